What follows belongs to an exercise in optimizing a design on an open flow for a short achievable clock period and few clock cycles; a production flow would make more cautious choices.
The RTL was checked by simulation tests, not by an equivalence proof against the original design.
Runs are listed by start time; runs that overlapped did not see each other's results, and the first one shown may already differ from the original design.
Some runs may be left out. An edit can pass the tests and still lose a function that they never use.
Power figures rest on the tool's default switching activity, not on a simulated workload.

==> flow/design.v <==
module ALU(
    output reg [31:0] alu_out,
    output flag_z, flag_v, flag_n,
    input [31:0] in0, in1,      
    input [4:0] shamt,
    input [15:0] perf_cnt,  
    input alu_ctrl0, alu_ctrl1, alu_ctrl2, alu_ctrl3
);
localparam ADD = 4'h0, SUB = 4'h1, LUI = 4'h2, MOV = 4'h3;
localparam AND = 4'h4, SLL = 4'h5, SRA = 4'h6, SRL = 4'h7; 
localparam NOT = 4'h8, OR = 4'h9, XOR = 4'ha, ADDB = 4'hb;
localparam ADDBI = 4'hc, SUBB = 4'hd, SUBBI = 4'he, LDC = 4'hf;  
wire [3:0] alu_ctrl = {alu_ctrl3, alu_ctrl2, alu_ctrl1, alu_ctrl0};
wire [31:0] dsll0, dsll1, dsll2, dsll3, dsll4;
wire [31:0] dsrl0, dsrl1, dsrl2, dsrl3, dsrl4;
wire [31:0] dsra0, dsra1, dsra2, dsra3, dsra4;
wire [8:0] addb0_int, addb1_int, addb2_int, addb3_int; 
wire [7:0] addb0, addb1, addb2, addb3;       
wire [7:0] subb0, subb1, subb2, subb3;
always @(*) begin
    case (alu_ctrl)
        ADD: alu_out = in0 + in1;
        SUB: alu_out = in0 - in1;
        LUI: alu_out = {in1[15:0], 16'h0000};    
        MOV: alu_out = in0;
        AND: alu_out = in0 & in1;
        SLL: alu_out = dsll4;
        SRA: alu_out = dsra4;
        SRL: alu_out = dsrl4;
        NOT: alu_out = ~in0;
        OR: alu_out = in0 | in1;
        XOR: alu_out = in0 ^ in1;
        ADDB: alu_out = {addb3, addb2, addb1, addb0};          
        ADDBI: alu_out = {addb3, addb2, addb1, addb0};
        SUBB: alu_out = {subb3, subb2, subb1, subb0};
        SUBBI: alu_out = {subb3, subb2, subb1, subb0};
        LDC: alu_out = {16'h0000, perf_cnt};
    endcase
end
assign flag_z = ~(|alu_out);
assign flag_n = alu_out[31];
assign flag_v = (in0[31] & in1[31] & ~alu_out[31]) || (~in0[31] & ~in1[31] & alu_out[31]);
assign dsll0 = shamt[0] ? {in0[30:0], 1'b0} : in0;         
assign dsll1 = shamt[1] ? {dsll0[29:0], 2'b00} : dsll0;
assign dsll2 = shamt[2] ? {dsll1[27:0], 4'h0} : dsll1;
assign dsll3 = shamt[3] ? {dsll2[23:0], 8'h00} : dsll2;
assign dsll4 = shamt[4] ? {dsll3[15:0], 16'h0000} : dsll3;
assign dsrl0 = shamt[0] ? {1'b0, in0[31:1]} : in0;     
assign dsrl1 = shamt[1] ? {2'b00, dsrl0[31:2]} : dsrl0;  
assign dsrl2 = shamt[2] ? {4'h0, dsrl1[31:4]} : dsrl1;
assign dsrl3 = shamt[3] ? {8'h00, dsrl2[31:8]} : dsrl2;
assign dsrl4 = shamt[4] ? {16'h0000, dsrl3[31:16]} : dsrl3;
assign dsra0 = shamt[0] ? { in0[31], in0[31:1]} : in0;
assign dsra1 = shamt[1] ? { {2{dsra0[31]}} , dsra0[31:2]} : dsra0;   
assign dsra2 = shamt[2] ? { {4{dsra1[31]}} , dsra1[31:4]} : dsra1;
assign dsra3 = shamt[3] ? { {8{dsra2[31]}} , dsra2[31:8]} : dsra2;
assign dsra4 = shamt[4] ? { {16{dsra3[31]}} , dsra3[31:16]} : dsra3;
assign addb0_int = in0[7:0] + in1[7:0];
assign addb1_int = (alu_ctrl == ADDBI) ? in0[15:8] + in1[7:0] : in0[15:8] + in1[15:8];
assign addb2_int = (alu_ctrl == ADDBI) ? in0[15:8] + in1[7:0] : in0[23:16] + in1[23:16];
assign addb3_int = (alu_ctrl == ADDBI) ? in0[15:8] + in1[7:0] : in0[31:24] + in1[31:24];
assign addb0 = addb0_int[8] ? 8'hFF : addb0_int[7:0];
assign addb1 = addb1_int[8] ? 8'hFF : addb1_int[7:0];
assign addb2 = addb2_int[8] ? 8'hFF : addb2_int[7:0];
assign addb3 = addb3_int[8] ? 8'hFF : addb3_int[7:0];
assign subb0 = in0[7:0] - in1[7:0];
assign subb1 = (alu_ctrl == SUBBI) ? in0[15:8] - in1[7:0] : in0[15:8] - in1[15:8];
assign subb2 = (alu_ctrl == SUBBI) ? in0[15:8] - in1[7:0] : in0[23:16] - in1[23:16];
assign subb3 = (alu_ctrl == SUBBI) ? in0[15:8] - in1[7:0] : in0[31:24] - in1[31:24];
endmodule
module branch_gen(
    output reg isBranch,
    input [5:0] opcode,
    input flag_z, flag_n, flag_v
);
localparam B = 6'b010011;
localparam BEQ = 6'b010100;
localparam BGT = 6'b010101;
localparam BGE = 6'b010110;
localparam BLE = 6'b010111;
localparam BLT = 6'b011000;  
localparam BNE = 6'b011001; 
always @(opcode or flag_n or flag_z or flag_v) begin
    case (opcode)
        B: isBranch = 1;
        BEQ: isBranch = flag_z;
        BGT: isBranch = (~flag_z) && (~flag_n);    
        BGE: isBranch = (~flag_n);
        BLE: isBranch = flag_z | flag_n;
        BLT: isBranch = flag_n;
        BNE: isBranch = ~flag_z;
        default: isBranch = 0;
    endcase
end
endmodule
module branch_pred(
    output pred_taken,    
    output [31:0] pred_addr,      
    input [31:0] pc_1, 
    input branch,           
    input taken, not_taken,   
    input [15:0] offset,     
    input clk, rst_n   
);
localparam TT = 2'b00;   
localparam T = 2'b01;     
localparam NT = 2'b10;    
localparam NNT = 2'b11;   
reg [1:0] state, nstate;
reg pred_taken_int;
always @(posedge clk or negedge rst_n) begin   
    if (!rst_n) 
        state <= T;    
    else 
        state <= nstate; 
end
always @(state or taken or not_taken) begin
    pred_taken_int = 0;
    nstate = T;
    case (state)
        TT: begin
            pred_taken_int = 1;
            if (not_taken) nstate = T;
            else nstate = TT;
            end
        T: begin
            pred_taken_int = 1;
            if (not_taken) nstate = NT;
            else if (taken) nstate = TT;
            else nstate = T;
           end
        NT: begin
             if (not_taken) nstate = NNT;
             else if (taken) nstate = T;
             else nstate = NT;
            end
       default: begin
             if (not_taken) nstate = NNT;
             else if (taken) nstate = NT;
             else nstate = NNT;
            end
    endcase
end
assign pred_taken = pred_taken_int && branch;
assign pred_addr = pc_1 + {{16{offset[15]}}, offset[15:0]};
endmodule
module decoder(
    input [5:0] opcode,
    output reg writeRd,
    output reg isSignEx,
    output reg ldic,
    output reg immed,
    output reg alu_ctrl3,
    output reg alu_ctrl2,
    output reg alu_ctrl1,
    output reg alu_ctrl0,
    output reg isJump,
    output reg isJR,
    output reg rs_read,
    output reg rt_read,
    output reg mem_ren,
    output reg mem_wen,
    output reg lw,
    output reg link,
    output reg reg_wen,
    output reg strcnt,
    output reg stpcnt,
    output reg halt,
    output reg inc_instr
 );
localparam NOP = 6'b000000;
localparam ADD = 6'b000001;
localparam ADDI = 6'b000010;
localparam SUB = 6'b000011;
localparam LUI = 6'b000100;
localparam MOV = 6'b000101;
localparam SLL = 6'b000110;
localparam SRA = 6'b000111;
localparam SRL = 6'b001000;
localparam AND = 6'b001001;
localparam ANDI = 6'b001010;
localparam NOT = 6'b001011;
localparam OR = 6'b001100;
localparam ORI = 6'b001101;
localparam XOR = 6'b001110;
localparam XORI = 6'b001111;
localparam LW = 6'b010001;
localparam SW = 6'b010010;
localparam B = 6'b010011;
localparam BEQ = 6'b010100;
localparam BGT = 6'b010101;
localparam BGE = 6'b010110;
localparam BLE = 6'b010111;
localparam BLT = 6'b011000;
localparam BNE = 6'b011001;
localparam J = 6'b011010;
localparam JAL = 6'b011011;
localparam JALR = 6'b011100;
localparam JR = 6'b011101;
localparam STRCNT = 6'b100000;
localparam STPCNT = 6'b100001;
localparam LDCC = 6'b100010;
localparam LDIC = 6'b100011;
localparam TX = 6'b110000;
localparam HALT = 6'b110001;
localparam ADDB = 6'b010100;
localparam ADDBI = 6'b010101;
localparam SUBB = 6'b010110;
localparam SUBBI = 6'b010111;
wire [5:0] ctrl_codes = opcode;
always @(ctrl_codes) begin
    case(ctrl_codes)
        NOP: begin
            writeRd = 0;
             isSignEx = 0;
             ldic = 0;
             immed = 0;
             alu_ctrl3 = 0;
             alu_ctrl2 = 0;
             alu_ctrl1 = 0;
             alu_ctrl0 = 0;
             isJump = 0;
             isJR = 0;
             rs_read = 0;
             rt_read = 0;
             mem_ren = 0;
             mem_wen = 0;
             lw = 0;
             link = 0;
             reg_wen = 0;
             strcnt = 0;
             stpcnt = 0;
             halt = 0;
             inc_instr = 0;
         end
        ADD: begin
            writeRd = 1;
             isSignEx = 0;
             ldic = 0;
             immed = 0;
             alu_ctrl3 = 0;
             alu_ctrl2 = 0;
             alu_ctrl1 = 0;
             alu_ctrl0 = 0;
             isJump = 0;
             isJR = 0;
             rs_read = 1;
             rt_read = 1;
             mem_ren = 0;
             mem_wen = 0;
             lw = 0;
             link = 0;
             reg_wen = 1;
             strcnt = 0;
             stpcnt = 0;
             halt = 0;
             inc_instr = 1;
         end
        ADDI: begin
            writeRd = 0;
             isSignEx = 1;
             ldic = 0;
             immed = 1;
             alu_ctrl3 = 0;
             alu_ctrl2 = 0;
             alu_ctrl1 = 0;
             alu_ctrl0 = 0;
             isJump = 0;
             isJR = 0;
             rs_read = 1;
             rt_read = 0;
             mem_ren = 0;
             mem_wen = 0;
             lw = 0;
             link = 0;
             reg_wen = 1;
             strcnt = 0;
             stpcnt = 0;
             halt = 0;
             inc_instr = 1;
         end
        SUB: begin
            writeRd = 1;
             isSignEx = 0;
             ldic = 0;
             immed = 0;
             alu_ctrl3 = 0;
             alu_ctrl2 = 0;
             alu_ctrl1 = 0;
             alu_ctrl0 = 1;
             isJump = 0;
             isJR = 0;
             rs_read = 1;
             rt_read = 1;
             mem_ren = 0;
             mem_wen = 0;
             lw = 0;
             link = 0;
             reg_wen = 1;
             strcnt = 0;
             stpcnt = 0;
             halt = 0;
             inc_instr = 1;
         end
        LUI: begin
            writeRd = 0;
             isSignEx = 0;
             ldic = 0;
             immed = 1;
             alu_ctrl3 = 0;
             alu_ctrl2 = 0;
             alu_ctrl1 = 1;
             alu_ctrl0 = 0;
             isJump = 0;
             isJR = 0;
             rs_read = 0;
             rt_read = 0;
             mem_ren = 0;
             mem_wen = 0;
             lw = 0;
             link = 0;
             reg_wen = 1;
             strcnt = 0;
             stpcnt = 0;
             halt = 0;
             inc_instr = 1;
         end
        MOV: begin
            writeRd = 0;
             isSignEx = 0;
             ldic = 0;
             immed = 0;
             alu_ctrl3 = 0;
             alu_ctrl2 = 0;
             alu_ctrl1 = 1;
             alu_ctrl0 = 1;
             isJump = 0;
             isJR = 0;
             rs_read = 1;
             rt_read = 0;
             mem_ren = 0;
             mem_wen = 0;
             lw = 0;
             link = 0;
             reg_wen = 1;
             strcnt = 0;
             stpcnt = 0;
             halt = 0;
             inc_instr = 1;
         end
        SLL: begin
            writeRd = 1;
             isSignEx = 0;
             ldic = 0;
             immed = 0;
             alu_ctrl3 = 0;
             alu_ctrl2 = 1;
             alu_ctrl1 = 0;
             alu_ctrl0 = 1;
             isJump = 0;
             isJR = 0;
             rs_read = 1;
             rt_read = 0;
             mem_ren = 0;
             mem_wen = 0;
             lw = 0;
             link = 0;
             reg_wen = 1;
             strcnt = 0;
             stpcnt = 0;
             halt = 0;
             inc_instr = 1;
         end
        SRA: begin
            writeRd = 1;
             isSignEx = 0;
             ldic = 0;
             immed = 0;
             alu_ctrl3 = 0;
             alu_ctrl2 = 1;
             alu_ctrl1 = 1;
             alu_ctrl0 = 0;
             isJump = 0;
             isJR = 0;
             rs_read = 1;
             rt_read = 0;
             mem_ren = 0;
             mem_wen = 0;
             lw = 0;
             link = 0;
             reg_wen = 1;
             strcnt = 0;
             stpcnt = 0;
             halt = 0;
             inc_instr = 1;
         end
        SRL: begin
            writeRd = 1;
             isSignEx = 0;
             ldic = 0;
             immed = 0;
             alu_ctrl3 = 0;
             alu_ctrl2 = 1;
             alu_ctrl1 = 1;
             alu_ctrl0 = 1;
             isJump = 0;
             isJR = 0;
             rs_read = 1;
             rt_read = 0;
             mem_ren = 0;
             mem_wen = 0;
             lw = 0;
             link = 0;
             reg_wen = 1;
             strcnt = 0;
             stpcnt = 0;
             halt = 0;
             inc_instr = 1;
         end
        AND: begin
            writeRd = 1;
             isSignEx = 0;
             ldic = 0;
             immed = 0;
             alu_ctrl3 = 0;
             alu_ctrl2 = 1;
             alu_ctrl1 = 0;
             alu_ctrl0 = 0;
             isJump = 0;
             isJR = 0;
             rs_read = 1;
             rt_read = 1;
             mem_ren = 0;
             mem_wen = 0;
             lw = 0;
             link = 0;
             reg_wen = 1;
             strcnt = 0;
             stpcnt = 0;
             halt = 0;
             inc_instr = 1;
         end
        ANDI: begin
            writeRd = 0;
             isSignEx = 0;
             ldic = 0;
             immed = 1;
             alu_ctrl3 = 0;
             alu_ctrl2 = 1;
             alu_ctrl1 = 0;
             alu_ctrl0 = 0;
             isJump = 0;
             isJR = 0;
             rs_read = 1;
             rt_read = 0;
             mem_ren = 0;
             mem_wen = 0;
             lw = 0;
             link = 0;
             reg_wen = 1;
             strcnt = 0;
             stpcnt = 0;
             halt = 0;
             inc_instr = 1;
         end
        NOT: begin
            writeRd = 0;
             isSignEx = 0;
             ldic = 0;
             immed = 0;
             alu_ctrl3 = 1;
             alu_ctrl2 = 0;
             alu_ctrl1 = 0;
             alu_ctrl0 = 0;
             isJump = 0;
             isJR = 0;
             rs_read = 1;
             rt_read = 0;
             mem_ren = 0;
             mem_wen = 0;
             lw = 0;
             link = 0;
             reg_wen = 1;
             strcnt = 0;
             stpcnt = 0;
             halt = 0;
             inc_instr = 1;
         end
        OR: begin
            writeRd = 1;
             isSignEx = 0;
             ldic = 0;
             immed = 0;
             alu_ctrl3 = 1;
             alu_ctrl2 = 0;
             alu_ctrl1 = 0;
             alu_ctrl0 = 1;
             isJump = 0;
             isJR = 0;
             rs_read = 1;
             rt_read = 1;
             mem_ren = 0;
             mem_wen = 0;
             lw = 0;
             link = 0;
             reg_wen = 1;
             strcnt = 0;
             stpcnt = 0;
             halt = 0;
             inc_instr = 1;
         end
        ORI: begin
            writeRd = 0;
             isSignEx = 0;
             ldic = 0;
             immed = 1;
             alu_ctrl3 = 1;
             alu_ctrl2 = 0;
             alu_ctrl1 = 0;
             alu_ctrl0 = 1;
             isJump = 0;
             isJR = 0;
             rs_read = 1;
             rt_read = 0;
             mem_ren = 0;
             mem_wen = 0;
             lw = 0;
             link = 0;
             reg_wen = 1;
             strcnt = 0;
             stpcnt = 0;
             halt = 0;
             inc_instr = 1;
         end
        XOR: begin
            writeRd = 1;
             isSignEx = 0;
             ldic = 0;
             immed = 0;
             alu_ctrl3 = 1;
             alu_ctrl2 = 0;
             alu_ctrl1 = 1;
             alu_ctrl0 = 0;
             isJump = 0;
             isJR = 0;
             rs_read = 1;
             rt_read = 1;
             mem_ren = 0;
             mem_wen = 0;
             lw = 0;
             link = 0;
             reg_wen = 1;
             strcnt = 0;
             stpcnt = 0;
             halt = 0;
             inc_instr = 1;
         end
        XORI: begin
            writeRd = 0;
             isSignEx = 0;
             ldic = 0;
             immed = 1;
             alu_ctrl3 = 1;
             alu_ctrl2 = 0;
             alu_ctrl1 = 1;
             alu_ctrl0 = 0;
             isJump = 0;
             isJR = 0;
             rs_read = 1;
             rt_read = 0;
             mem_ren = 0;
             mem_wen = 0;
             lw = 0;
             link = 0;
             reg_wen = 1;
             strcnt = 0;
             stpcnt = 0;
             halt = 0;
             inc_instr = 1;
         end
        LW: begin
            writeRd = 0;
             isSignEx = 0;
             ldic = 0;
             immed = 0;
             alu_ctrl3 = 0;
             alu_ctrl2 = 0;
             alu_ctrl1 = 0;
             alu_ctrl0 = 0;
             isJump = 0;
             isJR = 0;
             rs_read = 1;
             rt_read = 0;
             mem_ren = 1;
             mem_wen = 0;
             lw = 1;
             link = 0;
             reg_wen = 1;
             strcnt = 0;
             stpcnt = 0;
             halt = 0;
             inc_instr = 1;
         end
        SW: begin
            writeRd = 0;
             isSignEx = 0;
             ldic = 0;
             immed = 0;
             alu_ctrl3 = 0;
             alu_ctrl2 = 0;
             alu_ctrl1 = 0;
             alu_ctrl0 = 1;
             isJump = 0;
             isJR = 0;
             rs_read = 1;
             rt_read = 1;
             mem_ren = 0;
             mem_wen = 1;
             lw = 0;
             link = 0;
             reg_wen = 0;
             strcnt = 0;
             stpcnt = 0;
             halt = 0;
             inc_instr = 1;
         end
        B: begin
            writeRd = 0;
             isSignEx = 0;
             ldic = 0;
             immed = 0;
             alu_ctrl3 = 0;
             alu_ctrl2 = 0;
             alu_ctrl1 = 0;
             alu_ctrl0 = 1;
             isJump = 0;
             isJR = 0;
             rs_read = 1;
             rt_read = 1;
             mem_ren = 0;
             mem_wen = 0;
             lw = 0;
             link = 0;
             reg_wen = 0;
             strcnt = 0;
             stpcnt = 0;
             halt = 0;
             inc_instr = 1;
         end
        BEQ: begin
            writeRd = 0;
             isSignEx = 0;
             ldic = 0;
             immed = 0;
             alu_ctrl3 = 0;
             alu_ctrl2 = 0;
             alu_ctrl1 = 0;
             alu_ctrl0 = 1;
             isJump = 0;
             isJR = 0;
             rs_read = 1;
             rt_read = 1;
             mem_ren = 0;
             mem_wen = 0;
             lw = 0;
             link = 0;
             reg_wen = 0;
             strcnt = 0;
             stpcnt = 0;
             halt = 0;
             inc_instr = 1;
         end
        BGT: begin
            writeRd = 0;
             isSignEx = 0;
             ldic = 0;
             immed = 0;
             alu_ctrl3 = 0;
             alu_ctrl2 = 0;
             alu_ctrl1 = 0;
             alu_ctrl0 = 1;
             isJump = 0;
             isJR = 0;
             rs_read = 1;
             rt_read = 1;
             mem_ren = 0;
             mem_wen = 0;
             lw = 0;
             link = 0;
             reg_wen = 0;
             strcnt = 0;
             stpcnt = 0;
             halt = 0;
             inc_instr = 1;
         end
        BGE: begin
            writeRd = 0;
             isSignEx = 0;
             ldic = 0;
             immed = 0;
             alu_ctrl3 = 0;
             alu_ctrl2 = 0;
             alu_ctrl1 = 0;
             alu_ctrl0 = 1;
             isJump = 0;
             isJR = 0;
             rs_read = 1;
             rt_read = 1;
             mem_ren = 0;
             mem_wen = 0;
             lw = 0;
             link = 0;
             reg_wen = 0;
             strcnt = 0;
             stpcnt = 0;
             halt = 0;
             inc_instr = 1;
         end
        BLE: begin
            writeRd = 0;
             isSignEx = 0;
             ldic = 0;
             immed = 0;
             alu_ctrl3 = 0;
             alu_ctrl2 = 0;
             alu_ctrl1 = 0;
             alu_ctrl0 = 1;
             isJump = 0;
             isJR = 0;
             rs_read = 1;
             rt_read = 1;
             mem_ren = 0;
             mem_wen = 0;
             lw = 0;
             link = 0;
             reg_wen = 0;
             strcnt = 0;
             stpcnt = 0;
             halt = 0;
             inc_instr = 1;
         end
        BLT: begin
            writeRd = 0;
             isSignEx = 0;
             ldic = 0;
             immed = 0;
             alu_ctrl3 = 0;
             alu_ctrl2 = 0;
             alu_ctrl1 = 0;
             alu_ctrl0 = 1;
             isJump = 0;
             isJR = 0;
             rs_read = 1;
             rt_read = 1;
             mem_ren = 0;
             mem_wen = 0;
             lw = 0;
             link = 0;
             reg_wen = 0;
             strcnt = 0;
             stpcnt = 0;
             halt = 0;
             inc_instr = 1;
         end
        BNE: begin
            writeRd = 0;
             isSignEx = 0;
             ldic = 0;
             immed = 0;
             alu_ctrl3 = 0;
             alu_ctrl2 = 0;
             alu_ctrl1 = 0;
             alu_ctrl0 = 1;
             isJump = 0;
             isJR = 0;
             rs_read = 1;
             rt_read = 1;
             mem_ren = 0;
             mem_wen = 0;
             lw = 0;
             link = 0;
             reg_wen = 0;
             strcnt = 0;
             stpcnt = 0;
             halt = 0;
             inc_instr = 1;
         end
        J: begin
            writeRd = 0;
             isSignEx = 0;
             ldic = 0;
             immed = 0;
             alu_ctrl3 = 0;
             alu_ctrl2 = 0;
             alu_ctrl1 = 0;
             alu_ctrl0 = 0;
             isJump = 1;
             isJR = 0;
             rs_read = 0;
             rt_read = 0;
             mem_ren = 0;
             mem_wen = 0;
             lw = 0;
             link = 0;
             reg_wen = 0;
             strcnt = 0;
             stpcnt = 0;
             halt = 0;
             inc_instr = 1;
         end
        JAL: begin
            writeRd = 0;
             isSignEx = 0;
             ldic = 0;
             immed = 0;
             alu_ctrl3 = 0;
             alu_ctrl2 = 0;
             alu_ctrl1 = 0;
             alu_ctrl0 = 0;
             isJump = 1;
             isJR = 0;
             rs_read = 0;
             rt_read = 0;
             mem_ren = 0;
             mem_wen = 0;
             lw = 0;
             link = 1;
             reg_wen = 1;
             strcnt = 0;
             stpcnt = 0;
             halt = 0;
             inc_instr = 1;
         end
        JALR: begin
            writeRd = 0;
             isSignEx = 0;
             ldic = 0;
             immed = 0;
             alu_ctrl3 = 0;
             alu_ctrl2 = 0;
             alu_ctrl1 = 0;
             alu_ctrl0 = 0;
             isJump = 1;
             isJR = 1;
             rs_read = 1;
             rt_read = 0;
             mem_ren = 0;
             mem_wen = 0;
             lw = 0;
             link = 1;
             reg_wen = 1;
             strcnt = 0;
             stpcnt = 0;
             halt = 0;
             inc_instr = 1;
         end
        JR: begin
            writeRd = 0;
             isSignEx = 0;
             ldic = 0;
             immed = 0;
             alu_ctrl3 = 0;
             alu_ctrl2 = 0;
             alu_ctrl1 = 0;
             alu_ctrl0 = 0;
             isJump = 1;
             isJR = 1;
             rs_read = 1;
             rt_read = 0;
             mem_ren = 0;
             mem_wen = 0;
             lw = 0;
             link = 0;
             reg_wen = 0;
             strcnt = 0;
             stpcnt = 0;
             halt = 0;
             inc_instr = 1;
         end
        STRCNT: begin
            writeRd = 0;
             isSignEx = 0;
             ldic = 0;
             immed = 0;
             alu_ctrl3 = 0;
             alu_ctrl2 = 0;
             alu_ctrl1 = 0;
             alu_ctrl0 = 0;
             isJump = 0;
             isJR = 0;
             rs_read = 0;
             rt_read = 0;
             mem_ren = 0;
             mem_wen = 0;
             lw = 0;
             link = 0;
             reg_wen = 0;
             strcnt = 1;
             stpcnt = 0;
             halt = 0;
             inc_instr = 1;
         end
        STPCNT: begin
            writeRd = 0;
             isSignEx = 0;
             ldic = 0;
             immed = 0;
             alu_ctrl3 = 0;
             alu_ctrl2 = 0;
             alu_ctrl1 = 0;
             alu_ctrl0 = 0;
             isJump = 0;
             isJR = 0;
             rs_read = 0;
             rt_read = 0;
             mem_ren = 0;
             mem_wen = 0;
             lw = 0;
             link = 0;
             reg_wen = 0;
             strcnt = 0;
             stpcnt = 1;
             halt = 0;
             inc_instr = 1;
         end
        LDCC: begin
            writeRd = 0;
             isSignEx = 0;
             ldic = 0;
             immed = 0;
             alu_ctrl3 = 1;
             alu_ctrl2 = 1;
             alu_ctrl1 = 1;
             alu_ctrl0 = 1;
             isJump = 0;
             isJR = 0;
             rs_read = 0;
             rt_read = 0;
             mem_ren = 0;
             mem_wen = 0;
             lw = 0;
             link = 0;
             reg_wen = 1;
             strcnt = 0;
             stpcnt = 0;
             halt = 0;
             inc_instr = 1;
         end
        LDIC: begin
            writeRd = 0;
             isSignEx = 0;
             ldic = 1;
             immed = 0;
             alu_ctrl3 = 1;
             alu_ctrl2 = 1;
             alu_ctrl1 = 1;
             alu_ctrl0 = 1;
             isJump = 0;
             isJR = 0;
             rs_read = 0;
             rt_read = 0;
             mem_ren = 0;
             mem_wen = 0;
             lw = 0;
             link = 0;
             reg_wen = 1;
             strcnt = 0;
             stpcnt = 0;
             halt = 0;
             inc_instr = 1;
         end
        TX: begin
            writeRd = 0;
             isSignEx = 0;
             ldic = 0;
             immed = 0;
             alu_ctrl3 = 0;
             alu_ctrl2 = 0;
             alu_ctrl1 = 0;
             alu_ctrl0 = 0;
             isJump = 0;
             isJR = 0;
             rs_read = 0;
             rt_read = 0;
             mem_ren = 0;
             mem_wen = 0;
             lw = 0;
             link = 0;
             reg_wen = 0;
             strcnt = 0;
             stpcnt = 0;
             halt = 0;
             inc_instr = 1;
         end
        HALT: begin
            writeRd = 0;
             isSignEx = 0;
             ldic = 0;
             immed = 0;
             alu_ctrl3 = 0;
             alu_ctrl2 = 0;
             alu_ctrl1 = 0;
             alu_ctrl0 = 0;
             isJump = 0;
             isJR = 0;
             rs_read = 0;
             rt_read = 0;
             mem_ren = 0;
             mem_wen = 0;
             lw = 0;
             link = 0;
             reg_wen = 0;
             strcnt = 0;
             stpcnt = 0;
             halt = 1;
             inc_instr = 1;
         end
        ADDB: begin
            writeRd = 1;
             isSignEx = 0;
             ldic = 0;
             immed = 0;
             alu_ctrl3 = 1;
             alu_ctrl2 = 0;
             alu_ctrl1 = 1;
             alu_ctrl0 = 1;
             isJump = 0;
             isJR = 0;
             rs_read = 1;
             rt_read = 1;
             mem_ren = 0;
             mem_wen = 0;
             lw = 0;
             link = 0;
             reg_wen = 1;
             strcnt = 0;
             stpcnt = 0;
             halt = 0;
             inc_instr = 1;
         end
        ADDBI: begin
            writeRd = 0;
             isSignEx = 0;
             ldic = 0;
             immed = 1;
             alu_ctrl3 = 1;
             alu_ctrl2 = 1;
             alu_ctrl1 = 0;
             alu_ctrl0 = 0;
             isJump = 0;
             isJR = 0;
             rs_read = 1;
             rt_read = 0;
             mem_ren = 0;
             mem_wen = 0;
             lw = 0;
             link = 0;
             reg_wen = 1;
             strcnt = 0;
             stpcnt = 0;
             halt = 0;
             inc_instr = 1;
         end
        SUBB: begin
            writeRd = 1;
             isSignEx = 0;
             ldic = 0;
             immed = 0;
             alu_ctrl3 = 1;
             alu_ctrl2 = 1;
             alu_ctrl1 = 0;
             alu_ctrl0 = 1;
             isJump = 0;
             isJR = 0;
             rs_read = 1;
             rt_read = 1;
             mem_ren = 0;
             mem_wen = 0;
             lw = 0;
             link = 0;
             reg_wen = 1;
             strcnt = 0;
             stpcnt = 0;
             halt = 0;
             inc_instr = 1;
         end
        SUBBI: begin
            writeRd = 0;
             isSignEx = 0;
             ldic = 0;
             immed = 1;
             alu_ctrl3 = 1;
             alu_ctrl2 = 1;
             alu_ctrl1 = 1;
             alu_ctrl0 = 0;
             isJump = 0;
             isJR = 0;
             rs_read = 1;
             rt_read = 0;
             mem_ren = 0;
             mem_wen = 0;
             lw = 0;
             link = 0;
             reg_wen = 1;
             strcnt = 0;
             stpcnt = 0;
             halt = 0;
             inc_instr = 1;
         end
        default: begin
            writeRd = 0;
             isSignEx = 0;
             ldic = 0;
             immed = 0;
             alu_ctrl3 = 0;
             alu_ctrl2 = 0;
             alu_ctrl1 = 0;
             alu_ctrl0 = 0;
             isJump = 0;
             isJR = 0;
             rs_read = 0;
             rt_read = 0;
             mem_ren = 0;
             mem_wen = 0;
             lw = 0;
             link = 0;
             reg_wen = 0;
             strcnt = 0;
             stpcnt = 0;
             halt = 0;
             inc_instr = 0;
         end
    endcase
end
endmodule
module register_file(
    input [4:0] raddr0, raddr1,
    input we,
    input [4:0] waddr,
    input [31:0] din,
    input clk,
    output [31:0] dout0,
    output [31:0] dout1
);
reg [31:0] mem [0:31];
wire [31:0] dout0_int, dout1_int;
always @(posedge clk) begin
   if (we)
       mem[waddr] <= din;
end
assign dout0 = (we && raddr0 == waddr) ? din : mem[raddr0];
assign dout1 = (we && raddr1 == waddr) ? din : mem[raddr1];
endmodule
module hazard_detect(
    input changeFlow,  
    input [4:0] ID_rs, ID_rt,
    input rs_read, rt_read,
    input [4:0] EX_dst_reg, MEM_dst_reg,
    input EX_reg_wen, MEM_reg_wen,
    output flush_ID, flush_EX,    
    output stall_PC_ID
);
wire ex_dep, mem_dep;
assign ex_dep = (((ID_rs == EX_dst_reg) && rs_read) ||
                ((ID_rt == EX_dst_reg) && rt_read)) && EX_reg_wen;
assign mem_dep = (((ID_rs == MEM_dst_reg) && rs_read) ||
                ((ID_rt == MEM_dst_reg) && rt_read)) && MEM_reg_wen;
assign flush_ID = changeFlow;         
assign flush_EX = changeFlow || ex_dep || mem_dep;
assign stall_PC_ID = (ex_dep || mem_dep) && !changeFlow;    
endmodule
module IF_stage(
    input clk, rst,
    input changeFlow,
    input [31:0] jb_addr,
    input stall_PC,
    input taken, not_taken,    
    output [31:0] instr,
    output [31:0] pc_1,
    output pred_taken,
    output [9:0] imem_addr,
    input [31:0] imem_data
);
reg [31:0] pc;
wire [31:0] nxt_pc;
wire [31:0] pred_addr;
wire branch;    
always @(posedge clk or posedge rst) begin
    if (rst) 
        pc <= 32'h00000000;
    else if (!stall_PC)
        pc <= nxt_pc;
end
assign pc_1 = pc + 1;
assign nxt_pc = changeFlow ? jb_addr : (pred_taken ? pred_addr : pc_1);
assign imem_addr = pc[9:0];
assign instr = imem_data;
assign branch = (instr[31:26] == 6'b010011) |
                (instr[31:26] == 6'b010100) |
                (instr[31:26] == 6'b010101) |
                (instr[31:26] == 6'b010110) |
                (instr[31:26] == 6'b010111) |
                (instr[31:26] == 6'b011000) |
                (instr[31:26] == 6'b011001);
branch_pred i_branch_pred(
                          .branch(branch),
                          .taken(taken),
                          .not_taken(not_taken),
                          .pc_1(pc_1),
                          .offset(instr[15:0]),
                          .clk(clk),
                          .rst_n(rst),
                          .pred_taken(pred_taken),
                          .pred_addr(pred_addr));
endmodule
module ID_stage(
    input [31:0] instr,
    input clk,
    input [31:0] wdata,
    input [4:0] waddr,
    input reg_wen_WB,   
    output [31:0] rs_data, rt_data,
    output writeRd, ldic, isSignEx, immed,
    output alu_ctrl0, alu_ctrl1, alu_ctrl2, alu_ctrl3,
    output isJump, isJR, 
    output rs_read, rt_read,
    output mem_ren, mem_wen,
    output lw, link, reg_wen,
    output halt, strcnt, stpcnt,
    output inc_instr   
);
register_file i_register_file(
                              .raddr0(instr[25:21]),    
                              .raddr1(instr[20:16]),    
                              .we(reg_wen_WB),
                              .waddr(waddr),
                              .din(wdata),
                              .clk(clk),
                              .dout0(rs_data),
                              .dout1(rt_data));
decoder i_decoder(
                  .opcode(instr[31:26]),
                  .writeRd(writeRd),
                  .isSignEx(isSignEx),
                  .ldic(ldic),
                  .immed(immed),
                  .alu_ctrl3(alu_ctrl3),
                  .alu_ctrl2(alu_ctrl2),
                  .alu_ctrl1(alu_ctrl1),
                  .alu_ctrl0(alu_ctrl0),
                  .isJump(isJump),
                  .isJR(isJR),
                  .rs_read(rs_read),
                  .rt_read(rt_read),
                  .mem_ren(mem_ren),
                  .mem_wen(mem_wen),
                  .lw(lw),
                  .link(link),
                  .reg_wen(reg_wen),
                  .strcnt(strcnt),
                  .stpcnt(stpcnt),
                  .halt(halt),
                  .inc_instr(inc_instr));
endmodule
module EX_stage(              
    input [31:0] rs_data, rt_data,
    input [31:0] instr,
    input [15:0] instr_cnt, cycle_cnt,
    input [31:0] pc_1,
    input writeRd,    
    input ldic,     
    input isSignEx,   
    input immed,    
    input alu_ctrl0, alu_ctrl1, alu_ctrl2, alu_ctrl3,
    input isJump, isJR,
    input pred_taken,
    output [31:0] alu_result,
    output [31:0] mem_addr,
    output [31:0] jb_addr,    
    output [4:0] dst_reg,
    output changeFlow,    
    output taken, not_taken
);
wire flag_z, flag_n, flag_v;
wire [31:0] alu_in0, alu_in1;
wire [15:0] perf_cnt;
wire [4:0] shamt;
wire isBranch;
wire [31:0] branch_addr;
assign alu_in0 = rs_data;
assign alu_in1 = immed ? (isSignEx ? {{16{instr[15]}}, instr[15:0]} : {16'h0000, instr[15:0]}) : rt_data;
assign perf_cnt = ldic ? instr_cnt : cycle_cnt;
assign shamt = instr[10:6];
ALU iALU(.alu_out(alu_result), .flag_z(flag_z), .flag_v(flag_v), .flag_n(flag_n), .in1(alu_in1), .in0(alu_in0), .shamt(shamt),
         .perf_cnt(perf_cnt), .alu_ctrl0(alu_ctrl0), .alu_ctrl1(alu_ctrl1), .alu_ctrl2(alu_ctrl2), .alu_ctrl3(alu_ctrl3));
assign mem_addr = rs_data + {{16{instr[15]}}, instr[15:0]};
assign dst_reg = writeRd ? instr[15:11] : instr[20:16];
wire mispred_taken, mispred_nottaken;
branch_gen ibranch_gen(.isBranch(isBranch), .opcode(instr[31:26]), .flag_n(flag_n), .flag_z(flag_z), .flag_v(flag_v));
assign branch_addr = mispred_nottaken ? (pc_1 + {{16{instr[15]}}, instr[15:0]}) : pc_1;
assign mispred_taken = pred_taken && ~isBranch;   
assign mispred_nottaken = ~pred_taken && isBranch;
assign taken = isBranch;
assign not_taken = !isBranch;
assign jb_addr = (mispred_taken|mispred_nottaken) ? branch_addr : (isJR ? rs_data : {pc_1[31:26], instr[25:0]});
assign changeFlow = (mispred_taken|mispred_nottaken) | isJump;    
endmodule
module WB_stage(
    input [31:0] pc_1, alu_result, mem_rdata,
    input [4:0] dst_reg,
    input lw, link,
    output [31:0] wb_data,
    output [4:0] wb_addr
);
    assign wb_data = lw ? mem_rdata : (link ? pc_1 : alu_result);
    assign wb_addr = link ? 5'b11111 : dst_reg;
endmodule
module in_order_cpu(
    input clk, rst,
    output spart_wrt_en,
    output [31:0] spart_wrt_add,
    output [31:0] spart_wrt_data,
    output [9:0] imem_addr,
    input [31:0] imem_data,
    output dmem_ren,
    input [31:0] dmem_rdata
);
wire changeFlow;   
wire [31:0] jb_addr;   
wire [31:0] instr_IF;  
wire [31:0] pc_1_IF;    
wire flush_ID, flush_EX, stall_PC_ID;
wire taken, not_taken;    
wire pred_taken;
IF_stage i_IF_stage(.instr(instr_IF), .pc_1(pc_1_IF), .jb_addr(jb_addr), .changeFlow(changeFlow), 
                    .clk(clk), .rst(rst), .stall_PC(stall_PC_ID), .taken(taken), .not_taken(not_taken),
                    .pred_taken(pred_taken), .imem_addr(imem_addr), .imem_data(imem_data));
reg [31:0] instr_IF_ID;    
reg [31:0] pc_1_IF_ID;    
reg pred_taken_IF_ID;
always @(posedge clk or posedge rst) begin
    if (rst)
        {instr_IF_ID, pc_1_IF_ID, pred_taken_IF_ID} <= 0;
    else if (flush_ID) 
        {instr_IF_ID, pc_1_IF_ID, pred_taken_IF_ID} <= 0; 
    else if (!stall_PC_ID)
        {instr_IF_ID, pc_1_IF_ID, pred_taken_IF_ID} <= {instr_IF, pc_1_IF, pred_taken};
end
wire [31:0] rs_data, rt_data;
wire [31:0] wdata_WB;
wire [4:0] waddr_WB;
reg reg_wen_WB;
wire writeRd, ldic, isSignEx, immed;
wire alu_ctrl0, alu_ctrl1, alu_ctrl2, alu_ctrl3;
wire isJump, isJR;
wire rs_read, rt_read;
wire mem_ren, mem_wen;
wire lw, link, reg_wen;
wire halt, strcnt, stpcnt;
wire inc_instr;
ID_stage i_ID_stage(
                    .instr(instr_IF_ID),
                    .clk(clk),
                    .wdata(wdata_WB),
                    .waddr(waddr_WB),
                    .reg_wen_WB(reg_wen_WB),
                    .rs_data(rs_data),
                    .rt_data(rt_data),
                    .rs_read(rs_read),
                    .rt_read(rt_read),
                    .writeRd(writeRd),
                    .ldic(ldic),
                    .isSignEx(isSignEx),
                    .immed(immed),
                    .alu_ctrl0(alu_ctrl0),
                    .alu_ctrl1(alu_ctrl1),
                    .alu_ctrl2(alu_ctrl2),
                    .alu_ctrl3(alu_ctrl3),
                    .isJump(isJump),
                    .isJR(isJR),
                    .mem_ren(mem_ren),
                    .mem_wen(mem_wen),
                    .lw(lw),
                    .link(link),
                    .reg_wen(reg_wen),
                    .halt(halt),
                    .strcnt(strcnt),
                    .stpcnt(stpcnt),
                    .inc_instr(inc_instr));
reg [31:0] instr_ID_EX;    
reg [31:0] pc_1_ID_EX;    
reg writeRd_ID_EX, ldic_ID_EX, isSignEx_ID_EX, immed_ID_EX;
reg alu_ctrl0_ID_EX, alu_ctrl1_ID_EX, alu_ctrl2_ID_EX, alu_ctrl3_ID_EX;
reg isJump_ID_EX, isJR_ID_EX;
reg mem_ren_ID_EX, mem_wen_ID_EX;
reg lw_ID_EX, link_ID_EX, reg_wen_ID_EX;
reg strcnt_ID_EX, stpcnt_ID_EX;     
reg inc_instr_ID_EX;
reg pred_taken_ID_EX;
reg [31:0] rs_data_ID_EX, rt_data_ID_EX;
always @(posedge clk or posedge rst) begin
    if (rst) begin
        {rs_data_ID_EX, rt_data_ID_EX} <= 0;
    end
    else begin
        {rs_data_ID_EX, rt_data_ID_EX} <= {rs_data, rt_data};
    end
end
always @(posedge clk or posedge rst) begin
    if (rst) begin
        {writeRd_ID_EX, ldic_ID_EX, isSignEx_ID_EX, immed_ID_EX} <= 0;
        {alu_ctrl0_ID_EX, alu_ctrl1_ID_EX, alu_ctrl2_ID_EX, alu_ctrl3_ID_EX} <= 0;
        {isJump_ID_EX, isJR_ID_EX} <= 0;
        {mem_ren_ID_EX, mem_wen_ID_EX} <= 0;
        {lw_ID_EX, link_ID_EX, reg_wen_ID_EX} <= 0;
        {instr_ID_EX, pc_1_ID_EX} <= 0;
        {strcnt_ID_EX, stpcnt_ID_EX, inc_instr_ID_EX} <= 0;
        pred_taken_ID_EX <= 0;
   end
   else if (flush_EX) begin
        {writeRd_ID_EX, ldic_ID_EX, isSignEx_ID_EX, immed_ID_EX} <= 0;
        {alu_ctrl0_ID_EX, alu_ctrl1_ID_EX, alu_ctrl2_ID_EX, alu_ctrl3_ID_EX} <= 0;
        {isJump_ID_EX, isJR_ID_EX} <= 0;
        {mem_ren_ID_EX, mem_wen_ID_EX} <= 0;
        {lw_ID_EX, link_ID_EX, reg_wen_ID_EX} <= 0;
        {instr_ID_EX, pc_1_ID_EX} <= 0;
        {strcnt_ID_EX, stpcnt_ID_EX, inc_instr_ID_EX} <= 0;
        pred_taken_ID_EX <= 0;
   end
   else begin
        {writeRd_ID_EX, ldic_ID_EX, isSignEx_ID_EX, immed_ID_EX} <= {writeRd, ldic, isSignEx, immed};
        {alu_ctrl0_ID_EX, alu_ctrl1_ID_EX, alu_ctrl2_ID_EX, alu_ctrl3_ID_EX} <= {alu_ctrl0, alu_ctrl1, alu_ctrl2, alu_ctrl3};
        {isJump_ID_EX, isJR_ID_EX} <= {isJump, isJR};
        {mem_ren_ID_EX, mem_wen_ID_EX} <= {mem_ren, mem_wen};
        {lw_ID_EX, link_ID_EX, reg_wen_ID_EX} <= {lw, link, reg_wen};
        {instr_ID_EX, pc_1_ID_EX} <= {instr_IF_ID, pc_1_IF_ID};
        {strcnt_ID_EX, stpcnt_ID_EX, inc_instr_ID_EX} <= {strcnt, stpcnt, inc_instr};
        pred_taken_ID_EX <= pred_taken_IF_ID;
   end
end
wire [31:0] alu_result;
wire [31:0] mem_addr;
wire [4:0] dst_reg;
wire [15:0] instr_cnt, cycle_cnt;
EX_stage i_EX_stage(
                    .rs_data(rs_data_ID_EX),
                    .rt_data(rt_data_ID_EX),
                    .instr(instr_ID_EX),
                    .instr_cnt(instr_cnt),
                    .cycle_cnt(cycle_cnt),
                    .pc_1(pc_1_ID_EX),
                    .writeRd(writeRd_ID_EX),
                    .ldic(ldic_ID_EX),
                    .isSignEx(isSignEx_ID_EX),
                    .immed(immed_ID_EX),
                    .alu_ctrl0(alu_ctrl0_ID_EX),
                    .alu_ctrl1(alu_ctrl1_ID_EX),
                    .alu_ctrl2(alu_ctrl2_ID_EX),
                    .alu_ctrl3(alu_ctrl3_ID_EX),
                    .isJump(isJump_ID_EX),
                    .isJR(isJR_ID_EX),
                    .pred_taken(pred_taken_ID_EX),
                    .alu_result(alu_result),
                    .mem_addr(mem_addr),
                    .jb_addr(jb_addr),
                    .dst_reg(dst_reg),
                    .changeFlow(changeFlow),
                    .taken(taken),
                    .not_taken(not_taken));
reg [31:0] store_data;
reg [31:0] pc_1_EX_MEM; 
reg [31:0] alu_result_EX_MEM;
reg [31:0] mem_addr_EX_MEM;
reg [4:0] dst_reg_EX_MEM;
reg mem_ren_EX_MEM, mem_wen_EX_MEM;
reg lw_EX_MEM, link_EX_MEM, reg_wen_EX_MEM; 
reg strcnt_EX_MEM, stpcnt_EX_MEM;
reg inc_instr_EX_MEM;
always @(posedge clk or posedge rst) begin
    if (rst) begin 
        {store_data, pc_1_EX_MEM, alu_result_EX_MEM, mem_addr_EX_MEM, dst_reg_EX_MEM} <= 0;    
        {mem_ren_EX_MEM, mem_wen_EX_MEM} <= 0;           
        {lw_EX_MEM, link_EX_MEM, reg_wen_EX_MEM} <= 0;    
        {strcnt_EX_MEM, stpcnt_EX_MEM, inc_instr_EX_MEM} <= 0;
    end
    else begin
        {store_data, pc_1_EX_MEM, alu_result_EX_MEM}  <= {rt_data_ID_EX, pc_1_ID_EX, alu_result};    
        {mem_addr_EX_MEM, dst_reg_EX_MEM} <= {mem_addr, dst_reg};        
        {mem_ren_EX_MEM, mem_wen_EX_MEM} <= {mem_ren_ID_EX, mem_wen_ID_EX};           
        {lw_EX_MEM, link_EX_MEM, reg_wen_EX_MEM} <= {lw_ID_EX, link_ID_EX, reg_wen_ID_EX};    
        {strcnt_EX_MEM, stpcnt_EX_MEM, inc_instr_EX_MEM} <= {strcnt_ID_EX, stpcnt_ID_EX, inc_instr_ID_EX};
    end
end
hazard_detect i_hazard_detect(
                              .changeFlow(changeFlow),
                              .ID_rs(instr_IF_ID[25:21]),
                              .ID_rt(instr_IF_ID[20:16]),
                              .rs_read(rs_read),
                              .rt_read(rt_read),
                              .EX_dst_reg(dst_reg),
                              .MEM_dst_reg(dst_reg_EX_MEM),
                              .EX_reg_wen(reg_wen_ID_EX),
                              .MEM_reg_wen(reg_wen_EX_MEM),
                              .flush_ID(flush_ID),
                              .flush_EX(flush_EX),
                              .stall_PC_ID(stall_PC_ID));
wire [31:0] mem_rdata_MEM_WB;
assign dmem_ren = mem_ren_EX_MEM;
assign mem_rdata_MEM_WB = dmem_rdata;
assign spart_wrt_en = mem_wen_EX_MEM;
assign spart_wrt_add = mem_addr_EX_MEM;
assign spart_wrt_data = store_data;
reg [31:0] pc_1_MEM_WB;
reg [31:0] alu_result_MEM_WB;
reg [4:0] dst_reg_MEM_WB;
reg lw_MEM_WB, link_MEM_WB;   
reg strcnt_MEM_WB, stpcnt_MEM_WB;
reg inc_instr_MEM_WB;
always @(posedge clk or posedge rst) begin
    if (rst) begin
        {pc_1_MEM_WB, alu_result_MEM_WB, dst_reg_MEM_WB} <= 0;
        {lw_MEM_WB, link_MEM_WB, reg_wen_WB} <= 0;
        {strcnt_MEM_WB, stpcnt_MEM_WB} <= 0;
    end
    else begin
        {pc_1_MEM_WB, alu_result_MEM_WB, dst_reg_MEM_WB} <= {pc_1_EX_MEM, alu_result_EX_MEM, dst_reg_EX_MEM};
        {lw_MEM_WB, link_MEM_WB, reg_wen_WB} <= {lw_EX_MEM, link_EX_MEM, reg_wen_EX_MEM};
        {strcnt_MEM_WB, stpcnt_MEM_WB, inc_instr_MEM_WB} <= {strcnt_EX_MEM, stpcnt_EX_MEM, inc_instr_EX_MEM};
    end
end
WB_stage i_WB_stage(
                    .pc_1(pc_1_MEM_WB),
                    .alu_result(alu_result_MEM_WB),
                    .mem_rdata(mem_rdata_MEM_WB),
                    .dst_reg(dst_reg_MEM_WB),
                    .lw(lw_MEM_WB),
                    .link(link_MEM_WB),
                    .wb_data(wdata_WB),
                    .wb_addr(waddr_WB));
assign instr_cnt = 16'h0000;
assign cycle_cnt = 16'h0000;
endmodule
==> flow/run.sh <==
#!/bin/bash
# synth_recipe.tcl (not shown) runs the flow's synth.tcl, then flattens the netlist and writes it again
# the make line also repeats each setting of config.mk as NAME=value (left out here)
make -C /OpenROAD-flow-scripts/flow DESIGN_CONFIG=/design/flow/config.mk WORK_HOME=/design/flow/orfs CLKGATE_MAP_FILE= SYNTH_SCRIPT=/design/flow/synth_recipe.tcl finish
==> flow/config.mk <==
export PLATFORM = sky130hd
export DESIGN_NAME = in_order_cpu
export DESIGN_NICKNAME = in_order_cpu
export VERILOG_FILES = /design/flow/design.v
export SDC_FILE = /design/flow/constraint.sdc
export NUM_CORES = 4
export LEC_CHECK = 0
export CAP_MARGIN = 20
export CORE_MARGIN = 2
export CORE_UTILIZATION = 40
export SLEW_MARGIN = 20
==> flow/constraint.sdc <==
create_clock -name core_clock -period 10.5 [get_ports {clk}]
set_input_delay 2.1000 -clock core_clock [delete_from_list [all_inputs] [get_ports {clk}]]
set_output_delay 2.1000 -clock core_clock [all_outputs]
set_load 0.01 [all_outputs]
==> results of run 1 <==
layout make-up:
class,instances,area share
Antenna cell,7,0.000190
Clock buffer,206,0.0464
Clock inverter,82,0.00937
Inverter,211,0.00870
Multi-Input combinational cell,3941,0.411
Sequential cell,1474,0.457
Tap cell,2688,0.0365
Timing Repair Buffer,319,0.0310
worst max-delay path, delay by kind of cell (launching register included):
family	cells	cell delay [ns]
flops	1	0.66
compound gates	11	2.84
xor+xnor	1	0.19
buf+inv	4	0.59
fa+ha+maj	2	0.75
simple gates	12	4.76
synth_stat cells, drive strengths merged, types with 37 or more instances:
library cell,count
a211oi,49
a21o,59
a21oi,370
a22oi,44
a31oi,37
and2,81
buf,153
clkbuf,255
dfrtp,449
edfxtp,1024
ha,257
inv,209
mux2i,282
mux4,663
nand2,297
nand2b,46
nand3,88
nor2,477
nor3,74
o211ai,57
o21ai,213
o22ai,45
xnor2,154
xor2,73
worst min-delay path by stage:
stage,startpoint,end,slack [ns],cells after the start
6_report,alu_result_EX_MEM[3],alu_result_MEM_WB[3],0.33,0
5_1_grt,alu_result_EX_MEM[3],alu_result_MEM_WB[3],0.34,0
4_1_cts,alu_result_EX_MEM[3],alu_result_MEM_WB[3],0.32,0
3_5_place_dp,alu_result_EX_MEM[18],alu_result_MEM_WB[18],0.33,0
3_3_place_gp,pc_1_EX_MEM[25],pc_1_MEM_WB[25],0.33,0
2_1_floorplan,alu_result_EX_MEM[0],alu_result_MEM_WB[0],0.33,0
logic make-up (layout without fill, tap and decap cells):
family                     count (synthesis)  in the layout  share of synthesized area
AOI/OAI and AO/OA                       1187           1187                     0.0952
other                                      0              7                          0
adders and majority gates                271            271                     0.0426
and+or+nand+nor                         1278           1278                     0.0735
buffers and inverters                    621            818                     0.0313
xor gates and xnor gates                 227            227                     0.0242
DFF                                     1474           1474                      0.512
muxes                                    978            978                      0.221
registers in the layout, summed over array words and instances (netlist names), 2 cells and up:
signal and count:
alu_result_EX_MEM 32, alu_result_MEM_WB 32, dst_reg_EX_MEM 5, dst_reg_MEM_WB 5, i_ID_stage.i_register_file.mem 1024, i_IF_stage.i_branch_pred.state 2, i_IF_stage.pc 32, instr_ID_EX 32
instr_IF_ID 32, mem_addr_EX_MEM 32, pc_1_EX_MEM 32, pc_1_ID_EX 32, pc_1_IF_ID 32, pc_1_MEM_WB 32, rs_data_ID_EX 32, rt_data_ID_EX 32
store_data 32
metal layers:
| metal | share of wire | up-vias |
|---|---|---|
| met5 | 0.00019 | - |
| met4 | 0.068 | 10 |
| met3 | 0.086 | 848 |
| met2 | 0.46 | 3284 |
| met1 | 0.39 | 30100 |
| li1 | - | 23700 |
metrics by stage:
stage / worst slack [ns] / utilization / std cells / hold slack [ns]
detailed placement: 0.805 / 0.425 / 8632 / 0.335
finish: 0.525 / 0.451 / 8928 / 0.330
global placement: 0.730 / 0.425 / 8632 / 0.332
floorplan: 1.86 / - / 6036 / 0.331
global route: 0.0301 / 0.451 / 8921 / 0.338
CTS: 0.742 / 0.451 / 8920 / 0.323
==> out/metrics.yaml, run 1 <==
die:
  fp-row-count: 166
  core_area_um2: 204000
  die-area_um2: 209000
  initial_core_util: 0.402
  die_y_um: 457
  die_w_um: 457
  ios: 142
global_route:
  grt_pass1_vias: 56900
  grt_max_degree: 182
  met2_usage: 0.462
  antenna_found_initial: 22
  gr-total-overflow: 0
  grt_pass1_wl_um: 439000
  grt_use_met1: 0.389
  grt_usage: 0.296
  grt_util_met3: 0.0543
  busiest_layer: "met2"
placement:
  placed_area_um2: 86800
  io_buffers: 141
  routabilityCongestion: 1.09
  place_hpwl_um: 212000
logic_synthesis:
  asyncSetResetFlopFracSynth: 0.305
  ys_ff_latch: 1474
  syn_area_um2: 82100
  synthTopCellsByArea: "edfxtp_1 37%, mux4_2 18%, dfrtp_1 14%"
  syn_nets: 6373
  synth.avg_cell_area_um2: 13.6
  synth-edff-count: 1024
  ys_seq_area_frac: 0.512
  synth_top_area_frac: 0.375
  synth_ff_type: "edfxtp_1"
  yosysUniqueCellTypes: 114
  yosysWarnings: 7
  synth_area_leader_cell: "edfxtp_1"
  syn_inst: 6036
timing:
  fmax_mhz: 100
  rsz0062_at_grt: "false"
  finalHoldViolations: 0
  relSlewSlack: 0.161
  tightest_slew_ns: 1.22
  final-setup-viol-count: 0
  post-route-period-util: 0.950
  clock_skew_ns: 0.0537
  setup_tns_ns: 0
  finalMaxSlewViolations: 0
  min_period_ns: 9.97
setup_path:
  max_stage_delay_ns: 0.75
  crit_arrival_ns: 10.66
  cp_slowest_cell: "or4_1"
  cp-start-kind: "flop"
  reg2reg_slack_ns: 0.53
  cpMostUsedCell: "o21ai_0"
  crit_end: "i_IF_stage.pc[31]"
  startpoint: "immed_ID_EX"
  r2r_end: "i_IF_stage.pc[31]"
  cp_max_fo: 14
  reg2regPathDepth: 30
  crit_type: "flop to flop"
  end_kind: "flop"
  r2r-start: "immed_ID_EX"
  cp_data_required_time_ns: 11.19
job:
  cap_violations: 0
final_layout:
  multi_input_area_um2: 37800
  layout_commonest_cell: "edfxtp_1"
  drive_gt1_frac: 0.197
  fillers: 18000
  final_cell_mix: "1024 x edfxtp_1, 662 x mux4_2, 443 x nor2_1, 432 x dfrtp_1, 370 x a21oi_1"
  seqCellArea_um2: 42100
  synthToLayoutAreaGrowth_pct: 12.2
  fin_nets: 6441
  postLayoutCellArea_um2: 92000
clock_tree:
  cts_setup_buffers: 0
  cts_resized: 0
  clk_latency_ns: 0.86
  ctsHoldBuffers: 0
  cts_tree: "built"
  root_buffer: "clkbuf_16"
  cts-htree-levels: 4
  cts_buffers: 157
  path_clk_slew_ns: 0.07
  cts.sinks: 1474
  clk_path_buf_depth: 3
worst_hold_path:
  hold_class: "flop to flop"
routing:
  first_pass_iters: 19
  drc: 0
  wirelength_um: 313000
  wl_per_cell_um: 35.1
  antenna_left: 0
  drt-initial-drc-count: 7511
  vias_per_cell: 6.50
  num_vias: 58000
run_status:
  status: "finished clean"
Testbench counts, summed over its fixed seeds: cycles 172,265.
Power of run 1 is not shown: the default activity estimate is doubtful for this run.
==> inputs of run 2 (changes only) <==
==> flow/design.v (replaced) <==
module in_order_cpu(
    input clk, rst,
    output spart_wrt_en,
    output [31:0] spart_wrt_add,
    output [31:0] spart_wrt_data,
    output [9:0] imem_addr,
    input [31:0] imem_data,
    output dmem_ren,
    input [31:0] dmem_rdata
);
localparam NB = 8;    
localparam A_ADD = 0, A_SUB = 1, A_AND = 2, A_OR = 3, A_XOR = 4, A_SLL = 5, A_SRL = 6, A_SRA = 7;
reg [31:0] pc;
reg        d_valid;
reg [31:0] d_instr;
reg [31:0] d_pc;
reg [31:0] d_pc1;
reg        d_hit;      
reg        e_valid;
reg [31:0] e_a, e_b, e_sd;
reg [7:0]  e_op;
reg [4:0]  e_sh;
reg [4:0]  e_dst;
reg        e_regw, e_lw, e_sw, e_br, e_jr;
reg [2:0]  e_cond;
reg [31:0] e_pc1;
reg [31:0] m_res, m_sd;
reg [4:0]  m_dst;
reg        m_regw, m_lw, m_sw;
reg [31:0] w_res;
reg [4:0]  w_dst;
reg        w_regw, w_lw;
reg [31:0] x_val;
reg [4:0]  x_dst;
reg        x_regw;
reg [31:0] rf [0:31];
reg [NB-1:0] bt_v;
reg [31:0]   bt_tag [0:NB-1];
reg [31:0]   bt_tgt [0:NB-1];
reg [2:0]    bt_ptr;
assign imem_addr = pc[9:0];
wire [31:0] pc_inc = pc + 32'd1;
reg [NB-1:0] bt_hitv;
reg [31:0]   bt_target;
integer bi;
always @(*) begin
    bt_target = 32'd0;
    for (bi = 0; bi < NB; bi = bi + 1) begin
        bt_hitv[bi] = bt_v[bi] && (bt_tag[bi] == pc);
        bt_target = bt_target | ({32{bt_hitv[bi]}} & bt_tgt[bi]);
    end
end
wire bt_hit = |bt_hitv;
wire [5:0] op  = d_instr[31:26];
wire [4:0] rs  = d_instr[25:21];
wire [4:0] rt  = d_instr[20:16];
wire [4:0] rd  = d_instr[15:11];
wire [15:0] imm = d_instr[15:0];
wire op_add  = op == 6'h01;
wire op_addi = op == 6'h02;
wire op_sub  = op == 6'h03;
wire op_lui  = op == 6'h04;
wire op_mov  = op == 6'h05;
wire op_sll  = op == 6'h06;
wire op_sra  = op == 6'h07;
wire op_srl  = op == 6'h08;
wire op_and  = op == 6'h09;
wire op_andi = op == 6'h0a;
wire op_not  = op == 6'h0b;
wire op_or   = op == 6'h0c;
wire op_ori  = op == 6'h0d;
wire op_xor  = op == 6'h0e;
wire op_xori = op == 6'h0f;
wire op_lw   = op == 6'h11;
wire op_sw   = op == 6'h12;
wire op_b    = op == 6'h13;
wire op_bc   = (op >= 6'h14) && (op <= 6'h19);    
wire op_j    = op == 6'h1a;
wire op_jal  = op == 6'h1b;
wire op_jalr = op == 6'h1c;
wire op_jr   = op == 6'h1d;
wire op_ldc  = (op == 6'h22) || (op == 6'h23);
wire is_br   = op_b || op_bc;
wire is_ctrl = is_br || op_j || op_jal;        
wire link    = op_jal || op_jalr;
wire wr_rd   = op_add || op_sub || op_sll || op_sra || op_srl || op_and || op_or || op_xor;
wire wr_rt   = op_addi || op_lui || op_mov || op_andi || op_not || op_ori || op_xori || op_lw || op_ldc;
wire regw    = wr_rd || wr_rt || link;
wire [4:0] dst = link ? 5'd31 : (wr_rd ? rd : rt);
wire use_rs = op_add || op_addi || op_sub || op_mov || op_sll || op_sra || op_srl || op_and ||
              op_andi || op_not || op_or || op_ori || op_xor || op_xori || op_lw || op_sw ||
              op_bc || op_jalr || op_jr;
wire use_rt = op_add || op_sub || op_and || op_or || op_xor || op_sw || op_bc;
wire dep_e = e_valid && e_lw && ((use_rs && rs == e_dst) || (use_rt && rt == e_dst));
wire dep_m = m_lw && ((use_rs && rs == m_dst) || (use_rt && rt == m_dst));
wire stall = d_valid && (dep_e || dep_m);
wire [31:0] alu_res;
wire [31:0] w_val = w_lw ? dmem_rdata : w_res;
function [31:0] fwd;
    input [4:0] r;
    input [31:0] rfv, ev, mv, wv, xv;
    input e_hit_en, m_hit_en, w_hit_en, x_hit_en;
    input [4:0] ed, md, wd, xd;
    begin
        if (e_hit_en && ed == r)      fwd = ev;
        else if (m_hit_en && md == r) fwd = mv;
        else if (w_hit_en && wd == r) fwd = wv;
        else if (x_hit_en && xd == r) fwd = xv;
        else                             fwd = rfv;
    end
endfunction
wire e_fw = e_valid && e_regw;
wire [31:0] rs_val = fwd(rs, rf[rs], alu_res, m_res, w_val, x_val, e_fw, m_regw, w_regw, x_regw,
                     e_dst, m_dst, w_dst, x_dst);
wire [31:0] rt_val = fwd(rt, rf[rt], alu_res, m_res, w_val, x_val, e_fw, m_regw, w_regw, x_regw,
                     e_dst, m_dst, w_dst, x_dst);
wire [31:0] sext = {{16{imm[15]}}, imm};
wire [31:0] zext = {16'h0000, imm};
wire a_zero = op_lui || op_ldc || link;
wire [31:0] a_next = a_zero ? 32'd0 : rs_val;
wire [31:0] b_next = (op_addi || op_lw || op_sw)          ? sext :
                     (op_andi || op_ori || op_xori)       ? zext :
                     op_lui                               ? {imm, 16'h0000} :
                     op_not                               ? 32'hffffffff :
                     link                                 ? d_pc1 :
                     (op_mov || op_ldc)                   ? 32'd0 :
                     rt_val;
wire [7:0] op_next;
assign op_next[A_ADD] = op_add || op_addi || op_lw || op_sw;
assign op_next[A_SUB] = op_sub;
assign op_next[A_AND] = op_and || op_andi;
assign op_next[A_OR]  = op_or || op_ori || op_lui || op_mov || op_ldc || link;
assign op_next[A_XOR] = op_xor || op_xori || op_not;
assign op_next[A_SLL] = op_sll;
assign op_next[A_SRL] = op_srl;
assign op_next[A_SRA] = op_sra;
wire [31:0] br_tgt = d_pc1 + sext;
wire [31:0] d_tgt  = is_ctrl ? ((op_j || op_jal) ? {d_pc1[31:26], d_instr[25:0]} : br_tgt) : d_pc1;
wire d_go   = d_valid && !stall;
wire redir_d = d_go && (is_ctrl != d_hit);
wire bt_alloc = d_go && is_ctrl && !d_hit;
wire [31:0] sum  = e_a + e_b;
wire [31:0] diff = e_a - e_b;
wire [31:0] sll_r = e_a << e_sh;
wire [63:0] sr_w  = {{32{e_op[A_SRA] & e_a[31]}}, e_a} >> e_sh;
wire [31:0] sr_r  = sr_w[31:0];
assign alu_res = ({32{e_op[A_ADD]}} & sum) |
                 ({32{e_op[A_SUB]}} & diff) |
                 ({32{e_op[A_AND]}} & (e_a & e_b)) |
                 ({32{e_op[A_OR]}}  & (e_a | e_b)) |
                 ({32{e_op[A_XOR]}} & (e_a ^ e_b)) |
                 ({32{e_op[A_SLL]}} & sll_r) |
                 ({32{e_op[A_SRL] | e_op[A_SRA]}} & sr_r);
wire br_z = (e_a == e_b);
wire br_n = diff[31];
reg br_taken;
always @(*) begin
    case (e_cond)
        3'd0: br_taken = 1'b1;             
        3'd1: br_taken = br_z;             
        3'd2: br_taken = !br_z && !br_n;   
        3'd3: br_taken = !br_n;            
        3'd4: br_taken = br_z || br_n;     
        3'd5: br_taken = br_n;             
        3'd6: br_taken = !br_z;            
        default: br_taken = 1'b1;
    endcase
end
wire redir_e = e_valid && ((e_br && !br_taken) || e_jr);
wire [31:0] e_tgt = e_jr ? e_sd : e_pc1;    
always @(posedge clk or posedge rst) begin
    if (rst) begin
        pc <= 32'd0;
        d_valid <= 1'b0;
        d_instr <= 32'd0;
        d_pc <= 32'd0;
        d_pc1 <= 32'd0;
        d_hit <= 1'b0;
    end else if (redir_e) begin
        pc <= e_tgt;
        d_valid <= 1'b0;
    end else if (stall) begin
    end else if (redir_d) begin
        pc <= d_tgt;
        d_valid <= 1'b0;
    end else begin
        pc <= bt_hit ? bt_target : pc_inc;
        d_valid <= 1'b1;
        d_instr <= imem_data;
        d_pc <= pc;
        d_pc1 <= pc_inc;
        d_hit <= bt_hit;
    end
end
always @(posedge clk or posedge rst) begin
    if (rst) begin
        bt_v <= {NB{1'b0}};
        bt_ptr <= 3'd0;
    end else if (bt_alloc && !redir_e) begin
        bt_v[bt_ptr] <= 1'b1;
        bt_ptr <= bt_ptr + 3'd1;
    end
end
always @(posedge clk) begin
    if (bt_alloc && !redir_e) begin
        bt_tag[bt_ptr] <= d_pc;
        bt_tgt[bt_ptr] <= d_tgt;
    end
end
always @(posedge clk or posedge rst) begin
    if (rst) begin
        e_valid <= 1'b0;
        e_regw <= 1'b0; e_lw <= 1'b0; e_sw <= 1'b0; e_br <= 1'b0; e_jr <= 1'b0;
        e_a <= 32'd0; e_b <= 32'd0; e_sd <= 32'd0;
        e_op <= 8'd0; e_sh <= 5'd0; e_dst <= 5'd0; e_cond <= 3'd0; e_pc1 <= 32'd0;
    end else begin
        e_valid <= d_valid && !stall && !redir_e;
        e_regw <= regw;
        e_lw <= op_lw;
        e_sw <= op_sw;
        e_br <= is_br;
        e_jr <= op_jr || op_jalr;
        e_a <= a_next;
        e_b <= b_next;
        e_sd <= (op_jr || op_jalr) ? rs_val : rt_val;
        e_op <= op_next;
        e_sh <= d_instr[10:6];
        e_dst <= dst;
        e_cond <= op - 6'h13;
        e_pc1 <= d_pc1;
    end
end
always @(posedge clk or posedge rst) begin
    if (rst) begin
        m_res <= 32'd0; m_sd <= 32'd0; m_dst <= 5'd0; m_regw <= 1'b0; m_lw <= 1'b0; m_sw <= 1'b0;
        w_res <= 32'd0; w_dst <= 5'd0; w_regw <= 1'b0; w_lw <= 1'b0;
        x_val <= 32'd0; x_dst <= 5'd0; x_regw <= 1'b0;
    end else begin
        m_res <= alu_res;
        m_sd <= e_sd;
        m_dst <= e_dst;
        m_regw <= e_valid && e_regw;
        m_lw <= e_valid && e_lw;
        m_sw <= e_valid && e_sw;
        w_res <= m_res;
        w_dst <= m_dst;
        w_regw <= m_regw;
        w_lw <= m_lw;
        x_val <= w_val;
        x_dst <= w_dst;
        x_regw <= w_regw;
    end
end
always @(posedge clk) begin
    if (x_regw)
        rf[x_dst] <= x_val;
end
assign spart_wrt_en = m_sw;
assign spart_wrt_add = m_res;
assign spart_wrt_data = m_sd;
assign dmem_ren = m_lw;
endmodule
==> out/metrics.yaml, run 2 <==
routing:
  num_vias: 63800
  first_pass_iters: 9
  drt-initial-drc-count: 8545
  antenna_left: 0
  wl_per_cell_um: 34.2
  drc: 0
  wirelength_um: 339000
  vias_per_cell: 6.45
logic_synthesis:
  synth_top_family_by_area: "multiplexers"
  syn_area_um2: 97500
  asyncSetResetFlopFracSynth: 0.225
  synth-simple-area-share: 0.0535
  yosysMostFrequentCell: "edfxtp_1"
  muxShareOfSynthArea: 0.188
  synthTopCellsByArea: "edfxtp_1 47%, mux4_2 16%, dfrtp_1 11%"
  ys_seq_area_frac: 0.587
  syn_nets: 6662
  yosysUniqueCellTypes: 103
  ys_ff_latch: 1981
  synth_area_leader_cell: "edfxtp_1"
  synth_top_area_frac: 0.473
  syn_inst: 6456
  yosysWarnings: 1
  synth.avg_cell_area_um2: 15.1
  yosys-top-cells-count: "1536 x edfxtp_1, 680 x mux4_2, 445 x dfrtp_1"
  synth_compound_area_frac: 0.0895
  synth-edff-count: 1536
  synth_ff_type: "edfxtp_1"
  synth-xor-area-share: 0.0336
  yosys.area_share.adder: 0.0182
die:
  die_y_um: 498
  initial_core_util: 0.402
  die-area_um2: 248000
  fp-row-count: 181
  core_area_um2: 243000
  ios: 142
  die_w_um: 498
timing:
  finalMaxSlewViolations: 0
  clock_skew_ns: 0.0625
  tightest_slew_ns: 1.29
  finalHoldViolations: 0
  post-route-period-util: 0.616
  setup_tns_ns: 0
  final-setup-viol-count: 0
  min_period_ns: 6.47
  fmax_mhz: 155
  relSlewSlack: 0.130
  rsz0062_at_grt: "false"
global_route:
  grt_pass1_wl_um: 478000
  grt_max_degree: 161
  grt_pass1_vias: 61900
  gr-total-overflow: 0
  grt_usage: 0.268
  antenna_found_initial: 18
final_layout:
  largest_reg_flops: 1024
  reg_top3: "rf (1024), bt_tag (256), bt_tgt (256)"
  seqCellArea_um2: 57300
  fin_nets: 6714
  multi_input_area_um2: 37700
  final_cell_mix: "1536 x edfxtp_1, 680 x mux4_2, 410 x dfrtp_1, 323 x nand2_1, 270 x o21ai_0"
  fillers: 21100
  synthToLayoutAreaGrowth_pct: 12.3
  fin_util: 0.451
  drive_gt1_frac: 0.216
  layout_commonest_cell: "edfxtp_1"
  regMostFlops: "rf"
clock_tree:
  clk_latency_ns: 0.87
  cts_setup_buffers: 0
  root_buffer: "clkbuf_16"
  cts_resized: 0
  cts.sinks: 1981
  cts_buffers: 205
  cts_tree: "built"
  clk_path_buf_depth: 3
  cts-htree-levels: 4
  ctsHoldBuffers: 0
  path_clk_slew_ns: 0.07
setup_path:
  r2r-start: "e_a[24]"
  cp_top_family: "simple AND/OR/NAND/NOR gates"
  r2r_end: "bt_tgt[7][11]"
  worstPathCellList: "inv_1, ha_1, nor4_1, and3_1, a32oi_1, a311oi_1, nor2_1, o2bb2ai_1, o2111ai_2, a21oi_1, buf_4, nand2_1, nor2_4, buf_4"
  cpMostUsedCell: "buf_4"
  crit_type: "flop to flop"
  max_stage_delay_ns: 1.16
  cp_slowest_cell: "nor4_1"
  cp_max_fo: 34
  reg2regPathDepth: 14
  crit_arrival_ns: 6.97
  critical_path_buf_inv_count: 3
  startpoint: "e_a[24]"
  end_kind: "flop"
  cp_data_required_time_ns: 11.00
  cp-start-kind: "flop"
  reg2reg_slack_ns: 4.03
placement:
  place_hpwl_um: 215000
  routabilityCongestion: 0.994
  io_buffers: 141
worst_hold_path:
  hold_class: "flop to flop"
  holdPathStages: 0
  hold_start: "m_regw"
  hold_end: "w_regw"
job:
  cap_violations: 0
run_status:
  status: "finished clean"
## run 2: how the worst max path moves through the flow
stage | to | slack (ns) | cells past startpoint
floorplan | bt_tag[2][0] | 0.55 | 11
global placement | bt_tgt[7][4] | 4.19 | 14
detailed placement | bt_tgt[7][4] | 4.15 | 14
CTS | bt_tgt[7][10] | 4.13 | 14
global route | bt_tgt[7][11] | 3.79 | 14
finish | bt_tgt[7][11] | 4.03 | 14
## run 2: routing by layer
layer	global-route usage	vias up	wire [um]	share of wire
met1	0.356	33400	129000	0.38
met4	0.120	12	17200	0.051
met5	0	-	79	0.00023
li1	-	25800	-	-
met2	0.428	3814	161000	0.47
met3	0.0546	762	31900	0.094
## run 2: through the flow
stage                     worst slack (ns)  area, um2  hold WS [ns]  cells
after floorplan                      0.554      97500         0.349   6456
after global placement                4.19     102000         0.426   9499
after detailed placement              4.15     102000         0.416   9502
after CTS                             4.13     109000         0.442   9883
after global routing                  3.79     110000         0.460   9885
final                                 4.03     110000         0.447   9898
## run 2: cell families (layout without fill, tap and decap cells)
kind of cell	Yosys count	in the layout
flops	1981	1981
compound gates	1282	1282
simple gates	1085	1085
mux	958	958
buf+inv	636	862
xor+xnor	374	374
fa+ha+maj	140	140
other cells	0	14
## run 2: cell type report
| cell class | count | share of cell area |
|---|---|---|
| Multi-Input combinational cell | 3839 | 0.344 |
| Clock buffer | 257 | 0.0507 |
| Antenna cell | 14 | 0.000320 |
| Sequential cell | 1981 | 0.523 |
| Tap cell | 3202 | 0.0366 |
| Inverter | 155 | 0.00547 |
| Timing Repair Buffer | 326 | 0.0262 |
| Clock inverter | 124 | 0.0131 |
## run 2: worst reg2reg max path, cell delays in order (launching register included)
cell,delay [ns]
dfrtp_1,0.54
inv_1,0.08
ha_1,0.57
nor4_1,1.17
and3_1,0.35
a32oi_1,0.11
a311oi_1,0.30
nor2_1,0.09
o2bb2ai_1,0.18
o2111ai_2,0.34
a21oi_1,0.46
buf_4,0.29
nand2_1,0.17
nor2_4,0.82
buf_4,0.61
Testbench counts for the RTL of run 2, summed over its fixed seeds: cycles 120,764.
Power of run 2 is not shown: the default activity estimate is doubtful for this run.
==> inputs of run 3 (changes only) <==
--- a/flow/design.v
+++ b/flow/design.v
@@ -8,49 +8,45 @@
     output dmem_ren,
     input [31:0] dmem_rdata
 );
-localparam NB = 8;    
 localparam A_ADD = 0, A_SUB = 1, A_AND = 2, A_OR = 3, A_XOR = 4, A_SLL = 5, A_SRL = 6, A_SRA = 7;
 reg [31:0] pc;
 reg        d_valid;
 reg [31:0] d_instr;
 reg [31:0] d_pc;
 reg [31:0] d_pc1;
-reg        d_hit;      
+reg        d_pjr;      
+reg [31:0] d_ptgt;
 reg        e_valid;
 reg [31:0] e_a, e_b, e_sd;
 reg [7:0]  e_op;
 reg [4:0]  e_sh;
 reg [4:0]  e_dst;
-reg        e_regw, e_lw, e_sw, e_br, e_jr;
+reg        e_regw, e_lw, e_sw, e_br, e_jr;    
 reg [2:0]  e_cond;
 reg [31:0] e_pc1;
-reg [31:0] m_res, m_sd;
+reg        e_pjr, e_link;
+reg [31:0] e_ptgt;
+reg [31:0] mr_addr, mr_data;
+reg        mr_wen, mr_ren;
+reg [31:0] m_res;
 reg [4:0]  m_dst;
-reg        m_regw, m_lw, m_sw;
+reg        m_regw, m_lw;
 reg [31:0] w_res;
 reg [4:0]  w_dst;
-reg        w_regw, w_lw;
-reg [31:0] x_val;
-reg [4:0]  x_dst;
-reg        x_regw;
+reg        w_regw;
 reg [31:0] rf [0:31];
-reg [NB-1:0] bt_v;
-reg [31:0]   bt_tag [0:NB-1];
-reg [31:0]   bt_tgt [0:NB-1];
-reg [2:0]    bt_ptr;
+reg        ra_v;
+reg [31:0] ra_val;
 assign imem_addr = pc[9:0];
 wire [31:0] pc_inc = pc + 32'd1;
-reg [NB-1:0] bt_hitv;
-reg [31:0]   bt_target;
-integer bi;
-always @(*) begin
-    bt_target = 32'd0;
-    for (bi = 0; bi < NB; bi = bi + 1) begin
-        bt_hitv[bi] = bt_v[bi] && (bt_tag[bi] == pc);
-        bt_target = bt_target | ({32{bt_hitv[bi]}} & bt_tgt[bi]);
-    end
-end
-wire bt_hit = |bt_hitv;
+wire [5:0] f_op = imem_data[31:26];
+wire f_br  = (f_op >= 6'h13) && (f_op <= 6'h19);
+wire f_j   = (f_op == 6'h1a) || (f_op == 6'h1b);
+wire f_ret = (f_op == 6'h1d) && (imem_data[25:21] == 5'd31) && ra_v;
+wire [31:0] f_brt = pc_inc + {{16{imem_data[15]}}, imem_data[15:0]};
+wire [31:0] f_next = f_br  ? f_brt :
+                     f_j   ? {pc_inc[31:26], imem_data[25:0]} :
+                     f_ret ? ra_val : pc_inc;
 wire [5:0] op  = d_instr[31:26];
 wire [4:0] rs  = d_instr[25:21];
 wire [4:0] rt  = d_instr[20:16];
@@ -91,29 +87,33 @@
               op_andi || op_not || op_or || op_ori || op_xor || op_xori || op_lw || op_sw ||
               op_bc || op_jalr || op_jr;
 wire use_rt = op_add || op_sub || op_and || op_or || op_xor || op_sw || op_bc;
+wire e_fw = e_valid && e_regw;
 wire dep_e = e_valid && e_lw && ((use_rs && rs == e_dst) || (use_rt && rt == e_dst));
-wire dep_m = m_lw && ((use_rs && rs == m_dst) || (use_rt && rt == m_dst));
-wire stall = d_valid && (dep_e || dep_m);
+wire agu_haz = op_lw && ((e_fw && rs == e_dst) || (m_lw && rs == m_dst));
+wire sw_early = op_sw && !(e_fw && (rs == e_dst || rt == e_dst)) && !(m_lw && rs == m_dst);
+wire mem_busy = (op_lw || sw_early) && e_valid && e_sw;
+wire stall = d_valid && (dep_e || agu_haz || mem_busy);
 wire [31:0] alu_res;
-wire [31:0] w_val = w_lw ? dmem_rdata : w_res;
+wire [31:0] m_val = m_lw ? dmem_rdata : m_res;
 function [31:0] fwd;
     input [4:0] r;
-    input [31:0] rfv, ev, mv, wv, xv;
-    input e_hit_en, m_hit_en, w_hit_en, x_hit_en;
-    input [4:0] ed, md, wd, xd;
+    input [31:0] rfv, ev, mv, wv;
+    input e_hit_en, m_hit_en, w_hit_en;
+    input [4:0] ed, md, wd;
     begin
         if (e_hit_en && ed == r)      fwd = ev;
         else if (m_hit_en && md == r) fwd = mv;
         else if (w_hit_en && wd == r) fwd = wv;
-        else if (x_hit_en && xd == r) fwd = xv;
-        else                             fwd = rfv;
+        else                          fwd = rfv;
     end
 endfunction
-wire e_fw = e_valid && e_regw;
-wire [31:0] rs_val = fwd(rs, rf[rs], alu_res, m_res, w_val, x_val, e_fw, m_regw, w_regw, x_regw,
-                     e_dst, m_dst, w_dst, x_dst);
-wire [31:0] rt_val = fwd(rt, rf[rt], alu_res, m_res, w_val, x_val, e_fw, m_regw, w_regw, x_regw,
-                     e_dst, m_dst, w_dst, x_dst);
+wire [31:0] rs_val = fwd(rs, rf[rs], alu_res, m_val, w_res, e_fw, m_regw, w_regw, e_dst, m_dst, w_dst);
+wire [31:0] rt_val = fwd(rt, rf[rt], alu_res, m_val, w_res, e_fw, m_regw, w_regw, e_dst, m_dst, w_dst);
+wire [31:0] base_val = fwd(rs, rf[rs], 32'd0, m_res, w_res, 1'b0, m_regw, w_regw, e_dst, m_dst, w_dst);
+wire [31:0] ag_addr = base_val + {{16{imm[15]}}, imm};
+wire [31:0] sd_early = fwd(rt, rf[rt], 32'd0, m_val, w_res, 1'b0, m_regw, w_regw, e_dst, m_dst, w_dst);
+wire ld_go = d_valid && op_lw && !stall;
+wire st_go = d_valid && sw_early && !stall && !redir_e;
 wire [31:0] sext = {{16{imm[15]}}, imm};
 wire [31:0] zext = {16'h0000, imm};
 wire a_zero = op_lui || op_ldc || link;
@@ -134,11 +134,6 @@
 assign op_next[A_SLL] = op_sll;
 assign op_next[A_SRL] = op_srl;
 assign op_next[A_SRA] = op_sra;
-wire [31:0] br_tgt = d_pc1 + sext;
-wire [31:0] d_tgt  = is_ctrl ? ((op_j || op_jal) ? {d_pc1[31:26], d_instr[25:0]} : br_tgt) : d_pc1;
-wire d_go   = d_valid && !stall;
-wire redir_d = d_go && (is_ctrl != d_hit);
-wire bt_alloc = d_go && is_ctrl && !d_hit;
 wire [31:0] sum  = e_a + e_b;
 wire [31:0] diff = e_a - e_b;
 wire [31:0] sll_r = e_a << e_sh;
@@ -166,7 +161,8 @@
         default: br_taken = 1'b1;
     endcase
 end
-wire redir_e = e_valid && ((e_br && !br_taken) || e_jr);
+wire jr_ok = e_pjr && (e_ptgt == e_sd);
+wire redir_e = e_valid && ((e_br && !br_taken) || (e_jr && !jr_ok));
 wire [31:0] e_tgt = e_jr ? e_sd : e_pc1;    
 always @(posedge clk or posedge rst) begin
     if (rst) begin
@@ -175,36 +171,29 @@
         d_instr <= 32'd0;
         d_pc <= 32'd0;
         d_pc1 <= 32'd0;
-        d_hit <= 1'b0;
+        d_pjr <= 1'b0;
+        d_ptgt <= 32'd0;
     end else if (redir_e) begin
         pc <= e_tgt;
         d_valid <= 1'b0;
     end else if (stall) begin
-    end else if (redir_d) begin
-        pc <= d_tgt;
-        d_valid <= 1'b0;
-    end else begin
-        pc <= bt_hit ? bt_target : pc_inc;
+    end else begin
+        pc <= f_next;
         d_valid <= 1'b1;
         d_instr <= imem_data;
         d_pc <= pc;
         d_pc1 <= pc_inc;
-        d_hit <= bt_hit;
-    end
-end
-always @(posedge clk or posedge rst) begin
-    if (rst) begin
-        bt_v <= {NB{1'b0}};
-        bt_ptr <= 3'd0;
-    end else if (bt_alloc && !redir_e) begin
-        bt_v[bt_ptr] <= 1'b1;
-        bt_ptr <= bt_ptr + 3'd1;
-    end
-end
-always @(posedge clk) begin
-    if (bt_alloc && !redir_e) begin
-        bt_tag[bt_ptr] <= d_pc;
-        bt_tgt[bt_ptr] <= d_tgt;
+        d_pjr <= f_ret;
+        d_ptgt <= ra_val;
+    end
+end
+always @(posedge clk or posedge rst) begin
+    if (rst) begin
+        ra_v <= 1'b0;
+        ra_val <= 32'd0;
+    end else if (e_valid && e_link) begin
+        ra_v <= 1'b1;
+        ra_val <= e_pc1;
     end
 end
 always @(posedge clk or posedge rst) begin
@@ -213,11 +202,12 @@
         e_regw <= 1'b0; e_lw <= 1'b0; e_sw <= 1'b0; e_br <= 1'b0; e_jr <= 1'b0;
         e_a <= 32'd0; e_b <= 32'd0; e_sd <= 32'd0;
         e_op <= 8'd0; e_sh <= 5'd0; e_dst <= 5'd0; e_cond <= 3'd0; e_pc1 <= 32'd0;
+        e_pjr <= 1'b0; e_link <= 1'b0; e_ptgt <= 32'd0;
     end else begin
         e_valid <= d_valid && !stall && !redir_e;
         e_regw <= regw;
         e_lw <= op_lw;
-        e_sw <= op_sw;
+        e_sw <= op_sw && !sw_early;
         e_br <= is_br;
         e_jr <= op_jr || op_jalr;
         e_a <= a_next;
@@ -228,35 +218,42 @@
         e_dst <= dst;
         e_cond <= op - 6'h13;
         e_pc1 <= d_pc1;
-    end
-end
-always @(posedge clk or posedge rst) begin
-    if (rst) begin
-        m_res <= 32'd0; m_sd <= 32'd0; m_dst <= 5'd0; m_regw <= 1'b0; m_lw <= 1'b0; m_sw <= 1'b0;
-        w_res <= 32'd0; w_dst <= 5'd0; w_regw <= 1'b0; w_lw <= 1'b0;
-        x_val <= 32'd0; x_dst <= 5'd0; x_regw <= 1'b0;
+        e_pjr <= d_pjr;
+        e_link <= link;
+        e_ptgt <= d_ptgt;
+    end
+end
+wire e_st = e_valid && e_sw;
+always @(posedge clk or posedge rst) begin
+    if (rst) begin
+        mr_addr <= 32'd0; mr_data <= 32'd0; mr_wen <= 1'b0; mr_ren <= 1'b0;
+    end else begin
+        mr_wen <= e_st || st_go;
+        mr_ren <= !e_st && ld_go;
+        mr_addr <= e_st ? alu_res : ag_addr;
+        mr_data <= e_st ? e_sd : sd_early;
+    end
+end
+always @(posedge clk or posedge rst) begin
+    if (rst) begin
+        m_res <= 32'd0; m_dst <= 5'd0; m_regw <= 1'b0; m_lw <= 1'b0;
+        w_res <= 32'd0; w_dst <= 5'd0; w_regw <= 1'b0;
     end else begin
         m_res <= alu_res;
-        m_sd <= e_sd;
         m_dst <= e_dst;
         m_regw <= e_valid && e_regw;
         m_lw <= e_valid && e_lw;
-        m_sw <= e_valid && e_sw;
-        w_res <= m_res;
+        w_res <= m_val;
         w_dst <= m_dst;
         w_regw <= m_regw;
-        w_lw <= m_lw;
-        x_val <= w_val;
-        x_dst <= w_dst;
-        x_regw <= w_regw;
     end
 end
 always @(posedge clk) begin
-    if (x_regw)
-        rf[x_dst] <= x_val;
-end
-assign spart_wrt_en = m_sw;
-assign spart_wrt_add = m_res;
-assign spart_wrt_data = m_sd;
-assign dmem_ren = m_lw;
+    if (w_regw)
+        rf[w_dst] <= w_res;
+end
+assign spart_wrt_en = mr_wen;
+assign spart_wrt_add = mr_addr;
+assign spart_wrt_data = mr_data;
+assign dmem_ren = mr_ren;
 endmodule
==> flow/flow/run.sh (new file) <==
#!/bin/bash
set -euo pipefail
bash standard.sh SETUP_SLACK_MARGIN=7.0 finish > standard_flow.log 2>&1
==> flow/standard.sh (new file) <==
#!/bin/bash
# synth_recipe.tcl (not shown) runs the flow's synth.tcl, then flattens the netlist and writes it again
# the make line also repeats each setting of config.mk as NAME=value (left out here)
make -C /OpenROAD-flow-scripts/flow DESIGN_CONFIG=/design/flow/config.mk WORK_HOME=/design/flow/orfs CLKGATE_MAP_FILE= SYNTH_SCRIPT=/design/flow/synth_recipe.tcl "${@:-finish}"
--- a/flow/config.mk
+++ b/flow/config.mk
@@ -5,7 +5,8 @@
 export SDC_FILE = /design/flow/constraint.sdc
 export NUM_CORES = 4
 export LEC_CHECK = 0
+export ABC_CLOCK_PERIOD_IN_PS = 3500
 export CAP_MARGIN = 20
 export CORE_MARGIN = 2
-export CORE_UTILIZATION = 40
+export CORE_UTILIZATION = 45
 export SLEW_MARGIN = 20
removed: flow/run.sh
==> out/metrics.yaml, run 3 <==
logic_synthesis:
  yosysWarnings: 1
  syn_inst: 5583
  synth.avg_cell_area_um2: 14.4
  yosysUniqueCellTypes: 87
  synth-edff-count: 1024
  synth_top_area_frac: 0.382
  yosys-top-cells-count: "1024 x edfxtp_1, 704 x mux4_2, 495 x dfrtp_1"
  synth_area_leader_cell: "edfxtp_1"
  yosysMostFrequentCell: "edfxtp_1"
  asyncSetResetFlopFracSynth: 0.326
  synthTopCellsByArea: "edfxtp_1 38%, mux4_2 20%, dfrtp_1 15%"
  syn_nets: 5816
  ys_ff_latch: 1519
  ys_seq_area_frac: 0.535
  syn_area_um2: 80600
  synth_ff_type: "edfxtp_1"
timing:
  post-route-period-util: 0.479
  fmax_mhz: 199
  fin_ws_ns: 5.48
  relSlewSlack: 0.202
  setup_tns_ns: 0
  rsz0062_at_grt: "true"
  tightest_slew_ns: 1.20
  min_period_ns: 5.02
  clock_skew_ns: 0.0556
  final-setup-viol-count: 0
  finalMaxSlewViolations: 0
  finalHoldViolations: 0
routing:
  first_pass_iters: 9
  wl_per_cell_um: 36.7
  drc: 0
  vias_per_cell: 6.80
  antenna_left: 0
  num_vias: 58400
  wirelength_um: 315000
  drt-initial-drc-count: 8384
global_route:
  antenna_found_initial: 12
  grt_max_degree: 151
  grt_pass1_vias: 56800
  grt_usage: 0.340
  gr-total-overflow: 0
  grt_pass1_wl_um: 436000
setup_path:
  crit_type: "flop to flop"
  cp_data_required_time_ns: 11.17
  cp_max_fo: 7
  end_kind: "flop"
  reg2regPathDepth: 20
  reg2reg_slack_ns: 5.48
  r2r_end: "mr_addr[29]"
  r2r-start: "d_instr[21]"
  cp-start-kind: "flop"
  crit_arrival_ns: 5.70
worst_hold_path:
  hold_end: "e_ptgt[12]"
  hold_class: "flop to flop"
  holdPathStages: 0
  hold_start: "d_ptgt[12]"
placement:
  place_hpwl_um: 189000
  preCtsSetupSlack_ns: 3.99
  io_buffers: 141
  routabilityCongestion: 0.986
die:
  core_area_um2: 178000
  fp-row-count: 155
  die_w_um: 427
  die-area_um2: 182000
  initial_core_util: 0.452
  die_y_um: 427
  ios: 142
power_and_ir_drop:
  irDropWorstVdd_mv: 0.211
  seq_power_share: 0.291
  power.switching_mw: 13.2
  clkPwrFrac: 0.186
  sw_frac_of_total: 0.415
  leakage_nw: 36.6
  comb_power_share: 0.523
  internal-power_mw: 18.6
  p_per_area_nw_per_um2: 316
final_layout:
  largest_reg_flops: 1024
  final_cell_mix: "1024 x edfxtp_1, 704 x mux4_2, 396 x dfrtp_1, 382 x nor2_1, 360 x buf_4"
  multi_input_area_um2: 39800
  seqCellArea_um2: 43300
  fin_nets: 6325
  layout_commonest_cell: "edfxtp_1"
  drive_gt1_frac: 0.416
  regMostFlops: "rf"
  fillers: 13900
  synthToLayoutAreaGrowth_pct: 25.2
clock_tree:
  cts_tree: "built"
  cts.sinks: 1519
  ctsHoldBuffers: 0
  clk_latency_ns: 0.84
  path_clk_slew_ns: 0.06
  cts-htree-levels: 4
  cts_buffers: 165
  clk_path_buf_depth: 3
  root_buffer: "clkbuf_16"
job:
  cap_violations: 0
run_status:
  status: "finished clean"
run 3: cell types whose count changed after synthesis, moves of 77 or more:
cell / previous run / this run
edfxtp_1: 1536 / 1024
xor2_1: 212 / 51
a22oi_1: 157 / 7
nor2_1: 299 / 440
buf_2: 168 / 38
nand2_1: 324 / 204
mux2_2: 64 / 141
run 3: how the worst max path moves through the flow:
stage	from	endpoint	slack (ns)	cells after the start
6_report	d_instr[21]	mr_addr[29]	5.48	20
5_1_grt	d_instr[21]	mr_addr[31]	5.35	20
4_1_cts	d_instr[21]	mr_addr[30]	5.57	21
3_5_place_dp	d_instr[25]	mr_addr[30]	3.99	17
3_3_place_gp	d_instr[25]	mr_addr[30]	4.00	17
2_1_floorplan	rst	d_instr[0]	1.69	1
run 3: logic make-up (layout without fill, tap and decap cells):
| logic type | count (synthesis) | in the layout | share of synthesized area |
|---|---|---|---|
| adder cells (fa/ha/maj) | 168 | 168 | 0.0265 |
| AO/OA/AOI/OAI | 1136 | 1136 | 0.0929 |
| AND/OR/NAND/NOR | 974 | 985 | 0.0550 |
| multiplexers | 1048 | 1048 | 0.244 |
| buffers and inverters | 578 | 1215 | 0.0285 |
| flip-flops | 1519 | 1519 | 0.535 |
| other | 0 | 6 | 0 |
| XOR/XNOR | 160 | 160 | 0.0174 |
run 3: timing repair:
item / in CTS / in global routing
pin swaps: 159 / 142
gates cloned: 65 / 16
gates resized for setup: 1155 / 320
endpoints found under the hold margin: 0 / 0
buffers inserted: 252 / 132
endpoints found under the setup margin: 397 / 438
run 3: per-layer routing:
layer  track usage  routed length [um]  vias up
met2         0.533              146000     3770
li1              -                   -    23300
met1         0.433              113000    30400
met4         0.221               25400        2
met3        0.0683               30600      926
met5             0                  13        -
run 3: power by group through the flow:
stage	clock [mW]	combinational, mW	sequential [mW]
after global routing	6.22	17.3	9.33
after detailed placement	0	11.7	9.49
final	5.92	16.7	9.27
after global placement	0	11.7	9.44
after floorplan	0	7.87	8.65
after CTS	5.97	14.9	9.20
run 3: final cells by class:
type / count / share of cell area
multi-input cells: 3497 / 0.394
flip-flops and latches: 1519 / 0.429
well taps: 2355 / 0.0292
diodes: 6 / 0.000149
clock inverters: 96 / 0.0103
clock buffers: 210 / 0.0441
inverters: 171 / 0.00674
repair buffers: 738 / 0.0860
run 3: worst max-delay path, stage by stage (launching register included):
cell      delay, ns
dfrtp_4        0.43
buf_12         0.15
buf_16         0.17
buf_12         0.15
buf_12         0.14
mux4_2         0.49
mux4_2         0.52
mux2i_4        0.30
a211oi_2       0.14
a21o_1         0.21
ha_4           0.26
a21o_1         0.17
a21oi_2        0.18
o21ai_2        0.08
a221o_1        0.36
a41oi_4        0.25
o21ai_4        0.10
a221oi_4       0.38
nor2_1         0.08
a41oi_1        0.20
nand3_1        0.10
run 3: metrics by stage:
stage	util	hold slack [ns]	power [mW]	cell area [um2]	cells
floorplan	-	0.349	16.5	81500	5583
global placement	0.478	0.353	21.1	85300	7814
detailed placement	0.479	0.357	21.2	85300	7815
CTS	0.549	0.370	30.0	97800	8438
global route	0.566	0.384	32.9	101000	8588
finish	0.566	0.366	31.9	101000	8592
Testbench counts for the RTL of run 3, summed over its fixed seeds: cycles 112,264.
==> inputs of run 4 (changes only) <==
--- a/flow/design.v
+++ b/flow/design.v
@@ -12,8 +12,8 @@
 reg [31:0] pc;
 reg        d_valid;
 reg [31:0] d_instr;
-reg [31:0] d_pc;
 reg [31:0] d_pc1;
+reg [31:0] d_rs_oh, d_rt_oh;    
 reg        d_pjr;      
 reg [31:0] d_ptgt;
 reg        e_valid;
@@ -107,11 +107,21 @@
         else                          fwd = rfv;
     end
 endfunction
-wire [31:0] rs_val = fwd(rs, rf[rs], alu_res, m_val, w_res, e_fw, m_regw, w_regw, e_dst, m_dst, w_dst);
-wire [31:0] rt_val = fwd(rt, rf[rt], alu_res, m_val, w_res, e_fw, m_regw, w_regw, e_dst, m_dst, w_dst);
-wire [31:0] base_val = fwd(rs, rf[rs], 32'd0, m_res, w_res, 1'b0, m_regw, w_regw, e_dst, m_dst, w_dst);
+reg [31:0] rf_rs, rf_rt;
+integer ri;
+always @(*) begin
+    rf_rs = 32'd0;
+    rf_rt = 32'd0;
+    for (ri = 0; ri < 32; ri = ri + 1) begin
+        rf_rs = rf_rs | ({32{d_rs_oh[ri]}} & rf[ri]);
+        rf_rt = rf_rt | ({32{d_rt_oh[ri]}} & rf[ri]);
+    end
+end
+wire [31:0] rs_val = fwd(rs, rf_rs, alu_res, m_val, w_res, e_fw, m_regw, w_regw, e_dst, m_dst, w_dst);
+wire [31:0] rt_val = fwd(rt, rf_rt, alu_res, m_val, w_res, e_fw, m_regw, w_regw, e_dst, m_dst, w_dst);
+wire [31:0] base_val = fwd(rs, rf_rs, 32'd0, m_res, w_res, 1'b0, m_regw, w_regw, e_dst, m_dst, w_dst);
 wire [31:0] ag_addr = base_val + {{16{imm[15]}}, imm};
-wire [31:0] sd_early = fwd(rt, rf[rt], 32'd0, m_val, w_res, 1'b0, m_regw, w_regw, e_dst, m_dst, w_dst);
+wire [31:0] sd_early = fwd(rt, rf_rt, 32'd0, m_val, w_res, 1'b0, m_regw, w_regw, e_dst, m_dst, w_dst);
 wire ld_go = d_valid && op_lw && !stall;
 wire st_go = d_valid && sw_early && !stall && !redir_e;
 wire [31:0] sext = {{16{imm[15]}}, imm};
@@ -168,85 +178,87 @@
     if (rst) begin
         pc <= 32'd0;
         d_valid <= 1'b0;
-        d_instr <= 32'd0;
-        d_pc <= 32'd0;
-        d_pc1 <= 32'd0;
-        d_pjr <= 1'b0;
-        d_ptgt <= 32'd0;
     end else if (redir_e) begin
         pc <= e_tgt;
         d_valid <= 1'b0;
-    end else if (stall) begin
-    end else begin
+    end else if (!stall) begin
         pc <= f_next;
         d_valid <= 1'b1;
+    end
+end
+always @(posedge clk) begin
+    if (!redir_e && !stall) begin
         d_instr <= imem_data;
-        d_pc <= pc;
+        d_rs_oh <= 32'd1 << imem_data[25:21];
+        d_rt_oh <= 32'd1 << imem_data[20:16];
         d_pc1 <= pc_inc;
         d_pjr <= f_ret;
         d_ptgt <= ra_val;
     end
 end
 always @(posedge clk or posedge rst) begin
+    if (rst)
+        ra_v <= 1'b0;
+    else if (e_valid && e_link)
+        ra_v <= 1'b1;
+end
+always @(posedge clk) begin
+    if (e_valid && e_link)
+        ra_val <= e_pc1;
+end
+always @(posedge clk or posedge rst) begin
+    if (rst)
+        e_valid <= 1'b0;
+    else
+        e_valid <= d_valid && !stall && !redir_e;
+end
+always @(posedge clk) begin
+    e_regw <= regw;
+    e_lw <= op_lw;
+    e_sw <= op_sw && !sw_early;
+    e_br <= is_br;
+    e_jr <= op_jr || op_jalr;
+    e_a <= a_next;
+    e_b <= b_next;
+    e_sd <= (op_jr || op_jalr) ? rs_val : rt_val;
+    e_op <= op_next;
+    e_sh <= d_instr[10:6];
+    e_dst <= dst;
+    e_cond <= op - 6'h13;
+    e_pc1 <= d_pc1;
+    e_pjr <= d_pjr;
+    e_link <= link;
+    e_ptgt <= d_ptgt;
+end
+wire e_st = e_valid && e_sw;
+always @(posedge clk or posedge rst) begin
     if (rst) begin
-        ra_v <= 1'b0;
-        ra_val <= 32'd0;
-    end else if (e_valid && e_link) begin
-        ra_v <= 1'b1;
-        ra_val <= e_pc1;
-    end
-end
-always @(posedge clk or posedge rst) begin
-    if (rst) begin
-        e_valid <= 1'b0;
-        e_regw <= 1'b0; e_lw <= 1'b0; e_sw <= 1'b0; e_br <= 1'b0; e_jr <= 1'b0;
-        e_a <= 32'd0; e_b <= 32'd0; e_sd <= 32'd0;
-        e_op <= 8'd0; e_sh <= 5'd0; e_dst <= 5'd0; e_cond <= 3'd0; e_pc1 <= 32'd0;
-        e_pjr <= 1'b0; e_link <= 1'b0; e_ptgt <= 32'd0;
-    end else begin
-        e_valid <= d_valid && !stall && !redir_e;
-        e_regw <= regw;
-        e_lw <= op_lw;
-        e_sw <= op_sw && !sw_early;
-        e_br <= is_br;
-        e_jr <= op_jr || op_jalr;
-        e_a <= a_next;
-        e_b <= b_next;
-        e_sd <= (op_jr || op_jalr) ? rs_val : rt_val;
-        e_op <= op_next;
-        e_sh <= d_instr[10:6];
-        e_dst <= dst;
-        e_cond <= op - 6'h13;
-        e_pc1 <= d_pc1;
-        e_pjr <= d_pjr;
-        e_link <= link;
-        e_ptgt <= d_ptgt;
-    end
-end
-wire e_st = e_valid && e_sw;
-always @(posedge clk or posedge rst) begin
-    if (rst) begin
-        mr_addr <= 32'd0; mr_data <= 32'd0; mr_wen <= 1'b0; mr_ren <= 1'b0;
+        mr_wen <= 1'b0;
+        mr_ren <= 1'b0;
     end else begin
         mr_wen <= e_st || st_go;
         mr_ren <= !e_st && ld_go;
-        mr_addr <= e_st ? alu_res : ag_addr;
-        mr_data <= e_st ? e_sd : sd_early;
-    end
+    end
+end
+always @(posedge clk) begin
+    mr_addr <= e_st ? alu_res : ag_addr;
+    mr_data <= e_st ? e_sd : sd_early;
 end
 always @(posedge clk or posedge rst) begin
     if (rst) begin
-        m_res <= 32'd0; m_dst <= 5'd0; m_regw <= 1'b0; m_lw <= 1'b0;
-        w_res <= 32'd0; w_dst <= 5'd0; w_regw <= 1'b0;
+        m_regw <= 1'b0; m_lw <= 1'b0;
+        w_regw <= 1'b0;
     end else begin
-        m_res <= alu_res;
-        m_dst <= e_dst;
         m_regw <= e_valid && e_regw;
         m_lw <= e_valid && e_lw;
-        w_res <= m_val;
-        w_dst <= m_dst;
         w_regw <= m_regw;
     end
+end
+always @(posedge clk) begin
+    m_res <= alu_res;
+    m_dst <= e_dst;
+    w_res <= m_val;
+    w_dst <= m_dst;
 end
 always @(posedge clk) begin
     if (w_regw)
==> out/metrics.yaml, run 4 <==
clock_tree:
  clk_path_buf_depth: 3
  path_clk_slew_ns: 0.07
  root_buffer: "clkbuf_16"
  ctsHoldBuffers: 0
  cts.sinks: 1583
  cts_buffers: 164
  cts_tree: "built"
  cts-htree-levels: 4
  clk_latency_ns: 0.86
setup_path:
  cp_top_family: "compound AO/OA/AOI/OAI gates"
  reg2regPathDepth: 21
  cp_slowest_cell: "nor4_4"
  crit_type: "flop to flop"
  crit_arrival_ns: 5.59
  cp_data_required_time_ns: 11.13
  cp_max_fo: 5
  end_kind: "flop"
  max_stage_delay_ns: 0.58
  worstPathCellList: "buf_6, buf_6, a22o_1, a221oi_2, nand3_1, nor4_4, nand2_1, o211ai_1, nand2_2, ha_4, buf_4, a311o_1, a22oi_2, o21ai_4, o21ai_2, a21boi_2, buf_4, or2_4, a41oi_2, xor2_1, a21oi_2"
  cp.depth: 21
  critical_path_buf_inv_count: 4
  cp-start-kind: "flop"
timing:
  min_period_ns: 4.96
  rsz0062_at_grt: "true"
  finalMaxSlewViolations: 0
  clock_skew_ns: 0.0611
  fmax_mhz: 202
  relSlewSlack: 0.195
  tightest_slew_ns: 1.21
  setup_tns_ns: 0
  finalHoldViolations: 0
  post-route-period-util: 0.473
  final-setup-viol-count: 0
final_layout:
  largest_reg_flops: 1024
  fin_nets: 7006
  layout_commonest_cell: "edfxtp_1"
  fillers: 13600
  drive_gt1_frac: 0.252
  final_cell_mix: "1217 x edfxtp_1, 773 x a22oi_1, 399 x buf_4, 383 x nor2_1, 332 x nand2_1"
  regMostFlops: "rf"
  synthToLayoutAreaGrowth_pct: 24.8
die:
  fp-row-count: 149
  die_w_um: 412
  die_y_um: 412
  die-area_um2: 170000
  core_area_um2: 165000
  initial_core_util: 0.453
  ios: 142
global_route:
  grt_pass1_wl_um: 503000
  grt_pass1_vias: 62100
  antenna_found_initial: 19
  gr-total-overflow: 0
  grt_max_degree: 94
  grt_usage: 0.428
routing:
  wirelength_um: 378000
  drt-initial-drc-count: 15700
  wl_per_cell_um: 41.5
  antenna_left: 0
  vias_per_cell: 7.49
  num_vias: 68300
  first_pass_iters: 11
  drc: 0
logic_synthesis:
  synth-edff-count: 1217
  syn_area_um2: 74900
  yosysUniqueCellTypes: 92
  synthTopCellsByArea: "edfxtp_1 49%, dfxtp_1 8.7%, a22oi_1 7.8%"
  yosysWarnings: 1
  yosys-top-cells-count: "1217 x edfxtp_1, 779 x a22oi_1, 437 x nor2_1"
  syn_nets: 6535
  syn_inst: 6302
  synth_ff_type: "edfxtp_1"
  asyncSetResetFlopFracSynth: 0.0253
  synth_top_area_frac: 0.488
  ys_ff_latch: 1583
  yosysMostFrequentCell: "edfxtp_1"
  ys_seq_area_frac: 0.589
  synth.avg_cell_area_um2: 11.9
  synth_area_leader_cell: "edfxtp_1"
placement:
  io_buffers: 141
  place_hpwl_um: 218000
  routabilityCongestion: 0.994
job:
  cap_violations: 0
power_and_ir_drop:
  finalPower_mw: 31.0
  leakage_nw: 32.7
  p_per_area_nw_per_um2: 332
  irDropWorstVdd_mv: 0.185
worst_hold_path:
  hold_class: "flop to flop"
  holdPathStages: 0
run_status:
  status: "finished clean"
-- run 4: changes by cell type in the layout (fill, tap and decap cells not counted), sizes merged, moves of 131 or more --
cell    change
a221oi    +133
a22o      +135
a22oi     +772
dfrtp     -455
dfxtp     +326
edfxtp    +193
mux4      -649
nand2     +145
nand3     +131
-- run 4: cell families (layout without fill, tap and decap cells) --
group	Yosys count	after routing	synth area share
AOI/OAI and AO/OA	2102	2102	0.201
DFF	1583	1583	0.589
and+or+nand+nor	1508	1517	0.0962
buffers and inverters	588	1190	0.0309
muxes	209	209	0.0382
adders and majority gates	167	167	0.0283
xor gates and xnor gates	145	145	0.0170
other	0	16	0
-- run 4: repair_timing --
action | in CTS | in global routing
setup endpoints to repair | 447 | 357
cloned | 23 | 22
gates resized for setup | 973 | 346
pin swaps | 180 | 173
setup buffers | 212 | 127
-- run 4: worst register-to-register path, stage by stage, from the launching register on --
cell      delay [ns]
edfxtp_1        0.39
buf_6           0.17
buf_6           0.13
a22o_1          0.23
a221oi_2        0.18
nand3_1         0.17
nor4_4          0.58
nand2_1         0.17
o211ai_1        0.19
nand2_2         0.16
ha_4            0.29
buf_4           0.14
a311o_1         0.33
a22oi_2         0.24
o21ai_4         0.12
o21ai_2         0.21
a21boi_2        0.14
buf_4           0.16
or2_4           0.22
a41oi_2         0.14
xor2_1          0.23
a21oi_2         0.15
-- run 4: layout make-up --
type	instances	area, um2	area share
flip-flops and latches	1583	44300	0.474
inverters	156	613	0.00656
repair buffers	728	7420	0.0795
clock buffers	202	4390	0.0470
diodes	16	40.0	0.000429
clock inverters	104	1420	0.0152
multi-input cells	4140	32500	0.348
well taps	2189	2740	0.0293
-- run 4: stage by stage --
step                      instances  setup WS [ns]  hold slack (ns)  area, um2  utilization
after floorplan                6302           5.69            0.323      75600            -
after global placement         8412           4.28            0.324      79700        0.483
after detailed placement       8412           4.29            0.327      79800        0.483
after CTS                      8953           5.78            0.342      90300        0.547
after global routing           9105           5.49            0.346      93400        0.565
final                          9118           5.54            0.341      93400        0.566
-- run 4: where the power goes --
part	internal, mW	leakage [nW]	switching, mW	total, mW
clock	3.63	2.80	2.70	6.33
sequential	8.31	14.6	1.37	9.68
combinational	5.74	15.3	9.28	15.0
-- run 4: path summary, 6_finish.rpt --
path / from / endpoint / slack, ns
min in group asynchronous: rst / pc[6] / 1.75
worst max register to register: d_rs_oh[0] / mr_addr[27] / 5.54
worst min-delay path: d_ptgt[13] / e_ptgt[13] / 0.34
max in group asynchronous: rst / pc[1] / 8.20
worst min register to register: d_ptgt[13] / e_ptgt[13] / 0.34
worst max-delay path: d_rs_oh[0] / mr_addr[27] / 5.54
-- run 4: per-layer routing --
metal	up-vias	global-route usage	wire [um]
li1	26000	-	-
met3	1752	0.192	68600
met4	12	0.237	28000
met2	7351	0.561	146000
met1	33200	0.582	136000
met5	-	0.0102	335
Testbench counts for the RTL of run 4, summed over its fixed seeds: cycles 112,264.
==> inputs of run 5 (changes only) <==
--- a/flow/design.v
+++ b/flow/design.v
@@ -1,3 +1,49 @@
+module ks_add #(parameter W = 32) (
+    input  [W-1:0] a, b,
+    input          cin,
+    output [W-1:0] s,
+    output         cout
+);
+localparam N = W + 1;               
+localparam L = (N <= 2) ? 1 : (N <= 4) ? 2 : (N <= 8) ? 3 : (N <= 16) ? 4 : (N <= 32) ? 5 : (N <= 64) ? 6 : 7;
+genvar l, i;
+generate
+    for (l = 0; l <= L; l = l + 1) begin : lv
+        wire [N-1:0] g, p;
+        if (l == 0) begin : first
+            assign g = {a & b, cin};
+            assign p = {a ^ b, 1'b0};
+        end else begin : next
+            for (i = 0; i < N; i = i + 1) begin : bt
+                if (i >= (1 << (l-1))) begin : cmb
+                    assign g[i] = lv[l-1].g[i] | (lv[l-1].p[i] & lv[l-1].g[i-(1<<(l-1))]);
+                    assign p[i] = lv[l-1].p[i] & lv[l-1].p[i-(1<<(l-1))];
+                end else begin : pas
+                    assign g[i] = lv[l-1].g[i];
+                    assign p[i] = lv[l-1].p[i];
+                end
+            end
+        end
+    end
+endgenerate
+assign s = (a ^ b) ^ lv[L].g[W-1:0];
+assign cout = lv[L].g[W];
+endmodule
+module add_sext16 (
+    input  [31:0] a,
+    input  [15:0] imm,
+    input         cin,
+    output [31:0] s
+);
+wire [15:0] lo;
+wire        c;
+wire [15:0] hi_p1, hi_m1;
+ks_add #(16) i_lo (.a(a[15:0]), .b(imm), .cin(cin), .s(lo), .cout(c));
+ks_add #(16) i_p1 (.a(a[31:16]), .b(16'h0000), .cin(1'b1), .s(hi_p1), .cout());
+ks_add #(16) i_m1 (.a(a[31:16]), .b(16'hffff), .cin(1'b0), .s(hi_m1), .cout());
+assign s[15:0] = lo;
+assign s[31:16] = (c == imm[15]) ? a[31:16] : (c ? hi_p1 : hi_m1);
+endmodule
 module in_order_cpu(
     input clk, rst,
     output spart_wrt_en,
@@ -14,6 +60,8 @@
 reg [31:0] d_instr;
 reg [31:0] d_pc1;
 reg [31:0] d_rs_oh, d_rt_oh;    
+reg        d_pt;       
+reg [31:0] d_brt;      
 reg        d_pjr;      
 reg [31:0] d_ptgt;
 reg        e_valid;
@@ -23,7 +71,9 @@
 reg [4:0]  e_dst;
 reg        e_regw, e_lw, e_sw, e_br, e_jr;    
 reg [2:0]  e_cond;
-reg [31:0] e_pc1;
+reg [31:0] e_alt;      
+reg        e_pt, e_sdm;    
+reg        e_brv, e_jrv;   
 reg        e_pjr, e_link;
 reg [31:0] e_ptgt;
 reg [31:0] mr_addr, mr_data;
@@ -38,13 +88,18 @@
 reg        ra_v;
 reg [31:0] ra_val;
 assign imem_addr = pc[9:0];
-wire [31:0] pc_inc = pc + 32'd1;
+wire [31:0] pc_inc;
+ks_add #(32) i_pc_inc (.a(pc), .b(32'd0), .cin(1'b1), .s(pc_inc), .cout());
 wire [5:0] f_op = imem_data[31:26];
 wire f_br  = (f_op >= 6'h13) && (f_op <= 6'h19);
 wire f_j   = (f_op == 6'h1a) || (f_op == 6'h1b);
 wire f_ret = (f_op == 6'h1d) && (imem_data[25:21] == 5'd31) && ra_v;
-wire [31:0] f_brt = pc_inc + {{16{imem_data[15]}}, imem_data[15:0]};
-wire [31:0] f_next = f_br  ? f_brt :
+wire [31:0] f_brt;       
+add_sext16 i_f_brt (.a(pc), .imm(imem_data[15:0]), .cin(1'b1), .s(f_brt));
+wire f_same = imem_data[25:21] == imem_data[20:16];
+wire f_pt  = f_br && !(f_same && (f_op == 6'h15 || f_op == 6'h18 || f_op == 6'h19)) &&
+             !(!f_same && f_op == 6'h14 && !imem_data[15]);
+wire [31:0] f_next = f_pt  ? f_brt :
                      f_j   ? {pc_inc[31:26], imem_data[25:0]} :
                      f_ret ? ra_val : pc_inc;
 wire [5:0] op  = d_instr[31:26];
@@ -88,7 +143,7 @@
               op_bc || op_jalr || op_jr;
 wire use_rt = op_add || op_sub || op_and || op_or || op_xor || op_sw || op_bc;
 wire e_fw = e_valid && e_regw;
-wire dep_e = e_valid && e_lw && ((use_rs && rs == e_dst) || (use_rt && rt == e_dst));
+wire dep_e = e_valid && e_lw && ((use_rs && rs == e_dst) || (use_rt && !op_sw && rt == e_dst));
 wire agu_haz = op_lw && ((e_fw && rs == e_dst) || (m_lw && rs == m_dst));
 wire sw_early = op_sw && !(e_fw && (rs == e_dst || rt == e_dst)) && !(m_lw && rs == m_dst);
 wire mem_busy = (op_lw || sw_early) && e_valid && e_sw;
@@ -120,10 +175,12 @@
 wire [31:0] rs_val = fwd(rs, rf_rs, alu_res, m_val, w_res, e_fw, m_regw, w_regw, e_dst, m_dst, w_dst);
 wire [31:0] rt_val = fwd(rt, rf_rt, alu_res, m_val, w_res, e_fw, m_regw, w_regw, e_dst, m_dst, w_dst);
 wire [31:0] base_val = fwd(rs, rf_rs, 32'd0, m_res, w_res, 1'b0, m_regw, w_regw, e_dst, m_dst, w_dst);
-wire [31:0] ag_addr = base_val + {{16{imm[15]}}, imm};
+wire [31:0] ag_addr;
+add_sext16 i_ag (.a(base_val), .imm(imm), .cin(1'b0), .s(ag_addr));
 wire [31:0] sd_early = fwd(rt, rf_rt, 32'd0, m_val, w_res, 1'b0, m_regw, w_regw, e_dst, m_dst, w_dst);
 wire ld_go = d_valid && op_lw && !stall;
 wire st_go = d_valid && sw_early && !stall && !redir_e;
+wire jr_d = d_valid && (op_jr || op_jalr) && !d_pjr && !stall;
 wire [31:0] sext = {{16{imm[15]}}, imm};
 wire [31:0] zext = {16'h0000, imm};
 wire a_zero = op_lui || op_ldc || link;
@@ -144,8 +201,9 @@
 assign op_next[A_SLL] = op_sll;
 assign op_next[A_SRL] = op_srl;
 assign op_next[A_SRA] = op_sra;
-wire [31:0] sum  = e_a + e_b;
-wire [31:0] diff = e_a - e_b;
+wire [31:0] sum, diff;
+ks_add #(32) i_sum (.a(e_a), .b(e_b), .cin(1'b0), .s(sum), .cout());
+ks_add #(32) i_diff (.a(e_a), .b(~e_b), .cin(1'b1), .s(diff), .cout());
 wire [31:0] sll_r = e_a << e_sh;
 wire [63:0] sr_w  = {{32{e_op[A_SRA] & e_a[31]}}, e_a} >> e_sh;
 wire [31:0] sr_r  = sr_w[31:0];
@@ -172,8 +230,8 @@
     endcase
 end
 wire jr_ok = e_pjr && (e_ptgt == e_sd);
-wire redir_e = e_valid && ((e_br && !br_taken) || (e_jr && !jr_ok));
-wire [31:0] e_tgt = e_jr ? e_sd : e_pc1;    
+wire redir_e = (e_brv && (br_taken != e_pt)) || (e_jrv && !jr_ok);
+wire [31:0] e_tgt = e_jr ? e_sd : e_alt;    
 always @(posedge clk or posedge rst) begin
     if (rst) begin
         pc <= 32'd0;
@@ -181,17 +239,22 @@
     end else if (redir_e) begin
         pc <= e_tgt;
         d_valid <= 1'b0;
+    end else if (jr_d) begin
+        pc <= rs_val;
+        d_valid <= 1'b0;
     end else if (!stall) begin
         pc <= f_next;
         d_valid <= 1'b1;
     end
 end
 always @(posedge clk) begin
-    if (!redir_e && !stall) begin
+    if (!stall) begin
         d_instr <= imem_data;
         d_rs_oh <= 32'd1 << imem_data[25:21];
         d_rt_oh <= 32'd1 << imem_data[20:16];
         d_pc1 <= pc_inc;
+        d_pt <= f_pt;
+        d_brt <= f_brt;
         d_pjr <= f_ret;
         d_ptgt <= ra_val;
     end
@@ -204,20 +267,25 @@
 end
 always @(posedge clk) begin
     if (e_valid && e_link)
-        ra_val <= e_pc1;
+        ra_val <= e_b;    
 end
 always @(posedge clk or posedge rst) begin
-    if (rst)
+    if (rst) begin
         e_valid <= 1'b0;
-    else
+        e_brv <= 1'b0;
+        e_jrv <= 1'b0;
+    end else begin
         e_valid <= d_valid && !stall && !redir_e;
+        e_brv <= d_valid && !stall && !redir_e && is_br;
+        e_jrv <= d_valid && !stall && !redir_e && (op_jr || op_jalr) && d_pjr;
+    end
 end
 always @(posedge clk) begin
     e_regw <= regw;
     e_lw <= op_lw;
     e_sw <= op_sw && !sw_early;
     e_br <= is_br;
-    e_jr <= op_jr || op_jalr;
+    e_jr <= (op_jr || op_jalr) && d_pjr;
     e_a <= a_next;
     e_b <= b_next;
     e_sd <= (op_jr || op_jalr) ? rs_val : rt_val;
@@ -225,7 +293,9 @@
     e_sh <= d_instr[10:6];
     e_dst <= dst;
     e_cond <= op - 6'h13;
-    e_pc1 <= d_pc1;
+    e_alt <= d_pt ? d_pc1 : d_brt;
+    e_pt <= d_pt;
+    e_sdm <= op_sw && e_valid && e_lw && rt == e_dst;
     e_pjr <= d_pjr;
     e_link <= link;
     e_ptgt <= d_ptgt;
@@ -242,7 +312,7 @@
 end
 always @(posedge clk) begin
     mr_addr <= e_st ? alu_res : ag_addr;
-    mr_data <= e_st ? e_sd : sd_early;
+    mr_data <= e_st ? (e_sdm ? m_val : e_sd) : sd_early;
 end
 always @(posedge clk or posedge rst) begin
     if (rst) begin
==> flow/flow/run.sh (replaced) <==
#!/bin/bash
# The standard layout (standard.sh), with two changes:
#  * synthesis: the standard flow's synthesis script, but abc maps the logic with a
#    delay-driven script (flow/abc_fast.script) and the adders are left to abc
#    (ADDER_MAP_FILE empty); registers are mapped exactly as in the standard
#    synthesis;
#  * timing repair aims below the design's period (SETUP_SLACK_MARGIN).
# The constraints (constraint.sdc) are the design's, unchanged.
set -euo pipefail
export FAST_ABC_SCRIPT="$PWD/flow/abc_fast.script"
bash standard.sh SYNTH_SCRIPT="$PWD/flow/synth.tcl" ADDER_MAP_FILE= SETUP_SLACK_MARGIN=7.0 finish > standard_flow.log 2>&1
==> flow/flow/abc_fast.script (new file) <==
strash
dch
map -D 500
buffer
upsize -D 500
dnsize -D 500
==> flow/flow/synth.tcl (new file) <==
# The standard flow's synthesis script (synth_recipe.tcl) with one change: abc maps the
# logic with abc_fast.script (delay-driven map) instead of ORFS's speed script.
# Registers are mapped before abc, as in the standard synthesis.
proc synth {args} { yosys synth -nofsm -noshare {*}$args }
proc abc {args} {
  set i [lsearch -exact $args -script]
  if { $i >= 0 } { lset args [expr { $i + 1 }] $::env(FAST_ABC_SCRIPT) }
  yosys abc {*}$args
}
source $::env(SCRIPTS_DIR)/synth.tcl
# left out here: clear keep_hierarchy, flatten, clean up, hide names made inside functions, write 1_2_yosys.v
==> out/metrics.yaml, run 5 <==
logic_synthesis:
  yosysWarnings: 1
  syn_inst: 8201
  synth_area_leader_cell: "edfxtp_1"
  syn_area_um2: 79000
  synthTopCellsByArea: "edfxtp_1 48%, dfxtp_1 8.3%, nand2_1 7.6%"
  ys_seq_area_frac: 0.571
  yosys-top-cells-count: "1597 x nand2_1, 1250 x edfxtp_1, 714 x nor2_1"
  yosysMostFrequentCell: "nand2_1"
  synth_top_area_frac: 0.475
  asyncSetResetFlopFracSynth: 0.0259
  synth.avg_cell_area_um2: 9.63
  yosysUniqueCellTypes: 84
  synth-edff-count: 1250
  syn_nets: 8267
  ys_ff_latch: 1619
  synth_ff_type: "edfxtp_1"
clock_tree:
  root_buffer: "clkbuf_16"
  ctsHoldBuffers: 0
  clk_path_buf_depth: 3
  path_clk_slew_ns: 0.06
  clk_latency_ns: 0.90
  cts_buffers: 174
  cts_tree: "built"
  cts-htree-levels: 4
  cts.sinks: 1619
timing:
  setup_tns_ns: 0
  finalHoldViolations: 0
  rsz0062_at_grt: "true"
  clock_skew_ns: 0.0914
  min_period_ns: 4.12
  final-setup-viol-count: 0
  relSlewSlack: 0.130
  finalMaxSlewViolations: 0
  tightest_slew_ns: 1.30
  post-route-period-util: 0.392
  fmax_mhz: 243
setup_path:
  r2r-start: "d_rs_oh[12]"
  reg2regPathDepth: 19
  reg2reg_slack_ns: 6.38
  r2r_end: "mr_addr[20]"
  startpoint: "d_rs_oh[12]"
  cp_max_fo: 13
  crit_type: "flop to flop"
  end_kind: "flop"
  cp-start-kind: "flop"
  crit_arrival_ns: 4.82
  cp_data_required_time_ns: 11.20
final_layout:
  fin_cells: 11200
  final_cell_mix: "1513 x nand2_1, 1250 x edfxtp_1, 681 x a22oi_1, 575 x nor2_1, 492 x inv_1"
  regMostFlops: "rf"
  fin_util: 0.560
  synthToLayoutAreaGrowth_pct: 23.4
  fin_nets: 8728
  drive_gt1_frac: 0.195
  largest_reg_flops: 1024
  layout_commonest_cell: "nand2_1"
power_and_ir_drop:
  internal-power_mw: 12.9
  p_per_area_nw_per_um2: 207
  sw_frac_of_total: 0.360
  clkPwrFrac: 0.314
  seq_power_share: 0.416
  comb_power_share: 0.270
  leakage_nw: 36.3
  irDropWorstVdd_mv: 0.219
  power.switching_mw: 7.24
  finalPower_mw: 20.1
run_status:
  status: "finished clean"
placement:
  place_hpwl_um: 286000
  dpl.cell_count: 10500
  routabilityCongestion: 1.04
  io_buffers: 141
routing:
  first_pass_iters: 21
  wirelength_um: 456000
  wl_per_cell_um: 40.9
  drc: 0
  drt-initial-drc-count: 16200
  num_vias: 79700
  vias_per_cell: 7.14
  antenna_left: 0
worst_hold_path:
  hold_start: "d_ptgt[21]"
  hold_class: "flop to flop"
  hold_end: "e_ptgt[21]"
  holdPathStages: 0
global_route:
  grt_pass1_vias: 73000
  grt_max_degree: 73
  antenna_found_initial: 44
  grt_pass1_wl_um: 600000
  grt_usage: 0.486
  gr-total-overflow: 0
die:
  initial_core_util: 0.453
  core_area_um2: 174000
  ios: 142
  die_w_um: 423
  die_y_um: 423
  die-area_um2: 179000
  fp-row-count: 153
job:
  cap_violations: 0
## run 5: layout make-up
type	instances	area, um2
repair buffers	709	7600
flip-flops and latches	1619	45300
multi-input cells	5604	33600
fillers	15400	76700
diodes	29	72.6
well taps	2325	2910
clock buffers	230	4800
inverters	549	2220
repair inverters	5	50.0
clock inverters	94	980
## run 5: timing repair
action                                  4_1_cts  5_1_grt
setup buffers                               168      123
pin swaps                                   140      195
gates cloned                                 32       12
endpoints found under the hold margin         0        0
endpoints found under the setup margin      516      215
gates resized for setup                    1185      469
## run 5: worst max-delay path by stage
stage / to
after floorplan: pc[24]
after CTS: mr_addr[18]
after global routing: mr_addr[25]
after detailed placement: pc[16]
final: mr_addr[20]
after global placement: pc[16]
## run 5: logic make-up after synthesis
group,share of synthesized area
simple gates,0.178
compound gates,0.188
flops,0.571
buf+inv,0.0488
xor+xnor,0.00894
mux,0.00480
## run 5: worst max-delay path: stages, from the launching register on
cell,delay [ns]
edfxtp_1,0.39
buf_6,0.21
buf_16,0.23
a22oi_1,0.18
nand2_1,0.08
nor2_1,0.10
nand4_1,0.56
nand2_1,0.27
o211ai_2,0.17
o211ai_2,0.14
nand2_1,0.20
nor2_4,0.17
nand4_1,0.16
buf_12,0.20
buf_6,0.12
o211ai_4,0.27
buf_12,0.18
a22oi_2,0.05
o22ai_1,0.12
nand2_1,0.14
## run 5: stage by stage
step	worst slack [ns]	hold WS (ns)	area, um2
floorplan	6.52	0.323	79300
detailed placement	4.33	0.327	83900
global route	6.38	0.341	97400
global placement	4.48	0.324	83900
CTS	6.70	0.337	94500
finish	6.38	0.336	97500
## run 5: routing by layer
metal | part of all wire | global-route usage | up-vias
li1 | - | - | 31300
met5 | 0.00099 | 0.00484 | -
met2 | 0.41 | 0.705 | 7727
met3 | 0.14 | 0.169 | 2402
met4 | 0.11 | 0.421 | 18
met1 | 0.33 | 0.574 | 38200
## run 5: power by group through the flow
stage	clock, mW	sequential, mW	combinational (mW)
after floorplan	0	8.14	2.45
after CTS	6.29	8.30	4.75
final	6.33	8.38	5.44
after global routing	6.55	8.39	5.64
after detailed placement	0	8.44	4.17
after global placement	0	8.44	4.19
Testbench counts for the RTL of run 5, summed over its fixed seeds: cycles 110,994.
==> inputs of run 6 (changes only) <==
--- a/flow/design.v
+++ b/flow/design.v
@@ -144,8 +144,8 @@
 wire use_rt = op_add || op_sub || op_and || op_or || op_xor || op_sw || op_bc;
 wire e_fw = e_valid && e_regw;
 wire dep_e = e_valid && e_lw && ((use_rs && rs == e_dst) || (use_rt && !op_sw && rt == e_dst));
-wire agu_haz = op_lw && ((e_fw && rs == e_dst) || (m_lw && rs == m_dst));
-wire sw_early = op_sw && !(e_fw && (rs == e_dst || rt == e_dst)) && !(m_lw && rs == m_dst);
+wire agu_haz = op_lw && ((e_fw && rs == e_dst) || (m_regw && rs == m_dst));
+wire sw_early = op_sw && !(e_fw && (rs == e_dst || rt == e_dst)) && !(m_regw && rs == m_dst);
 wire mem_busy = (op_lw || sw_early) && e_valid && e_sw;
 wire stall = d_valid && (dep_e || agu_haz || mem_busy);
 wire [31:0] alu_res;
@@ -174,7 +174,7 @@
 end
 wire [31:0] rs_val = fwd(rs, rf_rs, alu_res, m_val, w_res, e_fw, m_regw, w_regw, e_dst, m_dst, w_dst);
 wire [31:0] rt_val = fwd(rt, rf_rt, alu_res, m_val, w_res, e_fw, m_regw, w_regw, e_dst, m_dst, w_dst);
-wire [31:0] base_val = fwd(rs, rf_rs, 32'd0, m_res, w_res, 1'b0, m_regw, w_regw, e_dst, m_dst, w_dst);
+wire [31:0] base_val = fwd(rs, rf_rs, 32'd0, 32'd0, w_res, 1'b0, 1'b0, w_regw, e_dst, m_dst, w_dst);
 wire [31:0] ag_addr;
 add_sext16 i_ag (.a(base_val), .imm(imm), .cin(1'b0), .s(ag_addr));
 wire [31:0] sd_early = fwd(rt, rf_rt, 32'd0, m_val, w_res, 1'b0, m_regw, w_regw, e_dst, m_dst, w_dst);
==> out/metrics.yaml, run 6 <==
run_status:
  status: "finished clean"
logic_synthesis:
  syn_area_um2: 78600
  synthTopCellsByArea: "edfxtp_1 48%, dfxtp_1 8.3%, nand2_1 8.2%"
  syn_nets: 8257
  yosysUniqueCellTypes: 78
  synth_top_area_frac: 0.478
  synth-edff-count: 1250
  yosysMostFrequentCell: "nand2_1"
  synth_ff_type: "edfxtp_1"
  asyncSetResetFlopFracSynth: 0.0259
  ys_ff_latch: 1619
  syn_inst: 8191
  synth.avg_cell_area_um2: 9.59
  ys_seq_area_frac: 0.574
  yosys-top-cells-count: "1716 x nand2_1, 1250 x edfxtp_1, 717 x nor2_1"
  synth_area_leader_cell: "edfxtp_1"
  yosysWarnings: 1
clock_tree:
  cts-htree-levels: 4
  clk_path_buf_depth: 3
  cts_buffers: 172
  clk_latency_ns: 0.88
  cts.sinks: 1619
  cts_tree: "built"
  root_buffer: "clkbuf_16"
  path_clk_slew_ns: 0.06
worst_hold_path:
  hold_end: "e_ptgt[7]"
  hold_start: "d_ptgt[7]"
  holdPathStages: 0
  hold_class: "flop to flop"
die:
  ios: 142
  die_w_um: 422
  die_y_um: 422
  core_area_um2: 174000
  fp-row-count: 153
  die-area_um2: 178000
  initial_core_util: 0.453
setup_path:
  reg2reg_slack_ns: 6.51
  end_kind: "flop"
  reg2regPathDepth: 18
  cp_max_fo: 12
  crit_type: "flop to flop"
  worstPathCellList: "buf_12, buf_8, a22oi_1, nand2_1, nor2_1, nand4_1, o21ai_2, nand2_2, nand4_1, buf_4, o21a_2, a21oi_4, buf_12, o21ai_4, buf_4, a22oi_2, o22ai_2, nand2_2"
  r2r-start: "d_rs_oh[22]"
  cp_slowest_cell: "edfxtp_1"
  critical_path_buf_inv_count: 5
  cp-start-kind: "flop"
  crit_arrival_ns: 4.70
  cp_data_required_time_ns: 11.21
  cp_top_family: "compound AO/OA/AOI/OAI gates"
  r2r_end: "mr_addr[19]"
  max_stage_delay_ns: 0.44
routing:
  vias_per_cell: 7.18
  num_vias: 80500
  wl_per_cell_um: 40.6
  drc: 0
  drt-initial-drc-count: 16900
  wirelength_um: 456000
  first_pass_iters: 13
  antenna_left: 0
global_route:
  antenna_found_initial: 48
  grt_pass1_wl_um: 604000
  grt_use_met1: 0.578
  met2_usage: 0.697
  busiest_layer: "met2"
  grt_max_degree: 82
  grt_util_met3: 0.192
  grt_pass1_vias: 73400
  grt_usage: 0.492
  gr-total-overflow: 0
power_and_ir_drop:
  irDropWorstVdd_mv: 0.172
  power.switching_mw: 7.31
  seq_power_share: 0.411
  clkPwrFrac: 0.312
  p_per_area_nw_per_um2: 206
  internal-power_mw: 12.8
  comb_power_share: 0.277
  sw_frac_of_total: 0.363
  finalPower_mw: 20.1
  leakage_nw: 36.5
timing:
  clock_skew_ns: 0.0646
  setup_tns_ns: 0
  fin_ws_ns: 6.51
  post-route-period-util: 0.380
  relSlewSlack: 0.167
  tightest_slew_ns: 1.25
  rsz0062_at_grt: "true"
  finalMaxSlewViolations: 0
  final-setup-viol-count: 0
  fmax_mhz: 251
  min_period_ns: 3.99
  finalHoldViolations: 0
placement:
  io_buffers: 141
  placed_area_um2: 83600
  place_hpwl_um: 281000
  preCtsSetupSlack_ns: 3.68
  routabilityCongestion: 1.08
final_layout:
  largest_reg_flops: 1024
  fin_nets: 8774
  postLayoutCellArea_um2: 98000
  layout_commonest_cell: "nand2_1"
  drive_gt1_frac: 0.207
  synthToLayoutAreaGrowth_pct: 24.7
  regMostFlops: "rf"
  final_cell_mix: "1605 x nand2_1, 1250 x edfxtp_1, 650 x a22oi_1, 584 x nor2_1, 450 x inv_1"
job:
  cap_violations: 0
## run 6: cells by family after synthesis
logic type / after synthesis / share of synthesized area
XOR/XNOR: 71 / 0.00809
buffers and inverters: 928 / 0.0457
AO/OA/AOI/OAI: 2187 / 0.182
flip-flops: 1619 / 0.574
AND/OR/NAND/NOR: 3324 / 0.182
multiplexers: 62 / 0.00833
## run 6: cell type report
| class | count | area, um2 |
|---|---|---|
| repair inverters | 4 | 60.1 |
| fillers | 15100 | 75600 |
| clock buffers | 222 | 4750 |
| flip-flops and latches | 1619 | 45300 |
| clock inverters | 99 | 988 |
| multi-input cells | 5661 | 34000 |
| diodes | 29 | 72.6 |
| inverters | 496 | 2030 |
| repair buffers | 754 | 7900 |
| well taps | 2325 | 2910 |
## run 6: stage by stage
stage,hold slack [ns],cells,utilization
2_1_floorplan,0.323,8191,-
3_3_place_gp,0.324,10500,0.481
3_5_place_dp,0.327,10500,0.481
4_1_cts,0.316,11100,0.551
5_1_grt,0.316,11200,0.564
6_report,0.315,11200,0.564
## run 6: worst max path at each step
stage	to	start	slack, ns	cells after the start
6_report	mr_addr[19]	d_rs_oh[22]	6.51	18
5_1_grt	mr_addr[14]	d_rs_oh[12]	6.61	17
4_1_cts	pc[24]	imem_data[30]	6.83	13
3_5_place_dp	pc[27]	imem_data[21]	3.68	15
3_3_place_gp	pc[27]	imem_data[21]	3.63	15
2_1_floorplan	pc[16]	imem_data[13]	6.55	15
## run 6: repair_timing
action | in CTS | in global routing
gates cloned | 38 | 9
resized for setup | 1272 | 461
hold buffers | 0 | 0
buffers inserted | 256 | 92
setup endpoints to repair | 488 | 214
pin swaps | 180 | 182
## run 6: power by group through the flow
stage / combinational, mW / sequential [mW] / clock [mW]
finish: 5.58 / 8.28 / 6.29
floorplan: 2.42 / 8.09 / 0
CTS: 4.94 / 8.22 / 6.24
global placement: 4.31 / 8.36 / 0
global route: 5.75 / 8.29 / 6.50
detailed placement: 4.31 / 8.37 / 0
## run 6: per-layer routing
metal  vias up  wire, um
met5         -       457
met4        42     53800
met3      2694     70800
met2      8340    183000
met1     38100    147000
li1      31300         -
Testbench counts for the RTL of run 6, summed over its fixed seeds: cycles 111,201.
==> inputs of run 7 (changes only) <==
--- a/flow/design.v
+++ b/flow/design.v
@@ -60,6 +60,7 @@
 reg [31:0] d_instr;
 reg [31:0] d_pc1;
 reg [31:0] d_rs_oh, d_rt_oh;    
+reg [31:0] d_rs_rf, d_rt_rf;    
 reg        d_pt;       
 reg [31:0] d_brt;      
 reg        d_pjr;      
@@ -84,6 +85,9 @@
 reg [31:0] w_res;
 reg [4:0]  w_dst;
 reg        w_regw;
+reg [31:0] x_res;
+reg [4:0]  x_dst;
+reg        x_regw;
 reg [31:0] rf [0:31];
 reg        ra_v;
 reg [31:0] ra_val;
@@ -144,40 +148,49 @@
 wire use_rt = op_add || op_sub || op_and || op_or || op_xor || op_sw || op_bc;
 wire e_fw = e_valid && e_regw;
 wire dep_e = e_valid && e_lw && ((use_rs && rs == e_dst) || (use_rt && !op_sw && rt == e_dst));
-wire agu_haz = op_lw && ((e_fw && rs == e_dst) || (m_regw && rs == m_dst));
-wire sw_early = op_sw && !(e_fw && (rs == e_dst || rt == e_dst)) && !(m_regw && rs == m_dst);
+wire agu_haz = op_lw && ((e_fw && rs == e_dst) || (m_lw && rs == m_dst));
+wire sw_early = op_sw && !(e_fw && (rs == e_dst || rt == e_dst)) && !(m_lw && rs == m_dst);
 wire mem_busy = (op_lw || sw_early) && e_valid && e_sw;
 wire stall = d_valid && (dep_e || agu_haz || mem_busy);
 wire [31:0] alu_res;
 wire [31:0] m_val = m_lw ? dmem_rdata : m_res;
 function [31:0] fwd;
     input [4:0] r;
-    input [31:0] rfv, ev, mv, wv;
-    input e_hit_en, m_hit_en, w_hit_en;
-    input [4:0] ed, md, wd;
+    input [31:0] rfv, ev, mv, wv, xv;
+    input e_hit_en, m_hit_en, w_hit_en, x_hit_en;
+    input [4:0] ed, md, wd, xd;
     begin
         if (e_hit_en && ed == r)      fwd = ev;
         else if (m_hit_en && md == r) fwd = mv;
         else if (w_hit_en && wd == r) fwd = wv;
+        else if (x_hit_en && xd == r) fwd = xv;
         else                          fwd = rfv;
     end
 endfunction
+wire [31:0] f_rs_oh = 32'd1 << imem_data[25:21];
+wire [31:0] f_rt_oh = 32'd1 << imem_data[20:16];
+wire [31:0] rd_rs_oh = stall ? d_rs_oh : f_rs_oh;
+wire [31:0] rd_rt_oh = stall ? d_rt_oh : f_rt_oh;
 reg [31:0] rf_rs, rf_rt;
 integer ri;
 always @(*) begin
     rf_rs = 32'd0;
     rf_rt = 32'd0;
     for (ri = 0; ri < 32; ri = ri + 1) begin
-        rf_rs = rf_rs | ({32{d_rs_oh[ri]}} & rf[ri]);
-        rf_rt = rf_rt | ({32{d_rt_oh[ri]}} & rf[ri]);
+        rf_rs = rf_rs | ({32{rd_rs_oh[ri]}} & rf[ri]);
+        rf_rt = rf_rt | ({32{rd_rt_oh[ri]}} & rf[ri]);
     end
 end
-wire [31:0] rs_val = fwd(rs, rf_rs, alu_res, m_val, w_res, e_fw, m_regw, w_regw, e_dst, m_dst, w_dst);
-wire [31:0] rt_val = fwd(rt, rf_rt, alu_res, m_val, w_res, e_fw, m_regw, w_regw, e_dst, m_dst, w_dst);
-wire [31:0] base_val = fwd(rs, rf_rs, 32'd0, 32'd0, w_res, 1'b0, 1'b0, w_regw, e_dst, m_dst, w_dst);
+wire [31:0] rs_val = fwd(rs, d_rs_rf, alu_res, m_val, w_res, x_res, e_fw, m_regw, w_regw, x_regw,
+                         e_dst, m_dst, w_dst, x_dst);
+wire [31:0] rt_val = fwd(rt, d_rt_rf, alu_res, m_val, w_res, x_res, e_fw, m_regw, w_regw, x_regw,
+                         e_dst, m_dst, w_dst, x_dst);
+wire [31:0] base_val = fwd(rs, d_rs_rf, 32'd0, m_res, w_res, x_res, 1'b0, m_regw, w_regw, x_regw,
+                           e_dst, m_dst, w_dst, x_dst);
 wire [31:0] ag_addr;
 add_sext16 i_ag (.a(base_val), .imm(imm), .cin(1'b0), .s(ag_addr));
-wire [31:0] sd_early = fwd(rt, rf_rt, 32'd0, m_val, w_res, 1'b0, m_regw, w_regw, e_dst, m_dst, w_dst);
+wire [31:0] sd_early = fwd(rt, d_rt_rf, 32'd0, m_val, w_res, x_res, 1'b0, m_regw, w_regw, x_regw,
+                           e_dst, m_dst, w_dst, x_dst);
 wire ld_go = d_valid && op_lw && !stall;
 wire st_go = d_valid && sw_early && !stall && !redir_e;
 wire jr_d = d_valid && (op_jr || op_jalr) && !d_pjr && !stall;
@@ -248,10 +261,12 @@
     end
 end
 always @(posedge clk) begin
+    d_rs_rf <= rf_rs;
+    d_rt_rf <= rf_rt;
     if (!stall) begin
         d_instr <= imem_data;
-        d_rs_oh <= 32'd1 << imem_data[25:21];
-        d_rt_oh <= 32'd1 << imem_data[20:16];
+        d_rs_oh <= f_rs_oh;
+        d_rt_oh <= f_rt_oh;
         d_pc1 <= pc_inc;
         d_pt <= f_pt;
         d_brt <= f_brt;
@@ -318,10 +333,12 @@
     if (rst) begin
         m_regw <= 1'b0; m_lw <= 1'b0;
         w_regw <= 1'b0;
+        x_regw <= 1'b0;
     end else begin
         m_regw <= e_valid && e_regw;
         m_lw <= e_valid && e_lw;
         w_regw <= m_regw;
+        x_regw <= w_regw;
     end
 end
 always @(posedge clk) begin
@@ -329,6 +346,8 @@
     m_dst <= e_dst;
     w_res <= m_val;
     w_dst <= m_dst;
+    x_res <= w_res;
+    x_dst <= w_dst;
 end
 always @(posedge clk) begin
     if (w_regw)
--- a/flow/config.mk
+++ b/flow/config.mk
@@ -5,8 +5,7 @@
 export SDC_FILE = /design/flow/constraint.sdc
 export NUM_CORES = 4
 export LEC_CHECK = 0
-export ABC_CLOCK_PERIOD_IN_PS = 3500
 export CAP_MARGIN = 20
 export CORE_MARGIN = 2
-export CORE_UTILIZATION = 45
+export CORE_UTILIZATION = 58
 export SLEW_MARGIN = 20
==> out/metrics.yaml, run 7 <==
run_status:
  status: "aborted with a tool error"
  stop_stage: "global routing"
  stop_error: "[ERROR GRT-0116] Global routing finished with congestion. Check the congestion regions in the DRC Viewer."
logic_synthesis:
  synth_top_family_by_area: "compound AO/OA/AOI/OAI gates"
  syn_nets: 9889
  ys_ff_latch: 1721
  yosysWarnings: 1
  yosysUniqueCellTypes: 95
  yosys-top-cells-count: "2174 x o21ai_0, 1186 x edfxtp_1, 1089 x nand2_1"
  synthTopCellsByArea: "edfxtp_1 41%, o21ai_0 12%, dfxtp_1 11%"
  synth_area_leader_cell: "edfxtp_1"
  synth-edff-count: 1186
  syn_area_um2: 87100
  yosys.area_share.adder: 0
  synth.avg_cell_area_um2: 8.86
  yosysMostFrequentCell: "o21ai_0"
  synth_top_area_frac: 0.409
  ys_seq_area_frac: 0.535
  asyncSetResetFlopFracSynth: 0.0250
  synth-xor-area-share: 0.00730
  syn_inst: 9823
  muxShareOfSynthArea: 0.00473
  synth_compound_area_frac: 0.221
  synth_ff_type: "edfxtp_1"
  synth-simple-area-share: 0.170
clock_tree:
  cts.sinks: 1721
  root_buffer: "clkbuf_16"
  cts_buffers: 178
  cts-htree-levels: 4
  clk_path_buf_depth: 3
placement:
  routabilityCongestion: 1.11
  io_buffers: 141
  place_hpwl_um: 314000
die:
  fp-row-count: 142
  die_w_um: 391
  ios: 142
  die_y_um: 391
  initial_core_util: 0.583
global_route:
  gr-total-overflow: 2
  grt_pass1_vias: 101000
  grt_pass1_wl_um: 819000
  grt_usage: 0.765
  grt_max_degree: 65
## run 7: cell count changes after synthesis, moves of 137 or more
cell,change
o21ai_0,+1597
nand2_1,-627
a22oi_1,-613
inv_1,+279
nand3_1,+210
nor2_1,+193
o2111ai_1,+176
dfxtp_1,+165
clkbuf_1,+137
## run 7: what timing repair did
item	CTS
gates resized for setup	1530
setup buffers	301
hold endpoints to repair	0
endpoints found under the setup margin	513
hold buffers	0
gates cloned	45
pin swaps	171
## run 7: layer usage
metal,GRT overflow,GRT usage
met1,0,0.790
met3,0,0.632
met4,1,0.723
met2,1,0.892
met5,0,0.401
## run 7: logic make-up after synthesis
family	after synthesis
flops	1721
buf+inv	1389
compound gates	3360
mux	40
xor+xnor	71
simple gates	3242
## run 7: how the worst min path moves through the flow
stage	cells after the start	endpoint
after detailed placement	0	e_ptgt[30]
after global placement	0	e_ptgt[2]
after floorplan	0	e_ptgt[0]
after CTS	0	e_ptgt[4]
## run 7: per-stage QoR
step / util / setup slack (ns) / cells / hold slack, ns / instance area [um2]
floorplan: - / 6.36 / 9823 / 0.323 / 87500
global placement: 0.615 / 4.22 / 11600 / 0.324 / 91900
detailed placement: 0.615 / 4.53 / 11600 / 0.327 / 91900
CTS: 0.707 / 6.86 / 12300 / 0.313 / 106000
Testbench counts for the RTL of run 7, summed over its fixed seeds: cycles 110,994.
==> inputs of run 8 (changes only) <==
--- a/flow/design.v
+++ b/flow/design.v
@@ -59,8 +59,8 @@
 reg        d_valid;
 reg [31:0] d_instr;
 reg [31:0] d_pc1;
-reg [31:0] d_rs_oh, d_rt_oh;    
 reg [31:0] d_rs_rf, d_rt_rf;    
+reg [4:0]  d_rs_sel, d_rt_sel;  
 reg        d_pt;       
 reg [31:0] d_brt;      
 reg        d_pjr;      
@@ -147,50 +147,57 @@
               op_bc || op_jalr || op_jr;
 wire use_rt = op_add || op_sub || op_and || op_or || op_xor || op_sw || op_bc;
 wire e_fw = e_valid && e_regw;
-wire dep_e = e_valid && e_lw && ((use_rs && rs == e_dst) || (use_rt && !op_sw && rt == e_dst));
-wire agu_haz = op_lw && ((e_fw && rs == e_dst) || (m_lw && rs == m_dst));
-wire sw_early = op_sw && !(e_fw && (rs == e_dst || rt == e_dst)) && !(m_lw && rs == m_dst);
+wire rs_e = d_rs_sel[4], rs_m = d_rs_sel[3];    
+wire rt_e = d_rt_sel[4];
+wire dep_e = e_lw && ((use_rs && rs_e) || (use_rt && !op_sw && rt_e));
+wire agu_haz = op_lw && (rs_e || (m_lw && rs_m));
+wire sw_early = op_sw && !(rs_e || rt_e) && !(m_lw && rs_m);
 wire mem_busy = (op_lw || sw_early) && e_valid && e_sw;
 wire stall = d_valid && (dep_e || agu_haz || mem_busy);
 wire [31:0] alu_res;
 wire [31:0] m_val = m_lw ? dmem_rdata : m_res;
-function [31:0] fwd;
-    input [4:0] r;
-    input [31:0] rfv, ev, mv, wv, xv;
-    input e_hit_en, m_hit_en, w_hit_en, x_hit_en;
-    input [4:0] ed, md, wd, xd;
-    begin
-        if (e_hit_en && ed == r)      fwd = ev;
-        else if (m_hit_en && md == r) fwd = mv;
-        else if (w_hit_en && wd == r) fwd = wv;
-        else if (x_hit_en && xd == r) fwd = xv;
-        else                          fwd = rfv;
-    end
-endfunction
 wire [31:0] f_rs_oh = 32'd1 << imem_data[25:21];
 wire [31:0] f_rt_oh = 32'd1 << imem_data[20:16];
-wire [31:0] rd_rs_oh = stall ? d_rs_oh : f_rs_oh;
-wire [31:0] rd_rt_oh = stall ? d_rt_oh : f_rt_oh;
 reg [31:0] rf_rs, rf_rt;
 integer ri;
 always @(*) begin
     rf_rs = 32'd0;
     rf_rt = 32'd0;
     for (ri = 0; ri < 32; ri = ri + 1) begin
-        rf_rs = rf_rs | ({32{rd_rs_oh[ri]}} & rf[ri]);
-        rf_rt = rf_rt | ({32{rd_rt_oh[ri]}} & rf[ri]);
+        rf_rs = rf_rs | ({32{f_rs_oh[ri]}} & rf[ri]);
+        rf_rt = rf_rt | ({32{f_rt_oh[ri]}} & rf[ri]);
     end
 end
-wire [31:0] rs_val = fwd(rs, d_rs_rf, alu_res, m_val, w_res, x_res, e_fw, m_regw, w_regw, x_regw,
-                         e_dst, m_dst, w_dst, x_dst);
-wire [31:0] rt_val = fwd(rt, d_rt_rf, alu_res, m_val, w_res, x_res, e_fw, m_regw, w_regw, x_regw,
-                         e_dst, m_dst, w_dst, x_dst);
-wire [31:0] base_val = fwd(rs, d_rs_rf, 32'd0, m_res, w_res, x_res, 1'b0, m_regw, w_regw, x_regw,
-                           e_dst, m_dst, w_dst, x_dst);
+function [31:0] pick;
+    input [4:0] sel;
+    input [31:0] ev, mv, wv, xv, rfv;
+    begin
+        pick = ({32{sel[4]}} & ev) | ({32{sel[3]}} & mv) | ({32{sel[2]}} & wv) |
+               ({32{sel[1]}} & xv) | ({32{sel[0]}} & rfv);
+    end
+endfunction
+wire [31:0] rs_val = pick(d_rs_sel, alu_res, m_val, w_res, x_res, d_rs_rf);
+wire [31:0] rt_val = pick(d_rt_sel, alu_res, m_val, w_res, x_res, d_rt_rf);
+wire [31:0] base_val = pick(d_rs_sel, 32'd0, m_res, w_res, x_res, d_rs_rf);
 wire [31:0] ag_addr;
 add_sext16 i_ag (.a(base_val), .imm(imm), .cin(1'b0), .s(ag_addr));
-wire [31:0] sd_early = fwd(rt, d_rt_rf, 32'd0, m_val, w_res, x_res, 1'b0, m_regw, w_regw, x_regw,
-                           e_dst, m_dst, w_dst, x_dst);
+wire [31:0] sd_early = pick(d_rt_sel, 32'd0, m_val, w_res, x_res, d_rt_rf);
+wire [4:0] n_rs = stall ? rs : imem_data[25:21];
+wire [4:0] n_rt = stall ? rt : imem_data[20:16];
+wire n_e_fw = d_valid && !stall && regw;
+function [4:0] src;
+    input [4:0] r, ed, md, wd, xd;
+    input e_en, m_en, w_en, x_en;
+    begin
+        if (e_en && ed == r)      src = 5'b10000;
+        else if (m_en && md == r) src = 5'b01000;
+        else if (w_en && wd == r) src = 5'b00100;
+        else if (x_en && xd == r) src = 5'b00010;
+        else                      src = 5'b00001;
+    end
+endfunction
+wire [4:0] n_rs_sel = src(n_rs, dst, e_dst, m_dst, w_dst, n_e_fw, e_fw, m_regw, w_regw);
+wire [4:0] n_rt_sel = src(n_rt, dst, e_dst, m_dst, w_dst, n_e_fw, e_fw, m_regw, w_regw);
 wire ld_go = d_valid && op_lw && !stall;
 wire st_go = d_valid && sw_early && !stall && !redir_e;
 wire jr_d = d_valid && (op_jr || op_jalr) && !d_pjr && !stall;
@@ -261,12 +268,17 @@
     end
 end
 always @(posedge clk) begin
-    d_rs_rf <= rf_rs;
-    d_rt_rf <= rf_rt;
+    d_rs_sel <= n_rs_sel;
+    d_rt_sel <= n_rt_sel;
+    if (!stall) begin
+        d_rs_rf <= rf_rs;
+        d_rt_rf <= rf_rt;
+    end else begin
+        if (x_regw && x_dst == rs) d_rs_rf <= x_res;
+        if (x_regw && x_dst == rt) d_rt_rf <= x_res;
+    end
     if (!stall) begin
         d_instr <= imem_data;
-        d_rs_oh <= f_rs_oh;
-        d_rt_oh <= f_rt_oh;
         d_pc1 <= pc_inc;
         d_pt <= f_pt;
         d_brt <= f_brt;
@@ -310,7 +322,7 @@
     e_cond <= op - 6'h13;
     e_alt <= d_pt ? d_pc1 : d_brt;
     e_pt <= d_pt;
-    e_sdm <= op_sw && e_valid && e_lw && rt == e_dst;
+    e_sdm <= op_sw && e_lw && rt_e;
     e_pjr <= d_pjr;
     e_link <= link;
     e_ptgt <= d_ptgt;
==> out/metrics.yaml, run 8 <==
logic_synthesis:
  ys_ff_latch: 1667
  synth.avg_cell_area_um2: 9.42
  yosysWarnings: 1
  syn_area_um2: 82900
  syn_inst: 8802
  synth_top_area_frac: 0.453
  yosys-top-cells-count: "1293 x nand2_1, 1250 x edfxtp_1, 1077 x inv_1"
  yosysMostFrequentCell: "nand2_1"
  synth-edff-count: 1250
  yosysUniqueCellTypes: 91
  synth_area_leader_cell: "edfxtp_1"
  synth_ff_type: "edfxtp_1"
  synthTopCellsByArea: "edfxtp_1 45%, dfxtp_1 9.0%, nand2_1 5.9%"
  syn_nets: 8868
  asyncSetResetFlopFracSynth: 0.0258
  ys_seq_area_frac: 0.556
global_route:
  grt_max_degree: 152
  grt_pass1_wl_um: 793000
  gr-total-overflow: 224
  grt_usage: 0.777
  grt_pass1_vias: 94100
clock_tree:
  cts.sinks: 1667
  clk_path_buf_depth: 3
  ctsHoldBuffers: 0
  cts-htree-levels: 4
  cts_buffers: 167
  root_buffer: "clkbuf_16"
die:
  die_y_um: 382
  ios: 142
  fp-row-count: 138
  die_w_um: 382
  initial_core_util: 0.585
run_status:
  status: "aborted with a tool error"
  stop_error: "[ERROR GRT-0116] Global routing finished with congestion. Check the congestion regions in the DRC Viewer."
  stop_stage: "global routing"
placement:
  io_buffers: 141
  routabilityCongestion: 1.18
  place_hpwl_um: 291000
  preCtsSetupSlack_ns: 3.87
run 8: changes by cell type after synthesis, moves of 99 or more:
cell       change
a221oi_1     +353
nand4_1      -267
inv_1        +315
nand2_1      +204
o21ai_0     -1454
nor2_1       -174
nand3_1      -142
a22oi_1       +99
dfxtp_1      -118
o22ai_1      +361
clkbuf_1     -180
o2111ai_1    -169
run 8: repair_timing:
item	4_1_cts
setup buffers	428
gates resized for setup	1308
cloned	52
setup endpoints to repair	368
pin swaps	219
run 8: how the worst max path moves through the flow:
stage,startpoint,to,cells past startpoint
2_1_floorplan,imem_data[22],pc[14],13
3_3_place_gp,imem_data[24],d_rs_rf[23],13
3_5_place_dp,imem_data[24],d_rs_rf[23],13
4_1_cts,imem_data[24],d_rs_rf[0],15
run 8: through the flow:
stage | instance area [um2] | cells
after global placement | 88400 | 10600
after detailed placement | 88400 | 10600
after floorplan | 85800 | 8802
after CTS | 103000 | 11400
run 8: logic make-up after synthesis:
kind of cell | Yosys count | synth area share
and+or+nand+nor | 2854 | 0.149
muxes | 40 | 0.00519
AOI/OAI and AO/OA | 2635 | 0.210
DFF | 1667 | 0.556
xor gates and xnor gates | 82 | 0.00866
buffers and inverters | 1524 | 0.0715
run 8: routing by layer:
metal / GRT usage / GRT overflow
met1: 0.794 / 13
met2: 0.910 / 107
met3: 0.651 / 10
met4: 0.738 / 92
met5: 0.399 / 2
Testbench counts for the RTL of run 8, summed over its fixed seeds: cycles 110,994.
==> inputs of run 9 (changes only) <==
--- a/flow/design.v
+++ b/flow/design.v
@@ -59,7 +59,9 @@
 reg        d_valid;
 reg [31:0] d_instr;
 reg [31:0] d_pc1;
+reg [31:0] d_rs_oh, d_rt_oh;    
 reg [31:0] d_rs_rf, d_rt_rf;    
+reg        d_lw, d_sw, d_use_rs, d_use_rtx;    
 reg [4:0]  d_rs_sel, d_rt_sel;  
 reg        d_pt;       
 reg [31:0] d_brt;      
@@ -149,23 +151,32 @@
 wire e_fw = e_valid && e_regw;
 wire rs_e = d_rs_sel[4], rs_m = d_rs_sel[3];    
 wire rt_e = d_rt_sel[4];
-wire dep_e = e_lw && ((use_rs && rs_e) || (use_rt && !op_sw && rt_e));
-wire agu_haz = op_lw && (rs_e || (m_lw && rs_m));
-wire sw_early = op_sw && !(rs_e || rt_e) && !(m_lw && rs_m);
-wire mem_busy = (op_lw || sw_early) && e_valid && e_sw;
+wire dep_e = e_lw && ((d_use_rs && rs_e) || (d_use_rtx && rt_e));
+wire agu_haz = d_lw && (rs_e || (m_lw && rs_m));
+wire sw_early = d_sw && !(rs_e || rt_e) && !(m_lw && rs_m);
+wire mem_busy = (d_lw || sw_early) && e_valid && e_sw;
 wire stall = d_valid && (dep_e || agu_haz || mem_busy);
 wire [31:0] alu_res;
 wire [31:0] m_val = m_lw ? dmem_rdata : m_res;
 wire [31:0] f_rs_oh = 32'd1 << imem_data[25:21];
 wire [31:0] f_rt_oh = 32'd1 << imem_data[20:16];
+wire [31:0] rd_rs_oh = stall ? d_rs_oh : f_rs_oh;
+wire [31:0] rd_rt_oh = stall ? d_rt_oh : f_rt_oh;
+wire [5:0] fo = imem_data[31:26];
+wire f_lw = fo == 6'h11;
+wire f_sw = fo == 6'h12;
+wire f_use_rs = (fo >= 6'h01 && fo <= 6'h0f && fo != 6'h04) || f_lw || f_sw ||
+                (fo >= 6'h14 && fo <= 6'h19) || fo == 6'h1c || fo == 6'h1d;
+wire f_use_rtx = fo == 6'h01 || fo == 6'h03 || fo == 6'h09 || fo == 6'h0c || fo == 6'h0e ||
+                 (fo >= 6'h14 && fo <= 6'h19);
 reg [31:0] rf_rs, rf_rt;
 integer ri;
 always @(*) begin
     rf_rs = 32'd0;
     rf_rt = 32'd0;
     for (ri = 0; ri < 32; ri = ri + 1) begin
-        rf_rs = rf_rs | ({32{f_rs_oh[ri]}} & rf[ri]);
-        rf_rt = rf_rt | ({32{f_rt_oh[ri]}} & rf[ri]);
+        rf_rs = rf_rs | ({32{rd_rs_oh[ri]}} & rf[ri]);
+        rf_rt = rf_rt | ({32{rd_rt_oh[ri]}} & rf[ri]);
     end
 end
 function [31:0] pick;
@@ -270,15 +281,16 @@
 always @(posedge clk) begin
     d_rs_sel <= n_rs_sel;
     d_rt_sel <= n_rt_sel;
-    if (!stall) begin
-        d_rs_rf <= rf_rs;
-        d_rt_rf <= rf_rt;
-    end else begin
-        if (x_regw && x_dst == rs) d_rs_rf <= x_res;
-        if (x_regw && x_dst == rt) d_rt_rf <= x_res;
-    end
+    d_rs_rf <= rf_rs;
+    d_rt_rf <= rf_rt;
     if (!stall) begin
         d_instr <= imem_data;
+        d_rs_oh <= f_rs_oh;
+        d_rt_oh <= f_rt_oh;
+        d_lw <= f_lw;
+        d_sw <= f_sw;
+        d_use_rs <= f_use_rs;
+        d_use_rtx <= f_use_rtx;
         d_pc1 <= pc_inc;
         d_pt <= f_pt;
         d_brt <= f_brt;
--- a/flow/config.mk
+++ b/flow/config.mk
@@ -7,5 +7,5 @@
 export LEC_CHECK = 0
 export CAP_MARGIN = 20
 export CORE_MARGIN = 2
-export CORE_UTILIZATION = 58
+export CORE_UTILIZATION = 45
 export SLEW_MARGIN = 20
==> out/metrics.yaml, run 9 <==
final_layout:
  fin_util: 0.573
  layout_commonest_cell: "nand2_1"
  regMostFlops: "rf"
  fin_cells: 11400
  drive_gt1_frac: 0.228
  largest_reg_flops: 1024
  final_cell_mix: "1353 x nand2_1, 1190 x edfxtp_1, 569 x a22oi_1, 512 x nor2_1, 486 x inv_1"
  fillers: 15300
  fin_nets: 8953
  synthToLayoutAreaGrowth_pct: 26.4
logic_synthesis:
  synth_ff_type: "edfxtp_1"
  yosys-top-cells-count: "1429 x nand2_1, 1190 x edfxtp_1, 726 x a22oi_1"
  asyncSetResetFlopFracSynth: 0.0243
  yosysMostFrequentCell: "nand2_1"
  yosysUniqueCellTypes: 87
  syn_area_um2: 81900
  ys_seq_area_frac: 0.570
  syn_inst: 8354
  synth_top_area_frac: 0.436
  synthTopCellsByArea: "edfxtp_1 44%, dfxtp_1 12%, a22oi_1 6.7%"
  synth_area_leader_cell: "edfxtp_1"
  yosysWarnings: 1
  ys_ff_latch: 1729
  synth.avg_cell_area_um2: 9.81
  synth-edff-count: 1190
  syn_nets: 8420
timing:
  setup_tns_ns: 0
  fin_ws_ns: 6.79
  rsz0062_at_grt: "true"
  relSlewSlack: 0.167
  clock_skew_ns: 0.0807
  finalHoldViolations: 0
  finalMaxSlewViolations: 0
  post-route-period-util: 0.354
  final-setup-viol-count: 0
  min_period_ns: 3.71
  tightest_slew_ns: 1.24
  fmax_mhz: 269
die:
  initial_core_util: 0.453
  die_w_um: 431
  core_area_um2: 181000
  ios: 142
  fp-row-count: 156
  die-area_um2: 185000
  die_y_um: 431
placement:
  io_buffers: 141
  routabilityCongestion: 1.06
  dpl.cell_count: 10600
  preCtsSetupSlack_ns: 4.07
  place_hpwl_um: 276000
clock_tree:
  path_clk_slew_ns: 0.06
  cts_buffers: 183
  ctsHoldBuffers: 0
  clk_latency_ns: 0.89
  clk_path_buf_depth: 3
  cts.sinks: 1729
  cts-htree-levels: 4
  root_buffer: "clkbuf_16"
  cts_tree: "built"
global_route:
  gr-total-overflow: 0
  antenna_found_initial: 32
  grt_usage: 0.445
  grt_max_degree: 84
  grt_pass1_vias: 73400
  grt_pass1_wl_um: 578000
routing:
  drc: 0
  vias_per_cell: 6.92
  wirelength_um: 436000
  first_pass_iters: 8
  antenna_left: 0
  num_vias: 79100
  drt-initial-drc-count: 12900
  wl_per_cell_um: 38.1
setup_path:
  cp-start-kind: "primary input"
  cp_data_required_time_ns: 11.24
  crit_arrival_ns: 4.46
  cp_max_fo: 8
  crit_type: "primary input to flop"
  end_kind: "flop"
power_and_ir_drop:
  leakage_nw: 37.8
  p_per_area_nw_per_um2: 205
  irDropWorstVdd_mv: 0.164
worst_hold_path:
  hold_class: "flop to flop"
run_status:
  status: "finished clean"
job:
  cap_violations: 0
run 9: cell types whose count changed after synthesis, moves of 60 or more:
cell	previous run	this run
nand2_1	1293	1429
o21ai_0	720	540
edfxtp_1	1250	1190
nor2_1	736	649
buf_2	39	163
inv_1	1077	531
a221oi_1	372	124
a22oi_1	150	726
o22ai_1	478	120
clkbuf_1	336	219
dfxtp_1	374	497
run 9: layout make-up:
cell class	count	area (um2)	share of cell area
clock inverters	92	1020	0.00981
flip-flops and latches	1729	46900	0.453
multi-input cells	5636	36400	0.351
well taps	2370	2970	0.0286
inverters	557	2280	0.0220
repair buffers	775	8940	0.0863
repair inverters	5	51.3	0.000495
diodes	17	42.5	0.000411
clock buffers	252	5000	0.0483
run 9: repair_timing:
item                       4_1_cts  5_1_grt
buffers inserted               224      143
pin swaps                      141      204
setup endpoints to repair      412      209
resized for setup             1132      515
gates cloned                    43       18
run 9: where the power goes:
part	switching, mW	internal (mW)	leakage, nW	total [mW]
Sequential	0.782	8.13	15.8	8.91
Clock	2.95	3.66	2.89	6.61
Combinational	3.88	1.82	19.2	5.70
run 9: cells by family after synthesis:
kind of cell / synth area share
AOI/OAI and AO/OA: 0.209
xor gates and xnor gates: 0.00790
buffers and inverters: 0.0500
DFF: 0.570
muxes: 0.00632
and+or+nand+nor: 0.156
run 9: worst max-delay path, cell delays in order:
cell        delay, ns
buf_8            0.10
buf_12           0.14
clkinvlp_4       0.10
buf_8            0.12
buf_12           0.15
o31ai_4          0.08
buf_12           0.17
buf_4            0.14
buf_12           0.14
a221oi_2         0.29
nand4_1          0.37
or4_1            0.53
run 9: final timing paths:
| path | slack, ns | start | cells past startpoint | end |
|---|---|---|---|---|
| max in group asynchronous | 7.98 | rst | 3 | m_lw |
| setup / recovery | 6.79 | imem_data[25] | 12 | d_rs_rf[2] |
| setup reg to reg | 6.84 | d_rt_sel[4] | 16 | d_rs_rf[2] |
| min in group asynchronous | 1.78 | rst | 3 | pc[22] |
| hold / removal | 0.34 | d_ptgt[6] | 0 | e_ptgt[6] |
| hold reg to reg | 0.34 | d_ptgt[6] | 0 | e_ptgt[6] |
run 9: metal layers:
layer,part of all wire,vias to the layer above,global-route usage
met4,0.11,26,0.393
met1,0.33,38100,0.522
met5,0.00042,-,0
li1,-,32300,-
met3,0.12,1967,0.116
met2,0.43,6697,0.676
run 9: stage by stage:
stage | cell area (um2) | hold slack [ns] | power, mW
finish | 104000 | 0.340 | 21.2
global route | 104000 | 0.342 | 21.7
CTS | 100000 | 0.330 | 20.5
detailed placement | 88100 | 0.327 | 13.5
global placement | 88100 | 0.324 | 13.5
floorplan | 84500 | 0.323 | 11.3
Testbench counts for the RTL of run 9, summed over its fixed seeds: cycles 110,994.
==> inputs of run 10 (changes only) <==
--- a/flow/design.v
+++ b/flow/design.v
@@ -59,7 +59,6 @@
 reg        d_valid;
 reg [31:0] d_instr;
 reg [31:0] d_pc1;
-reg [31:0] d_rs_oh, d_rt_oh;    
 reg [31:0] d_rs_rf, d_rt_rf;    
 reg        d_lw, d_sw, d_use_rs, d_use_rtx;    
 reg [4:0]  d_rs_sel, d_rt_sel;  
@@ -158,10 +157,8 @@
 wire stall = d_valid && (dep_e || agu_haz || mem_busy);
 wire [31:0] alu_res;
 wire [31:0] m_val = m_lw ? dmem_rdata : m_res;
-wire [31:0] f_rs_oh = 32'd1 << imem_data[25:21];
-wire [31:0] f_rt_oh = 32'd1 << imem_data[20:16];
-wire [31:0] rd_rs_oh = stall ? d_rs_oh : f_rs_oh;
-wire [31:0] rd_rt_oh = stall ? d_rt_oh : f_rt_oh;
+wire [4:0] rd_rs = stall ? rs : imem_data[25:21];
+wire [4:0] rd_rt = stall ? rt : imem_data[20:16];
 wire [5:0] fo = imem_data[31:26];
 wire f_lw = fo == 6'h11;
 wire f_sw = fo == 6'h12;
@@ -169,16 +166,8 @@
                 (fo >= 6'h14 && fo <= 6'h19) || fo == 6'h1c || fo == 6'h1d;
 wire f_use_rtx = fo == 6'h01 || fo == 6'h03 || fo == 6'h09 || fo == 6'h0c || fo == 6'h0e ||
                  (fo >= 6'h14 && fo <= 6'h19);
-reg [31:0] rf_rs, rf_rt;
-integer ri;
-always @(*) begin
-    rf_rs = 32'd0;
-    rf_rt = 32'd0;
-    for (ri = 0; ri < 32; ri = ri + 1) begin
-        rf_rs = rf_rs | ({32{rd_rs_oh[ri]}} & rf[ri]);
-        rf_rt = rf_rt | ({32{rd_rt_oh[ri]}} & rf[ri]);
-    end
-end
+wire [31:0] rf_rs = rf[rd_rs];
+wire [31:0] rf_rt = rf[rd_rt];
 function [31:0] pick;
     input [4:0] sel;
     input [31:0] ev, mv, wv, xv, rfv;
@@ -285,8 +274,6 @@
     d_rt_rf <= rf_rt;
     if (!stall) begin
         d_instr <= imem_data;
-        d_rs_oh <= f_rs_oh;
-        d_rt_oh <= f_rt_oh;
         d_lw <= f_lw;
         d_sw <= f_sw;
         d_use_rs <= f_use_rs;
==> out/metrics.yaml, run 10 <==
placement:
  io_buffers: 141
  dpl.cell_count: 12200
  placed_area_um2: 91000
  place_hpwl_um: 287000
  routabilityCongestion: 1.07
logic_synthesis:
  syn_nets: 10000
  asyncSetResetFlopFracSynth: 0.0252
  synth.avg_cell_area_um2: 8.75
  ys_seq_area_frac: 0.522
  synth_ff_type: "edfxtp_1"
  yosysMostFrequentCell: "o21ai_0"
  synthTopCellsByArea: "edfxtp_1 41%, dfxtp_1 10%, o21ai_0 8.9%"
  syn_area_um2: 87100
  yosys-top-cells-count: "1555 x o21ai_0, 1190 x edfxtp_1, 1102 x nand2_1"
  synth_top_area_frac: 0.410
  yosysWarnings: 1
  synth-edff-count: 1190
  syn_inst: 9960
  ys_ff_latch: 1665
  synth_area_leader_cell: "edfxtp_1"
  yosysUniqueCellTypes: 91
routing:
  antenna_left: 0
  num_vias: 89900
  first_pass_iters: 8
  drc: 0
  vias_per_cell: 7.00
  wl_per_cell_um: 37.4
  drt-initial-drc-count: 16600
  wirelength_um: 480000
timing:
  post-route-period-util: 0.350
  min_period_ns: 3.68
  final-setup-viol-count: 0
  finalMaxSlewViolations: 0
  tightest_slew_ns: 1.18
  finalHoldViolations: 0
  setup_tns_ns: 0
  clock_skew_ns: 0.0814
  relSlewSlack: 0.214
  rsz0062_at_grt: "true"
  fmax_mhz: 272
  timing.hold.ws_ns: 0.301
final_layout:
  synthToLayoutAreaGrowth_pct: 20.6
  fin_util: 0.546
  fin_cells: 12800
  drive_gt1_frac: 0.160
  regMostFlops: "rf"
  postLayoutCellArea_um2: 105000
  fillers: 17100
  layout_commonest_cell: "o21ai_0"
  fin_nets: 10200
  largest_reg_flops: 1024
  final_cell_mix: "1479 x o21ai_0, 1190 x edfxtp_1, 1017 x nand2_1, 888 x a21oi_1, 845 x nor2_1"
die:
  core_area_um2: 192000
  die-area_um2: 197000
  initial_core_util: 0.453
  fp-row-count: 161
  die_y_um: 444
  ios: 142
  die_w_um: 444
clock_tree:
  cts_tree: "built"
  path_clk_slew_ns: 0.07
  cts_buffers: 182
  root_buffer: "clkbuf_16"
  cts-htree-levels: 4
  clk_path_buf_depth: 3
  cts.sinks: 1665
  clk_latency_ns: 0.88
  ctsHoldBuffers: 0
global_route:
  grt_max_degree: 106
  gr-total-overflow: 0
  grt_pass1_vias: 81900
  grt_usage: 0.458
  antenna_found_initial: 20
  grt_pass1_wl_um: 640000
setup_path:
  cp_data_required_time_ns: 11.28
  crit_arrival_ns: 4.46
  cp_max_fo: 20
  crit_type: "flop to flop"
  end_kind: "flop"
  cp-start-kind: "flop"
power_and_ir_drop:
  clkPwrFrac: 0.308
  sw_frac_of_total: 0.375
  seq_power_share: 0.396
  p_per_area_nw_per_um2: 208
  power.switching_mw: 8.18
  irDropWorstVdd_mv: 0.159
  leakage_nw: 38.9
  internal-power_mw: 13.6
  comb_power_share: 0.296
job:
  cap_violations: 0
worst_hold_path:
  hold_class: "flop to flop"
run_status:
  status: "finished clean"
==> run 10: cell count changes after synthesis, moves of 165 or more <==
cell	previous run	this run
o21ai_0	540	1555
a22oi_1	726	67
a21oi_1	372	935
nand2_1	1429	1102
nor2_1	649	950
nand3_1	355	597
clkbuf_1	219	450
inv_1	531	748
a31oi_1	45	210
==> run 10: worst max-delay path, stage by stage (launching register included) <==
cell	delay, ns
dfxtp_4	0.41
inv_1	0.27
nand2_1	0.20
nand2_2	0.20
nand4_1	0.22
nor2_1	0.26
nand2_1	0.13
a21oi_1	0.24
o21ai_0	0.15
nand3_2	0.11
buf_12	0.14
nand4_2	0.17
nand2_4	0.22
o22ai_4	0.12
buf_6	0.21
o41ai_2	0.32
buf_4	0.23
==> run 10: worst paths after layout <==
check,slack [ns],from,cells past startpoint,endpoint
hold reg to reg,0.30,d_ptgt[19],0,e_ptgt[19]
setup reg to reg,6.82,e_a[8],16,mr_wen
hold / removal,0.30,d_ptgt[19],0,e_ptgt[19]
max in group asynchronous,8.08,rst,3,m_lw
min in group asynchronous,1.78,rst,3,pc[20]
setup / recovery,6.82,e_a[8],16,mr_wen
==> run 10: repair_timing <==
item	CTS	global route
pin swaps	83	108
gates cloned	60	23
gates resized for setup	1081	397
buffers inserted	159	86
setup endpoints to repair	488	200
==> run 10: cell type report <==
cell class / count / area (um2) / area share
diodes: 7 / 17.5 / 0.000167
clock buffers: 247 / 5020 / 0.0478
clock inverters: 96 / 1180 / 0.0112
inverters: 782 / 3080 / 0.0293
multi-input cells: 6859 / 39000 / 0.371
flip-flops and latches: 1665 / 45700 / 0.435
well taps: 2526 / 3160 / 0.0301
repair buffers: 655 / 7860 / 0.0748
repair inverters: 7 / 77.6 / 0.000739
==> run 10: routing by layer <==
metal	vias up	share of wire	track usage
li1	36700	-	-
met1	43300	0.36	0.590
met2	7906	0.41	0.666
met3	1951	0.14	0.129
met4	14	0.090	0.319
met5	-	0.00030	0.00317
==> run 10: power groups by stage <==
stage	Combinational (mW)	Sequential, mW	Clock (mW)
2_1_floorplan	2.93	8.32	0
3_3_place_gp	5.09	8.69	0
3_5_place_dp	5.08	8.69	0
4_1_cts	5.77	8.57	6.70
5_1_grt	6.66	8.63	6.97
6_report	6.45	8.63	6.72
==> run 10: logic make-up (layout without fill, tap and decap cells) <==
group                     after synthesis  in the layout  share of synthesized area
muxes                                  36             36                    0.00452
buffers and inverters                1444           1787                     0.0674
and+or+nand+nor                      3011           3015                      0.149
other                                   0              7                          0
AOI/OAI and AO/OA                    3719           3723                      0.248
DFF                                  1665           1665                      0.522
xor gates and xnor gates               85             85                    0.00863
==> run 10: metrics by stage <==
stage / power [mW] / setup slack [ns]
after floorplan: 11.3 / 6.56
after global placement: 13.8 / 4.62
after detailed placement: 13.8 / 4.62
after CTS: 21.0 / 6.85
after global routing: 22.3 / 6.80
final: 21.8 / 6.82
Testbench counts for the RTL of run 10, summed over its fixed seeds: cycles 110,994.
==> inputs of run 11 (changes only) <==
--- a/flow/design.v
+++ b/flow/design.v
@@ -59,7 +59,10 @@
 reg        d_valid;
 reg [31:0] d_instr;
 reg [31:0] d_pc1;
-reg [31:0] d_rs_rf, d_rt_rf;    
+reg [31:0] d_rs_oh, d_rt_oh;    
+reg [31:0] d_rs_rfl, d_rs_rfh, d_rt_rfl, d_rt_rfh;
+wire [31:0] d_rs_rf = d_rs_rfl | d_rs_rfh;
+wire [31:0] d_rt_rf = d_rt_rfl | d_rt_rfh;
 reg        d_lw, d_sw, d_use_rs, d_use_rtx;    
 reg [4:0]  d_rs_sel, d_rt_sel;  
 reg        d_pt;       
@@ -157,8 +160,10 @@
 wire stall = d_valid && (dep_e || agu_haz || mem_busy);
 wire [31:0] alu_res;
 wire [31:0] m_val = m_lw ? dmem_rdata : m_res;
-wire [4:0] rd_rs = stall ? rs : imem_data[25:21];
-wire [4:0] rd_rt = stall ? rt : imem_data[20:16];
+wire [31:0] f_rs_oh = 32'd1 << imem_data[25:21];
+wire [31:0] f_rt_oh = 32'd1 << imem_data[20:16];
+wire [31:0] rd_rs_oh = stall ? d_rs_oh : f_rs_oh;
+wire [31:0] rd_rt_oh = stall ? d_rt_oh : f_rt_oh;
 wire [5:0] fo = imem_data[31:26];
 wire f_lw = fo == 6'h11;
 wire f_sw = fo == 6'h12;
@@ -166,8 +171,20 @@
                 (fo >= 6'h14 && fo <= 6'h19) || fo == 6'h1c || fo == 6'h1d;
 wire f_use_rtx = fo == 6'h01 || fo == 6'h03 || fo == 6'h09 || fo == 6'h0c || fo == 6'h0e ||
                  (fo >= 6'h14 && fo <= 6'h19);
-wire [31:0] rf_rs = rf[rd_rs];
-wire [31:0] rf_rt = rf[rd_rt];
+reg [31:0] rf_rsl, rf_rsh, rf_rtl, rf_rth;
+integer ri;
+always @(*) begin
+    rf_rsl = 32'd0;
+    rf_rsh = 32'd0;
+    rf_rtl = 32'd0;
+    rf_rth = 32'd0;
+    for (ri = 0; ri < 16; ri = ri + 1) begin
+        rf_rsl = rf_rsl | ({32{rd_rs_oh[ri]}} & rf[ri]);
+        rf_rtl = rf_rtl | ({32{rd_rt_oh[ri]}} & rf[ri]);
+        rf_rsh = rf_rsh | ({32{rd_rs_oh[ri+16]}} & rf[ri+16]);
+        rf_rth = rf_rth | ({32{rd_rt_oh[ri+16]}} & rf[ri+16]);
+    end
+end
 function [31:0] pick;
     input [4:0] sel;
     input [31:0] ev, mv, wv, xv, rfv;
@@ -270,10 +287,14 @@
 always @(posedge clk) begin
     d_rs_sel <= n_rs_sel;
     d_rt_sel <= n_rt_sel;
-    d_rs_rf <= rf_rs;
-    d_rt_rf <= rf_rt;
+    d_rs_rfl <= rf_rsl;
+    d_rs_rfh <= rf_rsh;
+    d_rt_rfl <= rf_rtl;
+    d_rt_rfh <= rf_rth;
     if (!stall) begin
         d_instr <= imem_data;
+        d_rs_oh <= f_rs_oh;
+        d_rt_oh <= f_rt_oh;
         d_lw <= f_lw;
         d_sw <= f_sw;
         d_use_rs <= f_use_rs;
==> out/metrics.yaml, run 11 <==
run_status:
  status: "finished clean"
power_and_ir_drop:
  p_per_area_nw_per_um2: 214
  comb_power_share: 0.266
  seq_power_share: 0.421
  clkPwrFrac: 0.312
  leakage_nw: 38.2
  finalPower_mw: 21.7
  irDropWorstVdd_mv: 0.167
  power.switching_mw: 7.82
  internal-power_mw: 13.9
  sw_frac_of_total: 0.360
placement:
  place_hpwl_um: 300000
  routabilityCongestion: 1.07
  dpl.cell_count: 11100
  io_buffers: 141
  preCtsSetupSlack_ns: 4.16
timing:
  fmax_mhz: 276
  min_period_ns: 3.63
  rsz0062_at_grt: "true"
  relSlewSlack: 0.239
  fin_ws_ns: 6.87
  post-route-period-util: 0.345
  tightest_slew_ns: 1.13
  setup_tns_ns: 0
  clock_skew_ns: 0.0561
  finalHoldViolations: 0
  finalMaxSlewViolations: 0
  final-setup-viol-count: 0
logic_synthesis:
  synth.avg_cell_area_um2: 9.66
  synth_ff_type: "edfxtp_1"
  yosysWarnings: 1
  yosys-top-cells-count: "1247 x nand2_1, 1190 x edfxtp_1, 910 x inv_1"
  ys_seq_area_frac: 0.570
  synthTopCellsByArea: "edfxtp_1 42%, dfxtp_1 13%, nand2_1 5.6%"
  yosysUniqueCellTypes: 93
  syn_nets: 8793
  syn_inst: 8727
  synth-edff-count: 1190
  synth_top_area_frac: 0.424
  syn_area_um2: 84300
  asyncSetResetFlopFracSynth: 0.0234
  ys_ff_latch: 1793
  synth_area_leader_cell: "edfxtp_1"
  yosysMostFrequentCell: "nand2_1"
routing:
  antenna_left: 0
  wirelength_um: 446000
  vias_per_cell: 6.77
  first_pass_iters: 7
  drc: 0
  wl_per_cell_um: 37.9
  num_vias: 79700
  drt-initial-drc-count: 13300
final_layout:
  largest_reg_flops: 1024
  fin_nets: 9186
  multi_input_area_um2: 34300
  final_cell_mix: "1193 x nand2_1, 1190 x edfxtp_1, 837 x inv_1, 548 x nor2_1, 530 x o21ai_0"
  seqCellArea_um2: 48100
  layout_commonest_cell: "nand2_1"
  fillers: 16500
  drive_gt1_frac: 0.183
  fin_cells: 11800
  regMostFlops: "rf"
  synthToLayoutAreaGrowth_pct: 20.6
global_route:
  grt_usage: 0.451
  grt_pass1_vias: 72800
  grt_max_degree: 107
  grt_pass1_wl_um: 595000
  gr-total-overflow: 0
  antenna_found_initial: 27
die:
  die_y_um: 437
  core_area_um2: 186000
  die-area_um2: 191000
  initial_core_util: 0.454
  die_w_um: 437
  ios: 142
  fp-row-count: 158
setup_path:
  cp_data_required_time_ns: 11.31
  reg2regPathDepth: 15
  end_kind: "flop"
  crit_arrival_ns: 4.44
  crit_type: "primary input to flop"
  r2r-start: "d_rs_rfh[7]"
  cp_max_fo: 25
  r2r_end: "mr_addr[23]"
  cp-start-kind: "primary input"
  reg2reg_slack_ns: 6.90
clock_tree:
  cts-htree-levels: 4
  cts.sinks: 1793
  root_buffer: "clkbuf_16"
  clk_latency_ns: 0.91
  clk_path_buf_depth: 3
  cts_buffers: 185
  cts_tree: "built"
  ctsHoldBuffers: 0
  path_clk_slew_ns: 0.06
worst_hold_path:
  hold_end: "e_ptgt[30]"
  hold_class: "flop to flop"
  hold_start: "d_ptgt[30]"
  holdPathStages: 0
job:
  cap_violations: 0
[run 11: cell count changes in the layout (fill, tap and decap cells not counted), moves of 73 or more]
cell      delta
a21oi_1    -518
nand3_1    -262
nand2_1    +176
a31oi_1    -140
a22oi_1    +224
inv_1      +122
a221oi_1   +194
o21ai_0    -949
dfxtp_1    +152
o22ai_1    +104
nor2_1     -297
nand4_1     +73
[run 11: power by group through the flow]
stage               Combinational (mW)  Sequential (mW)  Clock, mW
finish                            5.78             9.15       6.78
global route                      6.00             9.15       7.07
CTS                               5.27             9.09       6.79
detailed placement                4.89             9.26          0
global placement                  4.88             9.26          0
floorplan                         2.73             8.91          0
[run 11: logic make-up after synthesis]
family                    share of synthesized area
xor gates and xnor gates                     0.0100
muxes                                       0.00573
buffers and inverters                        0.0633
DFF                                           0.570
and+or+nand+nor                               0.137
AOI/OAI and AO/OA                             0.214
[run 11: final cells by class]
cell class	instances	share of cell area
flip-flops and latches	1793	0.474
multi-input cells	5580	0.338
repair buffers	609	0.0576
clock buffers	247	0.0499
inverters	946	0.0387
well taps	2480	0.0305
clock inverters	102	0.0111
diodes	18	0.000443
repair inverters	5	0.000382
[run 11: worst max-delay path by stage]
stage	from	to	cells past startpoint
2_1_floorplan	imem_data[13]	pc[26]	14
3_3_place_gp	imem_data[19]	d_rt_rfl[16]	10
3_5_place_dp	imem_data[19]	d_rt_rfl[17]	8
4_1_cts	pc[6]	imem_addr[6]	1
5_1_grt	pc[6]	imem_addr[6]	1
6_report	imem_data[25]	d_rs_rfh[5]	12
[run 11: stage by stage]
step	cell area, um2	hold WS (ns)	util
4_1_cts	99400	0.341	0.535
3_3_place_gp	89800	0.324	0.483
3_5_place_dp	89800	0.327	0.483
5_1_grt	102000	0.340	0.547
2_1_floorplan	85800	0.323	-
6_report	102000	0.341	0.547
[run 11: per-layer routing]
layer,vias to the layer above,track usage,part of all wire
li1,32900,-,-
met4,6,0.396,0.11
met3,1494,0.121,0.12
met2,6592,0.655,0.42
met5,-,0.000756,0.000094
met1,38700,0.551,0.35
[run 11: what timing repair did]
| item | 4_1_cts | 5_1_grt |
|---|---|---|
| setup buffers | 147 | 94 |
| resized for setup | 1051 | 356 |
| pin swaps | 52 | 69 |
| gates cloned | 25 | 10 |
| endpoints found under the setup margin | 532 | 270 |
[run 11: worst max-delay path, stage by stage]
cell,delay [ns]
buf_6,0.16
clkinvlp_4,0.16
buf_12,0.17
buf_4,0.15
o21ai_1,0.67
o21ai_2,0.15
buf_8,0.22
inv_8,0.23
nand2_1,0.07
o21ai_0,0.07
a221oi_1,0.07
nand4_1,0.11
Testbench counts for the RTL of run 11, summed over its fixed seeds: cycles 110,994.
==> inputs of run 12 (changes only) <==
--- a/flow/design.v
+++ b/flow/design.v
@@ -56,13 +56,11 @@
 );
 localparam A_ADD = 0, A_SUB = 1, A_AND = 2, A_OR = 3, A_XOR = 4, A_SLL = 5, A_SRL = 6, A_SRA = 7;
 reg [31:0] pc;
+reg [9:0]  fa;         
 reg        d_valid;
 reg [31:0] d_instr;
 reg [31:0] d_pc1;
-reg [31:0] d_rs_oh, d_rt_oh;    
-reg [31:0] d_rs_rfl, d_rs_rfh, d_rt_rfl, d_rt_rfh;
-wire [31:0] d_rs_rf = d_rs_rfl | d_rs_rfh;
-wire [31:0] d_rt_rf = d_rt_rfl | d_rt_rfh;
+reg [31:0] d_rs_rf, d_rt_rf;    
 reg        d_lw, d_sw, d_use_rs, d_use_rtx;    
 reg [4:0]  d_rs_sel, d_rt_sel;  
 reg        d_pt;       
@@ -95,7 +93,7 @@
 reg [31:0] rf [0:31];
 reg        ra_v;
 reg [31:0] ra_val;
-assign imem_addr = pc[9:0];
+assign imem_addr = fa;
 wire [31:0] pc_inc;
 ks_add #(32) i_pc_inc (.a(pc), .b(32'd0), .cin(1'b1), .s(pc_inc), .cout());
 wire [5:0] f_op = imem_data[31:26];
@@ -160,10 +158,8 @@
 wire stall = d_valid && (dep_e || agu_haz || mem_busy);
 wire [31:0] alu_res;
 wire [31:0] m_val = m_lw ? dmem_rdata : m_res;
-wire [31:0] f_rs_oh = 32'd1 << imem_data[25:21];
-wire [31:0] f_rt_oh = 32'd1 << imem_data[20:16];
-wire [31:0] rd_rs_oh = stall ? d_rs_oh : f_rs_oh;
-wire [31:0] rd_rt_oh = stall ? d_rt_oh : f_rt_oh;
+wire [4:0] rd_rs = stall ? rs : imem_data[25:21];
+wire [4:0] rd_rt = stall ? rt : imem_data[20:16];
 wire [5:0] fo = imem_data[31:26];
 wire f_lw = fo == 6'h11;
 wire f_sw = fo == 6'h12;
@@ -171,20 +167,8 @@
                 (fo >= 6'h14 && fo <= 6'h19) || fo == 6'h1c || fo == 6'h1d;
 wire f_use_rtx = fo == 6'h01 || fo == 6'h03 || fo == 6'h09 || fo == 6'h0c || fo == 6'h0e ||
                  (fo >= 6'h14 && fo <= 6'h19);
-reg [31:0] rf_rsl, rf_rsh, rf_rtl, rf_rth;
-integer ri;
-always @(*) begin
-    rf_rsl = 32'd0;
-    rf_rsh = 32'd0;
-    rf_rtl = 32'd0;
-    rf_rth = 32'd0;
-    for (ri = 0; ri < 16; ri = ri + 1) begin
-        rf_rsl = rf_rsl | ({32{rd_rs_oh[ri]}} & rf[ri]);
-        rf_rtl = rf_rtl | ({32{rd_rt_oh[ri]}} & rf[ri]);
-        rf_rsh = rf_rsh | ({32{rd_rs_oh[ri+16]}} & rf[ri+16]);
-        rf_rth = rf_rth | ({32{rd_rt_oh[ri+16]}} & rf[ri+16]);
-    end
-end
+wire [31:0] rf_rs = rf[rd_rs];
+wire [31:0] rf_rt = rf[rd_rt];
 function [31:0] pick;
     input [4:0] sel;
     input [31:0] ev, mv, wv, xv, rfv;
@@ -269,6 +253,13 @@
 wire jr_ok = e_pjr && (e_ptgt == e_sd);
 wire redir_e = (e_brv && (br_taken != e_pt)) || (e_jrv && !jr_ok);
 wire [31:0] e_tgt = e_jr ? e_sd : e_alt;    
+wire [9:0] fa_next = redir_e ? e_tgt[9:0] : jr_d ? rs_val[9:0] : stall ? pc[9:0] : f_next[9:0];
+always @(posedge clk or posedge rst) begin
+    if (rst)
+        fa <= 10'd0;
+    else
+        fa <= fa_next;
+end
 always @(posedge clk or posedge rst) begin
     if (rst) begin
         pc <= 32'd0;
@@ -287,14 +278,10 @@
 always @(posedge clk) begin
     d_rs_sel <= n_rs_sel;
     d_rt_sel <= n_rt_sel;
-    d_rs_rfl <= rf_rsl;
-    d_rs_rfh <= rf_rsh;
-    d_rt_rfl <= rf_rtl;
-    d_rt_rfh <= rf_rth;
+    d_rs_rf <= rf_rs;
+    d_rt_rf <= rf_rt;
     if (!stall) begin
         d_instr <= imem_data;
-        d_rs_oh <= f_rs_oh;
-        d_rt_oh <= f_rt_oh;
         d_lw <= f_lw;
         d_sw <= f_sw;
         d_use_rs <= f_use_rs;
==> out/metrics.yaml, run 12 <==
logic_synthesis:
  syn_inst: 9844
  syn_nets: 9910
  yosysWarnings: 1
  synth_area_leader_cell: "edfxtp_1"
  synthTopCellsByArea: "edfxtp_1 41%, dfxtp_1 10%, o21ai_0 9.2%"
  synth.avg_cell_area_um2: 8.82
  asyncSetResetFlopFracSynth: 0.0310
  yosysMostFrequentCell: "o21ai_0"
  synth_top_area_frac: 0.412
  synth_ff_type: "edfxtp_1"
  ys_ff_latch: 1675
  ys_seq_area_frac: 0.526
  synth-edff-count: 1190
  yosysUniqueCellTypes: 83
  syn_area_um2: 86800
  yosys-top-cells-count: "1589 x o21ai_0, 1190 x edfxtp_1, 1119 x nor2_1"
timing:
  fin_ws_ns: 6.84
  timing.hold.ws_ns: 0.338
  min_period_ns: 3.66
  final-setup-viol-count: 0
  finalHoldViolations: 0
  clock_skew_ns: 0.0459
  rsz0062_at_grt: "true"
  post-route-period-util: 0.349
  relSlewSlack: 0.0804
  tightest_slew_ns: 1.36
  setup_tns_ns: 0
  fmax_mhz: 273
  finalMaxSlewViolations: 0
clock_tree:
  ctsHoldBuffers: 0
  clk_latency_ns: 0.87
  path_clk_slew_ns: 0.06
  cts_tree: "built"
  clk_path_buf_depth: 3
  cts_buffers: 182
  root_buffer: "clkbuf_16"
  cts-htree-levels: 4
  cts.sinks: 1675
final_layout:
  final_cell_mix: "1481 x o21ai_0, 1190 x edfxtp_1, 1023 x nor2_1, 991 x nand2_1, 709 x a21oi_1"
  regMostFlops: "rf"
  fin_nets: 10000
  fin_util: 0.539
  synthToLayoutAreaGrowth_pct: 19.2
  layout_commonest_cell: "o21ai_0"
  drive_gt1_frac: 0.150
  fin_cells: 12700
  postLayoutCellArea_um2: 104000
  largest_reg_flops: 1024
  fillers: 17400
routing:
  vias_per_cell: 6.98
  wirelength_um: 458000
  drt-initial-drc-count: 16200
  first_pass_iters: 7
  drc: 0
  antenna_left: 0
  wl_per_cell_um: 36.2
  num_vias: 88400
setup_path:
  cp_top_family: "compound AO/OA/AOI/OAI gates"
  cp_max_fo: 7
  crit_type: "primary input to flop"
  cp-start-kind: "primary input"
  reg2regPathDepth: 14
  cp.depth: 17
  cpMostUsedCell: "buf_12"
  cp_data_required_time_ns: 11.21
  max_stage_delay_ns: 0.27
  critical_path_buf_inv_count: 5
  cp_slowest_cell: "a21oi_2"
  end_kind: "flop"
  worstPathCellList: "buf_12, and2_4, nor2_4, nand4_1, a21oi_2, o21ai_4, buf_12, a31oi_4, nor2_4, buf_12, buf_16, buf_8, nand2_2, o211a_1, o22ai_2, nand3_1, o221ai_1"
  crit_arrival_ns: 4.37
power_and_ir_drop:
  p_per_area_nw_per_um2: 205
  clkPwrFrac: 0.315
  finalPower_mw: 21.2
  power.switching_mw: 7.67
  leakage_nw: 38.0
  seq_power_share: 0.408
  internal-power_mw: 13.5
  irDropWorstVdd_mv: 0.136
  comb_power_share: 0.278
  sw_frac_of_total: 0.361
global_route:
  grt_usage: 0.441
  gr-total-overflow: 0
  antenna_found_initial: 24
  grt_max_degree: 102
  grt_pass1_vias: 80600
  grt_pass1_wl_um: 619000
worst_hold_path:
  hold_class: "flop to flop"
  holdPathStages: 0
placement:
  dpl.cell_count: 12000
  place_hpwl_um: 269000
  routabilityCongestion: 1.03
  placed_area_um2: 90700
  preCtsSetupSlack_ns: 4.09
  io_buffers: 141
die:
  core_area_um2: 192000
  fp-row-count: 161
  initial_core_util: 0.452
  die_w_um: 443
  die-area_um2: 196000
  ios: 142
  die_y_um: 443
run_status:
  status: "finished clean"
job:
  cap_violations: 0
run 12: what timing repair did:
item	CTS	global route
pin swaps	69	65
gates resized for setup	1047	300
setup endpoints to repair	433	193
gates cloned	66	17
buffers inserted	132	56
run 12: cell families (layout without fill, tap and decap cells):
group,Yosys count,in the layout,synth area share
multiplexers,52,52,0.00643
AND/OR/NAND/NOR,3189,3195,0.158
AO/OA/AOI/OAI,3525,3532,0.239
other,0,10,0
XOR/XNOR,80,80,0.00807
buffers and inverters,1323,1594,0.0619
flip-flops,1675,1675,0.526
run 12: path summary, 6_finish.rpt:
| check | start | endpoint | slack [ns] |
|---|---|---|---|
| worst max-delay path | imem_data[7] | pc[18] | 6.84 |
| worst min-delay path | d_ptgt[12] | e_ptgt[12] | 0.34 |
| worst max register to register | e_sh[1] | pc[16] | 6.85 |
| worst min register to register | d_ptgt[12] | e_ptgt[12] | 0.34 |
| max in group asynchronous | rst | m_lw | 7.85 |
| min in group asynchronous | rst | pc[8] | 1.84 |
run 12: power by group through the flow:
| stage | Sequential [mW] | Clock, mW | Combinational (mW) |
|---|---|---|---|
| after floorplan | 8.39 | 0 | 2.87 |
| after global placement | 8.70 | 0 | 4.79 |
| after detailed placement | 8.70 | 0 | 4.81 |
| after CTS | 8.59 | 6.66 | 5.39 |
| after global routing | 8.66 | 6.94 | 6.15 |
| final | 8.65 | 6.68 | 5.89 |
run 12: layout make-up:
| type | instances | area, um2 | share of cell area |
|---|---|---|---|
| clock buffer | 265 | 5320 | 0.0513 |
| multi-input combinational | 6859 | 38700 | 0.374 |
| timing repair buffer | 586 | 6930 | 0.0670 |
| tap | 2526 | 3160 | 0.0305 |
| sequential | 1675 | 45900 | 0.443 |
| inverter | 662 | 2620 | 0.0253 |
| antenna | 10 | 25.0 | 0.000242 |
| timing repair inverter | 5 | 43.8 | 0.000423 |
| clock inverter | 76 | 860 | 0.00830 |
run 12: worst reg2reg max path: cells and delay by family, from the launching register on:
| kind | cells | cell delay, ns |
|---|---|---|
| compound gates | 6 | 1.47 |
| simple gates | 4 | 0.57 |
| flops | 1 | 0.32 |
| buf+inv | 4 | 1.18 |
run 12: metal layers:
layer / routed length [um] / GRT usage
met4: 43400 / 0.337
met5: 122 / 0
met1: 160000 / 0.548
met2: 189000 / 0.635
met3: 66200 / 0.145
Testbench counts for the RTL of run 12, summed over its fixed seeds: cycles 110,994.
==> inputs of run 13 (changes only) <==
--- a/flow/design.v
+++ b/flow/design.v
@@ -60,7 +60,10 @@
 reg        d_valid;
 reg [31:0] d_instr;
 reg [31:0] d_pc1;
-reg [31:0] d_rs_rf, d_rt_rf;    
+reg [31:0] d_rs_oh, d_rt_oh;    
+reg [31:0] d_rs_rfl, d_rs_rfh, d_rt_rfl, d_rt_rfh;
+wire [31:0] d_rs_rf = d_rs_rfl | d_rs_rfh;
+wire [31:0] d_rt_rf = d_rt_rfl | d_rt_rfh;
 reg        d_lw, d_sw, d_use_rs, d_use_rtx;    
 reg [4:0]  d_rs_sel, d_rt_sel;  
 reg        d_pt;       
@@ -158,8 +161,10 @@
 wire stall = d_valid && (dep_e || agu_haz || mem_busy);
 wire [31:0] alu_res;
 wire [31:0] m_val = m_lw ? dmem_rdata : m_res;
-wire [4:0] rd_rs = stall ? rs : imem_data[25:21];
-wire [4:0] rd_rt = stall ? rt : imem_data[20:16];
+wire [31:0] f_rs_oh = 32'd1 << imem_data[25:21];
+wire [31:0] f_rt_oh = 32'd1 << imem_data[20:16];
+wire [31:0] rd_rs_oh = stall ? d_rs_oh : f_rs_oh;
+wire [31:0] rd_rt_oh = stall ? d_rt_oh : f_rt_oh;
 wire [5:0] fo = imem_data[31:26];
 wire f_lw = fo == 6'h11;
 wire f_sw = fo == 6'h12;
@@ -167,8 +172,20 @@
                 (fo >= 6'h14 && fo <= 6'h19) || fo == 6'h1c || fo == 6'h1d;
 wire f_use_rtx = fo == 6'h01 || fo == 6'h03 || fo == 6'h09 || fo == 6'h0c || fo == 6'h0e ||
                  (fo >= 6'h14 && fo <= 6'h19);
-wire [31:0] rf_rs = rf[rd_rs];
-wire [31:0] rf_rt = rf[rd_rt];
+reg [31:0] rf_rsl, rf_rsh, rf_rtl, rf_rth;
+integer ri;
+always @(*) begin
+    rf_rsl = 32'd0;
+    rf_rsh = 32'd0;
+    rf_rtl = 32'd0;
+    rf_rth = 32'd0;
+    for (ri = 0; ri < 16; ri = ri + 1) begin
+        rf_rsl = rf_rsl | ({32{rd_rs_oh[ri]}} & rf[ri]);
+        rf_rtl = rf_rtl | ({32{rd_rt_oh[ri]}} & rf[ri]);
+        rf_rsh = rf_rsh | ({32{rd_rs_oh[ri+16]}} & rf[ri+16]);
+        rf_rth = rf_rth | ({32{rd_rt_oh[ri+16]}} & rf[ri+16]);
+    end
+end
 function [31:0] pick;
     input [4:0] sel;
     input [31:0] ev, mv, wv, xv, rfv;
@@ -278,10 +295,14 @@
 always @(posedge clk) begin
     d_rs_sel <= n_rs_sel;
     d_rt_sel <= n_rt_sel;
-    d_rs_rf <= rf_rs;
-    d_rt_rf <= rf_rt;
+    d_rs_rfl <= rf_rsl;
+    d_rs_rfh <= rf_rsh;
+    d_rt_rfl <= rf_rtl;
+    d_rt_rfh <= rf_rth;
     if (!stall) begin
         d_instr <= imem_data;
+        d_rs_oh <= f_rs_oh;
+        d_rt_oh <= f_rt_oh;
         d_lw <= f_lw;
         d_sw <= f_sw;
         d_use_rs <= f_use_rs;
==> out/metrics.yaml, run 13 <==
die:
  initial_core_util: 0.453
  core_area_um2: 188000
  die_y_um: 439
  die_w_um: 439
  die-area_um2: 193000
  fp-row-count: 159
  ios: 142
clock_tree:
  cts-htree-levels: 4
  cts.sinks: 1803
  cts_tree: "built"
  root_buffer: "clkbuf_16"
  cts_buffers: 190
  path_clk_slew_ns: 0.06
  clk_path_buf_depth: 3
  clk_latency_ns: 0.90
  ctsHoldBuffers: 0
timing:
  finalHoldViolations: 0
  tightest_slew_ns: 1.34
  final-setup-viol-count: 0
  post-route-period-util: 0.354
  rsz0062_at_grt: "true"
  timing.hold.ws_ns: 0.293
  min_period_ns: 3.71
  fin_ws_ns: 6.79
  setup_tns_ns: 0
  relSlewSlack: 0.0968
  clock_skew_ns: 0.0744
  finalMaxSlewViolations: 0
  fmax_mhz: 269
routing:
  drc: 0
  wl_met3_um: 59000
  first_pass_iters: 9
  num_vias: 82500
  vias_per_cell: 6.89
  antenna_left: 0
  wl_per_cell_um: 38.3
  top_layer: "met5"
  met2WireLength_um: 192000
  wirelength_um: 458000
  m1WireLength_um: 155000
  drt-initial-drc-count: 14000
final_layout:
  layout_commonest_cell: "nand2_1"
  largest_reg_flops: 1024
  fin_cells: 12000
  regMostFlops: "rf"
  fin_util: 0.556
  postLayoutCellArea_um2: 104000
  fin_nets: 9367
  final_cell_mix: "1218 x nand2_1, 1190 x edfxtp_1, 809 x inv_1, 576 x o21ai_0, 538 x nor2_1"
  drive_gt1_frac: 0.197
  synthToLayoutAreaGrowth_pct: 22.6
run_status:
  status: "finished clean"
placement:
  preCtsSetupSlack_ns: 4.10
  io_buffers: 141
  dpl.cell_count: 11200
  place_hpwl_um: 303000
  routabilityCongestion: 1.10
  placed_area_um2: 90500
setup_path:
  end_kind: "flop"
  crit_type: "flop to flop"
  crit_arrival_ns: 4.44
  cp-start-kind: "flop"
  cp_max_fo: 11
  reg2regPathDepth: 13
  cp_data_required_time_ns: 11.23
logic_synthesis:
  synth_top_area_frac: 0.420
  synthTopCellsByArea: "edfxtp_1 42%, dfxtp_1 13%, nand2_1 5.7%"
  synth_ff_type: "edfxtp_1"
  synth.avg_cell_area_um2: 9.68
  syn_area_um2: 85100
  yosys-top-cells-count: "1295 x nand2_1, 1190 x edfxtp_1, 867 x inv_1"
  ys_ff_latch: 1803
  yosysMostFrequentCell: "nand2_1"
  asyncSetResetFlopFracSynth: 0.0288
  yosysWarnings: 1
  syn_inst: 8793
  synth_area_leader_cell: "edfxtp_1"
  ys_seq_area_frac: 0.567
  syn_nets: 8859
  synth-edff-count: 1190
  yosysUniqueCellTypes: 98
global_route:
  grt_pass1_vias: 75800
  antenna_found_initial: 24
  grt_usage: 0.459
  grt_pass1_wl_um: 612000
  grt_max_degree: 76
  gr-total-overflow: 0
worst_hold_path:
  hold_class: "flop to flop"
  holdPathStages: 0
power_and_ir_drop:
  p_per_area_nw_per_um2: 214
  finalPower_mw: 22.3
  irDropWorstVdd_mv: 0.147
  leakage_nw: 39.2
job:
  cap_violations: 0
run 13: cell types whose count changed in the layout (fill, tap and decap cells not counted), moves of 161 or more:
cell	before	now
o22ai_1	184	364
nand2_1	991	1218
nor2_1	1023	538
a22oi_1	59	220
a221oi_1	24	265
a21oi_1	709	363
inv_1	617	809
o21ai_0	1481	576
nand3_1	588	303
run 13: layer usage:
layer,vias to the layer above,track usage
li1,33600,-
met1,39800,0.548
met2,7175,0.673
met3,1858,0.132
met4,22,0.409
met5,-,0
run 13: power breakdown:
part	total (mW)	switching [mW]	leakage [nW]	internal [mW]
sequential	9.23	0.797	16.4	8.43
clock	6.99	3.03	3.16	3.96
combinational	6.11	4.28	19.6	1.83
total	22.3	8.11	39.2	14.2
run 13: cells by family after synthesis:
family          Yosys count  share of synthesized area
compound gates         2777                      0.216
xor+xnor                 74                    0.00786
buf+inv                1331                     0.0615
flops                  1803                      0.567
mux                      48                    0.00604
simple gates           2760                      0.142
run 13: critical path: stages (launching register included):
cell	delay [ns]
dfxtp_2	0.58
nand2b_1	0.28
nand2_2	0.22
nor2_1	0.29
nand4_1	0.19
a21oi_4	0.28
nor2_1	0.11
o21ai_0	0.37
o2111ai_1	0.29
buf_4	0.27
nand2_1	0.08
nand2_2	0.22
o2111ai_1	0.26
o221ai_1	0.14
run 13: final cells by class:
class                   instances  area (um2)
clock inverters                87         947
fillers                     16500       83400
multi-input cells            5668       35200
repair buffers                709        7170
repair inverters                6        45.0
flip-flops and latches       1803       48400
well taps                    2495        3120
inverters                     923        3930
diodes                         17        42.5
clock buffers                 267        5480
run 13: worst paths after layout:
path	startpoint	to	slack (ns)
min	d_ptgt[15]	e_ptgt[15]	0.29
max	e_b[14]	pc[15]	6.79
max reg2reg	e_b[14]	pc[15]	6.79
min in group asynchronous	rst	pc[8]	1.80
min reg2reg	d_ptgt[15]	e_ptgt[15]	0.29
max in group asynchronous	rst	m_lw	8.02
run 13: repair_timing:
action | CTS | global route
endpoints found under the setup margin | 492 | 276
setup buffers | 225 | 101
resized for setup | 1088 | 396
pin swaps | 100 | 84
gates cloned | 28 | 12
hold endpoints to repair | 0 | 0
Testbench counts for the RTL of run 13, summed over its fixed seeds: cycles 110,994.

[static timing again, ports no longer ideal]
No port has a modelled driver above. Below, the same layouts with a new extraction and two added sets of constraints.
Step 1 assumes that a clkbuf_16 drives the clock port and a buf_2 every other input.
Step 2 moves the port delays by t, midway between the first and last clock arrival at a register: inputs arrive t later, outputs are due t later. That takes back most of the time a late clock gives input paths.
Slacks: no drivers / after step 1 / after step 2; pairs: no drivers / after step 1.
run	shift t [ns]	setup WS [ns]	hold WS [ns]	worst setup path at the end	clock arrival spread, ns
run 1	0.930	0.525 / 0.525 / 0.525	0.330 / 0.330 / 0.330	register to register	0.056 / 0.057
run 2	0.938	4.028 / 4.028 / 4.028	0.447 / 0.447 / 0.447	register to register	0.076 / 0.075
run 3	0.905	5.476 / 5.476 / 5.476	0.366 / 0.366 / 0.366	register to register	0.059 / 0.059
run 4	0.910	5.538 / 5.538 / 5.430	0.341 / 0.341 / 0.341	input to register	0.062 / 0.061
run 5	0.958	6.382 / 6.382 / 5.901	0.336 / 0.336 / 0.336	input to register	0.093 / 0.093
run 6	0.959	6.511 / 6.511 / 5.718	0.315 / 0.315 / 0.315	input to register	0.069 / 0.069
run 9	0.953	6.787 / 6.827 / 5.875	0.340 / 0.340 / 0.340	input to register	0.083 / 0.083
run 10	0.934	6.824 / 6.784 / 6.032	0.301 / 0.301 / 0.301	input to register	0.082 / 0.082
run 11	0.970	6.874 / 6.845 / 5.940	0.341 / 0.341 / 0.341	input to register	0.060 / 0.061
run 12	0.951	6.837 / 6.848 / 5.936	0.338 / 0.338 / 0.338	input to register	0.049 / 0.049
run 13	0.946	6.786 / 6.786 / 5.975	0.293 / 0.293 / 0.293	input to register	0.079 / 0.080
After both steps setup and hold are still met in every run listed. For run 11, which loses most, drivers alone change the setup slack by -0.029 ns; drivers and shift together by -0.934 ns.
